From an optimization exercise on the open Yosys and OpenROAD flow, aimed at small area; shortcuts taken in it are not production practice. At most, simulation tests tie the RTL to the original design; equivalence was not proved. Order is by start time. A run may have started before the one above it ended, and the first run may already hold edits. Some runs may be left out. An edit can pass the tests and still lose a function that they never use. No functional check of the RTL was part of runs 3 to 5.

File: flow/design.v
`timescale 1ns/10ps
module fifo_data_buffer
(
    input logic clear, flush, 
    input logic clk, n_rst, 
    input logic store_tx_data, store_rx_packet_data, 
    input logic get_rx_data, get_tx_packet_data,
    input logic [7:0] tx_data, rx_packet_data,
    output logic [7:0] rx_data, tx_packet_data,
    output logic [6:0] buffer_occupancy
);
    logic s_reset;
    logic [7:0] wdata;
    logic [6:0] wpointer, n_wp;
    logic w_en;
    logic [7:0] rdata;
    logic [6:0] rpointer, n_rp;
    logic r_en;
    logic [63:0] [7:0] registers;
    logic [6:0] next_buffer_occupancy;
    always_ff @( posedge clk, negedge n_rst ) begin : BUFFER_OCCUPANCY
        if (n_rst == 1'b0) begin
            buffer_occupancy <= '0;
        end
        else if (s_reset) begin
            buffer_occupancy <= '0;
        end
        else begin
            buffer_occupancy <= next_buffer_occupancy;
        end
    end
    always_comb begin
        if (w_en && !r_en) begin
            next_buffer_occupancy = buffer_occupancy+1;
        end
        else if (r_en && !w_en) begin
            next_buffer_occupancy = buffer_occupancy-1;
        end
        else begin
            next_buffer_occupancy = buffer_occupancy;
        end
    end
    always_ff @( posedge clk, negedge n_rst ) begin : REGISTERS
        if (n_rst == 1'b0) begin
            rpointer <= '0;
            wpointer <= '0;
            registers <= '0;
        end
        else if (s_reset == 1'b1) begin
            rpointer <= '0;
            wpointer <= '0;
            registers <= '0;
        end
        else if (w_en == 1'b1) begin
            for (int i = 0; i < 64; i++) if (wpointer[5:0] == i) registers[i] <= wdata;
            rpointer <= n_rp;
            wpointer <= n_wp;
        end
        else begin
            rpointer <= n_rp;
            wpointer <= n_wp;
        end
    end
    always_comb begin
        rdata = '0;
        if (r_en == 1'b1) begin
            rdata = registers[rpointer[5:0]];
        end
    end
    always_comb begin : FLUSH_CONTROLLER
        s_reset = 1'b0;
        if (clear == 1'b1) begin
            s_reset = 1'b1;
        end
        else if (flush == 1'b1) begin
            s_reset = 1'b1;
        end
    end
    always_comb begin : NEXT_READ_POINTER
        n_rp = rpointer;
        if (r_en) begin
            n_rp = rpointer + 1;
        end
    end
    always_comb begin : READ_INPUT_HANDLER
        rx_data = '0;
        tx_packet_data = '0;
        r_en = 0;
        if (get_tx_packet_data == 1'b1) begin
            tx_packet_data = rdata;
            r_en = 1;
        end
        else if (get_rx_data == 1'b1) begin
            rx_data = rdata;
            r_en = 1;
        end
    end
    always_comb begin : NEXT_WPOINTER
        n_wp = wpointer;
        if (w_en) begin
            n_wp = wpointer + 1;
        end
    end
    always_comb begin : WRITE_INPUT_HANDLER
        if (store_tx_data == 1'b1) begin
            wdata = tx_data;
            w_en = 1;
        end
        else if (store_rx_packet_data) begin
            wdata = rx_packet_data;
            w_en = 1;
        end
        else begin
            wdata = '0;
            w_en = 0;
        end
    end
endmodule
module ahb_slave
(
    input logic clk,n_rst,
    input logic hsel,hwrite,
    input logic [1:0] htrans,hsize,
    input logic [3:0] haddr,
    input logic [31:0] hwdata,
    input logic [7:0]rx_data,
    input logic rx_data_ready,
    input logic rx_transfer_active,rx_error,
    input logic tx_transfer_active,tx_error,
    input logic [3:0] rx_packet,
    input logic [6:0] buffer_occupancy,
    output logic [7:0] tx_data,
    output logic store_tx_data,get_rx_data,
    output logic hready,hresp,
    output logic [3:0] tx_packet,
    output logic clear,
    output logic [31:0] hrdata,
    output logic d_mode
);
    localparam DATA = 0;
    localparam STATUS = 4;
    localparam ERROR = 6;
    localparam B_OCCUPY = 8;
    localparam FLUSH = 10;
    logic [3:0] [7:0] mem,nxt_mem;
    localparam TRANS_IDLE = 2'b00;
    localparam TRANS_NON = 2'b10;
    localparam OUT = 4'b0001;
    localparam IN = 4'b1001;
    localparam DATA0 = 4'b0011;
    localparam DATA1 = 4'b1011;
    localparam ACK = 4'b0010;
    localparam NAK = 4'b1010;
    localparam STALL = 4'b1110;
    logic [3:0] read_select;
    logic [3:0] write_select;
    logic [3:0] haddr_f;
    logic hwrite_f;
    logic [1:0] hsize_f,htrans_f;
    logic [31:0] nxt_hrdata;
    logic hazard;
    logic [3:0] x,tx_pac,nxt_tx_pac;
    logic flush_ctrl,nxt_flush_ctrl;
    logic tx_transfer_active_falling_edge;
    always_ff @(posedge clk,negedge n_rst) begin : FLOP_AHB_SIGNALS
        if (!n_rst)
        begin
            hsize_f <= '0;
            hwrite_f <= '0;
            haddr_f <= '0;
            htrans_f <= '0;
        end
        else
        begin
            hsize_f <= hsize;
            hwrite_f <= hwrite;
            haddr_f <= haddr;
            htrans_f <= htrans;
        end
    end
    assign hazard = ((!hwrite && hwrite_f) && (haddr_f == haddr)) ? 1'b1 : 1'b0;
    always_ff @(posedge clk,negedge n_rst) begin : REG_WRITE_SEL
        if (!n_rst)
            write_select <= '0;
        else
            write_select <= read_select;
    end
    always_comb begin : ADD_MAP
        read_select = write_select;
        if (hsel)
        begin
            if ((hwrite == 1) && (haddr<9) && (haddr>3) || (hsize == 3) || (haddr>13) || (haddr==9) || (haddr==10) || (haddr==11)) begin 
            end
            else  
            begin
                case (hsize)
                    2'b00: read_select = haddr;
                    2'b01: read_select = haddr >> 1 << 1;  
                    2'b10: read_select = haddr >> 2 << 2;  
                endcase
            end
        end
    end
    always_ff @(posedge clk,negedge n_rst) begin : REG_HRDATA
        if (!n_rst)
            hrdata <= '0;
        else
            hrdata <= nxt_hrdata;
    end
    logic [31:0] nxt_stat,stat,nxt_er,er;
    logic [6:0] bo;
    always_ff @(posedge clk,negedge n_rst) begin : STATS_FLOP
        if (!n_rst)
        begin
            stat <= '0;
            er <= '0;
            bo <= '0;
            mem <= '0;
        end
        else
        begin
            stat <= nxt_stat;
            er <= nxt_er;
            bo <= buffer_occupancy;
            mem <= nxt_mem;
        end
    end
    always_comb begin : STATUS_LOGIC
        nxt_stat = stat;
        if (rx_data_ready == 1'b1)
            nxt_stat[0] = 1'b1;
        else
            nxt_stat[0] = 1'b0;
        if (rx_packet == 4'b1001)
            nxt_stat[1] = 1'b1;
        else
            nxt_stat[1] = 1'b0;
        if (rx_packet == 4'b0001)
            nxt_stat[2] = 1'b1;
        else
            nxt_stat[2] = 1'b0;
        if (rx_packet == 4'b0010)
            nxt_stat[3] = 1'b1;
        else
            nxt_stat[3] = 1'b0;
        if (rx_packet == 4'b1010)
            nxt_stat[4] = 1'b1;
        else
            nxt_stat[4] = 1'b0;
        if (rx_transfer_active == 1'b1)
            nxt_stat[8] = 1'b1;
        else
            nxt_stat[8] = 1'b0;
        if (tx_transfer_active == 1'b1)
            nxt_stat[9] = 1'b1;
        else
            nxt_stat[9] = 1'b0;
    end
    always_comb begin : EEROR_LOGIC
        nxt_er = er;
        if (rx_error == 1'b1)
            nxt_er[0] = 1'b1;
        else
            nxt_er[0] = 1'b0;
        if (tx_error == 1'b1)
            nxt_er[8] = 1'b1;
        else
            nxt_er[8] = 1'b0;
    end
    logic [2:0] nxt_read_rx,read_rx;
    logic clear_rx;
    always_comb begin : AHB_MUX
        if (clear_rx == 1'b1)
            nxt_read_rx = '0;
        else
        begin
            nxt_read_rx = read_rx;
        end
        if ((hsel == 1) && (hwrite == 0) && (htrans == TRANS_NON))
        begin
                case (hsize)
                    2'b00:
                    begin
                        case (haddr)
                            4'd0:
                            begin
                                nxt_read_rx = 3'd1;
                            end
                            4'd1:
                            begin
                                nxt_read_rx = 3'd1;
                            end
                            4'd2:
                            begin
                                nxt_read_rx = 3'd1;
                            end
                            4'd3:
                            begin
                                nxt_read_rx = 3'd1;
                            end
                        endcase
                    end
                    2'b01:
                    begin
                        case (haddr)
                            4'd0:
                            begin
                                nxt_read_rx = 3'd2;
                            end
                            4'd1:
                            begin
                                nxt_read_rx = 3'd2;
                            end
                            4'd2:
                            begin
                                nxt_read_rx = 3'd2;
                            end
                            4'd3:
                            begin
                                nxt_read_rx = 3'd2;
                            end
                        endcase
                    end
                    2'b10:
                    begin
                        case (haddr)
                            4'd0:
                            begin
                                nxt_read_rx = 3'd4;
                            end
                            4'd1:
                            begin
                                nxt_read_rx = 3'd4;
                            end
                            4'd2:
                            begin
                                nxt_read_rx = 3'd4;
                            end
                            4'd3:
                            begin
                                nxt_read_rx = 3'd4;
                            end
                        endcase
                    end
                endcase
        end
    end
    logic [2:0] nxt_write_tx,write_tx;
    logic clear_tx;
    typedef enum bit [2:0] {IDLE,ACTIVE,RD1,RD2,RD3,RD4} stateType;
    typedef enum bit [2:0] {IDLEW,ACTIVED,W1,W2,W3,W4} statedataType;
    stateType read_state,nxt_read_state;
    statedataType write_data_state,nxt_write_data_state;
    always_ff @(posedge clk,negedge n_rst) begin : REG_READ_STATE
        if (!n_rst)
        begin
            read_state <= IDLE;
            write_data_state <= IDLEW;
            read_rx <= '0;
        end
        else
        begin
            read_state <= nxt_read_state;
            write_data_state <= nxt_write_data_state;
            read_rx <= nxt_read_rx;
        end
    end
    always_comb begin : NXT_READ_STATE
        nxt_read_state = read_state;
        clear_rx = 1'b0;
        case (read_state)
            IDLE:
            begin
                if (read_rx != 0)
                    nxt_read_state = RD1;
                else
                    nxt_read_state = IDLE;
            end
            RD1:
            begin
                if (read_rx == 3'd1)
                begin
                    nxt_read_state = IDLE;
                    clear_rx = 1'b1;
                end
                else
                    nxt_read_state = RD2;
            end
            RD2:
            begin
                if (read_rx == 3'd2)
                begin
                    nxt_read_state = IDLE;
                    clear_rx = 1'b1;
                end
                else
                    nxt_read_state = RD3;
            end
            RD3:
            begin
                if (read_rx == 3'd0)
                    nxt_read_state = IDLE;
                else
                    nxt_read_state = RD4;
            end
            RD4:
            begin
                nxt_read_state = IDLE;
                clear_rx = 1'b1;
            end
        endcase
    end
    always_comb begin : NXT_WRITE_DATA
        nxt_write_data_state = write_data_state;
        clear_tx = 1'b0;
        case (write_data_state)
            IDLEW: 
            begin
                if (write_tx != 3'd0)
                    nxt_write_data_state = ACTIVED;
                else
                    nxt_write_data_state = IDLEW;
            end
            ACTIVED:
            begin
                nxt_write_data_state = W1;
            end
            W1:
            begin
                if (write_tx == 3'd1)
                begin
                    nxt_write_data_state = IDLEW;
                    clear_tx = 1'b1;
                end
                else
                    nxt_write_data_state = W2;
            end
            W2:
            begin
                if (write_tx == 3'd2)
                begin
                    nxt_write_data_state = IDLEW;
                    clear_tx = 1'b1;
                end
                else
                    nxt_write_data_state = W3;
            end
            W3:
            begin
                if (write_tx == 3'd0)
                    nxt_write_data_state = IDLEW;
                else
                begin
                    nxt_write_data_state = W4;
                end
            end
            W4:
            begin
                nxt_write_data_state = IDLEW;
                clear_tx = 1'b1;
            end
        endcase
    end
    always_ff @(posedge clk,negedge n_rst) begin : REG_TX_FLUSH
        if (!n_rst)
        begin
            tx_pac <= '0;
            flush_ctrl <= '0;
            write_tx <= '0;
        end
        else
        begin
            tx_pac <= nxt_tx_pac;
            flush_ctrl <= nxt_flush_ctrl;
            write_tx <= nxt_write_tx;
        end
    end
    always_comb begin : WRITE_TO_DATA_B
        hready = 1'b1;
        get_rx_data = 1'b0;
        store_tx_data = 1'b0;
        tx_data = '0;
        nxt_tx_pac = tx_pac;
        nxt_flush_ctrl = flush_ctrl;
        nxt_mem = mem;
        nxt_hrdata = hrdata;
        hresp = '0;
        if (hsel)
        begin
            if ((hwrite == 1) && (haddr<9) && (haddr>3) || (hsize == 3) || (haddr>13) || (haddr==9) || (haddr==10) || (haddr==11))  
            begin
                hresp = 1'b1;
                hready = 1'b0;
            end
        end
        if (hsel) begin
            if ((hwrite_f == 1) && (haddr_f<9) && (haddr_f>3) || (hsize_f == 3) || (haddr_f>13) || (haddr_f==9) || (haddr_f==10) || (haddr_f==11))
            begin
                hresp = 1'b1;
                hready = 1'b1;
            end
        end
        if ((hsel == 1) && (hwrite == 0) && (htrans == TRANS_NON))
        begin
            if (hazard == 1)
            begin
                nxt_hrdata = hwdata;
            end
            else
            begin
                case (hsize)
                    2'b00:
                    begin
                        case (haddr)
                            4'd4: nxt_hrdata = {24'd0,stat[7:0]};
                            4'd5: nxt_hrdata = {16'd0,stat[15:8],8'd0};
                            4'd6: nxt_hrdata = {24'd0,er[7:0]};
                            4'd7: nxt_hrdata = {16'd0,er[15:8],8'd0};
                            4'd8: nxt_hrdata = {25'd0,bo};
                            4'd12: nxt_hrdata = {28'd0,tx_pac};
                            4'd13: nxt_hrdata = {31'd0,flush_ctrl};
                        endcase
                    end
                    2'b01:
                    begin
                        case (haddr)
                            4'd4: nxt_hrdata = stat;
                            4'd5: nxt_hrdata = stat;
                            4'd6: nxt_hrdata = er;
                            4'd7: nxt_hrdata = er;
                        endcase
                    end
                endcase
            end
        end
        case (read_state)
            IDLE:
            begin
                if (nxt_read_state == RD1)
                    hready = 1'b0;
            end
            RD1:
            begin
                get_rx_data = 1'b1;
                nxt_hrdata[7:0] = rx_data;
                hready = 1'b0;
            end
            RD2:
            begin
                get_rx_data = 1'b1;
                nxt_hrdata[15:8] = rx_data;
                hready = 1'b0;
            end
            RD3:
            begin
                get_rx_data = 1'b1;
                nxt_hrdata[23:16] = rx_data;
                hready = 1'b0;
            end
            RD4:
            begin
                get_rx_data = 1'b1;
                nxt_hrdata[31:24] = rx_data;
                hready = 1'b0;
            end
        endcase
        case (write_data_state)
            IDLEW:
            begin
                if (nxt_write_data_state == ACTIVED)
                    hready = 1'b0;
            end
            ACTIVED:
            begin
                if (nxt_write_data_state == W1)
                    hready = 1'b0;
            end
            W1:
            begin
                store_tx_data = 1'b1;
                for (int k = 0; k < 4; k++) if (write_select + 0 == k) tx_data = mem[k];
                hready = 1'b0;
            end
            W2:
            begin
                store_tx_data = 1'b1;
                for (int k = 0; k < 4; k++) if (write_select + 1 == k) tx_data = mem[k];
                hready = 1'b0;
            end
            W3:
            begin
                store_tx_data = 1'b1;
                for (int k = 0; k < 4; k++) if (write_select + 2 == k) tx_data = mem[k];
                hready = 1'b0;
            end
            W4:
            begin
                store_tx_data = 1'b1;
                for (int k = 0; k < 4; k++) if (write_select + 3 == k) tx_data = mem[k];
                hready = 1'b0;
            end
        endcase
        if (clear_tx == 1'b1)
            nxt_write_tx = '0;
        else
        begin
            nxt_write_tx = write_tx;
        end
        if ((hsel == 1) && (hwrite_f == 1) && (htrans_f == TRANS_NON))
        begin  
            case (hsize_f)
                2'd0:
                begin  
                    case (haddr_f)
                        4'd0 :
                        begin
                            for (int k = 0; k < 4; k++) begin if (write_select + 0 == k) nxt_mem[k] = hwdata[7:0]; end
                        end
                        4'd1 :
                        begin
                            for (int k = 0; k < 4; k++) begin if (write_select + 0 == k) nxt_mem[k] = hwdata[15:8]; end
                        end
                        4'd2 :
                        begin
                            for (int k = 0; k < 4; k++) begin if (write_select + 0 == k) nxt_mem[k] = hwdata[23:16]; end
                        end
                        4'd3 :
                        begin
                            for (int k = 0; k < 4; k++) begin if (write_select + 0 == k) nxt_mem[k] = hwdata[31:24]; end
                        end
                        4'd12: nxt_tx_pac = x;
                        4'd13: nxt_flush_ctrl = hwdata[0];
                    endcase
                end 
                2'd1:
                begin  
                    case (haddr_f)
                        4'd0,4'd1 :
                        begin
                            for (int k = 0; k < 4; k++) begin if (write_select + 0 == k) nxt_mem[k] = hwdata[7:0]; if (write_select + 1 == k) nxt_mem[k] = hwdata[15:8]; end
                        end
                        4'd2,4'd3 :
                        begin
                            for (int k = 0; k < 4; k++) begin if (write_select + 0 == k) nxt_mem[k] = hwdata[23:16]; if (write_select + 1 == k) nxt_mem[k] = hwdata[31:24]; end
                        end
                    endcase
                end
                2'd2:
                begin  
                    case (haddr_f)
                        4'd0,4'd1,4'd2,4'd3:
                        begin
                            for (int k = 0; k < 4; k++) begin if (write_select + 0 == k) nxt_mem[k] = hwdata[7:0]; if (write_select + 1 == k) nxt_mem[k] = hwdata[15:8]; if (write_select + 2 == k) nxt_mem[k] = hwdata[23:16]; if (write_select + 3 == k) nxt_mem[k] = hwdata[31:24]; end
                        end
                    endcase
                end
            endcase
        end
        if ((hsel == 1) && (hwrite == 1) && (htrans == TRANS_NON))
        begin  
            case (hsize)
                2'd0:
                begin  
                    case (haddr)
                        4'd0 :
                        begin
                            nxt_write_tx = 3'd1;
                        end
                        4'd1 :
                        begin
                            nxt_write_tx = 3'd1;
                        end
                        4'd2 :
                        begin
                            nxt_write_tx = 3'd1;
                        end
                        4'd3 :
                        begin
                            nxt_write_tx = 3'd1;
                        end
                    endcase
                end 
                2'd1:
                begin  
                    case (haddr)
                        4'd0,4'd1 :
                        begin
                            nxt_write_tx = 3'd2;
                        end
                        4'd2,4'd3 :
                        begin
                            nxt_write_tx = 3'd2;
                        end
                    endcase
                end
                2'd2:
                begin  
                    case (haddr)
                        4'd0,4'd1,4'd2,4'd3:
                        begin
                            nxt_write_tx = 3'd4;
                        end
                    endcase
                end
            endcase
        end
        if (buffer_occupancy == 0)
            nxt_flush_ctrl = '0;
        if (tx_transfer_active_falling_edge == 1)
            nxt_tx_pac = '0;
    end
    falling_edge_detect falling_edge_detect_tx_transfer_active (
        .clk(clk),
        .n_rst(n_rst),
        .dplus_sync(tx_transfer_active),
        .d_edge(tx_transfer_active_falling_edge)
    );
    always_comb begin : TX_CONTROL_OUT
        x = '0;
        case (hwdata)
            32'd1 : x = DATA0;
            32'd2 : x = ACK;
            32'd3 : x = NAK;
            32'd4 : x = STALL;
        endcase
    end
    assign clear = flush_ctrl;
    assign tx_packet = tx_pac;
    always_comb begin : D_MODE
        d_mode = '0;
        if (rx_transfer_active == 1'b0)
            d_mode = 1'b1;
    end
endmodule
module falling_edge_detect (
    input wire clk, n_rst, dplus_sync,
    output wire d_edge
);
logic dplus_prev;
always_ff @( posedge clk, negedge n_rst ) begin : FF
    if(!n_rst) dplus_prev <= 1'b1;
    else dplus_prev <= dplus_sync;
end
assign d_edge = ~dplus_sync & dplus_prev;
endmodule
module rising_edge_detector (
    input wire clk, n_rst, dplus_sync,
    output wire d_edge
);
logic dplus_prev;
always_ff @( posedge clk, negedge n_rst ) begin : FF
    if(!n_rst) dplus_prev <= 1'b1;
    else dplus_prev <= dplus_sync;
end
assign d_edge = dplus_sync & ~dplus_prev;
endmodule
module flex_counter_tx 
#(
    parameter NUM_CNT_BITS = 4
)
(
    input logic clk, n_rst, clear, count_enable,
    input logic [(NUM_CNT_BITS-1):0] rollover_val,
    output logic [(NUM_CNT_BITS-1):0] count_out,
    output logic rollover_flag
);
    logic next_flag;
    logic [(NUM_CNT_BITS-1):0] next_count;
    always_ff @(posedge clk, negedge n_rst) begin : FF_FLEX_COUNTER
        if (n_rst == 1'b0) begin
            count_out <= 'b0;
            rollover_flag <= 1'b0;
        end
        else begin
            if (clear == 1'b1) begin
                count_out <= 'b0;
                rollover_flag <= 1'b0;
            end
            else if (count_enable == 1'b1) begin
                count_out <= next_count;
                rollover_flag <= next_flag;
            end
        end
    end
    always_comb begin
        next_flag = 1'b0;
        if (count_out == rollover_val) begin
            next_count = (NUM_CNT_BITS)'(1'b1);
        end
        else if (count_out == rollover_val - 1) begin
            next_count = count_out + 1;
            next_flag = 1'b1;
        end
        else begin
            next_count = count_out + 1;
        end
    end
endmodule
module flex_pts_sr_tx
#(
    parameter NUM_BITS = 4,
    parameter SHIFT_MSB = 1
)
(
    input logic clk, n_rst, shift_enable, load_enable,
    input logic [NUM_BITS-1:0] parallel_in,
    output logic serial_out
);
    logic [NUM_BITS-1:0] state, next_state;
    assign serial_out = SHIFT_MSB ? state[NUM_BITS-1] : state[0];
    always_ff @ (posedge clk, negedge n_rst) begin
        if (n_rst == 1'b0) begin
            state <= '1;
        end
        else
            state <= next_state;
    end
    always_comb begin
        next_state = state;
        if (load_enable) begin
            next_state = parallel_in;
        end
        else if (shift_enable) begin
            if (SHIFT_MSB) begin
                next_state = {state[NUM_BITS-2:0], 1'b1};
            end
            else begin
                next_state = {1'b1, state[NUM_BITS-1:1]};
            end
        end
    end
endmodule
module tx_control_fsm
(
    input logic clk, n_rst,
    input logic next_byte, eop_done,
    input logic [3:0] tx_packet,
    input logic [6:0] buffer_occupancy,
    output logic send_eop, manual_load, initiate,
    output logic [1:0] packet_select,
    output logic tx_transfer_active, tx_error, get_tx_packet_data, enable_timer, clear_timer
);
    localparam IDLE_P = 4'b0000 ;
    localparam DATA0_P = 4'b0011 ;
    localparam DATA1_P = 4'b1011;
    localparam ACK_P = 4'b0010;
    localparam NAK_P = 4'b1010;
    typedef enum logic [3:0] { 
        IDLE,
        BUFF_CHECK,
        ERROR,
        ERROR_WAIT,
        SYNC_L,
        INITIATE,
        INITIATE_WAIT,
        PID_L,
        DATA_L,
        DATA_W,
        EOP,
        CLEAR,
        WAIT
    } stateType;
    stateType state, next_state;
    always_ff @( posedge clk, negedge n_rst ) begin : STATE
        if (n_rst == 1'b0) begin
            state <= IDLE;
        end
        else begin
            state <= next_state;
        end
    end
    always_comb begin : NEXT_STATE
        next_state = state;
        case (state)
            IDLE: begin
                case (tx_packet)
                    DATA0_P, DATA1_P: begin
                        next_state = BUFF_CHECK;
                    end
                    ACK_P, NAK_P: begin
                        next_state = SYNC_L;
                    end
                endcase
            end
            ERROR_WAIT: begin
                case (tx_packet)
                    DATA0_P, DATA1_P: begin
                        next_state = BUFF_CHECK;
                    end
                    ACK_P, NAK_P: begin
                        next_state = SYNC_L;
                    end
                endcase
            end
            ERROR: begin
                if (tx_packet == 0) begin
                    next_state = ERROR_WAIT;
                end
            end
            BUFF_CHECK: begin
                if (buffer_occupancy == 0) begin
                    next_state = ERROR;
                end
                else begin
                    next_state = SYNC_L;
                end
            end
            SYNC_L: begin
                next_state = INITIATE;
            end
            INITIATE: begin
                next_state = INITIATE_WAIT;
            end
            INITIATE_WAIT: begin
                if (next_byte == 1'b1) begin
                    next_state = PID_L;
                end
            end
            PID_L: begin
                if (next_byte == 1'b1) begin
                    case (tx_packet)
                        DATA0_P, DATA1_P: begin
                            next_state = DATA_L;
                        end
                        ACK_P, NAK_P: begin
                            next_state = EOP;
                        end
                    endcase
                end
            end
            DATA_L: begin
                next_state = DATA_W;
            end
            DATA_W: begin
                if (next_byte == 1'b1) begin
                    if (buffer_occupancy == 0) begin
                        next_state = EOP;
                    end
                    else begin
                        next_state = DATA_L;
                    end
                end
            end
            EOP: begin
                if (eop_done == 1'b1) begin
                    next_state = CLEAR;
                end
            end
            CLEAR: begin
                next_state = WAIT;
            end
            WAIT: begin
                if (tx_packet == 0) begin
                    next_state = IDLE;
                end
            end
        endcase
    end
    always_comb begin : OUTPUT_LOGIC
        send_eop = 0;
        manual_load = 0;
        initiate = 0;
        packet_select = '0;
        tx_transfer_active = 0;
        tx_error = 0;
        get_tx_packet_data = 0;
        enable_timer = 0;
        clear_timer = 0;
        case (state) 
            CLEAR: begin
                clear_timer = 1;
            end
            ERROR: begin
                tx_error = 1;
            end
            ERROR_WAIT: begin
                tx_error = 1;
            end
            BUFF_CHECK: begin
                tx_transfer_active = 1;
            end
            SYNC_L: begin
                tx_transfer_active = 1;
                manual_load = 1;
            end
            INITIATE: begin
                tx_transfer_active = 1;
                enable_timer = 1;
                initiate = 1;
            end
            INITIATE_WAIT: begin
                tx_transfer_active = 1;
                enable_timer = 1;
            end
            EOP: begin
                send_eop = 1;
                enable_timer = 1;
                tx_transfer_active = 1;
            end
            PID_L: begin
                packet_select = 2'd1;
                enable_timer = 1;
                tx_transfer_active = 1;
            end
            DATA_L: begin
                get_tx_packet_data = 1;
                packet_select = 2'd2;
                enable_timer = 1;
                tx_transfer_active = 1;
            end
            DATA_W: begin
                packet_select = 2'd2;
                enable_timer = 1;
                tx_transfer_active = 1;
            end
        endcase
    end
endmodule
module tx_encoder
(
    input logic clk, n_rst,
    input logic serial_out, new_bit, initiate, send_eop,
    output logic Dplus_out, Dminus_out, eop_done
);
    logic next_dp, next_dm;
    typedef enum logic [2:0] { NORMAL, P_EOP=4, EOP2, EOP3, IDLE} stateType;
    stateType state, next_state;
    always_ff @( posedge clk, negedge n_rst ) begin : REG
        if (n_rst == 1'b0) begin
            Dplus_out <= 1'b1;  
            Dminus_out <= 1'b0;
            state <= NORMAL;
        end
        else begin
            Dplus_out <= next_dp;
            Dminus_out <= next_dm;
            state <= next_state;
        end
    end
    always_comb begin : NEXT_STATE
        next_state = state;
        case (state)
            NORMAL: begin
                if (send_eop == 1'b1) begin
                    next_state = P_EOP;
                end
            end 
            P_EOP: begin
                if (new_bit == 1'b1) begin
                    next_state = EOP2;
                end
            end
            EOP2: begin
                if (new_bit == 1'b1) begin
                    next_state = EOP3;
                end
            end
            EOP3: begin
                if (new_bit == 1'b1) begin
                    next_state = IDLE;
                end
            end
            IDLE: begin
                if (new_bit == 1'b1) begin
                    next_state = NORMAL;
                end
            end
        endcase
    end
    always_comb begin : NEXT_DP_LOGIC
        next_dp = Dplus_out;
        next_dm = Dminus_out;
        eop_done = 0;
        case (state) 
            IDLE: begin
                next_dp = 1;
                next_dm = 0;
                if (new_bit == 1'b1) begin
                    eop_done = 1;
                end
            end
            NORMAL: begin
                if (new_bit == 1'b1 || initiate == 1'b1) begin
                    if (serial_out == 1'b0) begin
                        next_dp = ~Dplus_out;
                        next_dm = ~Dminus_out;
                    end
                end
            end
            P_EOP: begin
                if (new_bit == 1'b1) begin
                    next_dp = 0;
                    next_dm = 0;
                end
            end
            EOP2: begin
                next_dp = 0;
                next_dm = 0;
            end
            EOP3: begin
                if (new_bit == 1'b1) begin
                    next_dp = 1;
                    next_dm = 0;
                end
                else begin
                    next_dp = 0;
                    next_dm = 0;
                end
            end
        endcase
    end
endmodule
module tx_mux
(
    input logic [7:0] sync_byte, pid_byte, tx_packet_data,
    input logic [1:0] packet_select,
    output logic [7:0] parallel_in
);
    always_comb begin
        case (packet_select)
            2'd0: begin
                parallel_in = sync_byte;
            end 
            2'd1: begin
                parallel_in = pid_byte;
            end
            2'd2: begin
                parallel_in = tx_packet_data;
            end
            default: begin
                parallel_in = sync_byte;
            end
        endcase
    end
endmodule
module tx_pid_byte
(
    input logic [3:0] tx_packet,
    output logic [7:0] pid_byte
);
    localparam IDLE = 4'b0000 ;
    localparam DATA0 = 4'b0011 ;
    localparam DATA1 = 4'b1011;
    localparam ACK = 4'b0010;
    localparam NAK = 4'b1010;
    always_comb begin 
        pid_byte = {~tx_packet, tx_packet};
    end
endmodule
module tx_shift_register
(
    input logic clk, n_rst,
    input logic [7:0] parallel_in,
    input logic load_enable, shift_enable, manual_load,
    output logic serial_out
);
    logic load;
    assign load = manual_load | load_enable;
    flex_pts_sr_tx #(.NUM_BITS(8), .SHIFT_MSB(0)) pts_shift_reg 
    (
        .clk(clk),
        .n_rst(n_rst),
        .shift_enable(shift_enable),
        .load_enable(load),
        .parallel_in(parallel_in),
        .serial_out(serial_out)
    );
endmodule
module tx_sync_byte
(
    output logic [7:0] sync_byte
);
    assign sync_byte = 8'b10000000;
endmodule
module tx_timer
(
    input logic clk, n_rst,
    input logic clear_timer, enable_timer,
    output logic next_byte, shift_enable, new_bit, load_enable
);
    logic [3:0] bit_cycle_count;
    assign shift_enable = bit_cycle_count == 4'd7 ? 1'b1 : 1'b0;
    flex_counter_tx bit_period_tracker
    (
        .clk(clk),
        .n_rst(n_rst),
        .clear(clear_timer),
        .count_enable(enable_timer),
        .rollover_val(4'd8),
        .count_out(bit_cycle_count),
        .rollover_flag(new_bit)
    );
    logic [6:0] byte_count_out;
    assign load_enable = byte_count_out == 7'd63 ? 1'b1 : 1'b0;
    assign next_byte = byte_count_out == 7'd62 ? 1'b1 : 1'b0;
    flex_counter_tx #(.NUM_CNT_BITS(3'd7)) byte_complete_tracker
    (
        .clk(clk),
        .n_rst(n_rst),
        .clear(clear_timer),
        .count_enable(enable_timer),
        .rollover_val(7'd64),
        .count_out(byte_count_out)
    );
endmodule
module usb_tx
(
    input logic clk, n_rst,
    input logic [3:0] tx_packet,
    input logic [6:0] buffer_occupancy,
    input logic [7:0] tx_packet_data,
    output logic tx_transfer_active, tx_error, get_tx_packet_data, Dplus_out, Dminus_out
);
    logic next_byte; 
    logic eop_done;
    logic send_eop;
    logic manual_load;
    logic initiate;
    logic [1:0] packet_select;
    logic enable_timer;
    logic clear_timer;
    tx_control_fsm TX_CONTROL_FSM
    (
        .clk(clk),
        .n_rst(n_rst),
        .next_byte(next_byte),
        .eop_done(eop_done),
        .tx_packet(tx_packet),
        .buffer_occupancy(buffer_occupancy),
        .send_eop(send_eop),
        .manual_load(manual_load),
        .initiate(initiate),
        .packet_select(packet_select),
        .tx_transfer_active(tx_transfer_active),
        .tx_error(tx_error),
        .get_tx_packet_data(get_tx_packet_data),
        .enable_timer(enable_timer),
        .clear_timer(clear_timer)
    );
    logic shift_enable;
    logic new_bit;
    logic load_enable;
    tx_timer TX_TIMER
    (
        .clk(clk),
        .n_rst(n_rst),
        .clear_timer(clear_timer),
        .enable_timer(enable_timer),
        .next_byte(next_byte),
        .shift_enable(shift_enable),
        .new_bit(new_bit),
        .load_enable(load_enable)
    );
    logic serial_out;
    tx_encoder TX_ENCODER
    (
        .clk(clk),
        .n_rst(n_rst),
        .serial_out(serial_out),
        .new_bit(new_bit),
        .initiate(initiate),
        .send_eop(send_eop),
        .Dplus_out(Dplus_out),
        .Dminus_out(Dminus_out),
        .eop_done(eop_done)
    );
    logic [7:0] parallel_in;
    tx_shift_register TX_SHIFT_REGISTER
    (
        .clk(clk),
        .n_rst(n_rst),
        .parallel_in(parallel_in),
        .load_enable(load_enable),
        .shift_enable(shift_enable),
        .manual_load(manual_load),
        .serial_out(serial_out)
    );
    logic [7:0] pid_byte;
    tx_pid_byte TX_PID_BYTE
    (
        .tx_packet(tx_packet),
        .pid_byte(pid_byte)
    );
    logic [7:0] sync_byte;
    tx_sync_byte TX_SYNC_BYTE
    (
        .sync_byte(sync_byte)
    );
    tx_mux TX_MUX
    (
        .sync_byte(sync_byte),
        .pid_byte(pid_byte),
        .tx_packet_data(tx_packet_data),
        .packet_select(packet_select),
        .parallel_in(parallel_in)
    );
endmodule
module rx_decoder(
    input wire shift_en, clk, n_rst, dplus_sync, rcving,
    output logic d_orig
);
logic d_in1, d_in2, next_in1, next_in2;  
always_ff @( posedge clk, negedge n_rst ) begin : FF
    if(!n_rst) begin
        d_in1 <= 1;
        d_in2 <= 0;
    end
    else if(rcving) begin
       d_in1 <= next_in1;
       d_in2 <= next_in2;
    end
end
always_comb begin : Next_Serial_Logic
    next_in1 = d_in1;
    next_in2 = d_in2;
    if (shift_en) begin
        next_in1 = dplus_sync;
        next_in2 = d_in1;
    end
end
assign d_orig = ~(next_in1 ^ next_in2);
endmodule
module rx_edge_detector (
    input wire clk, n_rst, dplus_sync,
    output wire d_edge
);
logic dplus_prev;
always_ff @( posedge clk, negedge n_rst ) begin : FF
    if(!n_rst) dplus_prev <= 1'b1;
    else dplus_prev <= dplus_sync;
end
assign d_edge = dplus_sync == ~dplus_prev;
endmodule
module rx_eop_detector(
    input wire clk, n_rst, dplus_sync, dminus_sync, receiving,
    output wire eop
);
assign eop = (receiving && (dplus_sync == dminus_sync)) ? 1'b1 : 1'b0;
endmodule
module rx_flex_counter #(
    parameter NUM_CNT_BITS = 4
)
(
    input wire clk,
    input wire n_rst,
    input wire clear,
    input wire count_enable,
    input reg[NUM_CNT_BITS-1:0] rollover_val,
    output reg [NUM_CNT_BITS-1:0] count_out,
    output reg rollover_flag
);
reg [NUM_CNT_BITS-1:0] next_count;
reg next_rollover_flag;
always_ff @(posedge clk, negedge n_rst) 
begin
    if(n_rst == 1'b0) begin
        rollover_flag <= 1'b0;
        count_out <= '0;
    end 
    else begin
        rollover_flag <= next_rollover_flag;
        count_out <= next_count;
    end
end
always_comb begin
    next_count = count_out;
    next_rollover_flag = rollover_flag;
    if(clear == 1'b1) begin
        next_count = '0;
        next_rollover_flag = 1'b0;
    end 
    else begin
        if(count_enable == 1'b1) begin
            if(count_out == (rollover_val-1)) begin
                next_count = next_count + 1;
                next_rollover_flag = 1'b1;
            end
            else if(rollover_flag == 1'b1) begin
                next_count = {{{NUM_CNT_BITS-1}{1'b0}}, 1'b1};
                next_rollover_flag = 1'b0;
            end
            else 
                next_count = next_count + 1;
        end
    end
end
endmodule
module rx_flex_stp_sr #(
    parameter NUM_BITS = 8,
    parameter SHIFT_MSB = 0
)
(
  input wire clk,
  input wire n_rst,
  input wire serial_in,
  input wire shift_enable,
  output reg [NUM_BITS-1:0] parallel_out 
);
reg[NUM_BITS-1:0] next_data;
always_ff @(posedge clk, negedge n_rst) begin : FF
    if(n_rst == 1'b0) begin
        parallel_out <= '1;
    end
    else
        parallel_out <= next_data;
end
always_comb begin : Next_State
    next_data = parallel_out;
    if(shift_enable) begin
        if(!SHIFT_MSB)  
            next_data = {serial_in, parallel_out[NUM_BITS-1:1]};
        else
            next_data = {parallel_out[NUM_BITS-2:0], serial_in};
    end
end
endmodule
module rx_rcu(
    input wire clk, n_rst, eop, byte_received, d_edge, max_bytes_received,
    input wire [7:0] rcv_data,
    input wire [6:0] buffer_occupancy,
    input wire [3:0] count_bytes,
    output logic flush, store_rx_packet_data, rx_data_ready, rx_transfer_active, rx_error,
    output logic [7:0] rx_packet_data,
    output logic [3:0] rx_packet,
    output logic clear_byte_received
);
typedef enum logic [4:0] {DATA_SEND_NO_STORE, WAIT, IDLE, READ_SYNC, CHECK_SYNC, READ_PID, SEND_PID, ACK_NACK, FLUSH, TOKEN_D1, SEND_TOKEN1, TOKEN_D2, SEND_TOKEN2, NO_DATA, DATA_RECV, DATA_SEND, EOP_STATE, ERROR} state_type;
logic err_flag, next_err_flag;
state_type state, next_state;
localparam check_sync = 8'b10000000;
localparam IN = 4'b1001;
localparam OUT = 4'b0001;
localparam DATA0 = 4'b0011;
localparam DATA1 = 4'b1011;
localparam ACK = 4'b0010;
localparam NACK = 4'b1010;
always_ff @( posedge clk, negedge n_rst ) begin : FF2
    if(!n_rst) err_flag <= 1'b0;
    else err_flag <= next_err_flag;
end
always_ff @( posedge clk, negedge n_rst ) begin : FF
    if(!n_rst) 
         state <= IDLE;
    else
        state <= next_state;
end
always_comb begin : NEXT_STATE_LOGIC
    next_state = state;
    next_err_flag = err_flag;
    clear_byte_received = 1'b0;
    case (state)
        IDLE : begin
            if(d_edge) next_state = READ_SYNC;
            else next_state = IDLE;
        end 
        READ_SYNC : begin
            if(eop) next_state = ERROR;
            else if(byte_received) next_state = CHECK_SYNC;
            else next_state = READ_SYNC;
        end 
        CHECK_SYNC : begin
            if(eop) next_state = ERROR;
            else if(rcv_data == check_sync) begin 
                next_state = READ_PID;
                clear_byte_received = 1'b1;
            end
            else next_state = ERROR;
        end 
        READ_PID : begin
            if(eop) next_state = ERROR;
            else if(byte_received) next_state = SEND_PID;
            else next_state = READ_PID;
        end 
        SEND_PID : begin
            if(eop) next_state = ERROR;
            else begin 
                clear_byte_received = 1'b1;
                case (rcv_data[3:0])
                    ACK, NACK : next_state = ACK_NACK;  
                    IN, OUT : next_state = TOKEN_D1;
                    DATA0, DATA1 : next_state = FLUSH;  
                    default: next_state = ERROR;
                endcase
            end
        end 
        ACK_NACK : begin
            if(eop) next_state = EOP_STATE;
            else next_state = ERROR;
        end
        NO_DATA : begin
           if(eop) next_state = EOP_STATE;
           else next_state = ERROR; 
        end 
        TOKEN_D1 : begin
            if(eop) next_state = ERROR;
            if(byte_received) next_state = SEND_TOKEN1;
            else next_state = TOKEN_D1;
        end 
        SEND_TOKEN1 : begin
            if(eop) next_state = ERROR;
            clear_byte_received = 1'b1;
            next_state = TOKEN_D2;
        end 
        TOKEN_D2 : begin
            if(eop) next_state = ERROR;
            if(byte_received) next_state = SEND_TOKEN2;
            else next_state = TOKEN_D2;
        end 
        SEND_TOKEN2 : begin
            if(eop) next_state = EOP_STATE;
            else next_state = WAIT;
            clear_byte_received = 1'b1;
        end 
        FLUSH : begin
            if(eop) next_state = ERROR;
            else next_state = DATA_RECV;
        end 
        DATA_RECV : begin
            if(eop || max_bytes_received) next_state = ERROR;
            else if(byte_received) next_state = DATA_SEND;
            else next_state = DATA_RECV;
        end 
        DATA_SEND : begin
            if(eop) next_state = EOP_STATE;
            else if(~max_bytes_received && d_edge) begin
                next_state = DATA_RECV;
                clear_byte_received = 1'b1;
            end
            else begin 
                next_state = DATA_SEND_NO_STORE;
                clear_byte_received = 1'b1;
            end
        end 
        WAIT : begin
            if(eop) next_state = EOP_STATE;
            else next_state = WAIT;
        end
        DATA_SEND_NO_STORE: begin
            if(eop && count_bytes != 4'd8) next_state = ERROR;
            else if(eop) next_state = EOP_STATE;
            else if(max_bytes_received && d_edge) next_state = ERROR;
            else if(max_bytes_received && byte_received) next_state = ERROR;
            else if(~max_bytes_received && byte_received) begin
                next_state = DATA_SEND;
                clear_byte_received = 1'b1;
            end
            else next_state = DATA_SEND_NO_STORE;
        end
        EOP_STATE : begin
            if(d_edge) next_state = IDLE;
            else next_state = EOP_STATE;
        end 
        ERROR : begin
            if(eop) next_state = EOP_STATE;
            else next_state = ERROR;
        end 
        default: next_state = IDLE;
    endcase
    if(next_state == ERROR) next_err_flag = 1'b1;
    else if(next_state == READ_SYNC) next_err_flag = 1'b0;
end
always_comb begin : state_logic
        rx_transfer_active = 1'b0;
        rx_error = err_flag;
        flush = 1'b0;
        rx_data_ready = 1'b0;
        store_rx_packet_data = 1'b0;
        rx_transfer_active = 1'b0;
        rx_packet = '0;
        rx_packet_data = '0;
        case (state)
            IDLE : begin
                rx_transfer_active = 1'b0;
                flush = 1'b0;
                rx_data_ready = 1'b0;
                store_rx_packet_data = 1'b0;
            end 
            READ_SYNC : begin
                rx_transfer_active = 1'b1;
                flush = 1'b0;
                rx_data_ready = 1'b0;
                store_rx_packet_data = 1'b0;
            end 
            CHECK_SYNC : begin
                rx_transfer_active = 1'b1;
                rx_error = 1'b0;
                flush = 1'b0;
                rx_data_ready = 1'b0;
                store_rx_packet_data = 1'b0;
            end 
            READ_PID : begin
                rx_transfer_active = 1'b1;
                rx_error = 1'b0;
                flush = 1'b0;
                rx_data_ready = 1'b0;
                store_rx_packet_data = 1'b0;
            end 
            SEND_PID : begin
                rx_transfer_active = 1'b1;
                rx_error = 1'b0;
                flush = 1'b0;
                rx_data_ready = 1'b0;
                store_rx_packet_data = 1'b0;
                rx_packet = rcv_data[3:0];
            end 
            ACK_NACK : begin
                rx_transfer_active = 1'b1;
                rx_error = 1'b0;
                flush = 1'b0;
                rx_data_ready = 1'b0;
                store_rx_packet_data = 1'b0;
                rx_packet = rcv_data[3:0];
            end
            NO_DATA : begin
                rx_transfer_active = 1'b1;
                rx_error = 1'b0;
                flush = 1'b0;
                rx_data_ready = 1'b0;
                store_rx_packet_data = 1'b0;
            end 
            TOKEN_D1 : begin
                rx_transfer_active = 1'b1;
                rx_error = 1'b0;
                flush = 1'b0;
                rx_data_ready = 1'b0;
                store_rx_packet_data = 1'b0;
            end 
            SEND_TOKEN1 : begin
                rx_transfer_active = 1'b1;
                rx_error = 1'b0;
                flush = 1'b0;
                rx_data_ready = 1'b0;
                store_rx_packet_data = 1'b1;
                rx_packet_data = rcv_data;
            end 
            TOKEN_D2 : begin
                rx_transfer_active = 1'b1;
                rx_error = 1'b0;
                flush = 1'b0;
                rx_data_ready = 1'b0;
                store_rx_packet_data = 1'b0;
            end 
            SEND_TOKEN2 : begin
                rx_transfer_active = 1'b1;
                rx_error = 1'b0;
                flush = 1'b0;
                rx_data_ready = 1'b1;
                store_rx_packet_data = 1'b1;
                rx_packet_data = rcv_data;
            end 
            FLUSH : begin
                rx_transfer_active = 1'b1;
                rx_error = 1'b0;
                flush = 1'b1;
                rx_data_ready = 1'b0;
                store_rx_packet_data = 1'b0;
            end 
            DATA_RECV : begin
                rx_transfer_active = 1'b1;
                rx_error = 1'b0;
                flush = 1'b0;
                rx_data_ready = 1'b0;
                store_rx_packet_data = 1'b0;
            end 
            DATA_SEND : begin
                rx_transfer_active = 1'b1;
                rx_error = 1'b0;
                flush = 1'b0;
                rx_data_ready = 1'b1;
                store_rx_packet_data = 1'b1;
                rx_packet_data = rcv_data;
            end 
            DATA_SEND_NO_STORE: begin
                rx_transfer_active = 1'b1;
                rx_error = 1'b0;
                flush = 1'b0;
                rx_data_ready = 1'b0;
                store_rx_packet_data = 1'b0;
                rx_packet_data = rcv_data;
            end
            EOP_STATE : begin
                rx_transfer_active = 1'b0;
                flush = 1'b0;
                rx_data_ready = 1'b0;
                store_rx_packet_data = 1'b0;
            end 
            WAIT : begin
                rx_transfer_active = 1'b1;
                flush = 1'b0;
                rx_data_ready = 1'b0;
                store_rx_packet_data = 1'b0;
            end 
            ERROR : begin
                rx_transfer_active = 1'b1;
                rx_error = 1'b1;
                flush = 1'b0;
                rx_data_ready = 1'b0;
                store_rx_packet_data = 1'b0;
            end 
    endcase
end
endmodule
module rx_sync_high ( 
    input wire clk,
    input wire n_rst,
    input wire async_in,
    output logic sync_out
);
logic temp;
always_ff @(posedge clk, negedge n_rst)
begin
    if(n_rst == 1'b0) begin
        sync_out <= 1'b1;
        temp <= 1'b1;
    end
    else begin
        temp <= async_in;
        sync_out <= temp;
    end
end
endmodule
module rx_sync_low ( 
    input wire clk,
    input wire n_rst,
    input wire async_in,
    output logic sync_out
);
logic temp;
always_ff @(posedge clk, negedge n_rst)
begin
    if(n_rst == 1'b0) begin
        sync_out <= 1'b0;
        temp <= 1'b0;
    end
    else begin
        temp <= async_in;
        sync_out <= temp;
    end
end
endmodule
module rx_timer(
    input wire clk, n_rst, receiving,
    output logic shift_en, packet_received, max_data_received,
    output logic [3:0] count_out_bit
);
    logic rollover_flag;
    localparam num_bits = 4;
    logic [num_bits-1:0] count_out_10bit;
    rx_flex_counter #(num_bits) ten_bit_count(
                    .clk(clk), 
                    .n_rst(n_rst), 
                    .clear(!receiving), 
                    .count_enable(receiving), 
                    .rollover_val(4'd8), 
                    .count_out(count_out_10bit)
    );
    assign shift_en = count_out_10bit == 4'd3 ? 1'b1 : 1'b0;
    logic [num_bits-1:0] count_out_8bit;
    rx_flex_counter #(num_bits) nine_bit_count(
                    .clk(clk), 
                    .n_rst(n_rst), 
                    .clear(!receiving), 
                    .count_enable(shift_en), 
                    .rollover_val(4'd8), 
                    .count_out(count_out_8bit), 
                    .rollover_flag(rollover_flag)
    );
    rising_edge_detector rise (.clk(clk), .n_rst(n_rst), .dplus_sync(rollover_flag), .d_edge(packet_received) );
    assign count_out_bit = count_out_8bit;
    logic [6:0] count_out_64bytes;
    rx_flex_counter #(7) six_four_byte_count(
                    .clk(clk), 
                    .n_rst(n_rst), 
                    .clear(!receiving), 
                    .count_enable(packet_received), 
                    .rollover_val(7'd66), 
                    .count_out(count_out_64bytes), 
                    .rollover_flag(max_data_received)
    );
endmodule
module usb_rx
(
    input wire clk, n_rst, dplus_in, dminus_in,
    input logic [6:0] buffer_occupancy,
    output logic rx_transfer_active, rx_error, flush, store_rx_packet_data, rx_data_ready,
    output logic [3:0] rx_packet,
    output logic [7:0] rx_packet_data
);
logic dplus_sync, dminus_sync, d_edge, d_orig, eop, shift_en, buff_en, byte_received;
logic [3:0] bit_cnt, count_bytes;
logic [7:0] temp_hold, rcv_fifo;
logic [15:0] buffer;
logic max_data_bytes_received;
logic clear_byte_received;
rx_sync_high sync_h(.clk(clk), .n_rst(n_rst), .async_in(dplus_in), .sync_out(dplus_sync));
rx_sync_low sync_l(.clk(clk), .n_rst(n_rst), .async_in(dminus_in), .sync_out(dminus_sync));
rx_edge_detector EDG (.clk(clk), .n_rst(n_rst), .dplus_sync(dplus_sync), .d_edge(d_edge));
rx_decoder dec(.clk(clk), .n_rst(n_rst), .rcving(rx_transfer_active), .dplus_sync(dplus_sync), .shift_en(shift_en), .d_orig(d_orig));
rx_timer tim(.clk(clk), .n_rst(n_rst), .receiving(rx_transfer_active), .packet_received(byte_received), .shift_en(shift_en), .max_data_received(max_data_bytes_received), .count_out_bit(count_bytes));
rx_flex_stp_sr #(8, 0) shift_register (.clk(clk), .n_rst(n_rst), .serial_in(d_orig), .shift_enable(shift_en), .parallel_out(temp_hold));
always_ff @( posedge clk, negedge n_rst ) begin : blockName
    if(!n_rst) rcv_fifo <= '1;
    else if(byte_received) rcv_fifo <= temp_hold;
end
rx_eop_detector eop_detec (.clk(clk), .n_rst(n_rst), .dplus_sync(dplus_sync), .dminus_sync(dminus_sync), .receiving(rx_transfer_active), .eop(eop));
rx_rcu state(.clk(clk), .n_rst(n_rst), .eop(eop), .byte_received(byte_received), .d_edge(d_edge), .rcv_data(rcv_fifo), .flush(flush), .rx_error(rx_error), .max_bytes_received(max_data_bytes_received),
                    .store_rx_packet_data(store_rx_packet_data), .rx_packet_data(rx_packet_data), 
                    .rx_data_ready(rx_data_ready), .rx_packet(rx_packet), .rx_transfer_active(rx_transfer_active), .buffer_occupancy(buffer_occupancy), .clear_byte_received(clear_byte_received),
                    .count_bytes(count_bytes));
endmodule
module usb_endpoint
(
    input logic clk,
    input logic n_rst,
    input logic hsel,
    input logic [3:0] haddr,
    input logic [1:0] htrans,
    input logic [1:0] hsize,
    input logic hwrite,
    input logic [31:0] hwdata,
    input logic dplus_in,
    input logic dminus_in,
    output logic [31:0] hrdata,
    output logic hresp,
    output logic hready,
    output logic d_mode,
    output logic dplus_out,
    output logic dminus_out
);
    logic [3:0] rx_packet;
    logic rx_data_ready,rx_transfer_active,tx_transfer_active,rx_error,flush;
    logic [6:0] buffer_occupancy;
    logic [7:0] rx_data;
    logic get_rx_data,store_tx_data;
    logic [7:0] tx_data;
    logic clear;
    logic [7:0] tx_packet_data;
    logic [3:0] tx_packet;
    logic tx_error;
    logic get_tx_packet_data;
    logic store_rx_packet_data;
    logic [7:0] rx_packet_data;
    ahb_slave
    SLAVE(
        .clk(clk),
        .n_rst(n_rst),
        .hsel(hsel),
        .hwrite(hwrite),
        .htrans(htrans),
        .hsize(hsize),
        .haddr(haddr),
        .hwdata(hwdata),
        .rx_data(rx_data),
        .rx_data_ready(rx_data_ready),
        .rx_transfer_active(rx_transfer_active),
        .rx_error(rx_error),
        .tx_transfer_active(tx_transfer_active),
        .tx_error(tx_error),
        .rx_packet(rx_packet),
        .buffer_occupancy(buffer_occupancy),
        .tx_data(tx_data),
        .store_tx_data(store_tx_data),
        .get_rx_data(get_rx_data),
        .hready(hready),
        .hresp(hresp),
        .tx_packet(tx_packet),
        .clear(clear),
        .hrdata(hrdata),
        .d_mode(d_mode)
    );
    fifo_data_buffer
    FIFO_BUFFER(
        .clear(clear),
        .flush(flush), 
        .clk(clk),
        .n_rst(n_rst), 
        .store_tx_data(store_tx_data),
        .store_rx_packet_data(store_rx_packet_data), 
        .get_rx_data(get_rx_data),
        .get_tx_packet_data(get_tx_packet_data),
        .tx_data(tx_data),
        .rx_packet_data(rx_packet_data),
        .rx_data(rx_data),
        .tx_packet_data(tx_packet_data),
        .buffer_occupancy(buffer_occupancy)
    );
    usb_tx
    TX_USB(
        .clk(clk),
        .n_rst(n_rst),
        .tx_packet(tx_packet),
        .buffer_occupancy(buffer_occupancy),
        .tx_packet_data(tx_packet_data),
        .tx_transfer_active(tx_transfer_active),
        .tx_error(tx_error),
        .get_tx_packet_data(get_tx_packet_data),
        .Dplus_out(dplus_out),
        .Dminus_out(dminus_out)
    );
    usb_rx
    RX_USB(
        .clk(clk),
        .n_rst(n_rst),
        .dplus_in(dplus_in),
        .dminus_in(dminus_in),
        .buffer_occupancy(buffer_occupancy),
        .rx_transfer_active(rx_transfer_active),
        .rx_error(rx_error),
        .flush(flush),
        .store_rx_packet_data(store_rx_packet_data),
        .rx_data_ready(rx_data_ready),
        .rx_packet(rx_packet),
        .rx_packet_data(rx_packet_data)
    );
endmodule
File: flow/run.sh
#!/bin/bash
# synth_recipe.tcl (not shown) runs the flow's synth.tcl, then flattens the netlist and writes it again
# the make line also repeats each setting of config.mk as NAME=value (left out here)
make -C /OpenROAD-flow-scripts/flow DESIGN_CONFIG=/design/flow/config.mk WORK_HOME=/design/flow/orfs CLKGATE_MAP_FILE= SYNTH_SCRIPT=/design/flow/synth_recipe.tcl finish
File: flow/config.mk
export PLATFORM = sky130hd
export DESIGN_NAME = usb_endpoint
export DESIGN_NICKNAME = usb_endpoint
export VERILOG_FILES = /design/flow/design.v
export SDC_FILE = /design/flow/constraint.sdc
export NUM_CORES = 4
export LEC_CHECK = 0
export CAP_MARGIN = 20
export CORE_MARGIN = 2
export CORE_UTILIZATION = 45
export SLEW_MARGIN = 20
File: flow/constraint.sdc
create_clock -name core_clock -period 10.0 [get_ports {clk}]
set_input_delay 2.0000 -clock core_clock [delete_from_list [all_inputs] [get_ports {clk}]]
set_output_delay 2.0000 -clock core_clock [all_outputs]
set_load 0.01 [all_outputs]
==> notes.md, run 1 <==
Measured along the y axis, the die boundary spans 298 microns. The number of nets in the synthesized netlist is 4345. The clock slew at the register clock pins of the worst setup and hold paths is 50 ps.

Counting tap cells, the placed design contains a total of 5198 instances. The number of synthesized register bits was 718. From left edge to right edge, the die measures 298 microns. After synthesis, the cell types taking the most area are dfrtp_1, o21ai_0, nand2_1, mux4_2, mux2i_1.

The first routing iteration left 3330 violations. STA classifies the critical path startpoint as an input pin. For the number of nets still failing antenna checks after routing, the log shows 0. The largest total area in the synthesized netlist belongs to dfrtp_1. After floorplanning, the core was sized to cover 85300 sq um. Clock tree synthesis found a total of 718 sinks.

Yosys mapped a number of flops with a built-in enable equal to 0. In this design, the stage delay of the slowest critical-path cell is 800 ps. The longest clock path from root to sink contains 3 buffers. Most used standard cell by instance count after synthesis: nand2_1. Detailed-route wire length: 124000 microns. Summing over every cut layer, the via total after detailed routing is 33000.

Worst-path cell with the longest stage delay: clkdlybuf4s50_1. The share of the synthesized area in the top cell type came out at 0.442. TritonCTS built the clock tree. The sequential cell area fraction in the yosys report is 0.464.

The run gives 88700 sq um as the die area. After detailed routing, the number of remaining DRC violations is 0. The cell area that synthesis handed to floorplanning was 38800 sq um.

For the maximum clock frequency, the log shows 0.156 GHz. Traced cell by cell, the critical path runs through clkdlybuf4s50_1 > nor2_1 > a221oi_1 > nor2_1 > inv_1 > a311oi_1 > clkdlybuf4s50_1. The number of buffers and inverters on the critical path is 3. The congestion estimate from routability-driven global placement came to 0.904. The worst max-slew margin expressed relative to the limit was 0.255. A synthesized cell averages 9.10 sq um. The wire length per cell after detailed routing is 23.2 microns, and the number of max-cap violations is 0. The total global-route track usage was 0.278. The tools report the number of global-route vias before repair as 31500.

The period utilization works out to 0.642. The count of boundary I/O pins was 83. The critical path is of the input pin to primary output type. The via density per instance is 6.17, and the share of final-layout standard cells stronger than drive strength 1 is 0.109. The logs give 3 for the H-tree depth and 0 for the hold buffer count at CTS. The logs give 650 ps for the latest clock arrival within the worst-skew pair and 39.8 ps for the setup skew after layout.

The kind of cell with the highest combined delay along the critical path is buffers and inverters. The total inserted antenna cells was 0; the async set-or-reset flop fraction in the synthesized netlist was 1.00. The logs give 5355 for the count of non-filler cells in the finished layout and 12 for the count of TritonRoute iterations in the first routing pass.

The wire-length estimate of the detail-placed layout is 80400 microns. Setup violations remaining at the end of the flow were counted as 0. Actual slew at the worst max-slew pin: 1110 ps.

Setup repair after global routing left no endpoint under its margin. The run gives 0 ps as the final setup TNS. The number of port buffers was 82. Counting I/O delays and the setup requirement, the final critical path takes 6420 ps.

Cell at the root of the clock tree: clkbuf_16. The first global-routing pass estimated 194000 microns of wire. The class of the most critical hold timing path was flop to flop. The worst setup path is captured at a primary output. Summed over all layers, the global routing overflow is 0. Data arrives at the worst endpoint at 4420 ps. The net count of the finished layout is 4219.

The distinct cell type count of the synthesized netlist was 90; the number of buffers created by CTS was 84. The required time of the critical path was 8000 ps. In the synthesized netlist the dominant register cell turns out to be dfrtp_1. The count of synthesis-stage warnings from yosys was 20. The commonest cells after synthesis are nand2_1, dfrtp_1, o21ai_0. The number of antenna violations at the first check in global routing was 0. The total of cells resized after clock tree synthesis was 0. For the pin count of the biggest net entering global routing, the log shows 168. In this run the worst path has a maximum fanout of 18. The logs give 4267 for the cell count after synthesis and 0.455 for the initial core utilization. Total count of hold-check failures in the final report: 0. The floorplan has 107 rows. After clock tree synthesis, the setup repair step added 0 buffers. The flow ran to the end and the layout has no timing, DRC or antenna violations. The run gives 0 as the total count of max-transition violations in the final report. The area growth from synthesis to layout is 12.1%.
==> per-layer routing <==
| metal | GRT usage | vias to the layer above | wire length, microns | part of all wire |
|---|---|---|---|---|
| li1 | - | 15200 | - | - |
| met3 | 0.0518 | 207 | 10600 | 0.086 |
| met4 | 0.0744 | 0 | 2810 | 0.023 |
| met2 | 0.423 | 1405 | 55200 | 0.44 |
| met5 | 0 | - | 0 | 0 |
| met1 | 0.405 | 16300 | 55600 | 0.45 |
==> cells in the final DEF (no fill, tap or decap), types with 36 or more instances in the layout <==
cell type	instances
nor3_1	44
clkdlybuf4s50_1	81
dfrtp_1	683
nor2_1	255
a22oi_1	45
inv_1	48
a21oi_1	229
nand3_1	40
o21ai_1	60
o21ai_0	627
mux4_2	79
clkbuf_16	84
o22ai_1	39
mux2i_1	168
a31oi_1	46
nand2_1	748
a211oi_1	77
nand2b_1	36
buf_4	88
==> worst register-to-register path: stages, from the launching register on <==
cell,delay (ps)
dfrtp_1,830
xor2_1,240
mux2i_1,130
a21oi_2,690
inv_1,360
ha_1,340
inv_1,210
ha_1,290
nor2b_1,150
o21ai_0,210
a21boi_0,150
o21a_1,200
or4_1,420
a211o_1,310
nand2_1,60
==> cell type report <==
| cell class | count | area, sq um |
|---|---|---|
| Tap cell | 1144 | 1430 |
| Multi-Input combinational cell | 3114 | 19300 |
| Timing Repair Buffer | 174 | 1570 |
| Clock inverter | 34 | 546 |
| Fill cell | 7916 | 41800 |
| Sequential cell | 718 | 18000 |
| Inverter | 49 | 184 |
| Clock buffer | 122 | 2520 |
==> worst paths after layout <==
check,startpoint,to,slack (ps),cells after the start
min,RX_USB.sync_h.temp$_DFF_PN1_,RX_USB.sync_h.sync_out$_DFF_PN1_,360,0
min reg2reg,RX_USB.sync_h.temp$_DFF_PN1_,RX_USB.sync_h.sync_out$_DFF_PN1_,360,0
max in group asynchronous,n_rst,FIFO_BUFFER.registers[418]$_DFFE_PN0P_,6800,3
max,haddr[2],hready,3580,7
max reg2reg,RX_USB.state.state[0]$_DFF_PN0_,FIFO_BUFFER.buffer_occupancy[6]$_DFFE_PN0P_,5360,14
min in group asynchronous,n_rst,SLAVE.mem[13]$_DFFE_PN0P_,1260,1
==> cells by family after synthesis <==
group,share of synthesized area
xor gates and xnor gates,0.00767
buffers and inverters,0.0469
muxes,0.0955
adders and majority gates,0.0108
DFF,0.464
AOI/OAI and AO/OA,0.224
and+or+nand+nor,0.152
==> state kept, by name (all words and copies together) (netlist names), 4 cells and up <==
| register | cells |
|---|---|
| RX_USB.state.state | 5 |
| SLAVE.write_select | 4 |
| SLAVE.stat | 7 |
| FIFO_BUFFER.wpointer | 6 |
| RX_USB.tim.six_four_byte_count.count_out | 7 |
| TX_USB.TX_TIMER.bit_period_tracker.count_out | 4 |
| RX_USB.rcv_fifo | 8 |
| SLAVE.tx_pac | 4 |
| RX_USB.tim.nine_bit_count.count_out | 4 |
| RX_USB.shift_register.parallel_out | 8 |
| FIFO_BUFFER.rpointer | 6 |
| FIFO_BUFFER.registers | 512 |
| SLAVE.bo | 7 |
| SLAVE.hrdata | 32 |
| TX_USB.TX_CONTROL_FSM.state | 4 |
| SLAVE.mem | 32 |
| FIFO_BUFFER.buffer_occupancy | 7 |
| TX_USB.TX_SHIFT_REGISTER.pts_shift_reg.state | 8 |
| SLAVE.haddr_f | 4 |
| RX_USB.tim.ten_bit_count.count_out | 4 |
| TX_USB.TX_TIMER.byte_complete_tracker.count_out | 7 |
==> through the flow <==
stage | area, sq um | util | setup slack [ps] | hold WS (ps)
4_1_cts | 43400 | 0.509 | 3570 | 357
6_report | 43500 | 0.510 | 3580 | 356
2_1_floorplan | 38800 | - | 4920 | 331
3_3_place_gp | 40300 | 0.472 | 3610 | 349
3_5_place_dp | 40300 | 0.473 | 3580 | 349
5_1_grt | 43500 | 0.510 | 3350 | 359
Power of run 1 is not shown: the default activity estimate is doubtful for this run.
==> inputs of run 2 (changes only) <==
--- a/flow/design.v
+++ b/flow/design.v
@@ -1,7 +1,6 @@
-`timescale 1ns/10ps
 module fifo_data_buffer
 (
-    input logic clear, flush, 
-    input logic clk, n_rst, 
-    input logic store_tx_data, store_rx_packet_data, 
+    input logic clear, flush,
+    input logic clk, n_rst,
+    input logic store_tx_data, store_rx_packet_data,
     input logic get_rx_data, get_tx_packet_data,
@@ -11,108 +10,40 @@
 );
-    logic s_reset;
-    logic [7:0] wdata;
-    logic [6:0] wpointer, n_wp;
-    logic w_en;
-    logic [7:0] rdata;
-    logic [6:0] rpointer, n_rp;
-    logic r_en;
-    logic [63:0] [7:0] registers;
-    logic [6:0] next_buffer_occupancy;
-    always_ff @( posedge clk, negedge n_rst ) begin : BUFFER_OCCUPANCY
-        if (n_rst == 1'b0) begin
+    logic s_reset, w_en, r_en;
+    logic [7:0] wdata, rdata;
+    logic [5:0] wpointer, rpointer;
+    logic wrapped;            
+    logic [7:0] mem [0:63];
+    assign s_reset = clear | flush;
+    assign w_en = store_tx_data | store_rx_packet_data;
+    assign wdata = store_tx_data ? tx_data : rx_packet_data;
+    assign r_en = get_tx_packet_data | get_rx_data;
+    always_ff @(posedge clk, negedge n_rst) begin
+        if (!n_rst) begin
             buffer_occupancy <= '0;
-        end
-        else if (s_reset) begin
-            buffer_occupancy <= '0;
-        end
-        else begin
-            buffer_occupancy <= next_buffer_occupancy;
-        end
-    end
-    always_comb begin
-        if (w_en && !r_en) begin
-            next_buffer_occupancy = buffer_occupancy+1;
-        end
-        else if (r_en && !w_en) begin
-            next_buffer_occupancy = buffer_occupancy-1;
-        end
-        else begin
-            next_buffer_occupancy = buffer_occupancy;
-        end
-    end
-    always_ff @( posedge clk, negedge n_rst ) begin : REGISTERS
-        if (n_rst == 1'b0) begin
             rpointer <= '0;
             wpointer <= '0;
-            registers <= '0;
+            wrapped <= 1'b0;
         end
-        else if (s_reset == 1'b1) begin
+        else if (s_reset) begin
+            buffer_occupancy <= '0;
             rpointer <= '0;
             wpointer <= '0;
-            registers <= '0;
-        end
-        else if (w_en == 1'b1) begin
-            for (int i = 0; i < 64; i++) if (wpointer[5:0] == i) registers[i] <= wdata;
-            rpointer <= n_rp;
-            wpointer <= n_wp;
+            wrapped <= 1'b0;
         end
         else begin
-            rpointer <= n_rp;
-            wpointer <= n_wp;
-        end
-    end
-    always_comb begin
-        rdata = '0;
-        if (r_en == 1'b1) begin
-            rdata = registers[rpointer[5:0]];
-        end
-    end
-    always_comb begin : FLUSH_CONTROLLER
-        s_reset = 1'b0;
-        if (clear == 1'b1) begin
-            s_reset = 1'b1;
-        end
-        else if (flush == 1'b1) begin
-            s_reset = 1'b1;
-        end
-    end
-    always_comb begin : NEXT_READ_POINTER
-        n_rp = rpointer;
-        if (r_en) begin
-            n_rp = rpointer + 1;
-        end
-    end
-    always_comb begin : READ_INPUT_HANDLER
-        rx_data = '0;
-        tx_packet_data = '0;
-        r_en = 0;
-        if (get_tx_packet_data == 1'b1) begin
-            tx_packet_data = rdata;
-            r_en = 1;
-        end
-        else if (get_rx_data == 1'b1) begin
-            rx_data = rdata;
-            r_en = 1;
-        end
-    end
-    always_comb begin : NEXT_WPOINTER
-        n_wp = wpointer;
-        if (w_en) begin
-            n_wp = wpointer + 1;
+            if (w_en && !r_en) buffer_occupancy <= buffer_occupancy + 7'd1;
+            else if (r_en && !w_en) buffer_occupancy <= buffer_occupancy - 7'd1;
+            if (r_en) rpointer <= rpointer + 6'd1;
+            if (w_en) begin
+                wpointer <= wpointer + 6'd1;
+                if (wpointer == 6'd63) wrapped <= 1'b1;
+            end
         end
     end
-    always_comb begin : WRITE_INPUT_HANDLER
-        if (store_tx_data == 1'b1) begin
-            wdata = tx_data;
-            w_en = 1;
-        end
-        else if (store_rx_packet_data) begin
-            wdata = rx_packet_data;
-            w_en = 1;
-        end
-        else begin
-            wdata = '0;
-            w_en = 0;
-        end
+    always_ff @(posedge clk) begin
+        if (w_en) mem[wpointer] <= wdata;
     end
+    assign rdata = (wrapped || rpointer < wpointer) ? mem[rpointer] : 8'd0;
+    assign tx_packet_data = get_tx_packet_data ? rdata : 8'd0;
+    assign rx_data = (get_rx_data && !get_tx_packet_data) ? rdata : 8'd0;
 endmodule
@@ -139,77 +70,74 @@
 );
-    localparam DATA = 0;
-    localparam STATUS = 4;
-    localparam ERROR = 6;
-    localparam B_OCCUPY = 8;
-    localparam FLUSH = 10;
-    logic [3:0] [7:0] mem,nxt_mem;
-    localparam TRANS_IDLE = 2'b00;
-    localparam TRANS_NON = 2'b10;
-    localparam OUT = 4'b0001;
-    localparam IN = 4'b1001;
-    localparam DATA0 = 4'b0011;
-    localparam DATA1 = 4'b1011;
-    localparam ACK = 4'b0010;
-    localparam NAK = 4'b1010;
-    localparam STALL = 4'b1110;
-    logic [3:0] read_select;
-    logic [3:0] write_select;
+    logic nonseq, err_raw, fifo_addr, rd_cmd;
+    assign nonseq = (htrans == 2'b10);
+    assign err_raw = (hsize == 2'd3) || (hwrite && haddr >= 4'd4 && haddr <= 4'd8) ||
+                     (haddr >= 4'd9 && haddr <= 4'd11) || (haddr >= 4'd14);
+    assign fifo_addr = (haddr < 4'd4) && (hsize != 2'd3);
+    assign rd_cmd = hsel && !hwrite && nonseq;
     logic [3:0] haddr_f;
-    logic hwrite_f;
-    logic [1:0] hsize_f,htrans_f;
-    logic [31:0] nxt_hrdata;
-    logic hazard;
-    logic [3:0] x,tx_pac,nxt_tx_pac;
-    logic flush_ctrl,nxt_flush_ctrl;
-    logic tx_transfer_active_falling_edge;
-    always_ff @(posedge clk,negedge n_rst) begin : FLOP_AHB_SIGNALS
-        if (!n_rst)
-        begin
-            hsize_f <= '0;
-            hwrite_f <= '0;
+    logic hwrite_f, err_f, wr_fifo_f, wr12_f, wr13_f;
+    logic [1:0] align_f;
+    always_ff @(posedge clk, negedge n_rst) begin
+        if (!n_rst) begin
             haddr_f <= '0;
-            htrans_f <= '0;
+            hwrite_f <= 1'b0;
+            err_f <= 1'b0;
+            wr_fifo_f <= 1'b0;
+            wr12_f <= 1'b0;
+            wr13_f <= 1'b0;
+            align_f <= '0;
         end
-        else
-        begin
-            hsize_f <= hsize;
-            hwrite_f <= hwrite;
+        else begin
             haddr_f <= haddr;
-            htrans_f <= htrans;
-        end
-    end
-    assign hazard = ((!hwrite && hwrite_f) && (haddr_f == haddr)) ? 1'b1 : 1'b0;
-    always_ff @(posedge clk,negedge n_rst) begin : REG_WRITE_SEL
-        if (!n_rst)
-            write_select <= '0;
-        else
-            write_select <= read_select;
-    end
-    always_comb begin : ADD_MAP
-        read_select = write_select;
-        if (hsel)
-        begin
-            if ((hwrite == 1) && (haddr<9) && (haddr>3) || (hsize == 3) || (haddr>13) || (haddr==9) || (haddr==10) || (haddr==11)) begin 
-            end
-            else  
-            begin
-                case (hsize)
-                    2'b00: read_select = haddr;
-                    2'b01: read_select = haddr >> 1 << 1;  
-                    2'b10: read_select = haddr >> 2 << 2;  
-                endcase
-            end
-        end
-    end
-    always_ff @(posedge clk,negedge n_rst) begin : REG_HRDATA
-        if (!n_rst)
-            hrdata <= '0;
-        else
-            hrdata <= nxt_hrdata;
-    end
-    logic [31:0] nxt_stat,stat,nxt_er,er;
+            hwrite_f <= hwrite;
+            err_f <= err_raw;
+            wr_fifo_f <= hwrite && nonseq && fifo_addr;
+            wr12_f <= hwrite && nonseq && hsize == 2'd0 && haddr == 4'd12;
+            wr13_f <= hwrite && nonseq && hsize == 2'd0 && haddr == 4'd13;
+            align_f <= (hsize == 2'd0) ? haddr[1:0] : (hsize == 2'd1) ? {haddr[1], 1'b0} : 2'b00;
+        end
+    end
+    logic [2:0] pos;
+    logic [1:0] nm1;
+    logic mode_wr;
+    logic busy, byte_ph, last;
+    assign busy = !(pos[2] && !pos[1]);
+    assign byte_ph = !pos[2];
+    assign last = (pos[1:0] == nm1);
+    always_ff @(posedge clk, negedge n_rst) begin
+        if (!n_rst) begin
+            pos <= 3'd4;
+            nm1 <= '0;
+            mode_wr <= 1'b0;
+        end
+        else if (!busy) begin
+            if (hsel && nonseq && fifo_addr) begin
+                pos <= hwrite ? 3'd6 : 3'd7;
+                mode_wr <= hwrite;
+                nm1 <= (hsize == 2'd0) ? 2'd0 : (hsize == 2'd1) ? 2'd1 : 2'd3;
+            end
+        end
+        else if (byte_ph && last) pos <= 3'd4;
+        else pos <= pos + 3'd1;
+    end
+    assign get_rx_data = byte_ph && !mode_wr;
+    assign store_tx_data = byte_ph && mode_wr;
+    logic [31:0] wdata_q;
+    logic [1:0] wsel_q;
+    logic wr_data_ph;
+    assign wr_data_ph = hsel && wr_fifo_f;
+    always_ff @(posedge clk) begin
+        if (wr_data_ph) begin
+            wdata_q <= hwdata;
+            wsel_q <= align_f;
+        end
+    end
+    logic [1:0] tx_idx;
+    assign tx_idx = wsel_q + pos[1:0];
+    assign tx_data = store_tx_data ? wdata_q[8*tx_idx +: 8] : 8'd0;
+    logic [6:0] stat;   
+    logic [1:0] er;
     logic [6:0] bo;
-    always_ff @(posedge clk,negedge n_rst) begin : STATS_FLOP
-        if (!n_rst)
-        begin
+    always_ff @(posedge clk, negedge n_rst) begin
+        if (!n_rst) begin
             stat <= '0;
@@ -217,317 +145,65 @@
             bo <= '0;
-            mem <= '0;
         end
-        else
-        begin
-            stat <= nxt_stat;
-            er <= nxt_er;
+        else begin
+            stat <= {tx_transfer_active, rx_transfer_active,
+                     rx_packet == 4'b1010, rx_packet == 4'b0010,
+                     rx_packet == 4'b0001, rx_packet == 4'b1001, rx_data_ready};
+            er <= {tx_error, rx_error};
             bo <= buffer_occupancy;
-            mem <= nxt_mem;
         end
     end
-    always_comb begin : STATUS_LOGIC
-        nxt_stat = stat;
-        if (rx_data_ready == 1'b1)
-            nxt_stat[0] = 1'b1;
-        else
-            nxt_stat[0] = 1'b0;
-        if (rx_packet == 4'b1001)
-            nxt_stat[1] = 1'b1;
-        else
-            nxt_stat[1] = 1'b0;
-        if (rx_packet == 4'b0001)
-            nxt_stat[2] = 1'b1;
-        else
-            nxt_stat[2] = 1'b0;
-        if (rx_packet == 4'b0010)
-            nxt_stat[3] = 1'b1;
-        else
-            nxt_stat[3] = 1'b0;
-        if (rx_packet == 4'b1010)
-            nxt_stat[4] = 1'b1;
-        else
-            nxt_stat[4] = 1'b0;
-        if (rx_transfer_active == 1'b1)
-            nxt_stat[8] = 1'b1;
-        else
-            nxt_stat[8] = 1'b0;
-        if (tx_transfer_active == 1'b1)
-            nxt_stat[9] = 1'b1;
-        else
-            nxt_stat[9] = 1'b0;
-    end
-    always_comb begin : EEROR_LOGIC
-        nxt_er = er;
-        if (rx_error == 1'b1)
-            nxt_er[0] = 1'b1;
-        else
-            nxt_er[0] = 1'b0;
-        if (tx_error == 1'b1)
-            nxt_er[8] = 1'b1;
-        else
-            nxt_er[8] = 1'b0;
-    end
-    logic [2:0] nxt_read_rx,read_rx;
-    logic clear_rx;
-    always_comb begin : AHB_MUX
-        if (clear_rx == 1'b1)
-            nxt_read_rx = '0;
-        else
-        begin
-            nxt_read_rx = read_rx;
-        end
-        if ((hsel == 1) && (hwrite == 0) && (htrans == TRANS_NON))
-        begin
-                case (hsize)
-                    2'b00:
-                    begin
-                        case (haddr)
-                            4'd0:
-                            begin
-                                nxt_read_rx = 3'd1;
-                            end
-                            4'd1:
-                            begin
-                                nxt_read_rx = 3'd1;
-                            end
-                            4'd2:
-                            begin
-                                nxt_read_rx = 3'd1;
-                            end
-                            4'd3:
-                            begin
-                                nxt_read_rx = 3'd1;
-                            end
-                        endcase
-                    end
-                    2'b01:
-                    begin
-                        case (haddr)
-                            4'd0:
-                            begin
-                                nxt_read_rx = 3'd2;
-                            end
-                            4'd1:
-                            begin
-                                nxt_read_rx = 3'd2;
-                            end
-                            4'd2:
-                            begin
-                                nxt_read_rx = 3'd2;
-                            end
-                            4'd3:
-                            begin
-                                nxt_read_rx = 3'd2;
-                            end
-                        endcase
-                    end
-                    2'b10:
-                    begin
-                        case (haddr)
-                            4'd0:
-                            begin
-                                nxt_read_rx = 3'd4;
-                            end
-                            4'd1:
-                            begin
-                                nxt_read_rx = 3'd4;
-                            end
-                            4'd2:
-                            begin
-                                nxt_read_rx = 3'd4;
-                            end
-                            4'd3:
-                            begin
-                                nxt_read_rx = 3'd4;
-                            end
-                        endcase
-                    end
-                endcase
-        end
-    end
-    logic [2:0] nxt_write_tx,write_tx;
-    logic clear_tx;
-    typedef enum bit [2:0] {IDLE,ACTIVE,RD1,RD2,RD3,RD4} stateType;
-    typedef enum bit [2:0] {IDLEW,ACTIVED,W1,W2,W3,W4} statedataType;
-    stateType read_state,nxt_read_state;
-    statedataType write_data_state,nxt_write_data_state;
-    always_ff @(posedge clk,negedge n_rst) begin : REG_READ_STATE
-        if (!n_rst)
-        begin
-            read_state <= IDLE;
-            write_data_state <= IDLEW;
-            read_rx <= '0;
-        end
-        else
-        begin
-            read_state <= nxt_read_state;
-            write_data_state <= nxt_write_data_state;
-            read_rx <= nxt_read_rx;
-        end
-    end
-    always_comb begin : NXT_READ_STATE
-        nxt_read_state = read_state;
-        clear_rx = 1'b0;
-        case (read_state)
-            IDLE:
-            begin
-                if (read_rx != 0)
-                    nxt_read_state = RD1;
-                else
-                    nxt_read_state = IDLE;
-            end
-            RD1:
-            begin
-                if (read_rx == 3'd1)
-                begin
-                    nxt_read_state = IDLE;
-                    clear_rx = 1'b1;
-                end
-                else
-                    nxt_read_state = RD2;
-            end
-            RD2:
-            begin
-                if (read_rx == 3'd2)
-                begin
-                    nxt_read_state = IDLE;
-                    clear_rx = 1'b1;
-                end
-                else
-                    nxt_read_state = RD3;
-            end
-            RD3:
-            begin
-                if (read_rx == 3'd0)
-                    nxt_read_state = IDLE;
-                else
-                    nxt_read_state = RD4;
-            end
-            RD4:
-            begin
-                nxt_read_state = IDLE;
-                clear_rx = 1'b1;
-            end
-        endcase
-    end
-    always_comb begin : NXT_WRITE_DATA
-        nxt_write_data_state = write_data_state;
-        clear_tx = 1'b0;
-        case (write_data_state)
-            IDLEW: 
-            begin
-                if (write_tx != 3'd0)
-                    nxt_write_data_state = ACTIVED;
-                else
-                    nxt_write_data_state = IDLEW;
-            end
-            ACTIVED:
-            begin
-                nxt_write_data_state = W1;
-            end
-            W1:
-            begin
-                if (write_tx == 3'd1)
-                begin
-                    nxt_write_data_state = IDLEW;
-                    clear_tx = 1'b1;
-                end
-                else
-                    nxt_write_data_state = W2;
-            end
-            W2:
-            begin
-                if (write_tx == 3'd2)
-                begin
-                    nxt_write_data_state = IDLEW;
-                    clear_tx = 1'b1;
-                end
-                else
-                    nxt_write_data_state = W3;
-            end
-            W3:
-            begin
-                if (write_tx == 3'd0)
-                    nxt_write_data_state = IDLEW;
-                else
-                begin
-                    nxt_write_data_state = W4;
-                end
-            end
-            W4:
-            begin
-                nxt_write_data_state = IDLEW;
-                clear_tx = 1'b1;
-            end
+    logic [3:0] tx_pac;
+    logic flush_ctrl, tta_prev;
+    logic [3:0] x;
+    always_comb begin
+        x = '0;
+        case (hwdata)
+            32'd1 : x = 4'b0011;
+            32'd2 : x = 4'b0010;
+            32'd3 : x = 4'b1010;
+            32'd4 : x = 4'b1110;
+            default: x = '0;
         endcase
     end
-    always_ff @(posedge clk,negedge n_rst) begin : REG_TX_FLUSH
-        if (!n_rst)
-        begin
+    always_ff @(posedge clk, negedge n_rst) begin
+        if (!n_rst) begin
             tx_pac <= '0;
-            flush_ctrl <= '0;
-            write_tx <= '0;
+            flush_ctrl <= 1'b0;
+            tta_prev <= 1'b1;
         end
-        else
-        begin
-            tx_pac <= nxt_tx_pac;
-            flush_ctrl <= nxt_flush_ctrl;
-            write_tx <= nxt_write_tx;
+        else begin
+            tta_prev <= tx_transfer_active;
+            if (!tx_transfer_active && tta_prev) tx_pac <= '0;
+            else if (hsel && wr12_f) tx_pac <= x;
+            if (buffer_occupancy == 7'd0) flush_ctrl <= 1'b0;
+            else if (hsel && wr13_f) flush_ctrl <= hwdata[0];
         end
     end
-    always_comb begin : WRITE_TO_DATA_B
-        hready = 1'b1;
-        get_rx_data = 1'b0;
-        store_tx_data = 1'b0;
-        tx_data = '0;
-        nxt_tx_pac = tx_pac;
-        nxt_flush_ctrl = flush_ctrl;
-        nxt_mem = mem;
+    logic hazard;
+    assign hazard = hwrite_f && (haddr_f == haddr);
+    logic [31:0] nxt_hrdata;
+    always_comb begin
         nxt_hrdata = hrdata;
-        hresp = '0;
-        if (hsel)
-        begin
-            if ((hwrite == 1) && (haddr<9) && (haddr>3) || (hsize == 3) || (haddr>13) || (haddr==9) || (haddr==10) || (haddr==11))  
-            begin
-                hresp = 1'b1;
-                hready = 1'b0;
-            end
-        end
-        if (hsel) begin
-            if ((hwrite_f == 1) && (haddr_f<9) && (haddr_f>3) || (hsize_f == 3) || (haddr_f>13) || (haddr_f==9) || (haddr_f==10) || (haddr_f==11))
-            begin
-                hresp = 1'b1;
-                hready = 1'b1;
-            end
-        end
-        if ((hsel == 1) && (hwrite == 0) && (htrans == TRANS_NON))
-        begin
-            if (hazard == 1)
-            begin
-                nxt_hrdata = hwdata;
-            end
-            else
-            begin
+        if (rd_cmd) begin
+            if (hazard) nxt_hrdata = hwdata;
+            else begin
                 case (hsize)
                     2'b00:
-                    begin
                         case (haddr)
-                            4'd4: nxt_hrdata = {24'd0,stat[7:0]};
-                            4'd5: nxt_hrdata = {16'd0,stat[15:8],8'd0};
-                            4'd6: nxt_hrdata = {24'd0,er[7:0]};
-                            4'd7: nxt_hrdata = {16'd0,er[15:8],8'd0};
-                            4'd8: nxt_hrdata = {25'd0,bo};
-                            4'd12: nxt_hrdata = {28'd0,tx_pac};
-                            4'd13: nxt_hrdata = {31'd0,flush_ctrl};
+                            4'd4: nxt_hrdata = {27'd0, stat[4:0]};
+                            4'd5: nxt_hrdata = {22'd0, stat[6:5], 8'd0};
+                            4'd6: nxt_hrdata = {31'd0, er[0]};
+                            4'd7: nxt_hrdata = {23'd0, er[1], 8'd0};
+                            4'd8: nxt_hrdata = {25'd0, bo};
+                            4'd12: nxt_hrdata = {28'd0, tx_pac};
+                            4'd13: nxt_hrdata = {31'd0, flush_ctrl};
+                            default: ;
                         endcase
-                    end
                     2'b01:
-                    begin
                         case (haddr)
-                            4'd4: nxt_hrdata = stat;
-                            4'd5: nxt_hrdata = stat;
-                            4'd6: nxt_hrdata = er;
-                            4'd7: nxt_hrdata = er;
+                            4'd4, 4'd5: nxt_hrdata = {22'd0, stat[6:5], 3'd0, stat[4:0]};
+                            4'd6, 4'd7: nxt_hrdata = {23'd0, er[1], 7'd0, er[0]};
+                            default: ;
                         endcase
-                    end
+                    default: ;
                 endcase
@@ -535,200 +211,13 @@
         end
-        case (read_state)
-            IDLE:
-            begin
-                if (nxt_read_state == RD1)
-                    hready = 1'b0;
-            end
-            RD1:
-            begin
-                get_rx_data = 1'b1;
-                nxt_hrdata[7:0] = rx_data;
-                hready = 1'b0;
-            end
-            RD2:
-            begin
-                get_rx_data = 1'b1;
-                nxt_hrdata[15:8] = rx_data;
-                hready = 1'b0;
-            end
-            RD3:
-            begin
-                get_rx_data = 1'b1;
-                nxt_hrdata[23:16] = rx_data;
-                hready = 1'b0;
-            end
-            RD4:
-            begin
-                get_rx_data = 1'b1;
-                nxt_hrdata[31:24] = rx_data;
-                hready = 1'b0;
-            end
-        endcase
-        case (write_data_state)
-            IDLEW:
-            begin
-                if (nxt_write_data_state == ACTIVED)
-                    hready = 1'b0;
-            end
-            ACTIVED:
-            begin
-                if (nxt_write_data_state == W1)
-                    hready = 1'b0;
-            end
-            W1:
-            begin
-                store_tx_data = 1'b1;
-                for (int k = 0; k < 4; k++) if (write_select + 0 == k) tx_data = mem[k];
-                hready = 1'b0;
-            end
-            W2:
-            begin
-                store_tx_data = 1'b1;
-                for (int k = 0; k < 4; k++) if (write_select + 1 == k) tx_data = mem[k];
-                hready = 1'b0;
-            end
-            W3:
-            begin
-                store_tx_data = 1'b1;
-                for (int k = 0; k < 4; k++) if (write_select + 2 == k) tx_data = mem[k];
-                hready = 1'b0;
-            end
-            W4:
-            begin
-                store_tx_data = 1'b1;
-                for (int k = 0; k < 4; k++) if (write_select + 3 == k) tx_data = mem[k];
-                hready = 1'b0;
-            end
-        endcase
-        if (clear_tx == 1'b1)
-            nxt_write_tx = '0;
-        else
-        begin
-            nxt_write_tx = write_tx;
-        end
-        if ((hsel == 1) && (hwrite_f == 1) && (htrans_f == TRANS_NON))
-        begin  
-            case (hsize_f)
-                2'd0:
-                begin  
-                    case (haddr_f)
-                        4'd0 :
-                        begin
-                            for (int k = 0; k < 4; k++) begin if (write_select + 0 == k) nxt_mem[k] = hwdata[7:0]; end
-                        end
-                        4'd1 :
-                        begin
-                            for (int k = 0; k < 4; k++) begin if (write_select + 0 == k) nxt_mem[k] = hwdata[15:8]; end
-                        end
-                        4'd2 :
-                        begin
-                            for (int k = 0; k < 4; k++) begin if (write_select + 0 == k) nxt_mem[k] = hwdata[23:16]; end
-                        end
-                        4'd3 :
-                        begin
-                            for (int k = 0; k < 4; k++) begin if (write_select + 0 == k) nxt_mem[k] = hwdata[31:24]; end
-                        end
-                        4'd12: nxt_tx_pac = x;
-                        4'd13: nxt_flush_ctrl = hwdata[0];
-                    endcase
-                end 
-                2'd1:
-                begin  
-                    case (haddr_f)
-                        4'd0,4'd1 :
-                        begin
-                            for (int k = 0; k < 4; k++) begin if (write_select + 0 == k) nxt_mem[k] = hwdata[7:0]; if (write_select + 1 == k) nxt_mem[k] = hwdata[15:8]; end
-                        end
-                        4'd2,4'd3 :
-                        begin
-                            for (int k = 0; k < 4; k++) begin if (write_select + 0 == k) nxt_mem[k] = hwdata[23:16]; if (write_select + 1 == k) nxt_mem[k] = hwdata[31:24]; end
-                        end
-                    endcase
-                end
-                2'd2:
-                begin  
-                    case (haddr_f)
-                        4'd0,4'd1,4'd2,4'd3:
-                        begin
-                            for (int k = 0; k < 4; k++) begin if (write_select + 0 == k) nxt_mem[k] = hwdata[7:0]; if (write_select + 1 == k) nxt_mem[k] = hwdata[15:8]; if (write_select + 2 == k) nxt_mem[k] = hwdata[23:16]; if (write_select + 3 == k) nxt_mem[k] = hwdata[31:24]; end
-                        end
-                    endcase
-                end
-            endcase
-        end
-        if ((hsel == 1) && (hwrite == 1) && (htrans == TRANS_NON))
-        begin  
-            case (hsize)
-                2'd0:
-                begin  
-                    case (haddr)
-                        4'd0 :
-                        begin
-                            nxt_write_tx = 3'd1;
-                        end
-                        4'd1 :
-                        begin
-                            nxt_write_tx = 3'd1;
-                        end
-                        4'd2 :
-                        begin
-                            nxt_write_tx = 3'd1;
-                        end
-                        4'd3 :
-                        begin
-                            nxt_write_tx = 3'd1;
-                        end
-                    endcase
-                end 
-                2'd1:
-                begin  
-                    case (haddr)
-                        4'd0,4'd1 :
-                        begin
-                            nxt_write_tx = 3'd2;
-                        end
-                        4'd2,4'd3 :
-                        begin
-                            nxt_write_tx = 3'd2;
-                        end
-                    endcase
-                end
-                2'd2:
-                begin  
-                    case (haddr)
-                        4'd0,4'd1,4'd2,4'd3:
-                        begin
-                            nxt_write_tx = 3'd4;
-                        end
-                    endcase
-                end
-            endcase
-        end
-        if (buffer_occupancy == 0)
-            nxt_flush_ctrl = '0;
-        if (tx_transfer_active_falling_edge == 1)
-            nxt_tx_pac = '0;
+        if (get_rx_data) nxt_hrdata[8*pos[1:0] +: 8] = rx_data;
     end
-    falling_edge_detect falling_edge_detect_tx_transfer_active (
-        .clk(clk),
-        .n_rst(n_rst),
-        .dplus_sync(tx_transfer_active),
-        .d_edge(tx_transfer_active_falling_edge)
-    );
-    always_comb begin : TX_CONTROL_OUT
-        x = '0;
-        case (hwdata)
-            32'd1 : x = DATA0;
-            32'd2 : x = ACK;
-            32'd3 : x = NAK;
-            32'd4 : x = STALL;
-        endcase
+    always_ff @(posedge clk, negedge n_rst) begin
+        if (!n_rst) hrdata <= '0;
+        else hrdata <= nxt_hrdata;
     end
+    assign hresp = hsel && (err_raw || err_f);
+    assign hready = !busy && !(hsel && err_raw && !err_f);
     assign clear = flush_ctrl;
     assign tx_packet = tx_pac;
-    always_comb begin : D_MODE
-        d_mode = '0;
-        if (rx_transfer_active == 1'b0)
-            d_mode = 1'b1;
-    end
+    assign d_mode = !rx_transfer_active;
 endmodule
==> run 2 against run 1 <==
Net effect: still clean on timing, DRC and antenna; final cell count decreased by 41%; register-to-register slack about the same; global-route usage decreased by 4.9 points; area after synthesis decreased by 21%; setup slack improved by 64 ps; hold slack improved by 2.2 ps; non-clock buffer count decreased by 59; clock skew increased by 0.58 ps; first-iteration DRC count decreased by 36%; sequential share of layout area increased by 18 points; design area decreased by 20%; core utilization increased by 0.74 points; critical path type unchanged; largest cell class is now registers; highest routed layer unchanged.
==> notes.md, run 2 <==
The flow ran to the end and the layout has no timing, DRC or antenna violations. The mapped netlist covers 30800 sq um. The tools report the latest clock arrival within the worst-skew pair as 630 ps. Routed signal wires occupy layers up through met4. Leaving out filler cells and counting taps, the final layout contains 3145. After detailed routing, the wire length on met1 is 34100 microns. At the placement stage, the worst setup path has a slack of 3700 ps.

The critical path in this run is classified as input pin to primary output. In this run the critical register-to-register path is launched from FIFO_BUFFER.rpointer[0]$_DFFE_PN0P_. The cell type with the largest total area after synthesis was edfxtp_1. The maximum clock frequency is 0.157 GHz, and the wire length per cell after detailed routing is 25.5 microns. The class of the most critical hold timing path is flop to flop. The logs give 77 for the distinct cell type count of the synthesized netlist and 2137 for the cell count after synthesis.

The detail route stage leaves a number of antenna-violating nets equal to 0. The total global-route track usage is 0.229. Across the routed clock network, the largest skew measured is 40.4 ps.

The dominant synthesized flop cell was edfxtp_1. The library cells used most frequently in the layout, excluding fill and tap cells, are edfxtp_1, nor2_1, nand2_1. 83 I/O pins were placed.

Ranked by instance count, the synthesized netlist is headed by edfxtp_1, nor2_1, nand2_1. For this design, the CTS-stage hold fixing added 0 buffers. The tools report the count of TritonRoute iterations in the first routing pass as 5. The first global-routing pass estimated 121000 microns of wire. Adding up every negative setup slack in the final design gives 0 ps.

The run gives 713 as the number of clock sinks. The sort of element at the end of the critical path was a primary output. The run gives 0 as the total inserted antenna cells. Family with the most delay on the worst path: buffers and inverters.

The number of remaining DRC errors was 0; the placeable core area was 67400 sq um. The routed layout has 19000 vias. Die area: 70500 sq um. The worst hold path begins at RX_USB.sync_h.temp$_DFF_PN1_. The final global-route overflow total is 0. The horizontal die dimension was 266 microns; the growth of design area from synthesis to finish was 13.4%.

Data on the critical path arrives at its endpoint at 4360 ps. After detailed routing, the number of vias per cell comes to 6.04. Measured along the y axis, the die boundary spans 266 microns. Cell type with the highest occurrence count on the critical path: clkdlybuf4s50_1. The tool flagged a number of max-cap violations equal to 0. At the end of routability-driven placement, the weighted congestion stood at 0.916. The register with the most flip-flops in the final layout is FIFO_BUFFER.mem. The most common library cell in the layout ignoring fill and taps was edfxtp_1. For the count of routing violations after the opening detailed-route iteration, the log shows 2140. Counting flops with a built-in enable in the synthesized netlist gives 546.

The tools report the sequential cell area fraction in the yosys report as 0.670. For this run, the post-layout net count is 2285. The total count of hold-check failures in the final report was 0; the share of final-layout standard cells stronger than drive strength 1 was 0.130. Once detailed placement completed, the half-perimeter wirelength came to 51500 microns. The number of buffers created by CTS came out at 77. The async set-or-reset flop fraction in the synthesized netlist was 0.234; the minimum setup slack in the final design was 3640 ps.

The register with the most flip-flops in the layout has 512 of them. CTS placed an instance of clkbuf_16 at the clock tree root. The final cell utilization of the core came out at 0.518.

In this run the deepest clock path goes through 3 buffers. The most used standard cell by instance count after synthesis was edfxtp_1. Among all stages on the critical path, the largest delay is contributed by clkdlybuf4s50_1. The net count after synthesis came out at 2212. Setup repair after global routing left no endpoint under its margin.

The critical path goes through clkdlybuf4s50_1 > nor2b_1 > a21o_1 > o21ai_0 > o21a_1 > clkdlybuf4s50_1. Including well taps, the total number of placed cells is 3004. During synthesis, Yosys emitted a total of 19 warnings.

Port buffering added 82 buffers. The H-tree was split into 3 levels. The share of the synthesized area in the top cell type is 0.533. The run gives 18800 as the number of global-route vias before repair. Counting both buffers and inverters, the worst setup path holds a total of 2.

On the worst path, the slowest cell contributes a delay of 780 ps. STA puts the critical path data required time at 8000 ps. The actual slew at the worst max-slew pin came out at 1240 ps. The initial core utilization was 0.457. For the number of filler cells placed in the layout, the log shows 5538. In this run the core area contains 95 standard-cell rows. The largest registers in the layout are FIFO_BUFFER.mem: 512 flops, SLAVE.hrdata: 32 flops, SLAVE.wdata_q: 32 flops.

The total of endpoints with negative setup slack in the final report is 0. Entering global routing, the biggest net connects 75 pins. In this run, synthesis produced a sequential element count of 713. The period utilization was 0.636. The total of cells resized after clock tree synthesis was 0. The number of antenna violations at the first check in global routing was 0.

Highest fanout seen on the critical path: 19. After synthesis, the cell types taking the most area are edfxtp_1, dfrtp_1, mux4_2, mux2i_1, dfstp_2. Startpoint type of the worst setup path: an input pin. Averaged over all synthesized cells, the footprint is 14.4 sq um.

Critical path launch point: haddr[3]. Once the clock tree was built, the setup fixing pass inserted 0 buffers. After layout, the minimum clock period comes to 6360 ps.

The worst max-slew margin expressed relative to the limit came out at 0.170. Summed over all nets, wire length on met2 after detailed routing comes to 38400 microns. TritonCTS built the clock tree. Summed over all layers, the routed wires come to 80300 microns.

The logs give 0 for the total count of max-transition violations in the final report and 5680 microns for the met3 routed wirelength. The clock slew at the register clock pins of the worst setup and hold paths is 60 ps.
## run 2: cell count changes after synthesis, moves of 178 or more
cell,before,now
clkbuf_1,278,65
a21oi_1,261,83
nand2_1,748,146
edfxtp_1,0,546
dfrtp_1,686,134
o21ai_0,629,65
## run 2: area by class of cell
cell class / instances / area (sq um) / share of cell area
Inverter: 41 / 154 / 0.00441
Sequential cell: 713 / 20600 / 0.591
Tap cell: 873 / 1090 / 0.0313
Clock buffer: 101 / 2070 / 0.0593
Multi-Input combinational cell: 1262 / 9440 / 0.271
Clock inverter: 40 / 447 / 0.0128
Timing Repair Buffer: 115 / 1070 / 0.0307
## run 2: routing by layer
layer,global-route usage,vias to the layer above
met3,0.0451,137
met5,0,-
li1,-,8424
met1,0.322,9703
met4,0.0599,0
met2,0.366,721
## run 2: kinds of logic (layout without fill, tap and decap cells)
logic type | Yosys count | in the layout | share of synthesized area
flops | 713 | 713 | 0.670
simple gates | 533 | 533 | 0.0810
compound gates | 444 | 444 | 0.0978
mux | 227 | 227 | 0.107
buf+inv | 162 | 297 | 0.0245
fa+ha+maj | 29 | 29 | 0.0120
xor+xnor | 29 | 29 | 0.00825
## run 2: final timing paths
kind / to / slack, ps / depth (start not counted)
worst max-delay path: hresp / 3640 / 6
worst min-delay path: RX_USB.sync_h.sync_out$_DFF_PN1_ / 360 / 0
worst max register to register: SLAVE.hrdata[18]$_DFF_PN0_ / 5350 / 9
worst min register to register: RX_USB.sync_h.sync_out$_DFF_PN1_ / 360 / 0
max in group asynchronous: SLAVE.hrdata[10]$_DFF_PN0_ / 6760 / 3
min in group asynchronous: TX_USB.TX_CONTROL_FSM.state[1]$_DFFE_PN0P_ / 1300 / 1
## run 2: stage by stage
| step | area (sq um) | hold WS (ps) |
|---|---|---|
| 4_1_cts | 34900 | 362 |
| 2_1_floorplan | 30800 | 331 |
| 3_5_place_dp | 32400 | 336 |
| 6_report | 34900 | 358 |
| 3_3_place_gp | 32400 | 339 |
| 5_1_grt | 34900 | 362 |
Power of run 2 is not shown: the default activity estimate is doubtful for this run.
==> inputs of run 3 (changes only) <==
==> flow/design.v (replaced) <==
module fifo_data_buffer
(
    input logic clear, flush,
    input logic clk, n_rst,
    input logic store_tx_data, store_rx_packet_data,
    input logic get_rx_data, get_tx_packet_data,
    input logic [7:0] tx_data, rcv_data,
    output logic [7:0] rx_data, tx_packet_data,
    output logic [6:0] buffer_occupancy
);
    logic s_reset, w_en, r_en;
    logic [7:0] wdata, rdata;
    logic [5:0] wpointer, rpointer;
    logic wrapped;            
    logic [7:0] mem [0:63];
    assign s_reset = clear | flush;
    assign w_en = store_tx_data | store_rx_packet_data;
    assign wdata = store_tx_data ? tx_data : rcv_data;
    assign r_en = get_tx_packet_data | get_rx_data;
    always_ff @(posedge clk, negedge n_rst) begin
        if (!n_rst) begin
            buffer_occupancy <= '0;
            rpointer <= '0;
            wpointer <= '0;
            wrapped <= 1'b0;
        end
        else if (s_reset) begin
            buffer_occupancy <= '0;
            rpointer <= '0;
            wpointer <= '0;
            wrapped <= 1'b0;
        end
        else begin
            if (w_en && !r_en) buffer_occupancy <= buffer_occupancy + 7'd1;
            else if (r_en && !w_en) buffer_occupancy <= buffer_occupancy - 7'd1;
            if (r_en) rpointer <= rpointer + 6'd1;
            if (w_en) begin
                wpointer <= wpointer + 6'd1;
                if (wpointer == 6'd63) wrapped <= 1'b1;
            end
        end
    end
    always_ff @(posedge clk) begin
        if (w_en) mem[wpointer] <= wdata;
    end
    assign rdata = (wrapped || rpointer < wpointer) ? mem[rpointer] : 8'd0;
    assign tx_packet_data = get_tx_packet_data ? rdata : 8'd0;
    assign rx_data = (get_rx_data && !get_tx_packet_data) ? rdata : 8'd0;
endmodule
module ahb_slave
(
    input logic clk,n_rst,
    input logic hsel,hwrite,
    input logic [1:0] htrans,hsize,
    input logic [3:0] haddr,
    input logic [31:0] hwdata,
    input logic [7:0]rx_data,
    input logic rx_data_ready,
    input logic rx_transfer_active,rx_error,
    input logic tx_transfer_active,tx_error,
    input logic pid_in, pid_out, pid_ack, pid_nak,
    input logic [6:0] buffer_occupancy,
    output logic [7:0] tx_data,
    output logic store_tx_data,get_rx_data,
    output logic hready,hresp,
    output logic [3:0] tx_packet,
    output logic clear,
    output logic [31:0] hrdata,
    output logic d_mode
);
    logic nonseq, err_raw, fifo_addr, rd_cmd;
    assign nonseq = (htrans == 2'b10);
    assign err_raw = (hsize == 2'd3) || (hwrite && haddr >= 4'd4 && haddr <= 4'd8) ||
                     (haddr >= 4'd9 && haddr <= 4'd11) || (haddr >= 4'd14);
    assign fifo_addr = (haddr < 4'd4) && (hsize != 2'd3);
    assign rd_cmd = hsel && !hwrite && nonseq;
    logic [3:0] haddr_f;
    logic hwrite_f, err_f, wr_fifo_f, wr12_f, wr13_f;
    logic [1:0] align_f;
    always_ff @(posedge clk, negedge n_rst) begin
        if (!n_rst) begin
            haddr_f <= '0;
            hwrite_f <= 1'b0;
            err_f <= 1'b0;
            wr_fifo_f <= 1'b0;
            wr12_f <= 1'b0;
            wr13_f <= 1'b0;
            align_f <= '0;
        end
        else begin
            haddr_f <= haddr;
            hwrite_f <= hwrite;
            err_f <= err_raw;
            wr_fifo_f <= hwrite && nonseq && fifo_addr;
            wr12_f <= hwrite && nonseq && hsize == 2'd0 && haddr == 4'd12;
            wr13_f <= hwrite && nonseq && hsize == 2'd0 && haddr == 4'd13;
            align_f <= (hsize == 2'd0) ? haddr[1:0] : (hsize == 2'd1) ? {haddr[1], 1'b0} : 2'b00;
        end
    end
    logic [2:0] pos;
    logic [1:0] nm1;
    logic mode_wr;
    logic busy, byte_ph, last;
    assign busy = !(pos[2] && !pos[1]);
    assign byte_ph = !pos[2];
    assign last = (pos[1:0] == nm1);
    always_ff @(posedge clk, negedge n_rst) begin
        if (!n_rst) begin
            pos <= 3'd4;
            nm1 <= '0;
            mode_wr <= 1'b0;
        end
        else if (!busy) begin
            if (hsel && nonseq && fifo_addr) begin
                pos <= hwrite ? 3'd6 : 3'd7;
                mode_wr <= hwrite;
                nm1 <= (hsize == 2'd0) ? 2'd0 : (hsize == 2'd1) ? 2'd1 : 2'd3;
            end
        end
        else if (byte_ph && last) pos <= 3'd4;
        else pos <= pos + 3'd1;
    end
    assign get_rx_data = byte_ph && !mode_wr;
    assign store_tx_data = byte_ph && mode_wr;
    logic [31:0] wdata_q;
    logic [1:0] wsel_q;
    logic wr_data_ph;
    assign wr_data_ph = hsel && wr_fifo_f;
    always_ff @(posedge clk) begin
        if (wr_data_ph) begin
            wdata_q <= hwdata;
            wsel_q <= align_f;
        end
    end
    logic [1:0] tx_idx;
    assign tx_idx = wsel_q + pos[1:0];
    assign tx_data = store_tx_data ? wdata_q[8*tx_idx +: 8] : 8'd0;
    logic [6:0] stat;   
    logic [1:0] er;
    logic [6:0] bo;
    always_ff @(posedge clk, negedge n_rst) begin
        if (!n_rst) begin
            stat <= '0;
            er <= '0;
            bo <= '0;
        end
        else begin
            stat <= {tx_transfer_active, rx_transfer_active,
                     pid_nak, pid_ack, pid_out, pid_in, rx_data_ready};
            er <= {tx_error, rx_error};
            bo <= buffer_occupancy;
        end
    end
    logic [3:0] tx_pac;
    logic flush_ctrl, tta_prev;
    logic [3:0] x;
    always_comb begin
        x = '0;
        case (hwdata)
            32'd1 : x = 4'b0011;
            32'd2 : x = 4'b0010;
            32'd3 : x = 4'b1010;
            32'd4 : x = 4'b1110;
            default: x = '0;
        endcase
    end
    always_ff @(posedge clk, negedge n_rst) begin
        if (!n_rst) begin
            tx_pac <= '0;
            flush_ctrl <= 1'b0;
            tta_prev <= 1'b1;
        end
        else begin
            tta_prev <= tx_transfer_active;
            if (!tx_transfer_active && tta_prev) tx_pac <= '0;
            else if (hsel && wr12_f) tx_pac <= x;
            if (buffer_occupancy == 7'd0) flush_ctrl <= 1'b0;
            else if (hsel && wr13_f) flush_ctrl <= hwdata[0];
        end
    end
    logic hazard;
    assign hazard = hwrite_f && (haddr_f == haddr);
    logic [31:0] nxt_hrdata;
    always_comb begin
        nxt_hrdata = hrdata;
        if (rd_cmd) begin
            if (hazard) nxt_hrdata = hwdata;
            else begin
                case (hsize)
                    2'b00:
                        case (haddr)
                            4'd4: nxt_hrdata = {27'd0, stat[4:0]};
                            4'd5: nxt_hrdata = {22'd0, stat[6:5], 8'd0};
                            4'd6: nxt_hrdata = {31'd0, er[0]};
                            4'd7: nxt_hrdata = {23'd0, er[1], 8'd0};
                            4'd8: nxt_hrdata = {25'd0, bo};
                            4'd12: nxt_hrdata = {28'd0, tx_pac};
                            4'd13: nxt_hrdata = {31'd0, flush_ctrl};
                            default: ;
                        endcase
                    2'b01:
                        case (haddr)
                            4'd4, 4'd5: nxt_hrdata = {22'd0, stat[6:5], 3'd0, stat[4:0]};
                            4'd6, 4'd7: nxt_hrdata = {23'd0, er[1], 7'd0, er[0]};
                            default: ;
                        endcase
                    default: ;
                endcase
            end
        end
        if (get_rx_data) nxt_hrdata[8*pos[1:0] +: 8] = rx_data;
    end
    always_ff @(posedge clk, negedge n_rst) begin
        if (!n_rst) hrdata <= '0;
        else hrdata <= nxt_hrdata;
    end
    assign hresp = hsel && (err_raw || err_f);
    assign hready = !busy && !(hsel && err_raw && !err_f);
    assign clear = flush_ctrl;
    assign tx_packet = tx_pac;
    assign d_mode = !rx_transfer_active;
endmodule
module falling_edge_detect (
    input wire clk, n_rst, dplus_sync,
    output wire d_edge
);
logic dplus_prev;
always_ff @( posedge clk, negedge n_rst ) begin : FF
    if(!n_rst) dplus_prev <= 1'b1;
    else dplus_prev <= dplus_sync;
end
assign d_edge = ~dplus_sync & dplus_prev;
endmodule
module rising_edge_detector (
    input wire clk, n_rst, dplus_sync,
    output wire d_edge
);
logic dplus_prev;
always_ff @( posedge clk, negedge n_rst ) begin : FF
    if(!n_rst) dplus_prev <= 1'b1;
    else dplus_prev <= dplus_sync;
end
assign d_edge = dplus_sync & ~dplus_prev;
endmodule
module usb_tx
(
    input logic clk, n_rst,
    input logic [3:0] tx_packet,
    input logic [6:0] buffer_occupancy,
    input logic [7:0] tx_packet_data,
    output logic tx_transfer_active, tx_error, get_tx_packet_data, Dplus_out, Dminus_out
);
    localparam [3:0] IDLE = 4'd0, ERROR_WAIT = 4'd1, ERROR = 4'd2, WAIT = 4'd3,
                     CLEAR = 4'd4, BUFF_CHECK = 4'd8, SYNC_L = 4'd9,
                     PH_SYNC = 4'd12, PH_PID = 4'd13, PH_DATA = 4'd14, PH_EOP = 4'd15;
    logic [3:0] state, next_state;
    logic [5:0] k;
    logic en, is_data, is_hs;
    assign en = state[3] && state[2];
    assign is_data = (tx_packet == 4'b0011) || (tx_packet == 4'b1011);
    assign is_hs = (tx_packet == 4'b0010) || (tx_packet == 4'b1010);
    always_comb begin
        next_state = state;
        case (state)
            IDLE, ERROR_WAIT: begin
                if (is_data) next_state = BUFF_CHECK;
                else if (is_hs) next_state = SYNC_L;
            end
            ERROR: if (tx_packet == 4'd0) next_state = ERROR_WAIT;
            BUFF_CHECK: next_state = (buffer_occupancy == 7'd0) ? ERROR : SYNC_L;
            SYNC_L: next_state = PH_SYNC;
            PH_SYNC: if (k == 6'd62) next_state = PH_PID;
            PH_PID: begin
                if (k == 6'd62) begin
                    if (is_data) next_state = PH_DATA;
                    else if (is_hs) next_state = PH_EOP;
                end
            end
            PH_DATA: if (k == 6'd62 && buffer_occupancy == 7'd0) next_state = PH_EOP;
            PH_EOP: if (k == 6'd24) next_state = CLEAR;
            CLEAR: next_state = WAIT;
            WAIT: if (tx_packet == 4'd0) next_state = IDLE;
            default: next_state = IDLE;
        endcase
    end
    always_ff @(posedge clk, negedge n_rst) begin
        if (!n_rst) begin
            state <= IDLE;
            k <= '0;
        end
        else begin
            state <= next_state;
            if (state == CLEAR) k <= '0;
            else if (en) k <= k + 6'd1;
        end
    end
    assign tx_transfer_active = state[3];
    assign tx_error = (state == ERROR) || (state == ERROR_WAIT);
    assign get_tx_packet_data = (state == PH_DATA) && (k == 6'd63);
    logic [7:0] sr, pin;
    always_comb begin
        case (state)
            PH_PID: pin = {~tx_packet, tx_packet};
            PH_DATA: pin = tx_packet_data;
            default: pin = 8'b10000000;
        endcase
    end
    always_ff @(posedge clk) begin
        if (state == SYNC_L || k == 6'd63) sr <= pin;
        else if (k[2:0] == 3'd7) sr <= {1'b1, sr[7:1]};
    end
    always_ff @(posedge clk, negedge n_rst) begin
        if (!n_rst) begin
            Dplus_out <= 1'b1;
            Dminus_out <= 1'b0;
        end
        else if (state == PH_EOP) begin
            if (k != 6'd63) begin
                Dplus_out <= (k >= 6'd16);
                Dminus_out <= 1'b0;
            end
        end
        else if (en && k[2:0] == 3'd0 && !sr[0]) begin
            Dplus_out <= ~Dplus_out;
            Dminus_out <= ~Dminus_out;
        end
    end
endmodule
module usb_rx
(
    input wire clk, n_rst, dplus_in, dminus_in,
    output logic rx_transfer_active, rx_error, flush, store_rx_packet_data, rx_data_ready,
    output logic pid_in, pid_out, pid_ack, pid_nak,
    output logic [7:0] rcv_data
);
    localparam [4:0] IDLE = 5'd0, IDLE_E = 5'd1, EOP_S = 5'd2, EOP_E = 5'd3,
                     READ_SYNC = 5'd4, CHECK_SYNC = 5'd5, READ_PID = 5'd6, SEND_PID = 5'd7,
                     ACK_NACK = 5'd8, TOKEN_D1 = 5'd9, SEND_TOKEN1 = 5'd10, TOKEN_D2 = 5'd11,
                     SEND_TOKEN2 = 5'd12, WAIT = 5'd13, FLUSH = 5'd14, DATA_RECV = 5'd15,
                     DATA_SEND = 5'd16, DATA_NS = 5'd17, ERROR = 5'd18;
    logic [4:0] state, next_state;
    logic dp_t, dp_s, dp_p, dm_t, dm_s;
    always_ff @(posedge clk, negedge n_rst) begin
        if (!n_rst) begin
            dp_t <= 1'b1;
            dp_s <= 1'b1;
            dp_p <= 1'b1;
            dm_t <= 1'b0;
            dm_s <= 1'b0;
        end
        else begin
            dp_t <= dplus_in;
            dp_s <= dp_t;
            dp_p <= dp_s;
            dm_t <= dminus_in;
            dm_s <= dm_t;
        end
    end
    logic d_edge, eop, rcving;
    assign rcving = (state[4:2] != 3'd0);
    assign d_edge = dp_s ^ dp_p;
    assign eop = rcving && (dp_s == dm_s);
    logic [2:0] cyc, bits;
    logic full;                  
    logic [6:0] nbytes;
    logic shift_en, byte_received, max_bytes;
    assign shift_en = (cyc == 3'd3);
    assign byte_received = full && (cyc == 3'd4);
    assign max_bytes = (nbytes == 7'd66);
    always_ff @(posedge clk, negedge n_rst) begin
        if (!n_rst) begin
            cyc <= '0;
            bits <= '0;
            full <= 1'b0;
            nbytes <= '0;
        end
        else if (!rcving) begin
            cyc <= '0;
            bits <= '0;
            full <= 1'b0;
            nbytes <= '0;
        end
        else begin
            cyc <= cyc + 3'd1;
            if (shift_en) begin
                bits <= bits + 3'd1;
                full <= (bits == 3'd7);
            end
            if (byte_received) nbytes <= max_bytes ? 7'd1 : nbytes + 7'd1;
        end
    end
    logic d_last;
    always_ff @(posedge clk, negedge n_rst) begin
        if (!n_rst) d_last <= 1'b1;
        else if (rcving && shift_en) d_last <= dp_s;
    end
    always_ff @(posedge clk) begin
        if (shift_en) rcv_data <= {~(dp_s ^ d_last), rcv_data[7:1]};
    end
    logic err_now;
    assign err_now = (state == IDLE_E) || (state == EOP_E);
    always_comb begin
        next_state = state;
        case (state)
            IDLE, IDLE_E: if (d_edge) next_state = READ_SYNC;
            READ_SYNC: begin
                if (eop) next_state = ERROR;
                else if (byte_received) next_state = CHECK_SYNC;
            end
            CHECK_SYNC: begin
                if (eop) next_state = ERROR;
                else if (rcv_data == 8'b10000000) next_state = READ_PID;
                else next_state = ERROR;
            end
            READ_PID: begin
                if (eop) next_state = ERROR;
                else if (byte_received) next_state = SEND_PID;
            end
            SEND_PID: begin
                if (eop) next_state = ERROR;
                else case (rcv_data[3:0])
                    4'b0010, 4'b1010: next_state = ACK_NACK;
                    4'b1001, 4'b0001: next_state = TOKEN_D1;
                    4'b0011, 4'b1011: next_state = FLUSH;
                    default: next_state = ERROR;
                endcase
            end
            ACK_NACK: next_state = eop ? EOP_S : ERROR;
            TOKEN_D1: if (byte_received) next_state = SEND_TOKEN1;
            SEND_TOKEN1: next_state = TOKEN_D2;
            TOKEN_D2: if (byte_received) next_state = SEND_TOKEN2;
            SEND_TOKEN2: next_state = eop ? EOP_S : WAIT;
            FLUSH: next_state = eop ? ERROR : DATA_RECV;
            DATA_RECV: begin
                if (eop || max_bytes) next_state = ERROR;
                else if (byte_received) next_state = DATA_SEND;
            end
            DATA_SEND: begin
                if (eop) next_state = EOP_S;
                else if (!max_bytes && d_edge) next_state = DATA_RECV;
                else next_state = DATA_NS;
            end
            WAIT: if (eop) next_state = EOP_S;
            DATA_NS: begin
                if (eop && !full) next_state = ERROR;
                else if (eop) next_state = EOP_S;
                else if (max_bytes && (d_edge || byte_received)) next_state = ERROR;
                else if (byte_received) next_state = DATA_SEND;
            end
            EOP_S: if (d_edge) next_state = IDLE;
            EOP_E: if (d_edge) next_state = IDLE_E;
            ERROR: if (eop) next_state = EOP_E;
            default: next_state = IDLE;
        endcase
    end
    always_ff @(posedge clk, negedge n_rst) begin
        if (!n_rst) state <= IDLE;
        else state <= next_state;
    end
    assign rx_transfer_active = rcving;
    assign rx_error = err_now || (state == ERROR);
    assign flush = (state == FLUSH);
    assign store_rx_packet_data = (state == SEND_TOKEN1) || (state == SEND_TOKEN2) || (state == DATA_SEND);
    assign rx_data_ready = (state == SEND_TOKEN2) || (state == DATA_SEND);
    logic pid_st;
    assign pid_st = (state == SEND_PID) || (state == ACK_NACK);
    assign pid_in = pid_st && rcv_data[3:0] == 4'b1001;
    assign pid_out = pid_st && rcv_data[3:0] == 4'b0001;
    assign pid_ack = pid_st && rcv_data[3:0] == 4'b0010;
    assign pid_nak = pid_st && rcv_data[3:0] == 4'b1010;
endmodule
module usb_endpoint
(
    input logic clk,
    input logic n_rst,
    input logic hsel,
    input logic [3:0] haddr,
    input logic [1:0] htrans,
    input logic [1:0] hsize,
    input logic hwrite,
    input logic [31:0] hwdata,
    input logic dplus_in,
    input logic dminus_in,
    output logic [31:0] hrdata,
    output logic hresp,
    output logic hready,
    output logic d_mode,
    output logic dplus_out,
    output logic dminus_out
);
    logic rx_data_ready, rx_transfer_active, tx_transfer_active, rx_error, flush;
    logic pid_in, pid_out, pid_ack, pid_nak;
    logic [6:0] buffer_occupancy;
    logic [7:0] rx_data, tx_data, tx_packet_data, rcv_data;
    logic get_rx_data, store_tx_data, clear, tx_error, get_tx_packet_data, store_rx_packet_data;
    logic [3:0] tx_packet;
    ahb_slave SLAVE (
        .clk(clk), .n_rst(n_rst), .hsel(hsel), .hwrite(hwrite), .htrans(htrans),
        .hsize(hsize), .haddr(haddr), .hwdata(hwdata), .rx_data(rx_data),
        .rx_data_ready(rx_data_ready), .rx_transfer_active(rx_transfer_active),
        .rx_error(rx_error), .tx_transfer_active(tx_transfer_active), .tx_error(tx_error),
        .pid_in(pid_in), .pid_out(pid_out), .pid_ack(pid_ack), .pid_nak(pid_nak),
        .buffer_occupancy(buffer_occupancy), .tx_data(tx_data),
        .store_tx_data(store_tx_data), .get_rx_data(get_rx_data), .hready(hready),
        .hresp(hresp), .tx_packet(tx_packet), .clear(clear), .hrdata(hrdata),
        .d_mode(d_mode)
    );
    fifo_data_buffer FIFO_BUFFER (
        .clear(clear), .flush(flush), .clk(clk), .n_rst(n_rst),
        .store_tx_data(store_tx_data), .store_rx_packet_data(store_rx_packet_data),
        .get_rx_data(get_rx_data), .get_tx_packet_data(get_tx_packet_data),
        .tx_data(tx_data), .rcv_data(rcv_data), .rx_data(rx_data),
        .tx_packet_data(tx_packet_data), .buffer_occupancy(buffer_occupancy)
    );
    usb_tx TX_USB (
        .clk(clk), .n_rst(n_rst), .tx_packet(tx_packet),
        .buffer_occupancy(buffer_occupancy), .tx_packet_data(tx_packet_data),
        .tx_transfer_active(tx_transfer_active), .tx_error(tx_error),
        .get_tx_packet_data(get_tx_packet_data), .Dplus_out(dplus_out),
        .Dminus_out(dminus_out)
    );
    usb_rx RX_USB (
        .clk(clk), .n_rst(n_rst), .dplus_in(dplus_in), .dminus_in(dminus_in),
        .rx_transfer_active(rx_transfer_active), .rx_error(rx_error), .flush(flush),
        .store_rx_packet_data(store_rx_packet_data), .rx_data_ready(rx_data_ready),
        .pid_in(pid_in), .pid_out(pid_out), .pid_ack(pid_ack), .pid_nak(pid_nak),
        .rcv_data(rcv_data)
    );
endmodule
--- a/flow/config.mk
+++ b/flow/config.mk
@@ -9,3 +9,5 @@
 export CORE_MARGIN = 2
-export CORE_UTILIZATION = 45
+export CORE_UTILIZATION = 70
+export CTS_BUF_LIST = sky130_fd_sc_hd__clkbuf_4
+export CTS_CLUSTER_SIZE = 20
 export SLEW_MARGIN = 20
==> run 3 against run 2 <==
Net effect: still clean; global-route usage up 11 points; setup slack worse by 1.0 ps; clock-buffer cell count up 145; synthesized cell count down 13%; sequential share of layout area rose by 2.5 points; critical endpoint is now hready.
==> notes.md, run 3 <==
The latest clock arrival within the worst-skew pair was 1050 ps. Most common library cell in the layout ignoring fill and taps: edfxtp_1. 83 I/O pins were placed. The startpoint identified for the worst hold timing path is RX_USB.dm_t$_DFF_PN0_. The total global-route track usage is 0.339. In the layout the commonest cells are edfxtp_1, clkbuf_4, nor2_1. The number of clock sinks is 690, and the clock slew at the register clock pins of the worst setup and hold paths is 60 ps. The number of antenna violations at the first check in global routing is 5. Along the worst path, the maximum fanout reaches 14.

More flip-flops sit in one register than any other, and that register is FIFO_BUFFER.mem. The first detailed-routing pass took 6 iterations. For the distinct cell type count of the synthesized netlist, the log shows 88. The run gives 166 as the number of buffers created by CTS. By instance count, the leading cell after synthesis is edfxtp_1. The total count of max-transition violations in the final report came out at 0. The run gives 18100 as the via count of the routed design. For the number of remaining DRC errors, the log shows 0. For the setup skew after layout, the log shows 76.0 ps. A synthesized cell averages 15.8 sq um. The tools report the cell at the root of the clock tree as clkbuf_4. Period utilization: 0.636. Compound-cell area share of the yosys netlist: 0.0820.

The H-tree depth came out at 4. In this design, the stage delay of the slowest critical-path cell is 810 ps. The worst max-slew margin expressed relative to the limit is 0.173, and the setup slack on the worst flop-to-flop path is 5940 ps. The flip-flop count of the largest register, all copies and words added is 512, and the parity-gate share of the synthesized area counting xor and xnor cells is 0.00865. Setup repair after global routing left no endpoint under its margin. For the pin with the worst max-slew slack, the measured transition is 1240 ps. STA classifies the critical path startpoint as an input pin. Class of the most critical hold timing path: flop to flop. The cell count of the worst hold path works out to 0. The logs give 44700 microns for the sum of net half-perimeters after detailed placement and 75 for the number of placement rows. The worst hold path terminates at RX_USB.dm_s$_DFF_PN0_. The worst register-to-register path begins at RX_USB.state[2]$_DFFE_PN0P_. The worst reg-to-reg path cell count was 5; the number of global-route vias before repair was 18000.

The congestion estimate from routability-driven global placement came to 0.910. The area fraction in and, or, nand and nor cells after synthesis was 0.0780; the share of the synthesized area in the top cell type was 0.575. The wire length per cell after detailed routing was 26.5 microns. Ranked by instance count, the synthesized netlist is headed by edfxtp_1, nor2_1, dfrtp_1. The count of buffer and inverter cells on the critical path is 2. The tools report the hold buffer count at CTS as 0.

The run finished with no timing, DRC or antenna violations. For the placeable core area, the log shows 41700 sq um. The sort of element at the end of the critical path was a primary output. The pin count of the biggest net entering global routing was 161. After the last flow step, the layout net total stands at 2114.

In this run, synthesis produced a sequential element count of 690. The async set-or-reset flop fraction in the synthesized netlist was 0.186. The share of final-layout standard cells stronger than drive strength 1 was 0.210; the total of cells resized after clock tree synthesis was 0. During placement, the flow inserted port buffers numbering 82. Walking the worst path, the cells encountered are clkdlybuf4s50_1 > nor2b_1 > nand2_1 > o221ai_1 > nand2_1 > a31oi_1 > clkdlybuf4s50_1. The sequential cell area fraction in the yosys report came out at 0.684.

The main combinational cell family by area after synthesis was multiplexers. The growth of design area from synthesis to finish is 11.0%. In the post-synthesis netlist, the biggest area contributors are edfxtp_1, dfrtp_1, mux4_2, mux2i_1, nor2_1.

The horizontal die dimension is 209 microns. The wire length of the first global-routing pass is 107000 microns. Dominant synthesized flop cell: edfxtp_1.

For the worst setup path, the data arrival time is 4360 ps. The type of the setup path with the least slack is input pin to primary output. In this run the critical register-to-register path is captured at FIFO_BUFFER.mem[55][4]$_DFFE_PP_. Wires add up to 71600 microns. For the count of synthesis-stage warnings from yosys, the log shows 4.

The via density per instance is 6.71. The multiplexer share of the synthesized area came out at 0.112. The die area was 43600 sq um. The number of flops mapped to enable cells by yosys works out to 562. When the netlist entered floorplanning its net count stood at 1937. Setup violations remaining at the end of the flow were counted as 0. After layout, the minimum clock period comes to 6360 ps. In this run the cell area of the synthesized design comes to 29400 sq um. For the clock tree buffer depth, the log shows 3. The required time of the critical path is 8000 ps.

Count of routing violations after the opening detailed-route iteration: 2074. Among all stages on the critical path, the largest delay is contributed by clkdlybuf4s50_1. From bottom edge to top edge, the die measures 209 microns.

The number of max-cap violations was 0; the maximum clock frequency was 0.157 GHz. For the cell count after synthesis, the log shows 1860. Total count of hold-check failures in the final report: 0. The largest total area in the synthesized netlist belongs to edfxtp_1.

TritonCTS built the clock tree. The cell family contributing the most delay on the critical path is buffers and inverters. In this run the remaining antenna-violating nets after routing total 0. In the final timing run, aggregate negative setup slack is 0 ps. The total overflow left after global routing is 0. The share of synthesized cell area in full adder, half adder and majority cells came out at 0.0135. In the final layout, the registers with the most flip-flops are FIFO_BUFFER.mem: 512 flops, SLAVE.hrdata: 32 flops, SLAVE.wdata_q: 32 flops. The number of setup buffers added after CTS is 0. The run gives 0.705 as the initial core utilization.
run 3: changes by cell type after synthesis, sizes merged, moves of 19 or more:
cell    previous run  this run
clkbuf            65        39
nand2            146        87
a211oi            21         2
a22oi             80        34
mux4              80       108
mux2i            134        63
a221o              0        28
o21ai             72        45
a21oi             83        46
a22o              31         8
dfstp             33         7
run 3: layout make-up:
class                   instances  area (sq um)
inverters                      33           124
multi-input cells            1042          8650
flip-flops and latches        690         20100
fillers                      2405          9060
clock inverters                40           189
repair buffers                104          1020
diodes                          5          12.5
well taps                     539           674
clock buffers                 246          1850
run 3: worst max-delay path by stage:
stage / cells after the start / slack (ps) / startpoint / to
final: 7 / 3640 / haddr[2] / hready
after global routing: 7 / 3510 / haddr[2] / hready
after CTS: 7 / 3690 / haddr[2] / hready
after detailed placement: 7 / 3690 / haddr[2] / hready
after global placement: 7 / 3710 / haddr[2] / hready
after floorplan: 6 / 5020 / haddr[1] / hready
run 3: worst reg2reg max path, stage by stage, from the launching register on:
cell and delay, ps:
dfrtp_1 610, nor4b_2 470, a31oi_1 100, o21bai_2 530
nand4_1 940, nor2_1 1030
run 3: metal layers:
layer / up-vias / global-route usage / wire (microns)
met4: 2 / 0.177 / 3370
li1: 7863 / - / -
met2: 1129 / 0.513 / 33500
met3: 166 / 0.0890 / 7050
met1: 8958 / 0.463 / 27700
met5: - / 0 / 10
run 3: stage by stage:
| stage | hold WS, ps | setup slack (ps) | utilization | cell area (sq um) | std cells |
|---|---|---|---|---|---|
| 6_report | 351 | 3640 | 0.783 | 32600 | 2699 |
| 5_1_grt | 363 | 3510 | 0.783 | 32600 | 2698 |
| 4_1_cts | 358 | 3690 | 0.781 | 32600 | 2693 |
| 3_5_place_dp | 349 | 3690 | 0.733 | 30500 | 2407 |
| 3_3_place_gp | 338 | 3710 | 0.733 | 30500 | 2407 |
| 2_1_floorplan | 331 | 5020 | - | 29400 | 1860 |
run 3: cell families after synthesis:
logic type                 after synthesis
and+or+nand+nor                        461
xor gates and xnor gates                29
buffers and inverters                  128
DFF                                    690
adders and majority gates               31
AOI/OAI and AO/OA                      330
muxes                                  191
Power of run 3 is not shown: the default activity estimate is doubtful for this run.
==> inputs of run 4 (changes only) <==
--- a/flow/design.v
+++ b/flow/design.v
@@ -45,3 +45,18 @@
     end
-    assign rdata = (wrapped || rpointer < wpointer) ? mem[rpointer] : 8'd0;
+    logic [7:0] sa, sb;
+    logic [7:0] rmux;
+    logic [7:0][7:0] grp;
+    always_comb begin
+        for (int i = 0; i < 8; i++) begin
+            sa[i] = (rpointer[2:0] == i);
+            sb[i] = (rpointer[5:3] == i);
+        end
+        rmux = '0;
+        for (int k = 0; k < 8; k++) begin
+            grp[k] = '0;
+            for (int j = 0; j < 8; j++) grp[k] = grp[k] | ({8{sa[j]}} & mem[8*k+j]);
+            rmux = rmux | ({8{sb[k]}} & grp[k]);
+        end
+    end
+    assign rdata = (wrapped || rpointer < wpointer) ? rmux : 8'd0;
     assign tx_packet_data = get_tx_packet_data ? rdata : 8'd0;
--- a/flow/config.mk
+++ b/flow/config.mk
@@ -9,5 +9,6 @@
 export CORE_MARGIN = 2
-export CORE_UTILIZATION = 70
-export CTS_BUF_LIST = sky130_fd_sc_hd__clkbuf_4
-export CTS_CLUSTER_SIZE = 20
+export CORE_UTILIZATION = 65
+export CTS_BUF_LIST = sky130_fd_sc_hd__clkbuf_8
+export CTS_CLUSTER_DIAMETER = 60
+export CTS_CLUSTER_SIZE = 15
 export SLEW_MARGIN = 20
==> run 4 against run 3 <==
Net effect: still clean on timing, DRC and antenna; core utilization fell by 7.1 points; area after synthesis fell by 3.4%; routed wire length fell by 0.73%; critical endpoint is now hresp.
==> notes.md, run 4 <==
Across the run, the number of max-cap violations was 0. The logs give 1929 for the cell count after synthesis and 0 for the total count of hold-check failures in the final report. The worst max-slew margin expressed relative to the limit is 0.226, and the count of TritonRoute iterations in the first routing pass is 11. The share of synthesized cell area in full adder, half adder and majority cells is 0.0157, and the setup slack on the worst flop-to-flop path is 5830 ps. The run gives 2010 as the net count after synthesis. The number of antenna violations at the first check in global routing is 0. The commonest cells after synthesis are edfxtp_1, a222oi_1, nor2_1. Yosys attributes the largest share of cell area to edfxtp_1, dfrtp_1, a222oi_1, nor2_1, nand2_1. For the via count of the routed design, the log shows 18200. The total global-route track usage is 0.318, and the number of setup buffers added after CTS is 0.

During placement, the flow inserted port buffers numbering 82. The register with the most flip-flops in the layout has 512 of them. Multiplexer share of the synthesized area: 0.0208.

The time the worst path needs with I/O delays and setup works out to 6370 ps. The H-tree was split into 2 levels. The horizontal die dimension was 213 microns; the wire length of the first global-routing pass was 107000 microns. The number of buffers created by CTS is 55, and the latest clock arrival within the worst-skew pair is 720 ps. The number of flops mapped to enable cells by yosys works out to 562. STA classifies the critical path startpoint as an input pin. The most used flip-flop cell after synthesis is edfxtp_1. Entering global routing, the biggest net connects 70 pins.

The total overflow left after global routing is 0. The longest clock path from root to sink contains 3 buffers. The area fraction in and, or, nand and nor cells after synthesis was 0.0827. A synthesized cell averages 14.7 sq um. Setup repair after global routing left no endpoint under its margin. The die covers 45300 sq um.

The finished cells cover 30600 sq um. The critical path starts at haddr[1]. The synthesized design spends more area on one cell type than any other, namely edfxtp_1.

Once detail routing completed, the nets flagged for antenna violations numbered 0. The run gives 0.711 as the final cell utilization of the core. The core region is 43100 sq um.

The tools report the maximum clock frequency as 0.157 GHz. After clock tree synthesis, the clock-pin slew on the worst setup and hold paths is 90 ps. The hold buffer count at CTS is 0, and the endpoint arrival time on the critical path is 4370 ps.

The share of final-layout standard cells stronger than drive strength 1 was 0.0868; the count of nets after finishing was 2053. The repair_antennas step left the layout with diodes totalling 0. Beginning of the worst register-to-register path: FIFO_BUFFER.rpointer[0]$_DFFE_PN0P_. The async set-or-reset flop fraction in the synthesized netlist works out to 0.186.

At the pin with the least slew margin, the transition time is 1150 ps. The endpoint identified for the worst register-to-register timing path is TX_USB.sr[3]$_DFFE_PP_. Summed over all nets, the half-perimeter wirelength after detailed placement is 44800 microns. The total count of max-transition violations in the final report came out at 0. The cell at the root of the clock tree was clkbuf_8.

The run gives 0 as the total of cells resized after clock tree synthesis. Counting flops and latches in the post-synthesis netlist gives 690. The die outline height came out at 213 microns. CTS saw 690 sinks.

Leaving out fill and tap cells, the most frequent cell in the layout is edfxtp_1. The run gives 17300 as the number of global-route vias before repair. The number of placement rows is 76, and the sequential cell area fraction in the yosys report is 0.708. The capturing element of the worst setup path was hresp.

The library cells used most frequently in the layout, excluding fill and tap cells, are edfxtp_1, a222oi_1, nor2_1. The flow ran to the end and the layout has no timing, DRC or antenna violations. Yosys printed 4 warnings.

The placed instances occupy a cell area of 29600 sq um. Register containing the most flip-flops in the final layout: FIFO_BUFFER.mem. The main combinational cell family by area after synthesis is compound AO/OA/AOI/OAI gates. TritonCTS built the clock tree. For the count of routing violations after the opening detailed-route iteration, the log shows 2915.

For the total of endpoints with negative setup slack in the final report, the log shows 0. Type of the setup path with the least slack: input pin to primary output. Number of remaining DRC errors: 0. The class of the most critical hold timing path was flop to flop. The via density per instance came out at 7.02.

The period utilization was 0.637; the highest fanout seen on the critical path was 15. The initial core utilization was 0.659; the growth of design area from synthesis to finish was 7.98%. Wire length per cell after detailed routing: 27.5 microns.

The tools report the detailed-route wire length as 71100 microns. The share of the synthesized area in the top cell type is 0.595, and the count of boundary I/O pins is 83. Measured in cells, the most critical reg-to-reg path has a length of 9. Setup total negative slack on the finished layout was measured at 0 ps.

The compound-cell area share of the yosys netlist is 0.141, and the distinct cell type count of the synthesized netlist is 83. For the required time of the critical path, the log shows 8000 ps. Summing every instance area after synthesis gives 28400 sq um. Yosys instantiated no cell more often than edfxtp_1. The largest registers in the layout are FIFO_BUFFER.mem: 512 flops, SLAVE.hrdata: 32 flops, SLAVE.wdata_q: 32 flops. The parity-gate share of the synthesized area counting xor and xnor cells is 0.00772. At the end of routability-driven placement, the weighted congestion stood at 0.923. Between clock sinks in the finished design, the worst skew comes to 36.5 ps. Sort of element at the end of the critical path: a primary output.
## run 4: how the worst min path moves through the flow
stage	startpoint	end	slack, ps	cells past startpoint
finish	RX_USB.dp_t$_DFF_PN1_	RX_USB.dp_s$_DFF_PN1_	360	0
global route	RX_USB.dm_t$_DFF_PN0_	RX_USB.dm_s$_DFF_PN0_	370	0
CTS	RX_USB.dp_t$_DFF_PN1_	RX_USB.dp_s$_DFF_PN1_	360	0
detailed placement	RX_USB.dm_t$_DFF_PN0_	RX_USB.dm_s$_DFF_PN0_	340	0
global placement	RX_USB.dm_t$_DFF_PN0_	RX_USB.dm_s$_DFF_PN0_	340	0
floorplan	RX_USB.dm_t$_DFF_PN0_	RX_USB.dm_s$_DFF_PN0_	330	0
## run 4: critical path, stage by stage
cell	delay (ps)
clkdlybuf4s50_1	850
nor2_1	250
nor2b_1	170
nor2_1	60
o31ai_1	330
o21a_1	170
clkdlybuf4s50_1	540
## run 4: cells by family after synthesis
family | after synthesis
adder cells (fa/ha/maj) | 35
XOR/XNOR | 25
flip-flops | 690
buffers and inverters | 157
AND/OR/NAND/NOR | 467
AO/OA/AOI/OAI | 509
multiplexers | 46
## run 4: final cells by class
class,instances,area (sq um)
clock buffer,57,785
sequential,690,20100
fill,2872,12400
timing repair buffer,108,1010
tap,585,732
clock inverter,33,228
inverter,35,131
multi-input combinational,1082,7660
## run 4: through the flow
step,setup WS (ps),hold slack (ps),std cells
6_report,3630,361,2590
5_1_grt,3360,374,2590
4_1_cts,3650,364,2589
3_5_place_dp,3650,344,2499
3_3_place_gp,3670,336,2499
2_1_floorplan,5020,331,1929
## run 4: layer usage
metal  part of all wire  routed length [microns]  vias to the layer above  track usage
met2               0.47                    33400                     1059        0.501
met1               0.39                    27900                     9117        0.452
met5                  0                        0                        -            0
met3               0.10                     7090                      145       0.0568
met4              0.038                     2730                        0        0.120
li1                   -                        -                     7856            -
Power of run 4 is not shown: the default activity estimate is doubtful for this run.
==> inputs of run 5 (changes only) <==
--- a/flow/config.mk
+++ b/flow/config.mk
@@ -10,5 +10,5 @@
 export CORE_UTILIZATION = 65
-export CTS_BUF_LIST = sky130_fd_sc_hd__clkbuf_8
+export CTS_BUF_LIST = sky130_fd_sc_hd__clkbuf_16
 export CTS_CLUSTER_DIAMETER = 60
-export CTS_CLUSTER_SIZE = 15
+export CTS_CLUSTER_SIZE = 40
 export SLEW_MARGIN = 20
==> run 5 against run 4 <==
Net effect: fmax about the same; via count down 0.46%; global-route usage about the same; core utilization up 1.2 points; final cell count down 0.54%; design area up 1.7%; critical path depth unchanged; hold slack about the same; die area unchanged; flip-flop and latch count unchanged; critical path type unchanged; largest cell class unchanged.
==> notes.md, run 5 <==
TritonCTS built the clock tree. The most congested layer reported by global routing was met2. The wire length of the first global-routing pass is 107000 microns. Data on the critical path is required at its endpoint by 8000 ps. The cell count of the worst hold path is 0.

The worst hold path endpoint is RX_USB.dm_s$_DFF_PN0_. Averaged over all synthesized cells, the footprint is 14.7 sq um. Sorting the synthesized cells by area gives the leading types as edfxtp_1, dfrtp_1, a222oi_1, nor2_1, nand2_1. Yosys mapped the design onto 83 distinct sky130hd cell types. The tools report the met1 demand-to-capacity share in global routing as 0.452. Leaving out fill and tap cells, the most frequent cells in the layout are edfxtp_1, a222oi_1, nor2_1. Counting flops with a built-in enable in the synthesized netlist gives 562. In this run the remaining antenna-violating nets after routing total 0. In the final layout, the registers with the most flip-flops are FIFO_BUFFER.mem: 512 flops, SLAVE.hrdata: 32 flops, SLAVE.wdata_q: 32 flops.

Yosys printed 4 warnings. The met2 demand-to-capacity share in global routing is 0.502. The flip-flop count of the largest register, all copies and words added is 512, and the final cell utilization of the core is 0.723. The library cell used most frequently in the layout, excluding fill and tap cells, is edfxtp_1. The total of cells resized after clock tree synthesis is 0, and the hold buffer count at CTS is 0. The class of the most critical hold timing path was flop to flop. The number of synthesized register bits is 690. The worst max-slew margin expressed relative to the limit is 0.227, and the worst hold slack after final layout is 360 ps.

The total standard cell area after synthesis came out at 28400 sq um. Counting cells, the worst reg-to-reg path comes to 9. Count of boundary I/O pins: 83. The clock tree buffer depth is 3. STA classifies the critical path startpoint as an input pin.

The total count of max-transition violations in the final report was 0. In this run the horizontal extent of the chip is 213 microns. The net count after synthesis came out at 2010. The count of non-filler cells in the finished layout was 2576. The worst setup path is of the input pin to primary output kind. The largest total area in the synthesized netlist belongs to edfxtp_1.

The sort of element at the end of the critical path was a primary output. The number of port buffers is 82. The startpoint identified for the worst hold timing path is RX_USB.dm_t$_DFF_PN0_. The H-tree was split into 2 levels. From synthesis to final layout, the design area changed by 9.77%. Adding up every negative setup slack in the final design gives 0 ps. At the later pin of the worst-skew pair, clock insertion delay measures 610 ps. The share of final-layout standard cells stronger than drive strength 1 is 0.0909.

The total count of hold-check failures in the final report is 0. Measured along the y axis, the die boundary spans 213 microns. The number of instances in the placed design was 2499; the wire length per cell after detailed routing was 27.6 microns. For the maximum clock frequency, the log shows 0.157 GHz. The count of routing violations after the opening detailed-route iteration came out at 2945. The met3 track demand over resource is 0.0572. The clock period could shrink to 6370 ps. In the final design database the tool counted 2039 nets. Detailed placement finished with a half-perimeter wire length of 44800 microns. The run gives 690 as the number of clock sinks. Among all cell types in the netlist, the one instantiated most often is edfxtp_1.

Setup repair after global routing left no endpoint under its margin. The tools report the number of setup buffers added after CTS as 0. The number of antenna violations at the first check in global routing was 0. The period utilization is 0.637, and the weighted congestion at the end of routability-driven global placement is 0.923.

The via density per instance is 7.02, and the die area is 45300 sq um. The detailed-route wire length was 71200 microns. More flip-flops sit in one register than any other, and that register is FIFO_BUFFER.mem. Clock-pin slew was measured on the worst setup and hold paths at 90 ps. The share of the synthesized area in the top cell type is 0.595, and the sequential cell area fraction in the yosys report is 0.708.

Entering global routing, the biggest net connects 70 pins. The first detailed-routing pass ran for 9 iterations. Number of max-cap violations: 0. Sorting the synthesized cells by how often they occur yields edfxtp_1, a222oi_1, nor2_1. The flow ran to the end and the layout has no timing, DRC or antenna violations.

The setup skew after layout came out at 34.2 ps. The beginning of the worst register-to-register path is FIFO_BUFFER.rpointer[0]$_DFFE_PN0P_. The worst register-to-register path ends at TX_USB.sr[0]$_DFFE_PP_. The initial core utilization is 0.659.

The total global-route track usage is 0.319, and the number of placement rows is 76. For this run, design rule violations remaining after detail routing come to 0. 0 antenna diodes ended up in the layout. The placeable core area is 43100 sq um, and the number of global-route vias before repair is 17200.

The actual slew at the worst max-slew pin was 1150 ps; the highest fanout seen on the critical path was 15. The async set-or-reset flop fraction in the synthesized netlist was 0.186; the final global-route overflow total was 0. The logs give 41 for the number of buffers created by CTS and 4370 ps for the endpoint arrival time on the critical path. Across all register-to-register paths, the minimum setup slack is 5830 ps. Cell at the root of the clock tree: clkbuf_16. The logs give 0 for the total of endpoints with negative setup slack in the final report and 1929 for the cell count after synthesis. For this run, the leading register cell type out of synthesis is edfxtp_1. The final route contains 18100 vias.
==> run 5: cell count changes in the layout (fill, tap and decap cells not counted), sizes merged <==
cell	before	now
clkbuf	58	44
clkinv	5	10
inv	59	55
bufinv	2	1
==> run 5: critical path, cell delays in order <==
cell and delay (ps):
clkdlybuf4s50_1 840, nor2_1 250, nor2b_1 160, nor2_1 60
o31ai_1 330, o21a_1 170, clkdlybuf4s50_1 540
==> run 5: cells by family (layout without fill, tap and decap cells) <==
kind of cell | Yosys count | after routing | synth area share
flip-flops | 690 | 690 | 0.708
AO/OA/AOI/OAI | 509 | 509 | 0.141
AND/OR/NAND/NOR | 467 | 467 | 0.0827
buffers and inverters | 157 | 219 | 0.0240
multiplexers | 46 | 46 | 0.0208
adder cells (fa/ha/maj) | 35 | 35 | 0.0157
XOR/XNOR | 25 | 25 | 0.00772
==> run 5: final cells by class <==
class	count	area, sq um
clock inverter	33	444
inverter	35	131
multi-input combinational	1082	7660
sequential	690	20100
timing repair buffer	108	1010
fill	2826	11900
clock buffer	43	1080
tap	585	732
==> run 5: per-stage QoR <==
stage | instance area [sq um] | setup slack [ps]
6_report | 31100 | 3630
5_1_grt | 31100 | 3360
4_1_cts | 31100 | 3650
3_5_place_dp | 29600 | 3650
3_3_place_gp | 29600 | 3670
2_1_floorplan | 28400 | 5020
==> run 5: worst max-delay path by stage <==
stage	startpoint	to	slack (ps)	depth (start not counted)
after floorplan	haddr[3]	hresp	5020	5
after global routing	haddr[1]	hresp	3360	7
after global placement	haddr[1]	hresp	3670	7
after detailed placement	haddr[1]	hresp	3650	7
after CTS	haddr[1]	hresp	3650	7
final	haddr[1]	hresp	3630	7
==> run 5: layer usage <==
| metal | share of wire | wire length [microns] |
|---|---|---|
| met1 | 0.39 | 27800 |
| met2 | 0.47 | 33600 |
| met3 | 0.099 | 7020 |
| met4 | 0.040 | 2820 |
| met5 | 0 | 0 |
Power of run 5 is not shown: the default activity estimate is doubtful for this run.
==> inputs of run 6 (changes only) <==
--- a/flow/design.v
+++ b/flow/design.v
@@ -12,4 +12,5 @@
     logic [7:0] wdata, rdata;
+    logic [6:0] wcount, rcount;   
     logic [5:0] wpointer, rpointer;
-    logic wrapped;            
+    logic wrapped;                
     logic [7:0] mem [0:63];
@@ -19,7 +20,9 @@
     assign r_en = get_tx_packet_data | get_rx_data;
+    assign wpointer = wcount[5:0];
+    assign rpointer = rcount[5:0];
+    assign buffer_occupancy = wcount - rcount;
     always_ff @(posedge clk, negedge n_rst) begin
         if (!n_rst) begin
-            buffer_occupancy <= '0;
-            rpointer <= '0;
-            wpointer <= '0;
+            rcount <= '0;
+            wcount <= '0;
             wrapped <= 1'b0;
@@ -27,5 +30,4 @@
         else if (s_reset) begin
-            buffer_occupancy <= '0;
-            rpointer <= '0;
-            wpointer <= '0;
+            rcount <= '0;
+            wcount <= '0;
             wrapped <= 1'b0;
@@ -33,7 +35,5 @@
         else begin
-            if (w_en && !r_en) buffer_occupancy <= buffer_occupancy + 7'd1;
-            else if (r_en && !w_en) buffer_occupancy <= buffer_occupancy - 7'd1;
-            if (r_en) rpointer <= rpointer + 6'd1;
+            if (r_en) rcount <= rcount + 7'd1;
             if (w_en) begin
-                wpointer <= wpointer + 6'd1;
+                wcount <= wcount + 7'd1;
                 if (wpointer == 6'd63) wrapped <= 1'b1;
@@ -378,3 +378,2 @@
     logic [2:0] cyc, bits;
-    logic full;                  
     logic [6:0] nbytes;
@@ -382,3 +381,3 @@
     assign shift_en = (cyc == 3'd3);
-    assign byte_received = full && (cyc == 3'd4);
+    assign byte_received = (bits == 3'd0) && (cyc == 3'd4);
     assign max_bytes = (nbytes == 7'd66);
@@ -388,3 +387,2 @@
             bits <= '0;
-            full <= 1'b0;
             nbytes <= '0;
@@ -394,3 +392,2 @@
             bits <= '0;
-            full <= 1'b0;
             nbytes <= '0;
@@ -399,6 +396,3 @@
             cyc <= cyc + 3'd1;
-            if (shift_en) begin
-                bits <= bits + 3'd1;
-                full <= (bits == 3'd7);
-            end
+            if (shift_en) bits <= bits + 3'd1;
             if (byte_received) nbytes <= max_bytes ? 7'd1 : nbytes + 7'd1;
@@ -459,3 +453,3 @@
             DATA_NS: begin
-                if (eop && !full) next_state = ERROR;
+                if (eop && bits != 3'd0) next_state = ERROR;
                 else if (eop) next_state = EOP_S;
--- a/flow/config.mk
+++ b/flow/config.mk
@@ -10,5 +10,5 @@
 export CORE_UTILIZATION = 65
-export CTS_BUF_LIST = sky130_fd_sc_hd__clkbuf_16
+export CTS_BUF_LIST = sky130_fd_sc_hd__clkbuf_8
 export CTS_CLUSTER_DIAMETER = 60
-export CTS_CLUSTER_SIZE = 40
+export CTS_CLUSTER_SIZE = 15
 export SLEW_MARGIN = 20
==> run 6 against run 5 <==
Net effect: die area down 1.2%; area after synthesis down 1.2%; routed wire length down 0.26%; still clean on timing, DRC and antenna; critical endpoint unchanged; hold slack about the same.
==> notes.md, run 6 <==
Setup violations remaining at the end of the flow were counted as 0. Dominant synthesized flop cell: edfxtp_1. Traced cell by cell, the critical path runs through clkdlybuf4s50_1 > nor2_1 > o31ai_1 > o21a_1 > clkdlybuf4s50_1. Across the run, the number of max-cap violations was 0.

Family with the most delay on the worst path: buffers and inverters. The sort of element at the end of the critical path was a primary output. The number of synthesized register bits is 684, and the count of nets after finishing is 2055. The total of cells resized after clock tree synthesis was 0; the final setup TNS was 0 ps. The sequential cell area fraction in the yosys report is 0.711, and the compound-cell area share of the yosys netlist is 0.138. For the total count of max-transition violations in the final report, the log shows 0. The type of the setup path with the least slack was input pin to primary output. The number of flops mapped to enable cells by yosys came out at 562. Once layout is done, the placed cells without fillers occupy 30200 sq um. The share of the synthesized area in the top cell type came out at 0.602. The share of final-layout standard cells stronger than drive strength 1 is 0.0773, and the flip-flop count of the largest register, all copies and words added is 512. In the layout the commonest cells are edfxtp_1, nand2_1, a222oi_1. 83 I/O pins were placed. Setup repair after global routing left no endpoint under its margin.

The biggest area contributor in the post-synthesis netlist is edfxtp_1. The multiplexer share of the synthesized area is 0.0176. The setup skew after layout came out at 41.4 ps. The class of the most critical hold timing path was flop to flop. The worst-path cell with the longest stage delay is clkdlybuf4s50_1. In this run, CTS created clock tree buffers numbering 55. The final global-route overflow total came out at 0. By area, the combinational part of the netlist is dominated by compound AO/OA/AOI/OAI gates. The cell sitting at the root of the clock tree is a clkbuf_8. The met1 demand-to-capacity share in global routing is 0.450. The placeable core area came out at 42800 sq um. In the final layout, the registers with the most flip-flops are FIFO_BUFFER.mem: 512 flops, SLAVE.hrdata: 32 flops, SLAVE.wdata_q: 32 flops.

The tools report the met2 demand-to-capacity share in global routing as 0.512. Die area: 44800 sq um. The initial core utilization is 0.655. The share of synthesized cell area in full adder, half adder and majority cells is 0.0163. The number of instances in the placed design came out at 2461. The most common library cell in the layout ignoring fill and taps is edfxtp_1. The cell type with the highest occurrence count on the critical path is clkdlybuf4s50_1. The first global-routing pass estimated 106000 microns of wire.

Entering global routing, the biggest net connects 69 pins. The logs give 0 for the number of remaining DRC errors and 78 for the distinct cell type count of the synthesized netlist. For the detailed-route wire length, the log shows 71000 microns.

STA classifies the critical path startpoint as an input pin. The tools report the number of placement rows as 76. The per-instance average area after synthesis works out to 14.5 sq um. The run finished with no timing, DRC or antenna violations. In the synthesized netlist, the cells that appear most often are edfxtp_1, nand2_1, a222oi_1. The count of non-filler cells in the finished layout is 2552.

Summing over every cut layer, the via total after detailed routing is 18100. The first TritonRoute pass finished after 13 iterations. Post-place instance area: 29200 sq um. In the post-synthesis netlist, the biggest area contributors are edfxtp_1, dfrtp_1, a222oi_1, nand2_1, nor2_1. Time the worst path needs with I/O delays and setup: 6220 ps.

The met3 track demand over resource is 0.0533, and the longest individual stage delay on the worst path is 930 ps. The area fraction in and, or, nand and nor cells after synthesis works out to 0.0831. At the pin with the least slew margin, the transition time is 1030 ps.

The required time of the critical path was 8000 ps. The growth of design area from synthesis to finish is 7.86%. The tools report the net count after synthesis as 2011. The total count of hold-check failures in the final report came out at 0.

At the end of routability-driven placement, the weighted congestion stood at 0.916. Once detail routing completed, the nets flagged for antenna violations numbered 0. The sum of net half-perimeters after detailed placement came out at 44400 microns. More flip-flops sit in one register than any other, and that register is FIFO_BUFFER.mem.

The clock tree buffer depth is 3, and the maximum clock frequency is 0.161 GHz. In the post-synthesis netlist, the cell with the most instances is edfxtp_1. The tools report the worst max-slew margin expressed relative to the limit as 0.308.

The run gives 28000 sq um as the total standard cell area after synthesis. The hold buffer count at CTS is 0. TritonCTS built the clock tree. In the synthesized netlist, the number of instances is 1929. Post-CTS timing repair inserted 0 buffers for setup. 0 antenna diodes ended up in the layout. The wire length per cell after detailed routing was 27.8 microns; the worst hold slack after final layout was 360 ps. The total global-route track usage was 0.319; the highest fanout seen on the critical path was 18.

For the endpoint arrival time on the critical path, the log shows 4220 ps. The parity-gate share of the synthesized area counting xor and xnor cells is 0.0100. The period utilization is 0.622, and the number of antenna violations at the first check in global routing is 0. The async set-or-reset flop fraction in the synthesized netlist was 0.178. Counting every sink on the clock net gives 684. The Yosys step of the flow raised 4 warnings. Measured along the y axis, the die boundary spans 212 microns.

The number of global-route vias before repair is 17200. The via density per instance is 7.08. The tools report the H-tree depth as 2. For the worst-skew pair, the clock arrives at the later sink with an insertion delay of 710 ps. The die is 212 microns wide. The count of buffer and inverter cells on the critical path was 2. The count of routing violations after the opening detailed-route iteration was 2903; the number of port buffers was 82. Clock-pin slew was measured on the worst setup and hold paths at 90 ps. The most congested layer reported by global routing was met2.
[run 6: cell count changes after synthesis, sizes merged, moves of 10 or more]
cell,before,now
o211ai,3,13
o22ai,31,52
a222oi,152,172
nand2,135,173
a21oi,75,55
o32ai,33,6
a22oi,51,34
[run 6: routing by layer]
metal	routed length, microns	share of wire	vias to the layer above
met5	0	0	-
met4	2480	0.035	0
met3	7280	0.10	156
met2	34100	0.48	1084
met1	27200	0.38	9000
li1	-	-	7818
[run 6: final timing paths]
| kind | slack (ps) | endpoint | cells after the start | from |
|---|---|---|---|---|
| max | 3780 | hresp | 5 | haddr[1] |
| min | 360 | RX_USB.dp_s$_DFF_PN1_ | 0 | RX_USB.dp_t$_DFF_PN1_ |
| max reg2reg | 5390 | TX_USB.sr[1]$_DFFE_PP_ | 9 | FIFO_BUFFER.rcount[2]$_DFFE_PN0P_ |
| min reg2reg | 360 | RX_USB.dp_s$_DFF_PN1_ | 0 | RX_USB.dp_t$_DFF_PN1_ |
| max in group asynchronous | 7250 | RX_USB.dm_s$_DFF_PN0_ | 2 | n_rst |
| min in group asynchronous | 1370 | SLAVE.tx_pac[2]$_DFFE_PN0P_ | 1 | n_rst |
[run 6: area by class of cell]
class	instances	area, sq um
sequential	684	19900
clock buffer	56	771
tap	546	683
clock inverter	34	220
multi-input combinational	1083	7470
timing repair buffer	107	1000
fill	2909	12500
inverter	42	158
[run 6: stage by stage]
step,utilization,setup slack [ps]
after floorplan,-,5090
after global placement,0.684,3790
after detailed placement,0.684,3810
after CTS,0.707,3810
after global routing,0.707,3600
final,0.707,3780
[run 6: cell families after synthesis]
family,count (synthesis)
AO/OA/AOI/OAI,483
XOR/XNOR,32
adder cells (fa/ha/maj),36
buffers and inverters,162
flip-flops,684
multiplexers,37
AND/OR/NAND/NOR,495
Power of run 6 is not shown: the default activity estimate is doubtful for this run.
==> inputs of run 7 (changes only) <==
--- a/flow/config.mk
+++ b/flow/config.mk
@@ -9,3 +9,3 @@
 export CORE_MARGIN = 2
-export CORE_UTILIZATION = 65
+export CORE_UTILIZATION = 50
 export CTS_BUF_LIST = sky130_fd_sc_hd__clkbuf_8
==> run 7 against run 6 <==
Net effect: synthesized cell count did not move; register-to-register slack better by 100 ps; clock-buffer cell count rose by 2; die area increased by 29%; clock skew is 7.7 ps higher; non-clock buffer count decreased by 1; sequential share of layout area fell by 0.55 points; flip-flop and latch count unchanged.
==> notes.md, run 7 <==
The first global-routing pass estimated 112000 microns of wire. The logs give 684 for the number of clock sinks and 17400 for the number of global-route vias before repair. In this run, synthesis inferred 562 flip-flops with an integrated enable.

The logs give 1 for the number of antenna violations at the first check in global routing and 0 for the total of cells resized after clock tree synthesis. The via count of the routed design was 17900. Input and output buffers added on the ports amount to 82.

For the placeable core area, the log shows 55300 sq um. The longest individual stage delay on the worst path is 880 ps. The total of endpoints with negative setup slack in the final report is 0. The cell area that synthesis handed to floorplanning was 28000 sq um. The clock arrives with 49.1 ps of skew.

The count of synthesis-stage warnings from yosys is 4, and the number of filler cells placed in the layout is 4519. For the H-tree depth, the log shows 2. After technology mapping, the gate count stands at 1929. Among all flip-flop cells after synthesis, the most frequent one is edfxtp_1. The worst hold path endpoint was RX_USB.dm_s$_DFF_PN0_. STA classifies the critical path endpoint as a primary output. The initial core utilization was 0.507; the clock tree buffer depth was 3. The startpoint identified for the worst register-to-register timing path is FIFO_BUFFER.rcount[0]$_DFFE_PN0P_.

The number of hold buffers added after CTS was 0. The share of final-layout standard cells stronger than drive strength 1 works out to 0.0804. Timing analysis after detailed placement gives a worst setup slack of 3820 ps. The run finished with no timing, DRC or antenna violations. The worst max-slew margin expressed relative to the limit was 0.264; the clock slew at the register clock pins of the worst setup and hold paths was 100 ps. For this block, the routed nets add up to 75500 microns of wire.

The async set-or-reset flop fraction in the synthesized netlist is 0.178. The cell at the root of the clock tree is clkbuf_8. Traced cell by cell, the critical path runs through clkdlybuf4s50_1 > nor2_1 > o31ai_1 > o21a_1 > clkdlybuf4s50_1. The critical path is of the input pin to primary output type. The logs give 0.711 for the sequential cell area fraction in the yosys report and 0.261 for the total global-route track usage. For the worst setup path, the data required time is 8000 ps.

The most common cell in the synthesized netlist is edfxtp_1. Via density per instance: 6.50. The commonest cells after synthesis are edfxtp_1, nand2_1, a222oi_1. After detailed routing, the number of remaining DRC violations is 0.

The area growth from synthesis to layout is 8.76%. After synthesis, the mean cell area works out to 14.5 sq um. The largest registers in the layout are FIFO_BUFFER.mem: 512 flops, SLAVE.hrdata: 32 flops, SLAVE.wdata_q: 32 flops. The number of nets still failing antenna checks after routing was 0; the time the worst path needs with I/O delays and setup was 6210 ps.

The startpoint identified for the worst hold timing path is RX_USB.dm_t$_DFF_PN0_. Setup slack closes at 3790 ps. The routed design uses 35600 microns of met2 wire. From bottom edge to top edge, the die measures 241 microns. The horizontal die dimension came out at 241 microns. The startpoint type of the worst setup path is an input pin.

The setup slack on the worst flop-to-flop path was 5490 ps. After clock tree synthesis, the setup repair step added 0 buffers. The total overflow left after global routing is 0. The tools report the number of max-cap violations as 0. Capture instance of the worst register-to-register path: TX_USB.sr[1]$_DFFE_PP_.

Pin count of the biggest net entering global routing: 70. The run gives 4210 ps as the endpoint arrival time on the critical path. The wire length the detailed router placed on met1 was 31400 microns. Cell type with the highest occurrence count on the critical path: clkdlybuf4s50_1. The final layout contains 2056 nets. The count of routing violations after the opening detailed-route iteration came out at 2395. The synthesized design contains 684 register bits. At the later pin of the worst-skew pair, clock insertion delay measures 720 ps.

The tools report the total count of max-transition violations in the final report as 0. The floorplan step defined a die boundary enclosing 58000 sq um. The worst reg-to-reg path cell count was 9; the share of the synthesized area in the top cell type was 0.602.

Distinct cell type count of the synthesized netlist: 78. Worst-path cell with the longest stage delay: clkdlybuf4s50_1. The register containing the most flip-flops in the final layout is FIFO_BUFFER.mem.

Counting both buffers and inverters, the worst setup path holds a total of 2. The actual slew at the worst max-slew pin is 1100 ps. The number of nets handed over by synthesis was 2011. The wire length per cell after detailed routing is 27.4 microns.

In the layout the commonest cells are edfxtp_1, nand2_1, a222oi_1. The period utilization was 0.621; the met3 routed wirelength was 5690 microns. The total count of hold-check failures in the final report is 0, and the number of buffers created by CTS is 57.

The final setup TNS was 0 ps; the highest fanout seen on the critical path was 18. In this run the core area contains 86 standard-cell rows. TritonCTS built the clock tree. The family with the most delay on the worst path was buffers and inverters. Class of the most critical hold timing path: flop to flop. The register with the most flip-flops in the layout has 512 of them. The worst hold path passes through 0 cells.

The uppermost metal layer occupied by signal nets was met4. The maximum clock frequency is 0.161 GHz, and the count of TritonRoute iterations in the first routing pass is 11. Routability-driven placement finished with a final weighted congestion of 0.899. Cell type with the largest total area after synthesis: edfxtp_1.

Setup repair after global routing left no endpoint under its margin. Leaving out fill and tap cells, the most frequent cell in the layout is edfxtp_1. Summed over all nets, the half-perimeter wirelength after detailed placement is 46400 microns. Sorting the synthesized cells by area gives the leading types as edfxtp_1, dfrtp_1, a222oi_1, nand2_1, nor2_1. 83 I/O pins were placed.
run 7: cell counts after synthesis:
Identical to the previous run, type by type.
run 7: worst reg2reg max path: stages, from the launching register on:
cell      delay (ps)
dfrtp_1          510
inv_1            190
ha_4             430
buf_4            520
a222oi_1         510
nand2_1          140
a222oi_1         500
o21ai_0          330
a311oi_2         910
o221ai_1         200
run 7: kinds of logic (layout without fill, tap and decap cells):
kind of cell / count (synthesis) / in the layout / share of synthesized area
xor gates and xnor gates: 32 / 32 / 0.0100
DFF: 684 / 684 / 0.711
AOI/OAI and AO/OA: 483 / 483 / 0.138
muxes: 37 / 37 / 0.0176
and+or+nand+nor: 495 / 495 / 0.0831
other: 0 / 1 / 0
buffers and inverters: 162 / 236 / 0.0243
adders and majority gates: 36 / 36 / 0.0163
run 7: cell type report:
type                    count  area [sq um]  share of cell area
flip-flops and latches    684         19900               0.654
repair buffers            106           998              0.0327
clock buffers              58           798              0.0262
well taps                 748           936              0.0307
inverters                  42           158             0.00517
clock inverters            30           193             0.00632
multi-input cells        1083          7470               0.245
diodes                      1          2.50           0.0000821
run 7: routing by layer:
layer | vias up | track usage
met5 | - | 0
met4 | 0 | 0.102
met3 | 149 | 0.0343
met2 | 838 | 0.414
met1 | 9078 | 0.369
li1 | 7831 | -
run 7: worst max path at each step:
stage | start | endpoint | slack, ps | cells past startpoint
after global placement | haddr[1] | hresp | 3850 | 6
after detailed placement | haddr[1] | hresp | 3820 | 5
after global routing | haddr[1] | hresp | 3630 | 5
final | haddr[1] | hresp | 3790 | 5
after CTS | haddr[1] | hresp | 3810 | 5
after floorplan | haddr[0] | hresp | 5090 | 5
run 7: stage by stage:
step	instances	area, sq um	hold WS [ps]	utilization
floorplan	1929	28000	331	-
global placement	2663	29500	335	0.533
detailed placement	2663	29500	339	0.533
CTS	2751	30500	358	0.551
global route	2752	30500	363	0.551
finish	2752	30500	353	0.551
Power of run 7 is not shown: the default activity estimate is doubtful for this run.
==> inputs of run 8 (changes only) <==
--- a/flow/design.v
+++ b/flow/design.v
@@ -23,3 +23,3 @@
     assign buffer_occupancy = wcount - rcount;
-    always_ff @(posedge clk, negedge n_rst) begin
+    always_ff @(posedge clk) begin
         if (!n_rst) begin
@@ -45,14 +45,13 @@
     end
-    logic [7:0] sa, sb;
+    logic [3:0] sa;
+    logic [15:0] sb;
     logic [7:0] rmux;
-    logic [7:0][7:0] grp;
+    logic [15:0][7:0] grp;
     always_comb begin
-        for (int i = 0; i < 8; i++) begin
-            sa[i] = (rpointer[2:0] == i);
-            sb[i] = (rpointer[5:3] == i);
-        end
+        for (int i = 0; i < 4; i++) sa[i] = (rpointer[1:0] == i);
+        for (int i = 0; i < 16; i++) sb[i] = (rpointer[5:2] == i);
         rmux = '0;
-        for (int k = 0; k < 8; k++) begin
+        for (int k = 0; k < 16; k++) begin
             grp[k] = '0;
-            for (int j = 0; j < 8; j++) grp[k] = grp[k] | ({8{sa[j]}} & mem[8*k+j]);
+            for (int j = 0; j < 4; j++) grp[k] = grp[k] | ({8{sa[j]}} & mem[4*k+j]);
             rmux = rmux | ({8{sb[k]}} & grp[k]);
@@ -95,6 +94,10 @@
     always_ff @(posedge clk, negedge n_rst) begin
+        if (!n_rst) err_f <= 1'b0;
+        else err_f <= err_raw;
+    end
+    always_ff @(posedge clk) begin
+        haddr_f <= haddr;
+        align_f <= (hsize == 2'd0) ? haddr[1:0] : (hsize == 2'd1) ? {haddr[1], 1'b0} : 2'b00;
         if (!n_rst) begin
-            haddr_f <= '0;
             hwrite_f <= 1'b0;
-            err_f <= 1'b0;
             wr_fifo_f <= 1'b0;
@@ -102,8 +105,5 @@
             wr13_f <= 1'b0;
-            align_f <= '0;
         end
         else begin
-            haddr_f <= haddr;
             hwrite_f <= hwrite;
-            err_f <= err_raw;
             wr_fifo_f <= hwrite && nonseq && fifo_addr;
@@ -111,3 +111,2 @@
             wr13_f <= hwrite && nonseq && hsize == 2'd0 && haddr == 4'd13;
-            align_f <= (hsize == 2'd0) ? haddr[1:0] : (hsize == 2'd1) ? {haddr[1], 1'b0} : 2'b00;
         end
@@ -122,13 +121,5 @@
     always_ff @(posedge clk, negedge n_rst) begin
-        if (!n_rst) begin
-            pos <= 3'd4;
-            nm1 <= '0;
-            mode_wr <= 1'b0;
-        end
+        if (!n_rst) pos <= 3'd4;
         else if (!busy) begin
-            if (hsel && nonseq && fifo_addr) begin
-                pos <= hwrite ? 3'd6 : 3'd7;
-                mode_wr <= hwrite;
-                nm1 <= (hsize == 2'd0) ? 2'd0 : (hsize == 2'd1) ? 2'd1 : 2'd3;
-            end
+            if (hsel && nonseq && fifo_addr) pos <= hwrite ? 3'd6 : 3'd7;
         end
@@ -137,2 +128,8 @@
     end
+    always_ff @(posedge clk) begin
+        if (!busy) begin
+            mode_wr <= hwrite;
+            nm1 <= (hsize == 2'd0) ? 2'd0 : (hsize == 2'd1) ? 2'd1 : 2'd3;
+        end
+    end
     assign get_rx_data = byte_ph && !mode_wr;
@@ -155,6 +152,8 @@
     logic [6:0] bo;
-    always_ff @(posedge clk, negedge n_rst) begin
+    always_ff @(posedge clk) begin
+        stat[5:0] <= {rx_transfer_active, pid_nak, pid_ack, pid_out, pid_in, rx_data_ready};
+        er[0] <= rx_error;
         if (!n_rst) begin
-            stat <= '0;
-            er <= '0;
+            stat[6] <= 1'b0;
+            er[1] <= 1'b0;
             bo <= '0;
@@ -162,5 +161,4 @@
         else begin
-            stat <= {tx_transfer_active, rx_transfer_active,
-                     pid_nak, pid_ack, pid_out, pid_in, rx_data_ready};
-            er <= {tx_error, rx_error};
+            stat[6] <= tx_transfer_active;
+            er[1] <= tx_error;
             bo <= buffer_occupancy;
@@ -181,3 +179,3 @@
     end
-    always_ff @(posedge clk, negedge n_rst) begin
+    always_ff @(posedge clk) begin
         if (!n_rst) begin
@@ -237,24 +235,2 @@
 endmodule
-module falling_edge_detect (
-    input wire clk, n_rst, dplus_sync,
-    output wire d_edge
-);
-logic dplus_prev;
-always_ff @( posedge clk, negedge n_rst ) begin : FF
-    if(!n_rst) dplus_prev <= 1'b1;
-    else dplus_prev <= dplus_sync;
-end
-assign d_edge = ~dplus_sync & dplus_prev;
-endmodule
-module rising_edge_detector (
-    input wire clk, n_rst, dplus_sync,
-    output wire d_edge
-);
-logic dplus_prev;
-always_ff @( posedge clk, negedge n_rst ) begin : FF
-    if(!n_rst) dplus_prev <= 1'b1;
-    else dplus_prev <= dplus_sync;
-end
-assign d_edge = dplus_sync & ~dplus_prev;
-endmodule
 module usb_tx
@@ -357,3 +333,3 @@
     logic dp_t, dp_s, dp_p, dm_t, dm_s;
-    always_ff @(posedge clk, negedge n_rst) begin
+    always_ff @(posedge clk) begin
         if (!n_rst) begin
@@ -383,3 +359,3 @@
     assign max_bytes = (nbytes == 7'd66);
-    always_ff @(posedge clk, negedge n_rst) begin
+    always_ff @(posedge clk) begin
         if (!n_rst) begin
@@ -401,3 +377,3 @@
     logic d_last;
-    always_ff @(posedge clk, negedge n_rst) begin
+    always_ff @(posedge clk) begin
         if (!n_rst) d_last <= 1'b1;
==> flow/flow/run.sh (new file) <==
#!/bin/bash
# Standard layout with two changes: the port buffers use the smallest
# buffer cell, and clock tree synthesis balances the tree without dummy loads.
set -o pipefail
export BUFFER_PORTS_ARGS="-buffer_cell sky130_fd_sc_hd__buf_1"
export CTS_ARGS="-sink_clustering_enable -repair_clock_nets -sink_clustering_size 15 -sink_clustering_max_diameter 60 -buf_list sky130_fd_sc_hd__clkbuf_8 -dont_use_dummy_load"
bash standard.sh 2>&1 | tee standard.log
==> flow/standard.sh (new file) <==
#!/bin/bash
# synth_recipe.tcl (not shown) runs the flow's synth.tcl, then flattens the netlist and writes it again
# the make line also repeats each setting of config.mk as NAME=value (left out here)
make -C /OpenROAD-flow-scripts/flow DESIGN_CONFIG=/design/flow/config.mk WORK_HOME=/design/flow/orfs CLKGATE_MAP_FILE= SYNTH_SCRIPT=/design/flow/synth_recipe.tcl "${@:-finish}"
--- a/flow/config.mk
+++ b/flow/config.mk
@@ -10,5 +10,2 @@
 export CORE_UTILIZATION = 50
-export CTS_BUF_LIST = sky130_fd_sc_hd__clkbuf_8
-export CTS_CLUSTER_DIAMETER = 60
-export CTS_CLUSTER_SIZE = 15
 export SLEW_MARGIN = 20
removed: flow/run.sh
==> run 8 against run 7 <==
Net effect: final cell count shrank 1.7%; still clean on timing, DRC and antenna; global-route usage about the same; flip-flop and latch count stayed put; critical path type unchanged.
==> notes.md, run 8 <==
edfxtp_1 takes more of the synthesized area than any other cell. In this run, the number of DRC markers left after iteration 0 of detailed routing was 1897. For the number of filler cells placed in the layout, the log shows 4569. Setup slack on the worst flop-to-flop path: 5350 ps.

The hold buffer count at CTS came out at 0. The logs give 1980 for the net count after synthesis and 0 for the number of setup buffers added after CTS. The per-instance average area after synthesis was 14.6 sq um; the weighted congestion at the end of routability-driven global placement was 0.879.

Register containing the most flip-flops in the final layout: FIFO_BUFFER.mem. Die area: 57300 sq um. The run gives 2037 as the count of nets after finishing.

The tools report the worst hold path endpoint as SLAVE.wsel_q[1]$_DFFE_PP_. The sort of element at the end of the critical path was a primary output. Total global-route track usage: 0.261. The run finished with no timing, DRC or antenna violations. The critical path goes through buf_1 > or2_2 > a21oi_1 > o31ai_1 > o21a_1 > buf_1. The total count of hold-check failures in the final report was 0; the number of global-route vias before repair was 16800.

The required time of the critical path was 8000 ps; the total standard cell area after synthesis was 27700 sq um. Setup repair after global routing left no endpoint under its margin. For the latest clock arrival within the worst-skew pair, the log shows 720 ps. Dividing the detail-routed via count by the number of cells gives 6.48.

Relative to the synthesized area, the layout overhead comes to 6.52%. Clock slew at the register clock pins of the worst setup and hold paths: 70 ps. In this run the most critical hold path is launched from SLAVE.align_f[1]$_DFF_P_.

The number of different library cells used by synthesis comes to 75. The pin count of the biggest net entering global routing came out at 129. The actual slew at the worst max-slew pin is 1050 ps, and the number of nets still failing antenna checks after routing is 0. The sequential cell area fraction in the yosys report is 0.708.

The worst max-slew margin expressed relative to the limit is 0.301, and the total of cells resized after clock tree synthesis is 0. Leaving out fill and tap cells, the most frequent cells in the layout are edfxtp_1, nor2_1, a22o_1. The tools report the initial core utilization as 0.504. In this run the critical register-to-register path is captured at TX_USB.sr[5]$_DFFE_PP_.

In the post-synthesis netlist, the cell with the most instances is edfxtp_1. Dominant synthesized flop cell: edfxtp_1. The most common library cell in the layout ignoring fill and taps is edfxtp_1.

Yosys printed 4 warnings. The number of buffers created by CTS is 56, and the total of endpoints with negative setup slack in the final report is 0. For this design the top-level I/O count stands at 83. The count of buffer and inverter cells on the critical path works out to 2. The worst reg-to-reg path cell count was 10; the H-tree depth was 2.

In this run the standard cell core region covers 55000 sq um. The run gives 0 as the number of remaining DRC errors. For this design, the sink count on the clock tree is 684. The number of synthesized register bits came out at 684. Die outline height: 239 microns. By area the synthesized netlist is led by edfxtp_1, dfxtp_1, dfrtp_1, a22o_1, a221oi_1. Family with the most delay on the worst path: compound AO/OA/AOI/OAI gates.

STA puts the critical path data arrival time at 3510 ps. Worst-path cell with the longest stage delay: buf_1. The worst register-to-register path begins at FIFO_BUFFER.rcount[0]$_SDFFE_PP0P_. By count the netlist is led by edfxtp_1, nor2_1, a22o_1.

The number of flops mapped to enable cells by yosys was 565; the time the worst path needs with I/O delays and setup was 5510 ps. After global routing the overflow that remains totals 0. The cell type with the highest occurrence count on the critical path was buf_1. The longest clock path from root to sink contains 3 buffers. The register with the most flip-flops in the layout has 512 of them.

The routed layout has 17500 vias. The combined flip-flop and latch cell area is 19600 sq um, and the setup skew after layout is 98.1 ps. Along the worst hold path, the cell count comes to 0. The area occupied by multi-input gates came out at 7560 sq um. TritonCTS built the clock tree. The async set-or-reset flop fraction in the synthesized netlist works out to 0.0775. The horizontal die dimension was 239 microns; the number of max-cap violations was 0. The first global-routing pass estimated 111000 microns of wire.

The floorplan has 86 rows. The final setup TNS is 0 ps, and the wire length per cell after detailed routing is 27.5 microns. The first detailed-routing pass took 5 iterations.

The tools report the number of antenna violations at the first check in global routing as 1. In the final layout, the registers with the most flip-flops are FIFO_BUFFER.mem: 512 flops, SLAVE.hrdata: 32 flops, SLAVE.wdata_q: 32 flops. In this run the worst hold path is classified as flop to flop. The critical path in this run is classified as input pin to primary output. The share of final-layout standard cells stronger than drive strength 1 was 0.0680. The final layout contains routed wiring with a total length of 74400 microns. CTS placed an instance of clkbuf_8 at the clock tree root. The sum of net half-perimeters after detailed placement was 46900 microns; the longest individual stage delay on the worst path was 460 ps. The maximum clock frequency was 0.181 GHz. For the total count of max-transition violations in the final report, the log shows 0. STA classifies the critical path startpoint as an input pin. The count of buffers added on input and output ports is 82.

For the cell count after synthesis, the log shows 1900. Of all nets on the critical path, the largest fanout is 14. The share of the synthesized area in the top cell type is 0.612. The period utilization works out to 0.551.
## run 8: cell types whose count changed after synthesis, moves of 59 or more
cell,delta
a221oi_1,+89
a222oi_1,-170
a22o_1,+96
a22oi_1,+59
dfrtp_1,-64
dfxtp_1,+66
nand2_1,-113
## run 8: final cells by class
cell class              count  share of cell area
multi-input cells        1068               0.256
diodes                      2            0.000169
well taps                 748              0.0317
clock buffers              56              0.0261
inverters                  45             0.00572
flip-flops and latches    684               0.664
repair buffers            102              0.0160
## run 8: logic make-up after synthesis
family	count (synthesis)	share of synthesized area
adder cells (fa/ha/maj)	34	0.0156
flip-flops	684	0.708
multiplexers	24	0.0126
XOR/XNOR	37	0.0117
AO/OA/AOI/OAI	556	0.150
AND/OR/NAND/NOR	417	0.0801
buffers and inverters	148	0.0227
## run 8: through the flow
stage,instances,hold WS (ps),setup WS [ps],area [sq um],util
3_3_place_gp,2647,393,4540,28700,0.523
3_5_place_dp,2647,392,4500,28700,0.523
4_1_cts,2703,426,4490,29500,0.537
2_1_floorplan,1900,386,4880,27700,-
5_1_grt,2704,434,4320,29500,0.537
6_report,2705,424,4490,29500,0.537
## run 8: routing by layer
layer  up-vias  GRT usage  wire [microns]
met2       790      0.422           35500
met4         0      0.110            3170
li1       7694          -               -
met3       160     0.0422            5630
met5         -          0               0
met1      8894      0.352           30100
## run 8: worst max-delay path by stage
stage	depth (start not counted)	startpoint	endpoint	slack, ps
2_1_floorplan	5	haddr[3]	hresp	4880
3_3_place_gp	6	haddr[1]	hresp	4540
3_5_place_dp	6	haddr[1]	hresp	4500
4_1_cts	6	haddr[1]	hresp	4490
5_1_grt	6	haddr[1]	hresp	4320
6_report	6	haddr[1]	hresp	4490
Power of run 8 is not shown: the default activity estimate is doubtful for this run.
==> inputs of run 9 (changes only) <==
==> flow/flow/run.sh (replaced) <==
#!/bin/bash
# Standard layout with two changes: the port buffers use the smallest
# buffer cell, and clock tree synthesis balances the tree without dummy loads.
set -o pipefail
export BUFFER_PORTS_ARGS="-buffer_cell sky130_fd_sc_hd__buf_1"
export CTS_ARGS="-sink_clustering_enable -repair_clock_nets -sink_clustering_size 30 -sink_clustering_max_diameter 80 -buf_list sky130_fd_sc_hd__clkbuf_16 -dont_use_dummy_load"
bash standard.sh 2>&1 | tee standard.log
==> run 9 against run 8 <==
Net effect: clock skew shrank 35 ps; critical endpoint unchanged; critical path depth is the same; via count shrank 0.66%; die area is the same; clock-buffer cell count shrank 22; hold slack lost 19 ps; critical path type unchanged; non-clock buffer count is the same; final cell count shrank 0.89%; sequential share of layout area shrank 0.17 points; routed wire length shrank 0.59%; setup slack lost 18 ps; still clean on timing, DRC and antenna; fmax shrank 0.33%.
==> notes.md, run 9 <==
In the final layout, the registers with the most flip-flops are FIFO_BUFFER.mem: 512 flops, SLAVE.hrdata: 32 flops, SLAVE.wdata_q: 32 flops. The tools report the worst max-slew margin expressed relative to the limit as 0.275. The first detailed-routing pass took 6 iterations. The library cells used most frequently in the layout, excluding fill and tap cells, are edfxtp_1, nor2_1, a22o_1. The H-tree depth was 2.

Hold is met by 405 ps. For the worst-skew pair, the clock arrives at the later sink with an insertion delay of 590 ps. In this run, post-CTS repair resized a total of 0 instances.

For this block, the initial DRC count from the detailed router was 2091. For the wire length of the first global-routing pass, the log shows 110000 microns. The cell count after synthesis was 1900. At the end of the flow, the number of nets in the layout was 2015.

The number of antenna diodes in the final layout is 0. The area occupied by multi-input gates was 7560 sq um. Total count of hold-check failures in the final report: 0. The most used flip-flop cell after synthesis is edfxtp_1. Number of flops mapped to enable cells by yosys: 565. The run gives 55000 sq um as the placeable core area.

Async set-or-reset flop fraction in the synthesized netlist: 0.0775. The worst hold path passes through 0 cells. Worst-path cell with the longest stage delay: buf_1.

The combined flip-flop and latch cell area was 19600 sq um; the highest fanout seen on the critical path was 14. For this design the top-level I/O count stands at 83. For the maximum clock frequency, the log shows 0.181 GHz. The synthesized netlist occupies a cell area of 27700 sq um.

For the number of max-cap violations, the log shows 0. The distinct cell type count of the synthesized netlist was 75. Setup repair after global routing left no endpoint under its margin.

The logs give 0 for the number of antenna violations at the first check in global routing and 684 for the number of clock sinks. From bottom edge to top edge, the die measures 239 microns. Number of buffers created by CTS: 34.

Number of setup buffers added after CTS: 0. Across all register-to-register paths, the minimum setup slack is 5390 ps. The share of final-layout standard cells stronger than drive strength 1 came out at 0.0574. Yosys attributes the largest share of cell area to edfxtp_1, dfxtp_1, dfrtp_1, a22o_1, a221oi_1.

Wire length per cell after detailed routing: 27.6 microns. After legalization and detailed placement, the total HPWL measured 46900 microns. The actual slew at the worst max-slew pin came out at 1090 ps. The tools report the weighted congestion at the end of routability-driven global placement as 0.879. The capture instance of the worst register-to-register path was TX_USB.sr[3]$_DFFE_PP_.

The tree is rooted in a clkbuf_16. The type of the setup path with the least slack is input pin to primary output. The floorplan has 86 rows. Counting cells, the worst reg-to-reg path comes to 10. For the worst setup path, the data arrival time is 3530 ps. The most common library cell in the layout ignoring fill and taps is edfxtp_1. For this run, design rule violations remaining after detail routing come to 0. The tools report the worst hold path endpoint as SLAVE.wsel_q[0]$_DFFE_PP_.

Total global-route track usage: 0.258. In this run the most critical hold path is launched from SLAVE.align_f[0]$_SDFF_PN0_. STA classifies the critical path startpoint as an input pin.

The detailed-route wire length came out at 74000 microns. The cell type with the highest occurrence count on the critical path was buf_1. Setup total negative slack on the finished layout was measured at 0 ps. TritonCTS built the clock tree.

The clock slew at the register clock pins of the worst setup and hold paths is 60 ps. edfxtp_1 takes more of the synthesized area than any other cell. The time the worst path needs with I/O delays and setup is 5530 ps, and the clock tree buffer depth is 3.

The die area was 57300 sq um. Across all layers, the routed design uses 17400 vias. The summed area of non-filler cells in the final layout is 29600 sq um, and the period utilization is 0.553.

The required time of the critical path is 8000 ps. The most used standard cell by instance count after synthesis is edfxtp_1. The number of global-route vias before repair was 16600; the number of nets still failing antenna checks after routing was 0. Per-instance average area after synthesis: 14.6 sq um. By count the netlist is led by edfxtp_1, nor2_1, a22o_1. The number of synthesized register bits is 684, and the growth of design area from synthesis to finish is 6.79%. The startpoint identified for the worst register-to-register timing path is FIFO_BUFFER.rcount[1]$_SDFFE_PP0P_. The class of the most critical hold timing path is flop to flop.

STA classifies the critical path endpoint as a primary output. Via density per instance: 6.50. The logs give 129 for the pin count of the biggest net entering global routing and 0.504 for the initial core utilization. For the final global-route overflow total, the log shows 0. During synthesis, Yosys emitted a total of 4 warnings. Post-place instance area: 28700 sq um.

For this design, the CTS-stage hold fixing added 0 buffers. The share of the synthesized area in the top cell type was 0.612; the net count after synthesis was 1980. The run gives 0 as the total count of max-transition violations in the final report. The register with the most flip-flops in the layout has 512 of them. The family with the most delay on the worst path is compound AO/OA/AOI/OAI gates. The horizontal die dimension works out to 239 microns. Counting both buffers and inverters, the worst setup path holds a total of 2.

The setup skew after layout came out at 63.3 ps. The sequential cell area fraction in the yosys report came out at 0.708. Buffers placed on the I/O ports in this run total 82. The register containing the most flip-flops in the final layout is FIFO_BUFFER.mem. The flow ran to the end and the layout has no timing, DRC or antenna violations. Walking the worst path, the cells encountered are buf_1 > or2_2 > a21oi_1 > o31ai_1 > o21a_1 > buf_1.

The total of endpoints with negative setup slack in the final report was 0; the number of filler cells placed in the layout was 4539. On the worst path, the slowest cell contributes a delay of 470 ps.
[run 9: worst max path at each step]
| stage | cells past startpoint | slack (ps) | start | end |
|---|---|---|---|---|
| after detailed placement | 6 | 4500 | haddr[1] | hresp |
| after CTS | 6 | 4490 | haddr[1] | hresp |
| after global routing | 6 | 4320 | haddr[1] | hresp |
| after floorplan | 5 | 4880 | haddr[3] | hresp |
| final | 6 | 4470 | haddr[1] | hresp |
| after global placement | 6 | 4540 | haddr[1] | hresp |
[run 9: cell type report]
class | count | area share
multi-input combinational | 1068 | 0.255
sequential | 684 | 0.663
inverter | 45 | 0.00571
clock buffer | 34 | 0.0287
tap | 748 | 0.0316
timing repair buffer | 102 | 0.0159
[run 9: kinds of logic after synthesis]
family | share of synthesized area
AOI/OAI and AO/OA | 0.150
adders and majority gates | 0.0156
muxes | 0.0126
and+or+nand+nor | 0.0801
xor gates and xnor gates | 0.0117
DFF | 0.708
buffers and inverters | 0.0227
[run 9: routing by layer]
metal  global-route usage  wire [microns]
met1                0.356           30900
met2                0.419           35300
met3               0.0354            4840
met4                0.100            2900
met5                    0               0
[run 9: per-stage QoR]
stage          setup WS [ps]  std cells   util
2_1_floorplan           4880       1900      -
3_3_place_gp            4540       2647  0.523
3_5_place_dp            4500       2647  0.523
4_1_cts                 4490       2681  0.538
5_1_grt                 4320       2681  0.538
6_report                4470       2681  0.538
Power of run 9 is not shown: the default activity estimate is doubtful for this run.
==> inputs of run 10 (changes only) <==
==> flow/flow/run.sh (replaced) <==
#!/bin/bash
# Standard layout with two changes: the port buffers use the smallest
# buffer cell, and clock tree synthesis balances the tree without dummy loads.
set -o pipefail
export BUFFER_PORTS_ARGS="-buffer_cell sky130_fd_sc_hd__buf_1"
export CTS_ARGS="-sink_clustering_enable -repair_clock_nets -sink_clustering_size 20 -sink_clustering_max_diameter 60 -buf_list sky130_fd_sc_hd__clkbuf_8 -dont_use_dummy_load"
bash standard.sh 2>&1 | tee standard.log
==> run 10 against run 9 <==
Net effect: register-to-register slack lost 90 ps; via count grew 0.56%; largest cell class unchanged; global-route usage grew 0.14 points; flip-flop and latch count is the same; hold slack gained 18 ps; clock-buffer cell count grew 14; clock skew grew 33 ps; area after synthesis is the same.
==> notes.md, run 10 <==
In the post-route analysis, the smallest setup slack over all paths is 4490 ps. TritonCTS built the clock tree. The total count of max-transition violations in the final report is 0, and the clock slew at the register clock pins of the worst setup and hold paths is 70 ps.

Leaving out fill and tap cells, the most frequent cells in the layout are edfxtp_1, nor2_1, a22o_1. The via density per instance came out at 6.50. The run gives 0 as the number of setup buffers added after CTS. The H-tree generated during clock tree synthesis spans 2 levels. The area growth from synthesis to layout is 6.12%. The total count of hold-check failures in the final report is 0.

The uppermost metal layer occupied by signal nets was met4. The mapped netlist covers 27700 sq um. The run gives 0 as the total of endpoints with negative setup slack in the final report.

Derived from the worst setup path, the maximum achievable clock frequency is 0.181 GHz. The die is 239 microns tall. The worst slack at placement is 4500 ps. In the final routed layout, each cell accounts on average for 27.6 microns. The cell type with the highest occurrence count on the critical path was buf_1. The dominant synthesized flop cell was edfxtp_1. Count of nets after finishing: 2029. In the final layout, the registers with the most flip-flops are FIFO_BUFFER.mem: 512 flops, SLAVE.hrdata: 32 flops, SLAVE.wdata_q: 32 flops. Input and output buffers added on the ports amount to 82. The logs give 1 for the number of antenna violations at the first check in global routing and 46900 microns for the sum of net half-perimeters after detailed placement. The logs give 0.260 for the total global-route track usage and 0 for the number of max-cap violations.

Counting flops with a built-in enable in the synthesized netlist gives 565. The wire length the detailed router placed on met1 was 30800 microns; the distinct cell type count of the synthesized netlist was 75. Met3 routed wirelength: 5060 microns. Yosys printed 4 warnings. The floorplan step defined a die boundary enclosing 57300 sq um. Setup repair after global routing left no endpoint under its margin.

The largest single stage delay on the critical path is 460 ps. Synthesis inferred 684 register bits. The worst setup path is captured at a primary output. The share of final-layout standard cells stronger than drive strength 1 is 0.0642, and the number of global-route vias before repair is 16700. The run gives 0.504 as the initial core utilization.

For this run, design rule violations remaining after detail routing come to 0. The min-delay analysis places its worst path in the category flop to flop. The count of TritonRoute iterations in the first routing pass is 5. Summed over all instances, the cell type with the most area after synthesis is edfxtp_1.

The routed layout has 17500 vias. The worst-path cell with the longest stage delay is buf_1. The weighted congestion at the end of routability-driven global placement was 0.879.

The clock reaches the later pin of the worst-skew pair after 710 ps. Summed over all layers, the global routing overflow is 0. The flow ran to the end and the layout has no timing, DRC or antenna violations. The logs give 684 for the number of clock sinks and 129 for the pin count of the biggest net entering global routing. The flip-flop count of the largest register, all copies and words added was 512; the endpoint arrival time on the critical path was 3510 ps. The cell at the root of the clock tree was clkbuf_8. The placed instances occupy a cell area of 28700 sq um.

The clock tree buffer depth is 3, and the actual slew at the worst max-slew pin is 1030 ps. The period utilization works out to 0.551. By count the netlist is led by edfxtp_1, nor2_1, a22o_1.

For the worst setup path, the data required time is 8000 ps. The per-instance average area after synthesis is 14.6 sq um. The amount of wire on met2 after detailed routing is 35500 microns.

Startpoint type of the worst setup path: an input pin. The count of nets left with antenna violations once routing finished came out at 0. The total of cells resized after clock tree synthesis came out at 0.

The type of the setup path with the least slack was input pin to primary output. For the finished layout, the period the worst path requires is 5510 ps. The critical path goes through buf_1 > or2_2 > a21oi_1 > o31ai_1 > o21a_1 > buf_1. After routing, the total negative slack on setup checks comes to 0 ps.

Most common library cell in the layout ignoring fill and taps: edfxtp_1. The most used standard cell by instance count after synthesis was edfxtp_1. The run gives 95.9 ps as the setup skew after layout. Counting every net in the synthesized netlist gives 1980. 83 I/O pins were placed.

The worst max-slew margin expressed relative to the limit is 0.309, and the number of buffers created by CTS is 48. The async set-or-reset flop fraction in the synthesized netlist is 0.0775, and the detailed-route wire length is 74300 microns. The floorplan step defined a core boundary enclosing 55000 sq um. The horizontal die dimension is 239 microns.

The detailed router finished its first iteration with 1850 violations. The logs give 0.708 for the sequential cell area fraction in the yosys report and 1900 for the cell count after synthesis. The first global-routing pass estimated 110000 microns of wire. The initialized floorplan defines 86 standard-cell rows. Along the worst path, the maximum fanout reaches 14. The share of the synthesized area in the top cell type came out at 0.612. Ranked by total cell area, the synthesized netlist is headed by edfxtp_1, dfxtp_1, dfrtp_1, a22o_1, a221oi_1.

Counting flops per register, the top entry is FIFO_BUFFER.mem. After clock tree synthesis, the flow added hold-fix buffers numbering 0. Summed area of non-filler cells in the final layout: 29400 sq um.
==> run 10: changes by cell type in the layout (fill, tap and decap cells not counted) <==
cell / change
clkbuf_8: +48
clkbuf_16: -34
diode_2: +2
==> run 10: worst max-delay path: cells and delay by family <==
kind	cells	cell delay, ps
AO/OA/AOI/OAI	3	640
buffers and inverters	2	600
AND/OR/NAND/NOR	1	260
==> run 10: cell families after synthesis <==
kind of cell / count (synthesis) / synth area share
compound gates: 556 / 0.150
buf+inv: 148 / 0.0227
fa+ha+maj: 34 / 0.0156
simple gates: 417 / 0.0801
flops: 684 / 0.708
xor+xnor: 37 / 0.0117
mux: 24 / 0.0126
==> run 10: final timing paths <==
check,from,endpoint,slack [ps],cells after the start
setup / recovery,haddr[1],hresp,4490,6
hold / removal,SLAVE.align_f[1]$_DFF_P_,SLAVE.wsel_q[1]$_DFFE_PP_,420,0
setup reg to reg,FIFO_BUFFER.rcount[1]$_SDFFE_PP0P_,TX_USB.sr[3]$_DFFE_PP_,5300,10
hold reg to reg,SLAVE.align_f[1]$_DFF_P_,SLAVE.wsel_q[1]$_DFFE_PP_,420,0
max in group asynchronous,n_rst,RX_USB.state[4]$_DFFE_PN0P_,7560,2
min in group asynchronous,n_rst,TX_USB.state[3]$_DFFE_PN0P_,1350,1
==> run 10: per-stage QoR <==
step | utilization | instances | hold slack, ps
6_report | 0.535 | 2697 | 423
5_1_grt | 0.535 | 2697 | 434
4_1_cts | 0.535 | 2695 | 425
3_5_place_dp | 0.523 | 2647 | 392
3_3_place_gp | 0.523 | 2647 | 393
2_1_floorplan | - | 1900 | 386
==> run 10: cell type report <==
class | count | area (sq um)
inverters | 45 | 169
multi-input cells | 1068 | 7560
fillers | 4562 | 25600
diodes | 2 | 5.00
well taps | 748 | 936
flip-flops and latches | 684 | 19600
repair buffers | 102 | 472
clock buffers | 48 | 661
==> run 10: routing by layer <==
layer / track usage / up-vias
li1: - / 7679
met1: 0.357 / 8947
met2: 0.422 / 745
met3: 0.0339 / 149
met4: 0.104 / 0
met5: 0 / -
Power of run 10 is not shown: the default activity estimate is doubtful for this run.
==> inputs of run 11 (changes only) <==
==> flow/flow/run.sh (replaced) <==
#!/bin/bash
# The standard layout with three changes:
#  - synthesis is the standard one, except that ABC maps the logic with
#    area recovery (flow/abc_map.script) in place of ORFS's speed script;
#    the registers are those of the standard synthesis;
#  - the port buffers use the smallest buffer cell;
#  - clock tree synthesis uses clkbuf_8 with clusters of 15 sinks and no
#    dummy loads.
# Each step's full output goes to a log file in this folder.
set -euo pipefail
here=$(pwd)
rm -rf "$here/scripts_abc"
cp -r "$FLOW_HOME/scripts" "$here/scripts_abc"
cp "$here/flow/abc_map.script" "$here/scripts_abc/abc_speed.script"
SCRIPTS_DIR="$here/scripts_abc" bash standard.sh synth > "$here/synth.log" 2>&1
export BUFFER_PORTS_ARGS="-buffer_cell sky130_fd_sc_hd__buf_1"
export CTS_ARGS="-sink_clustering_enable -repair_clock_nets -sink_clustering_size 15 -sink_clustering_max_diameter 60 -buf_list sky130_fd_sc_hd__clkbuf_8 -dont_use_dummy_load"
bash standard.sh > "$here/layout.log" 2>&1
==> flow/flow/abc_map.script (new file) <==
&get -n
&st
&dch -f
&nf -p -a -F 8 -A 4 -R 1000
&put
topo
stime -c
==> run 11 against run 10 <==
Net effect: routed wire length decreased by 1.2%; hold slack got worse by 5.5 ps; non-clock buffer count grew 4; clock-buffer cell count up 7; highest routed layer unchanged.
==> notes.md, run 11 <==
The flow ran to the end and the layout has no timing, DRC or antenna violations. After clock tree synthesis, the clock-pin slew on the worst setup and hold paths is 90 ps. For the met3 track demand over resource, the log shows 0.0412. The multiplexer share of the synthesized area came out at 0.0119.

In the routed design, unresolved DRC markers number 0. The most used flip-flop cell after synthesis is edfxtp_1. In this design, the stage delay of the slowest critical-path cell is 350 ps. The count of TritonRoute iterations in the first routing pass came out at 12.

Global routing finished with a remaining overflow of 0. The number of clock sinks is 684, and the worst reg-to-reg path cell count is 12. Synthesis inferred 684 register bits. The count of buffer and inverter cells on the critical path was 3; the total of cells resized after clock tree synthesis was 0. Main combinational cell family by area after synthesis: compound AO/OA/AOI/OAI gates.

In the layout the commonest cells are edfxtp_1, nand2_1, a21oi_1. The total standard cell area after synthesis is 26900 sq um, and the latest clock arrival within the worst-skew pair is 720 ps. The run gives 46900 microns as the sum of net half-perimeters after detailed placement.

The period utilization is 0.570, and the met1 demand-to-capacity share in global routing is 0.360. The actual slew at the worst max-slew pin was 1100 ps. The final setup TNS is 0 ps.

After routing the design area is 29100 sq um. Port buffering added 82 buffers. In the final layout, the registers with the most flip-flops are FIFO_BUFFER.mem: 512 flops, SLAVE.hrdata: 32 flops, SLAVE.wdata_q: 32 flops. Entering global routing, the biggest net connects 67 pins. The sequential cell area fraction in the yosys report was 0.729; the total count of max-transition violations in the final report was 0. The floorplan has 85 rows. TritonCTS built the clock tree. Derived from the worst setup path, the maximum achievable clock frequency is 0.175 GHz. The die outline height was 236 microns; the net count after synthesis was 1993.

On the final layout, the worst clock skew is 90.7 ps. The first global-routing pass estimated 110000 microns of wire. The via density per instance was 6.46; the compound-cell area share of the yosys netlist was 0.123. By instance count, the cell type seen most on the critical path is buf_1. Share of final-layout standard cells stronger than drive strength 1: 0.0502. The number of flops mapped to enable cells by yosys was 565. Traced cell by cell, the critical path runs through buf_1 > clkinv_1 > and3_1 > o21ai_0 > o2111ai_1 > a31oi_1 > buf_1. The worst hold path endpoint is RX_USB.dp_s$_SDFF_PN1_. The horizontal die dimension works out to 236 microns. The cell sitting at the root of the clock tree is a clkbuf_8.

Worst max-slew margin expressed relative to the limit: 0.268. Setup violations remaining at the end of the flow were counted as 0. The number of setup buffers added after CTS was 0; the H-tree depth was 2. The final cell utilization of the core came out at 0.544. Max-cap violations in this run came to 0. The async set-or-reset flop fraction in the synthesized netlist is 0.0775. The cell count of the worst hold path is 1, and the time the worst path needs with I/O delays and setup is 5700 ps.

The run gives 0.261 as the total global-route track usage. Number of buffers created by CTS: 55. Setup slack on the worst reg-to-reg path comes out at 5190 ps.

Fill cells in the final layout number 4475. By area the synthesized netlist is led by edfxtp_1, dfxtp_1, a222oi_1, dfrtp_1, nand2_1. The met2 demand-to-capacity share in global routing was 0.434; the highest fanout seen on the critical path was 10. The number of global-route vias before repair was 17100. The critical hold path startpoint was RX_USB.dp_t$_SDFF_PN1_. The most common cell in the synthesized netlist is edfxtp_1. Leaving out fill and tap cells, the most frequent cell in the layout is edfxtp_1.

For the distinct cell type count of the synthesized netlist, the log shows 62. The worst register-to-register path ends at SLAVE.hrdata[14]$_DFF_PN0_. The family with the most delay on the worst path was buffers and inverters.

Startpoint type of the worst setup path: an input pin. The per-instance average area after synthesis is 14.1 sq um, and the cell count after synthesis is 1913. The first routing iteration left 2295 violations. Counting instances in the post-synthesis netlist gives the leading cell types as edfxtp_1, nand2_1, a21oi_1.

The share of the synthesized area in the top cell type was 0.630. Parity-gate share of the synthesized area counting xor and xnor cells: 0.00813. The total count of hold-check failures in the final report was 0. FIFO_BUFFER.mem holds more flip-flops than any other register.

Counting along the longest clock path gives a buffer depth of 3. Summed over all layers, the routed wires come to 73400 microns. The region available for standard cell placement spans 53500 sq um. The tools report the sort of element at the end of the critical path as a primary output.

Relative to the synthesized area, the layout overhead comes to 8.07%. The count of boundary I/O pins came out at 83. After clock tree synthesis, the flow added hold-fix buffers numbering 0. The required time of the critical path came out at 8000 ps. After global routing, the most crowded layer is met2. The area fraction in and, or, nand and nor cells after synthesis works out to 0.107. The class of the most critical hold timing path is flop to flop. The cell type with the largest total area after synthesis was edfxtp_1. The net count of the finished layout is 2155. The worst-path cell with the longest stage delay is and3_1. The tools report the beginning of the worst register-to-register path as FIFO_BUFFER.rcount[1]$_SDFFE_PP0P_. The detailed router placed 17900 vias in this run. The number of nets still failing antenna checks after routing is 0, and the share of synthesized cell area in full adder, half adder and majority cells is 0.0161.

The tools report the number of antenna violations at the first check in global routing as 1. The setup path with the least slack is of type input pin to primary output. The placed instances occupy a cell area of 28300 sq um. Data arrives at the worst endpoint at 3700 ps. The initial core utilization is 0.503, and the die area is 55700 sq um. The register with the most flip-flops in the layout has 512 of them.

The critical path crosses 7 cells after its start point. Setup repair after global routing left no endpoint under its margin. The wire length per cell after detailed routing was 26.5 microns; the count of synthesis-stage warnings from yosys was 4. At the end of routability-driven placement, the weighted congestion stood at 0.915.
[run 11: changes by cell type after synthesis, sizes merged, moves of 21 or more]
cell	previous run	this run
nand2	60	254
a222oi	2	129
a21oi	59	182
a22o	103	1
a221oi	102	2
a22oi	93	11
o22ai	80	7
clkbuf	62	0
inv	45	0
buf	41	1
clkinv	0	36
nor4	18	51
o21ai	45	75
nand4	30	9
[run 11: per-stage QoR]
step | hold slack [ps] | cells | setup WS, ps
6_report | 417 | 2770 | 4300
5_1_grt | 425 | 2770 | 4110
4_1_cts | 420 | 2769 | 4330
3_5_place_dp | 397 | 2714 | 4330
3_3_place_gp | 397 | 2713 | 4410
2_1_floorplan | 386 | 1913 | 5000
[run 11: area by class of cell]
type	instances	area, sq um	area share
antenna	1	2.50	0.0000860
multi-input combinational	1192	7230	0.248
timing repair buffer	106	487	0.0167
clock buffer	55	757	0.0260
tap	696	871	0.0299
inverter	36	135	0.00464
sequential	684	19600	0.674
[run 11: worst register-to-register path: cells and delay by family, from the launching register on]
family / cells / cell delay (ps)
simple gates: 5 / 1580
compound gates: 4 / 1320
buf+inv: 2 / 750
flops: 1 / 540
fa+ha+maj: 1 / 470
[run 11: per-layer routing]
metal  vias to the layer above  share of wire
li1                       7917              -
met1                      9002           0.41
met2                       833           0.49
met3                       133          0.075
met4                         0          0.030
met5                         -              0
[run 11: logic make-up (layout without fill, tap and decap cells)]
kind of cell,Yosys count,after routing
AND/OR/NAND/NOR,633,633
adder cells (fa/ha/maj),34,34
AO/OA/AOI/OAI,479,479
flip-flops,684,684
other,0,1
multiplexers,21,21
buffers and inverters,37,197
XOR/XNOR,25,25
[run 11: how the worst max path moves through the flow]
stage / end / startpoint
floorplan: hready / haddr[1]
global placement: hready / haddr[1]
detailed placement: hready / haddr[1]
CTS: hready / haddr[1]
global route: hready / haddr[1]
finish: hready / haddr[1]
Power of run 11 is not shown: the default activity estimate is doubtful for this run.
==> inputs of run 12 (changes only) <==
==> flow/design.v (replaced) <==
module usb_endpoint
(
    input logic clk,
    input logic n_rst,
    input logic hsel,
    input logic [3:0] haddr,
    input logic [1:0] htrans,
    input logic [1:0] hsize,
    input logic hwrite,
    input logic [31:0] hwdata,
    input logic dplus_in,
    input logic dminus_in,
    output logic [31:0] hrdata,
    output logic hresp,
    output logic hready,
    output logic d_mode,
    output logic dplus_out,
    output logic dminus_out
);
    logic rx_data_ready, rx_transfer_active, tx_transfer_active, rx_error, flush;
    logic pid_in, pid_out, pid_ack, pid_nak;
    logic [6:0] buffer_occupancy;
    logic [7:0] rx_data, tx_data, tx_packet_data, rcv_data;
    logic get_rx_data, store_tx_data, clear, tx_error, get_tx_packet_data, store_rx_packet_data;
    logic [3:0] tx_packet;
    logic [63:0][7:0] mem, mem_d;
    fifo_storage STORAGE (.clk(clk), .d(mem_d), .q(mem));
    logic nonseq, err_raw, fifo_addr, rd_cmd;
    assign nonseq = (htrans == 2'b10);
    assign err_raw = (hsize == 2'd3) || (hwrite && haddr >= 4'd4 && haddr <= 4'd8) ||
                     (haddr >= 4'd9 && haddr <= 4'd11) || (haddr >= 4'd14);
    assign fifo_addr = (haddr < 4'd4) && (hsize != 2'd3);
    assign rd_cmd = hsel && !hwrite && nonseq;
    logic [3:0] haddr_f;
    logic hwrite_f, err_f, wr_fifo_f, wr12_f, wr13_f;
    logic [1:0] align_f;
    always_ff @(posedge clk, negedge n_rst) begin
        if (!n_rst) err_f <= 1'b0;
        else err_f <= err_raw;
    end
    always_ff @(posedge clk) begin
        haddr_f <= haddr;
        align_f <= (hsize == 2'd0) ? haddr[1:0] : (hsize == 2'd1) ? {haddr[1], 1'b0} : 2'b00;
        if (!n_rst) begin
            hwrite_f <= 1'b0;
            wr_fifo_f <= 1'b0;
            wr12_f <= 1'b0;
            wr13_f <= 1'b0;
        end
        else begin
            hwrite_f <= hwrite;
            wr_fifo_f <= hwrite && nonseq && fifo_addr;
            wr12_f <= hwrite && nonseq && hsize == 2'd0 && haddr == 4'd12;
            wr13_f <= hwrite && nonseq && hsize == 2'd0 && haddr == 4'd13;
        end
    end
    logic [2:0] pos;
    logic [1:0] nm1;
    logic mode_wr;
    logic busy, byte_ph, last;
    assign busy = !(pos[2] && !pos[1]);
    assign byte_ph = !pos[2];
    assign last = (pos[1:0] == nm1);
    always_ff @(posedge clk, negedge n_rst) begin
        if (!n_rst) pos <= 3'd4;
        else if (!busy) begin
            if (hsel && nonseq && fifo_addr) pos <= hwrite ? 3'd6 : 3'd7;
        end
        else if (byte_ph && last) pos <= 3'd4;
        else pos <= pos + 3'd1;
    end
    always_ff @(posedge clk) begin
        if (!busy) begin
            mode_wr <= hwrite;
            nm1 <= (hsize == 2'd0) ? 2'd0 : (hsize == 2'd1) ? 2'd1 : 2'd3;
        end
    end
    assign get_rx_data = byte_ph && !mode_wr;
    assign store_tx_data = byte_ph && mode_wr;
    logic [31:0] wdata_q;
    logic [1:0] wsel_q;
    logic wr_data_ph;
    assign wr_data_ph = hsel && wr_fifo_f;
    always_ff @(posedge clk) begin
        if (wr_data_ph) begin
            wdata_q <= hwdata;
            wsel_q <= align_f;
        end
    end
    logic [1:0] tx_idx;
    assign tx_idx = wsel_q + pos[1:0];
    assign tx_data = store_tx_data ? wdata_q[8*tx_idx +: 8] : 8'd0;
    logic [6:0] stat;   
    logic [1:0] er;
    logic [6:0] bo;
    always_ff @(posedge clk) begin
        stat[5:0] <= {rx_transfer_active, pid_nak, pid_ack, pid_out, pid_in, rx_data_ready};
        er[0] <= rx_error;
        if (!n_rst) begin
            stat[6] <= 1'b0;
            er[1] <= 1'b0;
            bo <= '0;
        end
        else begin
            stat[6] <= tx_transfer_active;
            er[1] <= tx_error;
            bo <= buffer_occupancy;
        end
    end
    logic [3:0] tx_pac;
    logic flush_ctrl, tta_prev;
    logic [3:0] x;
    always_comb begin
        x = '0;
        case (hwdata)
            32'd1 : x = 4'b0011;
            32'd2 : x = 4'b0010;
            32'd3 : x = 4'b1010;
            32'd4 : x = 4'b1110;
            default: x = '0;
        endcase
    end
    always_ff @(posedge clk) begin
        if (!n_rst) begin
            tx_pac <= '0;
            flush_ctrl <= 1'b0;
            tta_prev <= 1'b1;
        end
        else begin
            tta_prev <= tx_transfer_active;
            if (!tx_transfer_active && tta_prev) tx_pac <= '0;
            else if (hsel && wr12_f) tx_pac <= x;
            if (buffer_occupancy == 7'd0) flush_ctrl <= 1'b0;
            else if (hsel && wr13_f) flush_ctrl <= hwdata[0];
        end
    end
    logic hazard;
    assign hazard = hwrite_f && (haddr_f == haddr);
    logic [31:0] nxt_hrdata;
    always_comb begin
        nxt_hrdata = hrdata;
        if (rd_cmd) begin
            if (hazard) nxt_hrdata = hwdata;
            else begin
                case (hsize)
                    2'b00:
                        case (haddr)
                            4'd4: nxt_hrdata = {27'd0, stat[4:0]};
                            4'd5: nxt_hrdata = {22'd0, stat[6:5], 8'd0};
                            4'd6: nxt_hrdata = {31'd0, er[0]};
                            4'd7: nxt_hrdata = {23'd0, er[1], 8'd0};
                            4'd8: nxt_hrdata = {25'd0, bo};
                            4'd12: nxt_hrdata = {28'd0, tx_pac};
                            4'd13: nxt_hrdata = {31'd0, flush_ctrl};
                            default: ;
                        endcase
                    2'b01:
                        case (haddr)
                            4'd4, 4'd5: nxt_hrdata = {22'd0, stat[6:5], 3'd0, stat[4:0]};
                            4'd6, 4'd7: nxt_hrdata = {23'd0, er[1], 7'd0, er[0]};
                            default: ;
                        endcase
                    default: ;
                endcase
            end
        end
        if (get_rx_data) nxt_hrdata[8*pos[1:0] +: 8] = rx_data;
    end
    always_ff @(posedge clk, negedge n_rst) begin
        if (!n_rst) hrdata <= '0;
        else hrdata <= nxt_hrdata;
    end
    assign hresp = hsel && (err_raw || err_f);
    assign hready = !busy && !(hsel && err_raw && !err_f);
    assign clear = flush_ctrl;
    assign tx_packet = tx_pac;
    assign d_mode = !rx_transfer_active;
    logic s_reset, w_en, r_en;
    logic [7:0] wdata, rdata;
    logic [6:0] wcount, rcount;   
    logic [5:0] wpointer, rpointer;
    logic wrapped;                
    assign s_reset = clear | flush;
    assign w_en = store_tx_data | store_rx_packet_data;
    assign wdata = store_tx_data ? tx_data : rcv_data;
    assign r_en = get_tx_packet_data | get_rx_data;
    assign wpointer = wcount[5:0];
    assign rpointer = rcount[5:0];
    assign buffer_occupancy = wcount - rcount;
    always_ff @(posedge clk) begin
        if (!n_rst) begin
            rcount <= '0;
            wcount <= '0;
            wrapped <= 1'b0;
        end
        else if (s_reset) begin
            rcount <= '0;
            wcount <= '0;
            wrapped <= 1'b0;
        end
        else begin
            if (r_en) rcount <= rcount + 7'd1;
            if (w_en) begin
                wcount <= wcount + 7'd1;
                if (wpointer == 6'd63) wrapped <= 1'b1;
            end
        end
    end
    always_comb for (int i = 0; i < 64; i++)
        mem_d[i] = (w_en && wpointer == i) ? wdata : mem[i];
    logic [3:0] sa;
    logic [15:0] sb;
    logic [7:0] rmux;
    logic [15:0][7:0] grp;
    always_comb begin
        for (int i = 0; i < 4; i++) sa[i] = (rpointer[1:0] == i);
        for (int i = 0; i < 16; i++) sb[i] = (rpointer[5:2] == i);
        rmux = '0;
        for (int k = 0; k < 16; k++) begin
            grp[k] = '0;
            for (int j = 0; j < 4; j++) grp[k] = grp[k] | ({8{sa[j]}} & mem[4*k+j]);
            rmux = rmux | ({8{sb[k]}} & grp[k]);
        end
    end
    assign rdata = (wrapped || rpointer < wpointer) ? rmux : 8'd0;
    assign tx_packet_data = get_tx_packet_data ? rdata : 8'd0;
    assign rx_data = (get_rx_data && !get_tx_packet_data) ? rdata : 8'd0;
    localparam [4:0] RX_IDLE = 5'd0, RX_IDLE_E = 5'd1, RX_EOP_S = 5'd2, RX_EOP_E = 5'd3,
                     RX_READ_SYNC = 5'd4, RX_CHECK_SYNC = 5'd5, RX_READ_PID = 5'd6, RX_SEND_PID = 5'd7,
                     RX_ACK_NACK = 5'd8, RX_TOKEN_D1 = 5'd9, RX_SEND_TOKEN1 = 5'd10, RX_TOKEN_D2 = 5'd11,
                     RX_SEND_TOKEN2 = 5'd12, RX_WAIT = 5'd13, RX_FLUSH = 5'd14, RX_DATA_RECV = 5'd15,
                     RX_DATA_SEND = 5'd16, RX_DATA_NS = 5'd17, RX_ERROR = 5'd18;
    logic [4:0] rx_state, rx_next;
    logic dp_t, dp_s, dp_p, dm_t, dm_s;
    always_ff @(posedge clk) begin
        if (!n_rst) begin
            dp_t <= 1'b1;
            dp_s <= 1'b1;
            dp_p <= 1'b1;
            dm_t <= 1'b0;
            dm_s <= 1'b0;
        end
        else begin
            dp_t <= dplus_in;
            dp_s <= dp_t;
            dp_p <= dp_s;
            dm_t <= dminus_in;
            dm_s <= dm_t;
        end
    end
    logic d_edge, eop, rcving;
    assign rcving = (rx_state[4:2] != 3'd0);
    assign d_edge = dp_s ^ dp_p;
    assign eop = rcving && (dp_s == dm_s);
    logic [2:0] cyc, bits;
    logic [6:0] nbytes;
    logic shift_en, byte_received, max_bytes;
    assign shift_en = (cyc == 3'd3);
    assign byte_received = (bits == 3'd0) && (cyc == 3'd4);
    assign max_bytes = (nbytes == 7'd66);
    always_ff @(posedge clk) begin
        if (!n_rst) begin
            cyc <= '0;
            bits <= '0;
            nbytes <= '0;
        end
        else if (!rcving) begin
            cyc <= '0;
            bits <= '0;
            nbytes <= '0;
        end
        else begin
            cyc <= cyc + 3'd1;
            if (shift_en) bits <= bits + 3'd1;
            if (byte_received) nbytes <= max_bytes ? 7'd1 : nbytes + 7'd1;
        end
    end
    logic d_last;
    always_ff @(posedge clk) begin
        if (!n_rst) d_last <= 1'b1;
        else if (rcving && shift_en) d_last <= dp_s;
    end
    always_ff @(posedge clk) begin
        if (shift_en) rcv_data <= {~(dp_s ^ d_last), rcv_data[7:1]};
    end
    logic err_now;
    assign err_now = (rx_state == RX_IDLE_E) || (rx_state == RX_EOP_E);
    always_comb begin
        rx_next = rx_state;
        case (rx_state)
            RX_IDLE, RX_IDLE_E: if (d_edge) rx_next = RX_READ_SYNC;
            RX_READ_SYNC: begin
                if (eop) rx_next = RX_ERROR;
                else if (byte_received) rx_next = RX_CHECK_SYNC;
            end
            RX_CHECK_SYNC: begin
                if (eop) rx_next = RX_ERROR;
                else if (rcv_data == 8'b10000000) rx_next = RX_READ_PID;
                else rx_next = RX_ERROR;
            end
            RX_READ_PID: begin
                if (eop) rx_next = RX_ERROR;
                else if (byte_received) rx_next = RX_SEND_PID;
            end
            RX_SEND_PID: begin
                if (eop) rx_next = RX_ERROR;
                else case (rcv_data[3:0])
                    4'b0010, 4'b1010: rx_next = RX_ACK_NACK;
                    4'b1001, 4'b0001: rx_next = RX_TOKEN_D1;
                    4'b0011, 4'b1011: rx_next = RX_FLUSH;
                    default: rx_next = RX_ERROR;
                endcase
            end
            RX_ACK_NACK: rx_next = eop ? RX_EOP_S : RX_ERROR;
            RX_TOKEN_D1: if (byte_received) rx_next = RX_SEND_TOKEN1;
            RX_SEND_TOKEN1: rx_next = RX_TOKEN_D2;
            RX_TOKEN_D2: if (byte_received) rx_next = RX_SEND_TOKEN2;
            RX_SEND_TOKEN2: rx_next = eop ? RX_EOP_S : RX_WAIT;
            RX_FLUSH: rx_next = eop ? RX_ERROR : RX_DATA_RECV;
            RX_DATA_RECV: begin
                if (eop || max_bytes) rx_next = RX_ERROR;
                else if (byte_received) rx_next = RX_DATA_SEND;
            end
            RX_DATA_SEND: begin
                if (eop) rx_next = RX_EOP_S;
                else if (!max_bytes && d_edge) rx_next = RX_DATA_RECV;
                else rx_next = RX_DATA_NS;
            end
            RX_WAIT: if (eop) rx_next = RX_EOP_S;
            RX_DATA_NS: begin
                if (eop && bits != 3'd0) rx_next = RX_ERROR;
                else if (eop) rx_next = RX_EOP_S;
                else if (max_bytes && (d_edge || byte_received)) rx_next = RX_ERROR;
                else if (byte_received) rx_next = RX_DATA_SEND;
            end
            RX_EOP_S: if (d_edge) rx_next = RX_IDLE;
            RX_EOP_E: if (d_edge) rx_next = RX_IDLE_E;
            RX_ERROR: if (eop) rx_next = RX_EOP_E;
            default: rx_next = RX_IDLE;
        endcase
    end
    always_ff @(posedge clk, negedge n_rst) begin
        if (!n_rst) rx_state <= RX_IDLE;
        else rx_state <= rx_next;
    end
    assign rx_transfer_active = rcving;
    assign rx_error = err_now || (rx_state == RX_ERROR);
    assign flush = (rx_state == RX_FLUSH);
    assign store_rx_packet_data = (rx_state == RX_SEND_TOKEN1) || (rx_state == RX_SEND_TOKEN2) || (rx_state == RX_DATA_SEND);
    assign rx_data_ready = (rx_state == RX_SEND_TOKEN2) || (rx_state == RX_DATA_SEND);
    logic pid_st;
    assign pid_st = (rx_state == RX_SEND_PID) || (rx_state == RX_ACK_NACK);
    assign pid_in = pid_st && rcv_data[3:0] == 4'b1001;
    assign pid_out = pid_st && rcv_data[3:0] == 4'b0001;
    assign pid_ack = pid_st && rcv_data[3:0] == 4'b0010;
    assign pid_nak = pid_st && rcv_data[3:0] == 4'b1010;
    localparam [3:0] TX_IDLE = 4'd0, TX_ERROR_WAIT = 4'd1, TX_ERROR = 4'd2, TX_WAIT = 4'd3,
                     TX_CLEAR = 4'd4, TX_BUFF_CHECK = 4'd8, TX_SYNC_L = 4'd9,
                     TX_PH_SYNC = 4'd12, TX_PH_PID = 4'd13, TX_PH_DATA = 4'd14, TX_PH_EOP = 4'd15;
    logic [3:0] tx_state, tx_next;
    logic [5:0] k;
    logic en, is_data, is_hs;
    assign en = tx_state[3] && tx_state[2];
    assign is_data = (tx_packet == 4'b0011) || (tx_packet == 4'b1011);
    assign is_hs = (tx_packet == 4'b0010) || (tx_packet == 4'b1010);
    always_comb begin
        tx_next = tx_state;
        case (tx_state)
            TX_IDLE, TX_ERROR_WAIT: begin
                if (is_data) tx_next = TX_BUFF_CHECK;
                else if (is_hs) tx_next = TX_SYNC_L;
            end
            TX_ERROR: if (tx_packet == 4'd0) tx_next = TX_ERROR_WAIT;
            TX_BUFF_CHECK: tx_next = (buffer_occupancy == 7'd0) ? TX_ERROR : TX_SYNC_L;
            TX_SYNC_L: tx_next = TX_PH_SYNC;
            TX_PH_SYNC: if (k == 6'd62) tx_next = TX_PH_PID;
            TX_PH_PID: begin
                if (k == 6'd62) begin
                    if (is_data) tx_next = TX_PH_DATA;
                    else if (is_hs) tx_next = TX_PH_EOP;
                end
            end
            TX_PH_DATA: if (k == 6'd62 && buffer_occupancy == 7'd0) tx_next = TX_PH_EOP;
            TX_PH_EOP: if (k == 6'd24) tx_next = TX_CLEAR;
            TX_CLEAR: tx_next = TX_WAIT;
            TX_WAIT: if (tx_packet == 4'd0) tx_next = TX_IDLE;
            default: tx_next = TX_IDLE;
        endcase
    end
    always_ff @(posedge clk, negedge n_rst) begin
        if (!n_rst) begin
            tx_state <= TX_IDLE;
            k <= '0;
        end
        else begin
            tx_state <= tx_next;
            if (tx_state == TX_CLEAR) k <= '0;
            else if (en) k <= k + 6'd1;
        end
    end
    assign tx_transfer_active = tx_state[3];
    assign tx_error = (tx_state == TX_ERROR) || (tx_state == TX_ERROR_WAIT);
    assign get_tx_packet_data = (tx_state == TX_PH_DATA) && (k == 6'd63);
    logic [7:0] sr, pin;
    always_comb begin
        case (tx_state)
            TX_PH_PID: pin = {~tx_packet, tx_packet};
            TX_PH_DATA: pin = tx_packet_data;
            default: pin = 8'b10000000;
        endcase
    end
    always_ff @(posedge clk) begin
        if (tx_state == TX_SYNC_L || k == 6'd63) sr <= pin;
        else if (k[2:0] == 3'd7) sr <= {1'b1, sr[7:1]};
    end
    always_ff @(posedge clk, negedge n_rst) begin
        if (!n_rst) begin
            dplus_out <= 1'b1;
            dminus_out <= 1'b0;
        end
        else if (tx_state == TX_PH_EOP) begin
            if (k != 6'd63) begin
                dplus_out <= (k >= 6'd16);
                dminus_out <= 1'b0;
            end
        end
        else if (en && k[2:0] == 3'd0 && !sr[0]) begin
            dplus_out <= ~dplus_out;
            dminus_out <= ~dminus_out;
        end
    end
endmodule
module fifo_storage (input logic clk, input logic [63:0][7:0] d, output logic [63:0][7:0] q);
    always_ff @(posedge clk) q <= d;
endmodule
==> flow/flow/run.sh (replaced) <==
#!/bin/bash
set -euo pipefail
here=$(pwd)
rm -rf "$here/scripts_abc"
cp -r "$FLOW_HOME/scripts" "$here/scripts_abc"
cp "$here/flow/abc_map.script" "$here/scripts_abc/abc_speed.script"
SCRIPTS_DIR="$here/scripts_abc" bash standard.sh synth > "$here/synth.log" 2>&1
export BUFFER_PORTS_ARGS="-buffer_cell sky130_fd_sc_hd__buf_1"
export CTS_ARGS="-sink_clustering_enable -repair_clock_nets -sink_clustering_size 15 -sink_clustering_max_diameter 60 -buf_list sky130_fd_sc_hd__clkbuf_8 -dont_use_dummy_load"
bash standard.sh > "$here/layout.log" 2>&1
--- a/flow/config.mk
+++ b/flow/config.mk
@@ -11 +11,2 @@
 export SLEW_MARGIN = 20
+export SYNTH_HIERARCHICAL = 1
==> run 12 against run 11 <==
Net effect: still clean on timing, DRC and antenna; clock-buffer cell count unchanged; core utilization up 0.85 points; area after synthesis down 2.4%; die area down 2.3%.
==> notes.md, run 12 <==
The first routing iteration left 2563 violations. In this run the deepest clock path goes through 3 buffers. The tools report the count of boundary I/O pins as 83. The latest clock arrival within the worst-skew pair was 720 ps. Among all flip-flop cells after synthesis, the most frequent one is dfxtp_1. The logs give 3590 ps for the endpoint arrival time on the critical path and 84100 microns for the detailed-route wire length. The logs give 2 for the H-tree depth and 0.503 for the initial core utilization. Critical hold path startpoint: align_f[1]$_DFF_P_. On the final layout, the worst clock skew is 69.3 ps. For flop-to-flop paths, the worst setup slack is 5330 ps. Among all cell types in the netlist, the one instantiated most often is a21oi_1. In this run, synthesis inferred 53 flip-flops with an integrated enable. Using the TritonRoute via totals, the vias-per-cell ratio works out to 6.07. The smallest clock period supported by the final layout is computed as 5590 ps. Number of antenna violations at the first check in global routing: 0. For the hold buffer count at CTS, the log shows 0. The run gives 54800 microns as the sum of net half-perimeters after detailed placement. After technology mapping, the gate count stands at 2927. The most numerous cell type found on the critical path is buf_1.

Setup violations remaining at the end of the flow were counted as 0. The run gives 3010 as the net count after synthesis. The count of non-filler cells in the finished layout is 3807, and the per-instance average area after synthesis is 8.98 sq um.

The share of final-layout standard cells stronger than drive strength 1 was 0.0497. Async set-or-reset flop fraction in the synthesized netlist: 0.0775. The final cell utilization of the core came out at 0.552.

The flow ran to the end and the layout has no timing, DRC or antenna violations. Dividing the detail-routed wire length by the instance count gives 22.1 microns. Counting the fill cells in the layout gives 4866.

The largest registers in the layout are STORAGE.q: 512 flops, hrdata: 32 flops, wdata_q: 32 flops. Actual slew at the worst max-slew pin: 1130 ps. Setup repair after global routing left no endpoint under its margin.

CTS saw 684 sinks. The signal on the critical path passes through buf_1 > nor2b_1 > nor3b_2 > o21ai_0 > o2111ai_1 > o21a_1 > buf_1. Counting flops per register, the top entry is STORAGE.q. At the end of the flow, the number of nets in the layout was 3203. Including well taps, the total number of placed cells is 3747. The worst setup path is launched from an input pin. Cell count of the worst hold path: 0. The tools report the sort of element at the end of the critical path as a primary output. The worst register-to-register path ends at hrdata[14]$_DFF_PN0_. Routability-driven placement finished with a final weighted congestion of 0.944.

The horizontal die dimension works out to 233 microns. After synthesis the cells add up to 26300 sq um. For this block, the via count after detailed routing is 23100. The number of port buffers was 82; the maximum clock frequency was 0.179 GHz.

After floorplanning, the core was sized to cover 52200 sq um. The largest single stage delay on the critical path is 510 ps. TritonCTS built the clock tree. The share of the synthesized area in the top cell type was 0.440. The synthesized design contains 684 register bits.

Registers take 14500 sq um. Leaving out fill and tap cells, the most frequent cells in the layout are a21oi_1, nor2_1, dfxtp_1. Along the worst path, the maximum fanout reaches 9. Clock-pin slew was measured on the worst setup and hold paths at 70 ps. Leaving out fill and tap cells, the most frequent cell in the layout is a21oi_1.

The tools report the distinct cell type count of the synthesized netlist as 62. For the worst flop-to-flop path, the logic depth is 12. The logs give 0.551 for the sequential cell area fraction in the yosys report and 6 for the count of TritonRoute iterations in the first routing pass. Worst-path cell with the longest stage delay: nor3b_2.

The total of cells resized after clock tree synthesis is 0. The area occupied by multi-input gates is 11900 sq um, and the final global-route overflow total is 0. The number of buffers created by CTS was 55; the period utilization was 0.559.

The logs give 21400 for the number of global-route vias before repair and 54400 sq um for the die area. In this run the critical register-to-register path is launched from rcount[1]$_SDFFE_PP0P_. The growth of design area from synthesis to finish is 9.78%, and the die outline height is 233 microns. The logs give 127000 microns for the wire length of the first global-routing pass and 0 for the number of remaining DRC errors.

The register with the most flip-flops in the layout has 512 of them. The type of the setup path with the least slack was input pin to primary output. Critical path launch point: haddr[3]. The total global-route track usage is 0.304. The class of the most critical hold timing path is flop to flop.

The run gives 0.242 as the worst max-slew margin expressed relative to the limit. Yosys attributes the largest share of cell area to dfxtp_1, a21oi_1, nor2_1, edfxtp_1, a222oi_1. Data on the critical path is required at its endpoint by 8000 ps. The tool flagged a number of max-cap violations equal to 0. Post-CTS timing repair inserted 0 buffers for setup. In the synthesized netlist, the cells that appear most often are a21oi_1, nor2_1, dfxtp_1.

The total count of max-transition violations in the final report is 0. For the total count of hold-check failures in the final report, the log shows 0. The count of synthesis-stage warnings from yosys came out at 8.

For the pin count of the biggest net entering global routing, the log shows 68. Number of placement rows: 84. In the final timing run, aggregate negative setup slack is 0 ps. In this run the clock root is driven by a clkbuf_8.

The count of nets left with antenna violations once routing finished came out at 0. For hold timing, the worst endpoint is wsel_q[1]$_DFFE_PP_. Summed over all instances, the cell type with the most area after synthesis is dfxtp_1.
[run 12: changes by cell type after synthesis, moves of 6 or more]
cell	change
o22ai_1	+11
a21oi_1	+514
edfxtp_1	-512
mux2_1	-6
nor3_1	+27
nor2_1	+480
dfxtp_1	+512
o21ai_0	-17
[run 12: metrics by stage]
step / worst slack, ps / hold slack [ps] / area (sq um)
final: 4410 / 409 / 28900
after global routing: 4240 / 427 / 28900
after CTS: 4060 / 410 / 28800
after detailed placement: 4070 / 389 / 28000
after global placement: 4150 / 387 / 28000
after floorplan: 4820 / 386 / 26300
[run 12: area by class of cell]
type,instances,area share
sequential,684,0.502
multi-input combinational,2204,0.412
tap,688,0.0298
clock buffer,55,0.0262
timing repair buffer,137,0.0250
inverter,38,0.00494
antenna,1,0.0000867
[run 12: layer usage]
metal,share of wire,global-route usage,vias up,routed length [microns]
li1,-,-,11100,-
met5,0,0,-,0
met4,0.044,0.134,0,3710
met3,0.071,0.0415,160,5960
met2,0.46,0.490,868,38500
met1,0.43,0.410,11000,35900
[run 12: how the worst max path moves through the flow]
stage / to / depth (start not counted) / slack (ps)
final: hresp / 7 / 4410
after global routing: hresp / 7 / 4240
after CTS: hresp / 7 / 4060
after detailed placement: hresp / 7 / 4070
after global placement: hresp / 7 / 4150
after floorplan: hresp / 5 / 4820
[run 12: cell families (layout without fill, tap and decap cells)]
group,Yosys count,after routing,share of synthesized area
simple gates,1135,1135,0.182
other cells,0,1,0
buf+inv,39,230,0.00557
xor+xnor,24,24,0.00800
flops,684,684,0.551
compound gates,988,988,0.224
fa+ha+maj,37,37,0.0179
mux,20,20,0.0115
[run 12: modules after synthesis (local to each module, per instance)]
module / flip-flops and latches / cells inside / cell area [sq um] / copies in the design
fifo_storage: 512 / 512 / 10200 / 1
usb_endpoint: 172 / 2415 / 16000 / 1
[run 12: worst max-delay path, delay by kind of cell]
| family | cells | cell delay, ps |
|---|---|---|
| compound gates | 3 | 510 |
| simple gates | 2 | 710 |
| buf+inv | 2 | 370 |
Power of run 12 is not shown: the default activity estimate is doubtful for this run.
==> inputs of run 13 (changes only) <==
--- a/flow/config.mk
+++ b/flow/config.mk
@@ -7,6 +7,6 @@
 export LEC_CHECK = 0
-export CAP_MARGIN = 20
+export CAP_MARGIN = 0
 export CORE_MARGIN = 2
 export CORE_UTILIZATION = 50
-export SLEW_MARGIN = 20
+export SLEW_MARGIN = 0
 export SYNTH_HIERARCHICAL = 1
==> run 13 against run 12 <==
Net effect: final cell count is 0.11% lower; flip-flop and latch count stayed put; hold slack hardly changed; critical path depth stayed put; core utilization is 0.11 points lower; critical endpoint unchanged; die area stayed put; design area is 0.20% lower; largest cell class unchanged.
==> notes.md, run 13 <==
The final setup TNS came out at 0 ps. For the initial core utilization, the log shows 0.503. For the finished layout, the period the worst path requires is 5950 ps.

For this run, the number of Yosys warnings is 8. The routed design has 84200 microns of wire. The critical path ends at hresp. Via density per instance: 6.09. The number of port buffers was 82. The number of gates on the worst path with buffers counted is 7. The endpoint arrival time on the critical path is 3950 ps, and the compound-cell area share of the yosys netlist is 0.224. On the worst path, the slowest cell contributes a delay of 840 ps. The wire-length estimate of the detail-placed layout is 54800 microns. The logs give 26300 sq um for the total standard cell area after synthesis and 0 for the number of setup buffers added after CTS. TritonCTS built the clock tree. After detailed routing, the average wire length per cell comes to 22.1 microns. For this run, the leading register cell type out of synthesis is dfxtp_1.

Leaving out fill and tap cells, the most frequent cell in the layout is a21oi_1. Counting both buffers and inverters, the worst setup path holds a total of 2. In this run the remaining antenna-violating nets after routing total 0.

Entering global routing, the biggest net connects 68 pins. In this design, the critical path's most frequently occurring cell is buf_1. The share of synthesized cell area in full adder, half adder and majority cells came out at 0.0179. For the total global-route track usage, the log shows 0.304.

Buffers inserted to repair hold after CTS numbered 0. Walking the worst path, the cells encountered are buf_1 > nor2b_1 > nor3b_1 > o21ai_0 > o2111ai_1 > o21a_1 > buf_1. The critical path starts at haddr[3]. The clock slew at the register clock pins of the worst setup and hold paths came out at 70 ps.

Setup repair after global routing left no endpoint under its margin. Number of antenna violations at the first check in global routing: 0. The run gives 0 as the total count of max-transition violations in the final report. For the number of filler cells placed in the layout, the log shows 4874. The most used standard cell by instance count after synthesis is a21oi_1.

Period utilization: 0.595. The library cells used most frequently in the layout, excluding fill and tap cells, are a21oi_1, nor2_1, dfxtp_1. Summed over all layers, the global routing overflow is 0.

In the synthesized netlist, the number of instances is 2927. Highest fanout seen on the critical path: 9. STA classifies the critical path startpoint as an input pin. In this run the worst hold path is classified as flop to flop. In this run, CTS created clock tree buffers numbering 55. For this run, design rule violations remaining after detail routing come to 0. The worst max-slew margin expressed relative to the limit is 0.222, and the distinct cell type count of the synthesized netlist is 62. The latest clock arrival within the worst-skew pair is 720 ps. For the pin with the worst max-slew slack, the measured transition is 1160 ps.

The tools report the number of placement rows as 84. The core region is 52200 sq um. For the count of routing violations after the opening detailed-route iteration, the log shows 2630. The count of TritonRoute iterations in the first routing pass is 10, and the clock tree buffer depth is 3.

Max-cap violations in this run came to 0. After synthesis, the largest family of logic cells by area is compound AO/OA/AOI/OAI gates. The run finished with no timing, DRC or antenna violations. The final route contains 23200 vias.

The tools report the sort of element at the end of the critical path as a primary output. Static timing analysis puts the maximum clock frequency at 0.168 GHz. The setup slack on the worst flop-to-flop path was 5330 ps; the setup skew after layout was 70.7 ps. The share of the synthesized area in the top cell type was 0.440; the total of cells resized after clock tree synthesis was 0. The clock net in this run drives a total of 684 sinks. Setup violations remaining at the end of the flow were counted as 0. The run gives 21400 as the number of global-route vias before repair. The area fraction in and, or, nand and nor cells after synthesis came out at 0.182.

The run gives 3199 as the count of nets after finishing. The register with the most flip-flops in the final layout is STORAGE.q. The tools report the wire length of the first global-routing pass as 127000 microns.

The congestion estimate from routability-driven global placement came to 0.944. Of all cell types, the one taking the most synthesized area is dfxtp_1. In this run the critical register-to-register path is launched from rcount[1]$_SDFFE_PP0P_. In the final layout, the registers with the most flip-flops are STORAGE.q: 512 flops, hrdata: 32 flops, wdata_q: 32 flops. Synthesis inferred 684 register bits. In this run the count of I/O pins placed on the die edge is 83. The sequential cell area fraction in the yosys report was 0.551. The H-tree was split into 2 levels.

The async set-or-reset flop fraction in the synthesized netlist came out at 0.0775. The per-instance average area after synthesis came out at 8.98 sq um. The type of the setup path with the least slack is input pin to primary output. The multiplexer share of the synthesized area works out to 0.0115. Counting flops with a built-in enable in the synthesized netlist gives 53. The share of final-layout standard cells stronger than drive strength 1 works out to 0.0450. In the synthesized netlist, the cells that appear most often are a21oi_1, nor2_1, dfxtp_1. Worst reg-to-reg path cell count: 12. The startpoint identified for the worst hold timing path is align_f[1]$_DFF_P_. Ranked by total cell area, the synthesized netlist is headed by dfxtp_1, a21oi_1, nor2_1, edfxtp_1, a222oi_1. The floorplan step defined a die boundary enclosing 54400 sq um. The number of nets handed over by synthesis was 3010. The cell sitting at the root of the clock tree is a clkbuf_8.

The die outline height is 233 microns. The parity-gate share of the synthesized area counting xor and xnor cells is 0.00800. The total count of hold-check failures in the final report was 0; the required time of the critical path was 8000 ps. The register with the most flip-flops in the layout has 512 of them.

The growth of design area from synthesis to finish came out at 9.55%. The capture instance of the worst register-to-register path was hrdata[14]$_DFF_PN0_. Measured along the x axis, the die boundary spans 233 microns. Among all stages on the critical path, the largest delay is contributed by nor3b_1. Family with the most delay on the worst path: simple AND/OR/NAND/NOR gates.
[run 13: changes by cell type in the layout (fill, tap and decap cells not counted), sizes merged]
cell	change
buf	-4
[run 13: Yosys stat by module, one instance, submodules excluded]
| module | copies in the design | flops+latches |
|---|---|---|
| usb_endpoint | 1 | 172 |
| fifo_storage | 1 | 512 |
[run 13: worst min-delay path by stage]
| stage | endpoint | cells past startpoint |
|---|---|---|
| after floorplan | wsel_q[0]$_DFFE_PP_ | 0 |
| after global placement | wsel_q[0]$_DFFE_PP_ | 0 |
| after detailed placement | wsel_q[0]$_DFFE_PP_ | 0 |
| after CTS | wsel_q[1]$_DFFE_PP_ | 0 |
| after global routing | wsel_q[1]$_DFFE_PP_ | 0 |
| final | wsel_q[1]$_DFFE_PP_ | 0 |
[run 13: cell type report]
class / count / area [sq um] / share of cell area
sequential: 684 / 14500 / 0.503
clock buffer: 55 / 757 / 0.0263
inverter: 38 / 143 / 0.00495
multi-input combinational: 2204 / 11900 / 0.412
antenna: 1 / 2.50 / 0.0000869
tap: 688 / 861 / 0.0299
timing repair buffer: 133 / 692 / 0.0240
[run 13: layer usage]
metal  wire length (microns)  vias to the layer above  GRT usage  part of all wire
li1                        -                    11100          -                 -
met1                   36100                    11000      0.410              0.43
met2                   38400                      911      0.490              0.46
met3                    5880                      170     0.0415             0.070
met4                    3770                        0      0.134             0.045
met5                       0                        -          0                 0
[run 13: per-stage QoR]
| stage | cells | instance area, sq um | worst slack, ps | util | hold WS (ps) |
|---|---|---|---|---|---|
| after floorplan | 2927 | 26300 | 4820 | - | 386 |
| after global placement | 3747 | 28000 | 4150 | 0.537 | 387 |
| after detailed placement | 3747 | 28000 | 4070 | 0.537 | 389 |
| after CTS | 3802 | 28800 | 4060 | 0.551 | 410 |
| after global routing | 3802 | 28800 | 3780 | 0.551 | 427 |
| final | 3803 | 28800 | 4050 | 0.551 | 409 |
[run 13: cell families (layout without fill, tap and decap cells)]
| group | Yosys count | in the layout |
|---|---|---|
| fa+ha+maj | 37 | 37 |
| mux | 20 | 20 |
| flops | 684 | 684 |
| simple gates | 1135 | 1135 |
| buf+inv | 39 | 226 |
| other cells | 0 | 1 |
| compound gates | 988 | 988 |
| xor+xnor | 24 | 24 |
Power of run 13 is not shown: the default activity estimate is doubtful for this run.
==> inputs of run 14 (changes only) <==
--- a/flow/design.v
+++ b/flow/design.v
@@ -210,13 +210,13 @@
         mem_d[i] = (w_en && wpointer == i) ? wdata : mem[i];
-    logic [3:0] sa;
-    logic [15:0] sb;
+    logic [7:0] sa;
+    logic [7:0] sb;
     logic [7:0] rmux;
-    logic [15:0][7:0] grp;
+    logic [7:0][7:0] grp;
     always_comb begin
-        for (int i = 0; i < 4; i++) sa[i] = (rpointer[1:0] == i);
-        for (int i = 0; i < 16; i++) sb[i] = (rpointer[5:2] == i);
+        for (int i = 0; i < 8; i++) sa[i] = (rpointer[2:0] == i);
+        for (int i = 0; i < 8; i++) sb[i] = (rpointer[5:3] == i);
         rmux = '0;
-        for (int k = 0; k < 16; k++) begin
+        for (int k = 0; k < 8; k++) begin
             grp[k] = '0;
-            for (int j = 0; j < 4; j++) grp[k] = grp[k] | ({8{sa[j]}} & mem[4*k+j]);
+            for (int j = 0; j < 8; j++) grp[k] = grp[k] | ({8{sa[j]}} & mem[8*k+j]);
             rmux = rmux | ({8{sb[k]}} & grp[k]);
--- a/flow/config.mk
+++ b/flow/config.mk
@@ -7,6 +7,6 @@
 export LEC_CHECK = 0
-export CAP_MARGIN = 0
+export CAP_MARGIN = 20
 export CORE_MARGIN = 2
 export CORE_UTILIZATION = 50
-export SLEW_MARGIN = 0
+export SLEW_MARGIN = 20
 export SYNTH_HIERARCHICAL = 1
==> run 14 against run 13 <==
Net effect: clock-buffer cell count down 1; die area decreased by 0.80%; fmax increased by 1.5%; clock skew is 0.94 ps lower; non-clock buffer count rose by 8; routed wire length fell by 2.0%; register-to-register slack got worse by 290 ps; final cell count shrank 3.5%; critical path depth unchanged; global-route usage fell by 0.36 points; core utilization increased by 0.93 points; area after synthesis fell by 0.82%.
==> notes.md, run 14 <==
Most common library cell in the layout ignoring fill and taps: nor2_1. Setup repair after global routing left no endpoint under its margin. The total of cells resized after clock tree synthesis is 0. The tools report the clock tree buffer depth as 3. The flow ran to the end and the layout has no timing, DRC or antenna violations. After synthesis the netlist holds a flip-flop and latch count of 684. Maximum clock frequency: 0.171 GHz. The endpoint arrival time on the critical path is 3860 ps. The share of final-layout standard cells stronger than drive strength 1 came out at 0.0619. TritonCTS built the clock tree.

For this block, the via count after detailed routing is 22800. For this run, the detailed router's first-pass iteration total came to 7. The run gives 0.556 as the sequential cell area fraction in the yosys report. H-tree depth: 2. The die covers 54000 sq um. The run gives 0.301 as the total global-route track usage. The beginning of the worst register-to-register path is rcount[1]$_SDFFE_PP0P_. Using the TritonRoute via totals, the vias-per-cell ratio works out to 6.21.

Register containing the most flip-flops in the final layout: STORAGE.q. In the final routed layout, each cell accounts on average for 22.5 microns. On the final layout, the worst clock skew is 69.8 ps. The logs give 0.234 for the worst max-slew margin expressed relative to the limit and 21300 for the number of global-route vias before repair. The run gives 0 as the total count of hold-check failures in the final report. After legalization and detailed placement, the total HPWL measured 53000 microns. Setup violations remaining at the end of the flow were counted as 0. Highest fanout seen on the critical path: 12.

The actual slew at the worst max-slew pin works out to 1150 ps. The tools report the startpoint type of the worst setup path as an input pin. Clock latency on the worst-skew pair, taken at its later pin, is 710 ps. The register with the most flip-flops in the layout has 512 of them. The core region is 51400 sq um.

The class of the most critical hold timing path is flop to flop. Compared with the post-synthesis result, the final layout area differs by 10.5%. Entering global routing, the biggest net connects 65 pins.

Yosys attributes the largest share of cell area to dfxtp_1, a21oi_1, nor2_1, edfxtp_1, a222oi_1. The distinct cell type count of the synthesized netlist is 62. The total inserted antenna cells was 0.

The detail route stage leaves a number of antenna-violating nets equal to 0. The largest registers in the layout are STORAGE.q: 512 flops, hrdata: 32 flops, wdata_q: 32 flops. Number of flops mapped to enable cells by yosys: 53.

Total standard cell area after synthesis: 26100 sq um. Cell type with the largest total area after synthesis: dfxtp_1. During synthesis, Yosys emitted a total of 8 warnings. Counting every instance in the synthesized netlist gives 2795. In this run, the number of DRC markers left after iteration 0 of detailed routing was 2774. The clock slew at the register clock pins of the worst setup and hold paths is 90 ps, and the worst reg-to-reg path cell count is 13. The top cell types in the final layout, fill and taps aside, are nor2_1, dfxtp_1, a21oi_1. The share of the synthesized area in the top cell type is 0.444. The detailed-route wire length came out at 82500 microns. The capture instance of the worst register-to-register path was hrdata[10]$_DFF_PN0_. Horizontal die dimension: 232 microns.

The count of buffers added on input and output ports is 82. The dominant synthesized flop cell was dfxtp_1. The first global-routing pass estimated 125000 microns of wire. The number of antenna violations at the first check in global routing came out at 0.

In this run the most critical hold path is launched from align_f[1]$_DFF_P_. nor2_1 is the most common cell in the netlist. The async set-or-reset flop fraction in the synthesized netlist came out at 0.0775. The tool flagged a number of max-cap violations equal to 0. In the synthesized netlist, the cells that appear most often are nor2_1, dfxtp_1, a21oi_1. The run gives 0.507 as the initial core utilization. Number of clock sinks: 684. Along the worst hold path, the cell count comes to 0. The tools report the net count after synthesis as 2880. After routing, the total negative slack on setup checks comes to 0 ps. In this run, CTS created clock tree buffers numbering 54.

The path with the worst hold slack has its endpoint at wsel_q[1]$_DFFE_PP_. Subtracting the final worst setup slack from the clock period gives 5860 ps. Hold repair after CTS inserted 0 buffers. The tools report the sort of element at the end of the critical path as a primary output. A synthesized cell averages 9.33 sq um. Buffers added to address setup during post-CTS repair amount to 0.

The number of placement rows is 83. Type of the setup path with the least slack: input pin to primary output. The count of nets after finishing came out at 3076.

The root buffer cell chosen for the clock tree is clkbuf_8. 83 I/O pins were placed. Weighted congestion at the end of routability-driven global placement: 0.912. The setup slack on the worst flop-to-flop path was 5040 ps.

The period utilization is 0.586. Summed over all layers, the global routing overflow is 0. The run gives 8000 ps as the required time of the critical path. The logs give 0 for the total count of max-transition violations in the final report and 0 for the number of remaining DRC errors. The die is 232 microns tall.
==> run 14: kinds of logic (layout without fill, tap and decap cells) <==
logic type | after synthesis | after routing | synth area share
AOI/OAI and AO/OA | 975 | 975 | 0.236
DFF | 684 | 684 | 0.556
xor gates and xnor gates | 20 | 20 | 0.00672
muxes | 20 | 20 | 0.0116
and+or+nand+nor | 995 | 995 | 0.162
adders and majority gates | 39 | 39 | 0.0190
buffers and inverters | 62 | 256 | 0.00893
==> run 14: how the worst max path moves through the flow <==
stage,slack (ps),end,start,cells after the start
finish,4140,hready,haddr[1],7
global route,3920,hready,haddr[1],7
detailed placement,4170,hready,haddr[1],7
floorplan,3600,hrdata[24]$_DFF_PN0_,haddr[1],8
global placement,4240,hready,haddr[1],7
CTS,4170,hready,haddr[1],7
==> run 14: critical path, stage by stage <==
cell and delay [ps]:
buf_1 290, clkinv_1 420, and3_1 400, o21ai_0 190
o2111ai_1 180, a31oi_1 200, buf_1 170
==> run 14: per-layer routing <==
| layer | GRT usage | wire length [microns] | vias up |
|---|---|---|---|
| li1 | - | - | 10800 |
| met5 | 0 | 0 | - |
| met1 | 0.404 | 35200 | 10900 |
| met4 | 0.127 | 3070 | 0 |
| met2 | 0.492 | 38400 | 955 |
| met3 | 0.0360 | 5870 | 165 |
==> run 14: through the flow <==
stage / std cells / area [sq um] / setup WS (ps) / utilization / hold WS [ps]
floorplan: 2795 / 26100 / 3600 / - / 386
global placement: 3610 / 27900 / 4240 / 0.543 / 390
detailed placement: 3610 / 27900 / 4170 / 0.543 / 393
CTS: 3664 / 28700 / 4170 / 0.558 / 414
global route: 3669 / 28800 / 3920 / 0.561 / 432
finish: 3669 / 28800 / 4140 / 0.561 / 413
==> run 14: Yosys stat by module (local to each module, per instance) <==
module / copies in the design / area, sq um / cells inside
fifo_storage: 1 / 10200 / 512
usb_endpoint: 1 / 15800 / 2283
==> run 14: final cells by class <==
type,count,area (sq um)
fillers,4725,22600
flip-flops and latches,684,14500
multi-input cells,2049,11700
well taps,680,851
repair buffers,141,758
clock buffers,54,743
inverters,61,229
Power of run 14 is not shown: the default activity estimate is doubtful for this run.
==> inputs of run 15 (changes only) <==
--- a/flow/flow/run.sh
+++ b/flow/flow/run.sh
@@ -8,3 +8,3 @@
 export BUFFER_PORTS_ARGS="-buffer_cell sky130_fd_sc_hd__buf_1"
-export CTS_ARGS="-sink_clustering_enable -repair_clock_nets -sink_clustering_size 15 -sink_clustering_max_diameter 60 -buf_list sky130_fd_sc_hd__clkbuf_8 -dont_use_dummy_load"
+export CTS_ARGS="-sink_clustering_enable -repair_clock_nets -sink_clustering_size 18 -sink_clustering_max_diameter 60 -buf_list sky130_fd_sc_hd__clkbuf_8 -dont_use_dummy_load"
 bash standard.sh > "$here/layout.log" 2>&1
==> run 15 against run 14 <==
Net effect: hold slack worse by 46 ps; area after synthesis unchanged; register-to-register slack improved by 150 ps; core utilization fell by 0.10 points; highest routed layer unchanged; clock skew increased by 6.4 ps; first-iteration DRC count rose by 2.3%; routed wire length decreased by 0.46%; final cell count decreased by 0.14%; critical path depth is the same; largest cell class unchanged; fmax is 0.29% higher; clock-buffer cell count decreased by 3; synthesized cell count is the same.
==> notes.md, run 15 <==
The run gives 0 as the number of max-cap violations. The number of antenna diodes in the final layout is 0. The register with the most flip-flops in the layout has 512 of them. Post-CTS timing repair inserted 0 buffers for setup. Per-instance average area after synthesis: 9.33 sq um. The tools report the sum of net half-perimeters after detailed placement as 53000 microns. The most used standard cell by instance count after synthesis was nor2_1. The tools report the worst max-slew margin expressed relative to the limit as 0.251. The initial core utilization came out at 0.507. Number of antenna violations at the first check in global routing: 0. TritonCTS built the clock tree. The tools report the final global-route overflow total as 0. The async set-or-reset flop fraction in the synthesized netlist was 0.0775.

For the number of buffers created by CTS, the log shows 51. In the layout the commonest cells are nor2_1, dfxtp_1, a21oi_1. The tools report the sequential cell area fraction in the yosys report as 0.556.

In the final routed layout, each cell accounts on average for 22.4 microns. Gates resized during post-CTS repair numbered 0. The floorplan step defined a die boundary enclosing 54000 sq um.

In this run the cell area of the synthesized design comes to 26100 sq um. The number of flops mapped to enable cells by yosys works out to 53. The number of global-route vias before repair was 21200; the number of port buffers was 82. The logs give 76.1 ps for the setup skew after layout and 367 ps for the worst hold slack after final layout. The endpoint arrival time on the critical path was 3840 ps; the net count after synthesis was 2880. STA classifies the critical path endpoint as a primary output. The first global-routing pass estimated 125000 microns of wire.

The commonest cells after synthesis are nor2_1, dfxtp_1, a21oi_1. Setup repair after global routing left no endpoint under its margin. STA puts the critical path data required time at 8000 ps.

Of all cell types, the one taking the most synthesized area is dfxtp_1. 83 I/O pins were placed. Share of the synthesized area in the top cell type: 0.444. The total count of max-transition violations in the final report was 0. For this block, the routed nets add up to 82200 microns of wire. The run finished with no timing, DRC or antenna violations.

The number of synthesized register bits is 684. Count of TritonRoute iterations in the first routing pass: 10. Setup violations remaining at the end of the flow were counted as 0. The tools report the pin count of the biggest net entering global routing as 65. Sorting the synthesized cells by area gives the leading types as dfxtp_1, a21oi_1, nor2_1, edfxtp_1, a222oi_1. In the post-route analysis, the smallest setup slack over all paths is 4160 ps. The number of clock sinks came out at 684.

By startpoint and endpoint, the worst setup path is classified as input pin to primary output. The time the worst path needs with I/O delays and setup is 5840 ps. The latest clock arrival within the worst-skew pair came out at 710 ps. After clock tree synthesis, the flow added hold-fix buffers numbering 0.

The number of different library cells used by synthesis comes to 62. The run gives 0.300 as the total global-route track usage. The Yosys step of the flow raised 8 warnings. The first routing iteration left 2837 violations. For this run, the leading register cell type out of synthesis is dfxtp_1. For the number of remaining DRC errors, the log shows 0. The register containing the most flip-flops in the final layout was STORAGE.q.

Relative to the synthesized area, the layout overhead comes to 10.3%. For this run, the post-layout net count is 3071. The share of final-layout standard cells stronger than drive strength 1 was 0.0607; the die outline height was 232 microns. In this run the horizontal extent of the chip is 232 microns.

At the pin with the least slew margin, the transition time is 1120 ps. The cell at the root of the clock tree was clkbuf_8. The routed layout has 22800 vias.

The via density per instance was 6.23. At the end of routability-driven placement, the weighted congestion stood at 0.912. The core region is 51400 sq um. The floorplan has 83 rows. Leaving out fill and tap cells, the most frequent cell in the layout is nor2_1. The clock slew at the register clock pins of the worst setup and hold paths was 100 ps; the number of filler cells placed in the layout was 4732. For the final setup TNS, the log shows 0 ps.

The H-tree was split into 2 levels. The total count of hold-check failures in the final report was 0. The clock passes through at most 3 buffers. The detail route stage leaves a number of antenna-violating nets equal to 0. The largest registers in the layout are STORAGE.q: 512 flops, hrdata: 32 flops, wdata_q: 32 flops. For the cell count after synthesis, the log shows 2795. The worst setup path is launched from an input pin. The period utilization came out at 0.584.

The tightest min-delay check is of the flop to flop type. The worst slack at placement is 4170 ps, and the highest fanout seen on the critical path is 12. The maximum clock frequency came out at 0.171 GHz.
## run 15: cell counts after synthesis
Identical to the previous run, type by type.
## run 15: per-module statistics from Yosys, one instance, submodules excluded
module	times used	flip-flops and latches	area, sq um	cells inside
usb_endpoint	1	172	15800	2283
fifo_storage	1	512	10200	512
## run 15: final cells by class
class,instances,area (sq um),share of cell area
Clock buffer,51,702,0.0244
Inverter,61,229,0.00796
Multi-Input combinational cell,2049,11700,0.408
Sequential cell,684,14500,0.504
Tap cell,680,851,0.0296
Timing Repair Buffer,139,743,0.0258
## run 15: path summary, 6_finish.rpt
path / from / to / slack, ps / depth (start not counted)
max in group asynchronous: n_rst / hrdata[14]$_DFF_PN0_ / 7720 / 2
min in group asynchronous: n_rst / tx_state[3]$_DFFE_PN0P_ / 1320 / 1
worst max register to register: rcount[1]$_SDFFE_PP0P_ / hrdata[14]$_DFF_PN0_ / 5190 / 13
worst max-delay path: haddr[1] / hready / 4160 / 7
worst min register to register: dp_t$_SDFF_PN1_ / dp_s$_SDFF_PN1_ / 370 / 1
worst min-delay path: dp_t$_SDFF_PN1_ / dp_s$_SDFF_PN1_ / 370 / 1
## run 15: critical path, stage by stage
cell,delay [ps]
buf_1,290
clkinv_1,410
and3_1,390
o21ai_0,180
o2111ai_1,190
a31oi_1,210
buf_1,170
## run 15: metal layers
metal,vias up,track usage,routed length (microns)
li1,10800,-,-
met1,10900,0.405,35100
met2,953,0.488,37800
met3,175,0.0382,5940
met4,0,0.118,3300
met5,-,0,0
## run 15: cell families (layout without fill, tap and decap cells)
| kind of cell | count (synthesis) | after routing | synth area share |
|---|---|---|---|
| muxes | 20 | 20 | 0.0116 |
| xor gates and xnor gates | 20 | 20 | 0.00672 |
| adders and majority gates | 39 | 39 | 0.0190 |
| buffers and inverters | 62 | 251 | 0.00893 |
| and+or+nand+nor | 995 | 995 | 0.162 |
| AOI/OAI and AO/OA | 975 | 975 | 0.236 |
| DFF | 684 | 684 | 0.556 |
## run 15: metrics by stage
stage | utilization | std cells | instance area [sq um]
floorplan | - | 2795 | 26100
global placement | 0.543 | 3610 | 27900
detailed placement | 0.543 | 3610 | 27900
CTS | 0.557 | 3661 | 28600
global route | 0.560 | 3664 | 28800
finish | 0.560 | 3664 | 28800
Power of run 15 is not shown: the default activity estimate is doubtful for this run.
==> inputs of run 16 (changes only) <==
--- a/flow/flow/run.sh
+++ b/flow/flow/run.sh
@@ -8,3 +8,3 @@
 export BUFFER_PORTS_ARGS="-buffer_cell sky130_fd_sc_hd__buf_1"
-export CTS_ARGS="-sink_clustering_enable -repair_clock_nets -sink_clustering_size 18 -sink_clustering_max_diameter 60 -buf_list sky130_fd_sc_hd__clkbuf_8 -dont_use_dummy_load"
+export CTS_ARGS="-sink_clustering_enable -repair_clock_nets -sink_clustering_size 15 -sink_clustering_max_diameter 60 -buf_list sky130_fd_sc_hd__clkbuf_8 -dont_use_dummy_load"
 bash standard.sh > "$here/layout.log" 2>&1
--- a/flow/config.mk
+++ b/flow/config.mk
@@ -9,3 +9,3 @@
 export CORE_MARGIN = 2
-export CORE_UTILIZATION = 50
+export CORE_UTILIZATION = 35
 export SLEW_MARGIN = 20
==> run 16 against run 15 <==
Net effect: first-iteration DRC count decreased by 12%; register-to-register slack improved by 70 ps; design area increased by 1.1%; routed wire length decreased by 2.8%; clock-buffer cell count increased by 3; area after synthesis unchanged; global-route usage decreased by 9.7 points; critical path depth unchanged; synthesized cell count unchanged; fmax decreased by 1.2%; hold slack improved by 41 ps; highest routed layer unchanged.
==> notes.md, run 16 <==
The flow ran to the end and the layout has no timing, DRC or antenna violations. Hold repair after CTS inserted 0 buffers. The tools report the number of filler cells placed in the layout as 7553. The async set-or-reset flop fraction in the synthesized netlist is 0.0775, and the parity-gate share of the synthesized area counting xor and xnor cells is 0.00672.

The actual slew at the worst max-slew pin is 1090 ps. Sort of element at the end of the critical path: a primary output. In this run, synthesis inferred 53 flip-flops with an integrated enable. The total count of hold-check failures in the final report came out at 0. For the net count after synthesis, the log shows 2880. The region available for standard cell placement spans 74100 sq um. Derived from the worst setup path, the maximum achievable clock frequency is 0.169 GHz. The count of nets after finishing was 3061; the required time of the critical path was 8000 ps. In this run the worst path has a maximum fanout of 12.

For this run, design rule violations remaining after detail routing come to 0. Ranked by instance count, the synthesized netlist is headed by nor2_1, dfxtp_1, a21oi_1. The multiplexer share of the synthesized area is 0.0116. The tools report the startpoint type of the worst setup path as an input pin. The worst max-slew margin expressed relative to the limit is 0.270, and the number of global-route vias before repair is 20600. The count of routing violations after the opening detailed-route iteration came out at 2489. The share of synthesized cell area in full adder, half adder and majority cells came out at 0.0190.

After routing, the total negative slack on setup checks comes to 0 ps. Number of antenna violations at the first check in global routing: 0. The initial core utilization was 0.352; the clock slew at the register clock pins of the worst setup and hold paths was 80 ps. Sequential cell area fraction in the yosys report: 0.556.

The die outline height is 277 microns, and the number of synthesized register bits is 684. Clock skew on the completed layout was measured at 74.6 ps. Setup violations remaining at the end of the flow were counted as 0. During synthesis, Yosys emitted a total of 8 warnings. The tools report the final global-route overflow total as 0.

The floorplan step set the die width to 277 microns. The register with the most flip-flops in the layout has 512 of them. The routed layout has 22200 vias. The class of the most critical hold timing path is flop to flop.

The floorplan has 100 rows. Yosys attributes the largest share of cell area to dfxtp_1, a21oi_1, nor2_1, edfxtp_1, a222oi_1. The floorplan step defined a die boundary enclosing 76700 sq um. The register containing the most flip-flops in the final layout is STORAGE.q. The run gives 0 as the number of max-cap violations. The tools report the total standard cell area after synthesis as 26100 sq um. The total global-route track usage came out at 0.202.

Total count of max-transition violations in the final report: 0. Synthesis produced 2795 cells. 83 I/O pins were placed. The logs give 700 ps for the latest clock arrival within the worst-skew pair and 62 for the distinct cell type count of the synthesized netlist.

The H-tree was split into 2 levels. TritonCTS created 54 clock buffers. The area fraction in and, or, nand and nor cells after synthesis is 0.162. The largest registers in the layout are STORAGE.q: 512 flops, hrdata: 32 flops, wdata_q: 32 flops. The period utilization was 0.591. The per-instance average area after synthesis was 9.33 sq um; the share of the synthesized area in the top cell type was 0.444. The run gives 79800 microns as the detailed-route wire length.

Cell type with the largest total area after synthesis: dfxtp_1. The total of cells resized after clock tree synthesis was 0; the number of nets still failing antenna checks after routing was 0. The first global-routing pass estimated 123000 microns of wire. The compound-cell area share of the yosys netlist came out at 0.236.

For the count of TritonRoute iterations in the first routing pass, the log shows 7. Detailed placement finished with a half-perimeter wire length of 50700 microns. The wire length per cell after detailed routing came out at 20.2 microns. At the end of routability-driven placement, the weighted congestion stood at 0.907. Most common library cell in the layout ignoring fill and taps: nor2_1.

TritonCTS built the clock tree. Among all cell types in the netlist, the one instantiated most often is nor2_1. The number of setup buffers added after CTS is 0, and the total inserted antenna cells is 0.

The share of final-layout standard cells stronger than drive strength 1 works out to 0.0582. Number of clock sinks: 684. The clock tree buffer depth came out at 3.

The time the worst path needs with I/O delays and setup came out at 5910 ps. The setup path with the least slack is of type input pin to primary output. In the layout the commonest cells are nor2_1, dfxtp_1, a21oi_1. The number of port buffers is 82, and the pin count of the biggest net entering global routing is 65. The growth of design area from synthesis to finish came out at 11.5%. The tools report the endpoint arrival time on the critical path as 3910 ps. In this run the clock root is driven by a clkbuf_8. By area, the combinational part of the netlist is dominated by compound AO/OA/AOI/OAI gates. For this run, the leading register cell type out of synthesis is dfxtp_1. In the routed layout, each cell is associated on average with a via count of 5.64.

Setup repair after global routing left no endpoint under its margin.
[run 16: cell counts after synthesis]
No cell type changed its count.
[run 16: modules after synthesis, one instance, submodules excluded]
module / flip-flops and latches / copies in the design
fifo_storage: 512 / 1
usb_endpoint: 172 / 1
[run 16: kinds of logic (layout without fill, tap and decap cells)]
kind of cell / Yosys count / in the layout
AND/OR/NAND/NOR: 995 / 995
adder cells (fa/ha/maj): 39 / 39
AO/OA/AOI/OAI: 975 / 975
flip-flops: 684 / 684
XOR/XNOR: 20 / 20
buffers and inverters: 62 / 241
multiplexers: 20 / 20
[run 16: cell type report]
| class | count | area (sq um) | area share |
|---|---|---|---|
| well taps | 969 | 1210 | 0.0417 |
| clock buffers | 54 | 743 | 0.0256 |
| multi-input cells | 2049 | 11800 | 0.404 |
| flip-flops and latches | 684 | 14500 | 0.498 |
| repair buffers | 126 | 642 | 0.0221 |
| inverters | 61 | 229 | 0.00788 |
[run 16: through the flow]
step	std cells	area [sq um]	utilization	hold WS [ps]	worst slack, ps
global placement	3885	28200	0.381	387	4180
floorplan	2795	26100	-	386	3600
CTS	3940	28900	0.391	410	4150
detailed placement	3886	28200	0.381	389	4170
global route	3943	29100	0.392	429	3910
finish	3943	29100	0.392	408	4090
[run 16: layer usage]
layer,vias up,part of all wire,routed length [microns],track usage
met4,0,0.022,1790,0.0520
met3,109,0.068,5410,0.0256
met5,-,0,0,0
met2,809,0.46,36500,0.329
met1,10600,0.45,36100,0.284
li1,10800,-,-,-
[run 16: worst paths after layout]
kind | startpoint | end | slack, ps | cells after the start
max | haddr[1] | hready | 4090 | 7
min | align_f[0]$_SDFF_PN0_ | wsel_q[0]$_DFFE_PP_ | 410 | 0
max reg2reg | rcount[2]$_SDFFE_PP0P_ | hrdata[12]$_DFF_PN0_ | 5260 | 14
min reg2reg | align_f[0]$_SDFF_PN0_ | wsel_q[0]$_DFFE_PP_ | 410 | 0
max in group asynchronous | n_rst | k[1]$_DFFE_PN0P_ | 7700 | 2
min in group asynchronous | n_rst | rx_state[1]$_DFFE_PN0P_ | 1230 | 1
[run 16: worst max-delay path: stages]
cell and delay (ps):
buf_1 290, clkinv_1 420, and3_1 400, o21ai_0 210, o2111ai_1 210, a31oi_1 210, buf_1 170
Power of run 16 is not shown: the default activity estimate is doubtful for this run.
==> inputs of run 17 (changes only) <==
--- a/flow/config.mk
+++ b/flow/config.mk
@@ -9,3 +9,3 @@
 export CORE_MARGIN = 2
-export CORE_UTILIZATION = 35
+export CORE_UTILIZATION = 65
 export SLEW_MARGIN = 20
==> run 17 against run 16 <==
Net effect: highest routed layer unchanged; register-to-register slack worse by 220 ps; critical path depth stayed put; clock skew down 18 ps; synthesized cell count did not move; clock-buffer cell count decreased by 2; hold slack about the same; critical endpoint unchanged; routed wire length decreased by 1.9%; setup slack improved by 83 ps; core utilization grew 33 points; still clean on timing, DRC and antenna; global-route usage grew 17 points.
==> notes.md, run 17 <==
A synthesized cell averages 9.33 sq um. The number of flops mapped to enable cells by yosys is 53. Once the clock tree was built, the resizer swapped 0 gates to a different size. In this run the cell area of the synthesized design comes to 26100 sq um. In the layout the commonest cells are nor2_1, dfxtp_1, a21oi_1. At the worst endpoint, the required time is 8000 ps.

Across the routed clock network, the largest skew measured is 56.3 ps. In this run the vertical extent of the chip is 204 microns. Cell at the root of the clock tree: clkbuf_8.

The most common library cell in the layout ignoring fill and taps was nor2_1. The total count of hold-check failures in the final report was 0. For the post-place instance area, the log shows 27700 sq um. In the post-route analysis, the smallest setup slack over all paths is 4170 ps. The largest registers in the layout are STORAGE.q: 512 flops, hrdata: 32 flops, wdata_q: 32 flops. The count of nets after finishing was 3067. The share of the synthesized area in the top cell type is 0.444. The worst path in the final design needs a cycle of 5830 ps, including I/O delays and setup. For the number of filler cells placed in the layout, the log shows 3016. The commonest cells after synthesis are nor2_1, dfxtp_1, a21oi_1.

The growth of design area from synthesis to finish is 9.22%, and the wire length of the first global-routing pass is 120000 microns. In the post-synthesis netlist, the cell with the most instances is nor2_1. The die is 204 microns wide. In this run the remaining antenna-violating nets after routing total 0. For the count of boundary I/O pins, the log shows 83.

For this run, the detailed router's first-pass iteration total came to 9. Summed over all layers, the global routing overflow is 0. The run gives 0.211 as the worst max-slew margin expressed relative to the limit. The clock slew at the register clock pins of the worst setup and hold paths is 90 ps, and the actual slew at the worst max-slew pin is 1180 ps. Summed area of non-filler cells in the final layout: 28500 sq um.

The number of clock buffers added by TritonCTS is 52. The run gives 50600 microns as the sum of net half-perimeters after detailed placement. The dominant synthesized flop cell was dfxtp_1. Entering global routing, the biggest net connects 65 pins. The period utilization works out to 0.583.

The number of clock sinks is 684. The number of synthesized register bits was 684. The cell type with the largest total area after synthesis is dfxtp_1. Setup repair after global routing left no endpoint under its margin. The initial core utilization is 0.658, and the highest fanout seen on the critical path is 12.

The worst setup path is launched from an input pin. Row generation in the floorplan step produced 73 rows. The wire length the detailed router placed on met1 is 31200 microns, and the wire length per cell after detailed routing is 22.3 microns. Summed over all nets, wire length on met2 after detailed routing comes to 36000 microns.

STA puts the critical path data arrival time at 3830 ps. Based on the critical path, the design can be clocked at up to 0.172 GHz. The clock passes through at most 3 buffers. The sort of element at the end of the critical path was a primary output. The path class of the tightest hold or removal check is flop to flop.

The core region is 39600 sq um. For the worst hold slack after final layout, the log shows 408 ps. The flow ran to the end and the layout has no timing, DRC or antenna violations. The run gives 21500 as the number of global-route vias before repair. The tools report the total count of max-transition violations in the final report as 0.

Input and output buffers added on the ports amount to 82. The logs give 700 ps for the latest clock arrival within the worst-skew pair and 0 for the number of antenna violations at the first check in global routing. Sequential cell area fraction in the yosys report: 0.556. TritonCTS built the clock tree. Setup violations remaining at the end of the flow were counted as 0.

0 antenna diodes ended up in the layout. The count of synthesis-stage warnings from yosys was 8; the net count after synthesis was 2880. Max-cap violations in this run came to 0. Timing analysis after detailed placement gives a worst setup slack of 4200 ps. The number of setup buffers added after CTS is 0. In this run, the number of DRC markers left after iteration 0 of detailed routing was 3161. The via count of the routed design is 23300, and the detailed-route wire length is 78300 microns. After detailed routing, the met3 layer carries 7840 microns of wire. In this run, distinct cell masters in the synthesized netlist total 62.

Share of final-layout standard cells stronger than drive strength 1: 0.0557. Weighted congestion at the end of routability-driven global placement: 0.987. The async set-or-reset flop fraction in the synthesized netlist is 0.0775. Synthesis handed over a netlist of 2795 instances.

The hold buffer count at CTS came out at 0. The register with the most flip-flops in the layout has 512 of them. Register containing the most flip-flops in the final layout: STORAGE.q.

In this run the number of H-tree levels came out at 2. The total global-route track usage is 0.369. After detailed routing, the number of vias per cell comes to 6.64. Yosys attributes the largest share of cell area to dfxtp_1, a21oi_1, nor2_1, edfxtp_1, a222oi_1. The die area was 41700 sq um.

Adding up every negative setup slack in the final design gives 0 ps. Type of the setup path with the least slack: input pin to primary output. The uppermost metal layer occupied by signal nets was met4.

After detailed routing, the number of remaining DRC violations is 0.
run 17: cell counts after synthesis:
Identical to the previous run, type by type.
run 17: cell type report:
cell class,count,area (sq um),share of cell area
Clock buffer,52,716,0.0251
Inverter,61,229,0.00804
Multi-Input combinational cell,2049,11700,0.410
Sequential cell,684,14500,0.509
Tap cell,525,657,0.0231
Timing Repair Buffer,134,699,0.0246
run 17: worst paths after layout:
kind / startpoint / end / slack, ps / depth (start not counted)
max: haddr[1] / hready / 4170 / 7
min: dp_t$_SDFF_PN1_ / dp_s$_SDFF_PN1_ / 410 / 1
max reg2reg: rcount[0]$_SDFFE_PP0P_ / hrdata[13]$_DFF_PN0_ / 5040 / 15
min reg2reg: dp_t$_SDFF_PN1_ / dp_s$_SDFF_PN1_ / 410 / 1
max in group asynchronous: n_rst / hrdata[3]$_DFF_PN0_ / 7550 / 2
min in group asynchronous: n_rst / hrdata[12]$_DFF_PN0_ / 1330 / 1
run 17: kinds of logic (layout without fill, tap and decap cells):
group,Yosys count,after routing,synth area share
AOI/OAI and AO/OA,975,975,0.236
xor gates and xnor gates,20,20,0.00672
adders and majority gates,39,39,0.0190
buffers and inverters,62,247,0.00893
DFF,684,684,0.556
muxes,20,20,0.0116
and+or+nand+nor,995,995,0.162
run 17: metrics by stage:
step	util	instances
after floorplan	-	2795
after global placement	0.697	3450
after detailed placement	0.698	3450
after CTS	0.716	3502
after global routing	0.718	3505
final	0.718	3505
run 17: worst max-delay path, stage by stage:
cell	delay [ps]
buf_1	270
clkinv_1	410
and3_1	390
o21ai_0	190
o2111ai_1	200
a31oi_1	210
buf_1	170
run 17: routing by layer:
metal / vias up / global-route usage
met4: 0 / 0.175
met5: - / 0
met3: 200 / 0.0623
li1: 10800 / -
met1: 11100 / 0.493
met2: 1225 / 0.585
run 17: modules after synthesis (local to each module, per instance):
module / area (sq um) / copies in the design / cells / flip-flops and latches
fifo_storage: 10200 / 1 / 512 / 512
usb_endpoint: 15800 / 1 / 2283 / 172
Power of run 17 is not shown: the default activity estimate is doubtful for this run.
==> inputs of run 18 (changes only) <==
--- a/flow/design.v
+++ b/flow/design.v
@@ -389,3 +389,3 @@
     end
-    always_ff @(posedge clk, negedge n_rst) begin
+    always_ff @(posedge clk) begin
         if (!n_rst) begin
==> run 18 against run 17 <==
Net effect: via count grew 0.34%; routed wire length shrank 0.12%; still clean on timing, DRC and antenna; hold slack better by 9.2 ps; highest routed layer unchanged; largest cell class unchanged; core utilization shrank 0.12 points; critical endpoint unchanged; area after synthesis fell by 0.24%.
==> notes.md, run 18 <==
The run gives 4260 ps as the worst slack at placement. The clock tree synthesis step divided the H-tree into 2 levels. The total standard cell area after synthesis is 26000 sq um. The congestion estimate from routability-driven global placement came to 0.976. Static timing analysis puts the maximum clock frequency at 0.172 GHz. The register with the most flip-flops in the layout has 512 of them. The setup skew after layout was 79.2 ps.

Sorting the synthesized cells by area gives the leading types as dfxtp_1, a21oi_1, nor2_1, edfxtp_1, a222oi_1. The share of final-layout standard cells stronger than drive strength 1 was 0.0580; the total of endpoints with negative setup slack in the final report was 0. The largest registers in the layout are STORAGE.q: 512 flops, hrdata: 32 flops, wdata_q: 32 flops. No sink is reached through more buffers than the 3 on the longest clock path. Cell at the root of the clock tree: clkbuf_8. Synthesis produced a netlist whose cell count is 2812. The most critical setup path has its startpoint at haddr[1]. The number of flops mapped to enable cells by yosys was 53. The run gives 0.599 as the met2 demand-to-capacity share in global routing. The final global-route overflow total was 0; the async set-or-reset flop fraction in the synthesized netlist was 0.0629. The run gives 0 as the total count of max-transition violations in the final report. The most congested layer reported by global routing was met2. In this run, post-CTS repair resized a total of 0 instances.

The met3 track demand over resource is 0.0485, and the clock slew at the register clock pins of the worst setup and hold paths is 90 ps. The tools report the sort of element at the end of the critical path as a primary output. After layout, the minimum clock period comes to 5810 ps. Averaged over all synthesized cells, the footprint is 9.25 sq um. Total count of hold-check failures in the final report: 0. Number of port buffers: 82. After routing, the total negative slack on setup checks comes to 0 ps. The tools report the number of max-cap violations as 0. The startpoint type of the worst setup path is an input pin.

STA puts the critical path data required time at 8000 ps. Measured along the y axis, the die boundary spans 204 microns. The period utilization is 0.581. The cell type with the largest total area after synthesis was dfxtp_1. In this run the most critical hold path is launched from dp_t$_SDFF_PN1_. Cell type with the highest occurrence count on the critical path: buf_1. Most common library cell in the layout ignoring fill and taps: nor2_1. The worst max-slew margin expressed relative to the limit is 0.273, and the sequential cell area fraction in the yosys report is 0.555.

Family with the most delay on the worst path: buffers and inverters. The wire length per cell after detailed routing came out at 22.2 microns. The number of antenna violations at the first check in global routing was 0. Before antenna repair, the detailed router went through 8 iterations.

TritonCTS built the clock tree. In this design, the stage delay of the slowest critical-path cell is 420 ps. The endpoint arrival time on the critical path came out at 3810 ps. The register containing the most flip-flops in the final layout is STORAGE.q. The run gives 57 as the distinct cell type count of the synthesized netlist.

The tools report the pin count of the biggest net entering global routing as 65. Summed over all layers, the routed wires come to 78200 microns. Number of synthesized register bits: 684. The growth of design area from synthesis to finish was 9.31%. Once placement completed, the tool counted placed cells totaling 3470.

The run finished with no timing, DRC or antenna violations. In this run the worst path has a maximum fanout of 12. Sum of net half-perimeters after detailed placement: 50200 microns. The initial core utilization was 0.656. Once the clock tree was built, the setup fixing pass inserted 0 buffers. The tools report the count of synthesis-stage warnings from yosys as 8. The run gives 73 as the number of placement rows.

Setup repair after global routing left no endpoint under its margin. The first global-routing pass estimated 121000 microns of wire. The tools report the number of nets still failing antenna checks after routing as 0.

The dominant synthesized flop cell is dfxtp_1. 0 antenna diodes ended up in the layout. After the first detailed-routing iteration, the DRC count stood at 2815. The die is 204 microns wide.

In the layout the commonest cells are nor2_1, a21oi_1, dfxtp_1. The most common cell in the synthesized netlist is nor2_1. Clock tree synthesis inserted a total of 52 buffers.

The met1 demand-to-capacity share in global routing is 0.497, and the number of global-route vias before repair is 21900. The tightest min-delay check is of the flop to flop type. The die covers 41600 sq um. Counting both buffers and inverters, the worst setup path holds a total of 3.

The via count of the routed design was 23300. The run gives 690 ps as the latest clock arrival within the worst-skew pair. The critical path goes through buf_1 > clkinv_1 > and3_1 > o21ai_0 > o2111ai_1 > a31oi_1 > buf_1. By startpoint and endpoint, the worst setup path is classified as input pin to primary output. The count of boundary I/O pins was 83; the net count after synthesis was 2897. For the total global-route track usage, the log shows 0.370. Counting instances in the post-synthesis netlist gives the leading cell types as nor2_1, a21oi_1, dfxtp_1. After detailed routing, the number of vias per cell comes to 6.62. The actual slew at the worst max-slew pin is 1090 ps. After the last flow step, the layout net total stands at 3087. Worst-path cell with the longest stage delay: clkinv_1. For this design, the CTS-stage hold fixing added 0 buffers. The minimum setup slack in the final design was 4190 ps. In the routed design, unresolved DRC markers number 0.

The core region is 39600 sq um. The tree built by TritonCTS fans out to 684 sinks. Share of the synthesized area in the top cell type: 0.453. The tools report the beginning of the worst register-to-register path as rcount[1]$_SDFFE_PP0P_. Leaving out filler cells and counting taps, the final layout contains 3525.
-- run 18: cell count changes after synthesis, moves of 8 or more --
| cell | delta |
|---|---|
| nand2_1 | +9 |
| a222oi_1 | -10 |
| dfrtp_1 | -10 |
| dfxtp_1 | +10 |
| nor2b_1 | +9 |
| nor3_1 | +12 |
| a21oi_1 | +27 |
| and3_1 | +8 |
| a31oi_1 | -8 |
-- run 18: path summary, 6_finish.rpt --
| path | endpoint | cells after the start | slack [ps] |
|---|---|---|---|
| worst max-delay path | hready | 7 | 4190 |
| worst min-delay path | dp_s$_SDFF_PN1_ | 1 | 420 |
| worst max register to register | hrdata[12]$_DFF_PN0_ | 15 | 4900 |
| worst min register to register | dp_s$_SDFF_PN1_ | 1 | 420 |
| max in group asynchronous | dplus_out$_DFFE_PN1P_ | 2 | 7580 |
| min in group asynchronous | rx_state[1]$_DFFE_PN0P_ | 1 | 1380 |
-- run 18: cell type report --
| class | instances | area [sq um] |
|---|---|---|
| sequential | 684 | 14400 |
| multi-input combinational | 2070 | 11700 |
| fill | 3100 | 11200 |
| timing repair buffer | 137 | 722 |
| clock buffer | 52 | 716 |
| tap | 525 | 657 |
| inverter | 57 | 214 |
-- run 18: per-layer routing --
metal  up-vias  part of all wire
met1     11100              0.40
met4         0             0.047
li1      10800                 -
met3       230             0.098
met2      1241              0.46
met5         -                 0
-- run 18: logic make-up (layout without fill, tap and decap cells) --
family,after synthesis,after routing,synth area share
simple gates,1014,1014,0.165
compound gates,975,975,0.233
flops,684,684,0.555
buf+inv,58,246,0.00837
fa+ha+maj,39,39,0.0191
xor+xnor,23,23,0.00775
mux,19,19,0.0113
-- run 18: Yosys stat by module, one instance, submodules excluded --
module | copies in the design | cells inside | flops+latches
usb_endpoint | 1 | 2300 | 172
fifo_storage | 1 | 512 | 512
-- run 18: stage by stage --
| stage | area, sq um | utilization | hold slack, ps |
|---|---|---|---|
| 2_1_floorplan | 26000 | - | 386 |
| 3_3_place_gp | 27600 | 0.696 | 392 |
| 3_5_place_dp | 27600 | 0.696 | 400 |
| 4_1_cts | 28300 | 0.714 | 407 |
| 5_1_grt | 28400 | 0.717 | 415 |
| 6_report | 28400 | 0.717 | 417 |
Power of run 18 is not shown: the default activity estimate is doubtful for this run.

[separate check: timing with driven ports]
How much do the figures lean on ideal ports? The routed layouts below were timed once more, with nothing changed but the port constraints. Step 1 assumes that a clkbuf_16 drives the clock port and a buf_2 every other input. Step 2 adds t to the input delays and takes it off the output delays; t is the mean of the earliest and latest rising clock arrival at the registers after step 1. Input paths then give back, and output paths get back, about the clock's delay inside the block. Slacks: no drivers / after step 1 / after step 2; pairs: no drivers / after step 1.
| run | t, ns | setup WS [ns] | latest minus earliest clock arrival (ns) | slew at the worst register clock pin (ns) | cell pins on the clock port's net |
|---|---|---|---|---|---|
| run 1 | 0.702 | 3.578 / 3.547 / 3.547 | 0.043 / 0.043 | 0.07 / 0.07 | 1 |
| run 2 | 0.671 | 3.642 / 3.617 / 3.617 | 0.045 / 0.045 | 0.07 / 0.07 | 1 |
| run 3 | 1.064 | 3.641 / 3.617 / 3.617 | 0.080 / 0.080 | 0.08 / 0.08 | 1 |
| run 4 | 0.755 | 3.633 / 3.599 / 3.599 | 0.040 / 0.040 | 0.10 / 0.10 | 1 |
| run 5 | 0.657 | 3.633 / 3.600 / 3.600 | 0.035 / 0.035 | 0.11 / 0.11 | 1 |
| run 6 | 0.744 | 3.783 / 3.758 / 3.758 | 0.042 / 0.042 | 0.11 / 0.11 | 1 |
| run 7 | 0.748 | 3.795 / 3.765 / 3.765 | 0.053 / 0.053 | 0.10 / 0.10 | 1 |
| run 8 | 0.725 | 4.489 / 4.465 / 4.465 | 0.098 / 0.098 | 0.10 / 0.10 | 1 |
| run 9 | 0.619 | 4.471 / 4.447 / 4.447 | 0.071 / 0.071 | 0.11 / 0.11 | 1 |
| run 10 | 0.722 | 4.489 / 4.465 / 4.465 | 0.096 / 0.096 | 0.12 / 0.12 | 1 |
| run 11 | 0.731 | 4.300 / 4.276 / 4.276 | 0.091 / 0.091 | 0.11 / 0.11 | 1 |
| run 12 | 0.744 | 4.412 / 4.387 / 4.387 | 0.070 / 0.069 | 0.10 / 0.10 | 1 |
| run 13 | 0.742 | 4.052 / 4.026 / 4.026 | 0.071 / 0.072 | 0.10 / 0.10 | 1 |
| run 14 | 0.734 | 4.141 / 4.113 / 4.113 | 0.069 / 0.070 | 0.10 / 0.10 | 1 |
| run 15 | 0.726 | 4.158 / 4.130 / 4.130 | 0.077 / 0.077 | 0.12 / 0.12 | 1 |
| run 16 | 0.728 | 4.088 / 4.038 / 4.038 | 0.075 / 0.075 | 0.10 / 0.10 | 1 |
| run 17 | 0.732 | 4.171 / 4.143 / 4.143 | 0.057 / 0.057 | 0.10 / 0.10 | 1 |
| run 18 | 0.711 | 4.193 / 4.164 / 4.164 | 0.081 / 0.080 | 0.11 / 0.11 | 1 |
After both steps setup and hold are still met in every run listed. The setup slack of run 16, which loses most, moves by -0.050 ns with the drivers and by -0.050 ns with both steps.
